This is an optimization exercise on Yosys and OpenROAD, whose aim is small area, not a production implementation.
The RTL was checked by simulation tests, not by an equivalence proof against the original design.
Runs are listed by start time; runs that overlapped did not see each other's results, and the first one shown may already differ from the original design.
Not every run is shown, and edits may drop behaviour that the tests do not exercise.
Power and IR drop assume default switching activity.

File: flow/design.v
`timescale 1ns / 1ps
module debounce(
    input wire clk,
    input wire rst,
    input wire i_btn,
    output reg o_state,
    output wire o_ondn,
    output wire o_onup
    );
    reg sync_0, sync_1;
    always @(posedge clk) sync_0 <= rst ? 1'b0 : i_btn;
    always @(posedge clk) sync_1 <= rst ? 1'b0 : sync_0;
    reg [18:0] counter;
    wire idle = (o_state == sync_1);
    wire max = &counter;
    always @(posedge clk)
    if (rst)
    begin
        counter <= 0;
        o_state <= 1'b0;
    end
    else
    begin
        if (idle)
            counter <= 0;
        else
        begin
            counter <= counter + 1;
            if (max)
                o_state <= ~o_state;
        end
    end
    assign o_ondn = ~idle & max & ~o_state;
    assign o_onup = ~idle & max & o_state;
endmodule
`timescale 1ns / 1ps
module rocket
#(
    P_WIDTH=5,      
    P_HEIGHT=10,      
    IX=160,          
    IY=480,          
    IX_DIR=0,        
    D_WIDTH=640,     
    D_HEIGHT=480     
    )
    (
    input wire endgame,        
    input wire i_clk,          
    input wire rst,            
    input wire i_ani_stb,      
    input wire i_animate,      
    input wire [7:0] keycode,      
    output reg [11:0] o_x1,   
    output reg [11:0] o_x2,   
    output reg [11:0] o_y1,   
    output reg [11:0] o_y2,    
    output wire active,      
    output wire [7:0] com,   
    output reg [8:0] lives,
    output reg [2:0] hold 
    );
    assign com = keycode;  
    assign active = 1'b0;  
    wire [8:0] L = 5;
    reg [11:0] x;    
    reg [11:0] y;    
    reg[2:0] btnPress;
    reg[1:0] movement; 
    always @ (posedge i_clk)
    if (rst)
    begin
        x <= IX;
        y <= IY;
        btnPress <= 0;
        movement <= 0;
    end
    else
    begin
        if (endgame)   
        begin
            x <= IX;  
            y <= IY;  
        end
        if (i_animate & i_ani_stb & !endgame) begin
            if (keycode == 8'h1B & o_y2<=D_HEIGHT) begin 
                btnPress <= 1;
                movement <= 1;
            end
            else if (keycode == 8'h1D & o_y1>=10) begin 
                btnPress <= 2;
                movement <= 2;
            end
            else if (keycode == 8'h1C & o_y1>=10) begin 
                btnPress <= 3;
                movement <= 0;
            end
            else if (keycode == 8'h23 & o_y1>=10) begin 
                btnPress <= 4;
            end
           else
                btnPress <= 5;
            end 
        else
        btnPress <= 0;
    if(btnPress) begin
    if (movement == 1 && o_y2<=D_HEIGHT-5) begin
            y <= y + 10;  
    end
    else if (movement == 2 && o_y1>=10) begin
            y <= y - 10;  
    end
    end
    end
    always @(*)
    begin
        o_x1 = x - P_WIDTH;   
        o_x2 = x + P_WIDTH;   
        o_y1 = y - P_HEIGHT;   
        o_y2 = y + P_HEIGHT;   
        hold = btnPress;
        lives = L;
    end
endmodule
`timescale 1ns / 1ps
module rocket2
#(
    P_WIDTH=5,      
    P_HEIGHT=10,      
    IX=160,          
    IY=480,          
    IX_DIR=0,        
    D_WIDTH=640,     
    D_HEIGHT=480     
    )
    (
    input wire endgame,        
    input wire i_clk,          
    input wire rst,            
    input wire i_ani_stb,      
    input wire i_animate,      
    input wire [7:0] keycode,      
    output reg [11:0] o_x1,   
    output reg [11:0] o_x2,   
    output reg [11:0] o_y1,   
    output reg [11:0] o_y2,    
    output wire active,      
    output wire [7:0] com,   
    output reg [8:0] lives
    );
    assign com = keycode;  
    assign active = 1'b0;  
    wire [8:0] L = 5;
    reg [11:0] x;    
    reg [11:0] y;    
    reg[2:0] btnPress;
    reg[1:0] movement; 
     always @ (posedge i_clk)
    if (rst)
    begin
        x <= IX;
        y <= IY;
        btnPress <= 0;
        movement <= 0;
    end
    else
    begin
        if (endgame)   
        begin
            x <= IX;  
            y <= IY;  
        end
        if (i_animate & i_ani_stb & !endgame) begin
            if (keycode == 8'h72 & o_y2<=D_HEIGHT) begin 
                btnPress <= 1;
                movement <= 1;
            end
            else if (keycode == 8'h75 & o_y1>=10) begin 
                btnPress <= 2;
                movement <= 2;
            end
            else if (keycode == 8'h6B & o_y1>=10) begin 
                btnPress <= 3;
                movement <= 0;
            end
           else if (keycode == 8'h74 & o_y1>=10) begin 
                btnPress <= 4;
            end
           else
                btnPress <= 5;
            end 
        else
        btnPress <= 0;
    if(btnPress) begin
    if (movement == 1 && o_y2<=D_HEIGHT-5) begin
            y <= y + 10;  
    end
    else if (movement == 2 && o_y1>=10) begin
            y <= y - 10;  
    end
    end
    end
    always @(*)
    begin
        o_x1 = x - P_WIDTH;   
        o_x2 = x + P_WIDTH;   
        o_y1 = y - P_HEIGHT;   
        o_y2 = y + P_HEIGHT;   
        lives = L;
    end
endmodule
`timescale 1ns / 1ps
module square_4 #(
    RY=10,           
    RH=10,           
    H_SIZE=80,       
    IX=320,          
    IY=240,          
    IY_DIR=0,        
    D_WIDTH=640,     
    D_HEIGHT=480     
    )
    (
    input wire toggle,
    input wire [1:0] com,
    input wire [1:0] mode,         
    input wire start,        
    input wire [11:0] i_x1,  
    input wire [11:0] i_x2,  
    input wire [11:0] i_y1,
    input wire [11:0] i_y2,
    input wire [11:0] t_x1,
    input wire [11:0] t_x2,
    input wire [11:0] t_y1,
    input wire [11:0] t_y2,
    input wire i_clk,          
    input wire rst,            
    input wire i_ani_stb,      
    input wire i_animate,      
    output wire [11:0] o_x1,   
    output wire [11:0] o_x2,   
    output wire [11:0] o_y1,   
    output wire [11:0] o_y2,    
    output reg endgame,
    output reg [8:0] lives1,     
    output reg [8:0] lives2      
    );
    reg [8:0] s;
    reg [2:0] wall1, wall2;  
    reg [8:0] L1;    
    reg [8:0] L2;    
    reg [11:0] x;    
    reg [11:0] y;    
    reg y_dir;   
    reg x_dir;            
    reg [3:0] incx, incy;  
    assign o_x1 = x - H_SIZE;   
    assign o_x2 = x + H_SIZE;   
    assign o_y1 = y - H_SIZE;   
    assign o_y2 = y + H_SIZE;   
    reg [28:0] ctr;  
    wire y_state, y_dn, y_up;
    debounce detecty(.clk(i_clk), .rst(rst), .i_btn(y_dir), .o_state(y_state), .o_ondn(y_dn), .o_onup(y_up));  
    wire x_state, x_dn, x_up;
    debounce detectx(.clk(i_clk), .rst(rst), .i_btn(x_dir), .o_state(x_state), .o_ondn(x_dn), .o_onup(x_up));  
    always @ (posedge i_clk)
    if (rst)
    begin
        ctr = 0;
        endgame <= 0;
        L1 = 5;
        L2 = 5;
        x <= IX;
        y <= IY;
        x_dir <= 0;
        y_dir <= IY_DIR;
        incx <= 1;
        incy <= 1;
    end
    else
    begin
        ctr = ctr + 1;  
        if (ctr ==  500000000) begin  
            ctr = 0;  
        end
        if (start & endgame) begin
            endgame <= 0;
            x <= IX;  
            y <= IY;  
            x_dir <= ctr;  
            y_dir <= IY_DIR;  
            incx <= 1;  
            incy <= 1;  
        end
        if (x <= H_SIZE + 1 && toggle)   
        begin
            L2 = L2 - 1;        
                if (L2==0)
            begin
               endgame <= 1;  
            end
            x <= IX;  
            y <= IY;  
            x_dir <= ctr;  
            y_dir <= IY_DIR;  
            incx <= 1;  
            incy <= 1;  
        end
       if (x >= D_WIDTH- H_SIZE - 1 && toggle)   
        begin
            L1 = L1 - 1;     
             if (L1==0)
             begin
               endgame <= 1;  
             end
            x <= IX;  
            y <= IY;  
            x_dir <= ctr;  
            y_dir <= IY_DIR;  
            incx <= 1;  
            incy <= 1;  
        end
        if (x_up & incx !=3) begin  
            incx <= incx + 1;  
        end
        if (y_up & incy !=3) begin  
                incy <= incy + 1;  
                if ((com[0] | com[1]) & incx != 3) begin  
                    incx <= incx + 1;  
                end
        end
        if (!mode) begin  
            x <= IX;  
            y <= IY;  
            x_dir <= ctr;  
            y_dir <= IY_DIR;  
            incx <= 1;  
            incy <= 1;  
        end
        if (i_animate && i_ani_stb && !endgame && mode)
        begin;
            x <= (x_dir) ? x + incx : x - incx;   
            y <= (y_dir) ? y + incy : y - incy;   
            if (y <= H_SIZE + 1) begin  
                y_dir <= 1;   
            end
            if (y >= (D_HEIGHT - H_SIZE - 1)) begin  
                y_dir <= 0;   
            end
            if ((i_x2+1>=o_x1) && ((i_y1<=o_y1 && o_y1<=i_y2) || (i_y1<=o_y2 && o_y2<=i_y2)))
              begin
                x_dir <= 1;
          end
          if ((t_x1+1<=o_x2) && ((t_y1<=o_y1 && o_y1<=t_y2) || (t_y1<=o_y2 && o_y2<=t_y2)))
              begin
                x_dir <=0;
            end
       end
    end
    always @(*)
    begin
        lives1 = L1;
        lives2 = L2;
    end    
endmodule
`timescale 1ns / 1ps
module square1 #(
    RY=10,           
    RH=10,           
    H_SIZE=80,       
    IX=320,          
    IY=240,          
    IY_DIR=0,        
    D_WIDTH=640,     
    D_HEIGHT=480,     
    wall_l = 310
    )
    (
    input wire toggle,
    input wire [1:0] com,
    input wire [1:0] mode,         
    input wire start,        
    input wire [11:0] i_x1,  
    input wire [11:0] i_x2,  
    input wire [11:0] i_y1,
    input wire [11:0] i_y2,
    input wire [11:0] t_x1,
    input wire [11:0] t_x2,
    input wire [11:0] t_y1,
    input wire [11:0] t_y2,
    input wire i_clk,          
    input wire rst,            
    input wire i_ani_stb,      
    input wire i_animate,      
    output wire [11:0] o_x1,   
    output wire [11:0] o_x2,   
    output wire [11:0] o_y1,   
    output wire [11:0] o_y2,    
    output reg endgame,
    output reg [8:0] lives1
    );
    reg [8:0] s;
    reg [2:0] wall1, wall2;  
    reg [8:0] L1;  
    reg [11:0] x;    
    reg [11:0] y;    
    reg y_dir;   
    reg x_dir;            
    reg [3:0] incx, incy;  
    assign o_x1 = x - H_SIZE;   
    assign o_x2 = x + H_SIZE;   
    assign o_y1 = y - H_SIZE;   
    assign o_y2 = y + H_SIZE;   
    reg [28:0] ctr;  
    wire y_state, y_dn, y_up;
    debounce detecty(.clk(i_clk), .rst(rst), .i_btn(y_dir), .o_state(y_state), .o_ondn(y_dn), .o_onup(y_up));  
    wire x_state, x_dn, x_up;
    debounce detectx(.clk(i_clk), .rst(rst), .i_btn(x_dir), .o_state(x_state), .o_ondn(x_dn), .o_onup(x_up));  
    always @ (posedge i_clk)
    if (rst)
    begin
        ctr = 0;
        endgame <= 0;
        L1 = 5;
        x <= IX;
        y <= IY;
        x_dir <= 0;
        y_dir <= IY_DIR;
        incx <= 1;
        incy <= 1;
        wall2 <= 0;
    end
    else
    begin
        ctr = ctr + 1;  
        if (ctr ==  500000000) begin  
            ctr = 0;  
        end
        if (start & endgame) begin
            endgame <= 0;
            x <= IX;  
            y <= IY;  
            x_dir <= ctr;  
            y_dir <= IY_DIR;  
            incx <= 1;  
            incy <= 1;  
        end
        if (x <= H_SIZE + 1 && toggle)   
        begin
              L1 = L1 - 1; 
             if (L1==0)
                 begin
                   endgame <= 1;  
                 end
            x <= IX;  
            y <= IY;  
            x_dir <= ctr;  
            y_dir <= IY_DIR;  
            incx <= 1;  
            incy <= 1;  
        end
       if (x >= wall_l- H_SIZE - 1 && toggle)   
        begin
            x_dir <=0;
            if (wall2>=5)
              wall2 <=0;
        end
        if (x_up & incx !=3) begin  
            incx <= incx + 1;  
        end
        if (y_up & incy !=3) begin  
                incy <= incy + 1;  
                if ((com[0] | com[1]) & incx != 3) begin  
                    incx <= incx + 1;  
                end
        end
        if (!mode) begin  
            x <= IX;  
            y <= IY;  
            x_dir <= ctr;  
            y_dir <= IY_DIR;  
            incx <= 1;  
            incy <= 1;  
        end
        if (i_animate && i_ani_stb && !endgame && mode && toggle)
        begin;
            x <= (x_dir) ? x + incx : x - incx;   
            y <= (y_dir) ? y + incy : y - incy;   
            if (y <= H_SIZE + 1) begin  
                y_dir <= 1;   
            end
            if (y >= (D_HEIGHT - H_SIZE - 1)) begin  
                y_dir <= 0;   
            end
            if ((i_x2+1>=o_x1) && ((i_y1<=o_y1 && o_y1<=i_y2) || (i_y1<=o_y2 && o_y2<=i_y2)))
              begin
                x_dir <= 1;
          end
       end
    end
    always @(*)
    begin
            lives1 = L1;
    end    
endmodule
`timescale 1ns / 1ps
module square2 #(
    RY=10,           
    RH=10,           
    H_SIZE=80,       
    IX=320,          
    IY=240,          
    IY_DIR=0,        
    D_WIDTH=640,     
    D_HEIGHT=480,     
    wall_r = 330
    )
    (
    input wire toggle,
    input wire [1:0] com,
    input wire [1:0] mode,         
    input wire start,        
    input wire [11:0] i_x1,  
    input wire [11:0] i_x2,  
    input wire [11:0] i_y1,
    input wire [11:0] i_y2,
    input wire [11:0] t_x1,
    input wire [11:0] t_x2,
    input wire [11:0] t_y1,
    input wire [11:0] t_y2,
    input wire i_clk,          
    input wire rst,            
    input wire i_ani_stb,      
    input wire i_animate,      
    output wire [11:0] o_x1,   
    output wire [11:0] o_x2,   
    output wire [11:0] o_y1,   
    output wire [11:0] o_y2,    
    output reg endgame,
    output reg [8:0] lives2
    );
    reg [8:0] s;
    reg [2:0] wall1, wall2;  
    reg [8:0] L2;  
    reg [11:0] x;    
    reg [11:0] y;    
    reg y_dir;   
    reg x_dir;            
    reg [3:0] incx, incy;  
    assign o_x1 = x - H_SIZE;   
    assign o_x2 = x + H_SIZE;   
    assign o_y1 = y - H_SIZE;   
    assign o_y2 = y + H_SIZE;   
    reg [28:0] ctr;  
    wire y_state, y_dn, y_up;
    debounce detecty(.clk(i_clk), .rst(rst), .i_btn(y_dir), .o_state(y_state), .o_ondn(y_dn), .o_onup(y_up));  
    wire x_state, x_dn, x_up;
    debounce detectx(.clk(i_clk), .rst(rst), .i_btn(x_dir), .o_state(x_state), .o_ondn(x_dn), .o_onup(x_up));  
    always @ (posedge i_clk)
    if (rst)
    begin
        ctr = 0;
        endgame <= 0;
        L2 = 5;
        x <= IX;
        y <= IY;
        x_dir <= 0;
        y_dir <= IY_DIR;
        incx <= 1;
        incy <= 1;
        wall1 <= 0;
        wall2 <= 0;
    end
    else
    begin
        ctr = ctr + 1;  
        if (ctr ==  500000000) begin  
            ctr = 0;  
        end
        if (start & endgame) begin
            endgame <= 0;
            x <= IX;  
            y <= IY;  
            x_dir <= ctr;  
            y_dir <= IY_DIR;  
            incx <= 1;  
            incy <= 1;  
        end
        if (x <= wall_r + (H_SIZE + 1) && toggle)   
        begin
            wall1 <= wall1 + 1;
            if (wall1>=5)
               wall1 <=0;
               x_dir <=1;
        end
       if (x >= D_WIDTH- H_SIZE - 1 && toggle)   
        begin
            L2 = L2 - 1;
            if (L2==0)
            begin
               endgame <= 1;  
            end
            if (wall2>=5)
              wall2 <=0;
            x <= IX;  
            y <= IY;  
            x_dir <= ctr;  
            y_dir <= IY_DIR;  
            incx <= 1;  
            incy <= 1;  
        end
        if (x_up & incx !=3) begin  
            incx <= incx + 1;  
        end
        if (y_up & incy !=3) begin  
                incy <= incy + 1;  
                if ((com[0] | com[1]) & incx != 3) begin  
                    incx <= incx + 1;  
                end
        end
        if (!mode) begin  
            x <= IX;  
            y <= IY;  
            x_dir <= ctr;  
            y_dir <= IY_DIR;  
            incx <= 1;  
            incy <= 1;  
        end
        if (i_animate && i_ani_stb && !endgame && mode && toggle)
        begin;
            x <= (x_dir) ? x + incx : x - incx;   
            y <= (y_dir) ? y + incy : y - incy;   
            if (y <= H_SIZE + 1) begin  
                y_dir <= 1;   
            end
            if (y >= (D_HEIGHT - H_SIZE - 1)) begin  
                y_dir <= 0;   
            end
           if ((i_x1+1<=o_x2) && ((i_y1<=o_y1 && o_y1<=i_y2) || (i_y1<=o_y2 && o_y2<=i_y2)))
              begin
                x_dir <=0;
            end
       end
    end
    always @(*)
    begin
         lives2 = L2;
    end    
endmodule
`timescale 1ns / 1ps
module game(
    input wire [1:0] mode,
    input wire CLK,  
    input wire rst,  
    input wire [7:0] keycode,  
    input wire switch,
    input wire animate,  
    input wire [9:0] x,  
    input wire [8:0] y,  
    output reg [3:0] VGA_R,  
    output reg [3:0] VGA_G,  
    output reg [3:0] VGA_B,  
    output wire [2:0] endgame,  
    output wire [8:0] lives1,lives2
    );    
    wire lives1A,lives2A,lives10,lives20;
    localparam RW = 10;  
    localparam RH = 30;  
    localparam RY = 440 - RH;  
    localparam RX1 = 640-RW;  
    localparam RX = 0 + RW;  
    localparam RX3 = 320 - RW;  
    localparam IX = 300;  
    localparam IY = 470 -RH - RH - 30;  
    localparam IX2= 340;
    localparam B_SIZE = 10;  
    localparam wall_l = 310;
    localparam wall_r = 330;
    localparam height = 477;
    wire collide;  
    reg sq_a, sq_b, sq_c,sq_d,sq_e,sq_f;  
    wire [11:0] sq_a_x1, sq_a_x2, sq_a_y1, sq_a_y2;  
    wire [11:0] sq_b_x1, sq_b_x2, sq_b_y1, sq_b_y2;  
    wire [11:0] sq_c_x1, sq_c_x2, sq_c_y1, sq_c_y2;  
    wire [11:0] sq_d_x1, sq_d_x2, sq_d_y1, sq_d_y2;  
    wire [11:0] sq_e_x1, sq_e_x2, sq_e_y1, sq_e_y2;  
    wire [11:0] sq_f_x1, sq_f_x2, sq_f_y1, sq_f_y2;  
    wire active1;
    wire active;  
    wire active2;
    wire [1:0] com;  
    wire [1:0] com1;  
    wire [1:0] com2;  
    wire [7:0] keycode1;
    wire [7:0] keycode2;
    assign keycode1 = keycode;
    assign keycode2 = keycode;
    wire player1, player2;
    wire pix_stb = 1'b1;  
    rocket #(.P_WIDTH(RW), .P_HEIGHT(RH), .IX(RX), .IY(RY)) R1(
        .endgame(endgame|!mode),
        .i_clk(CLK), 
        .rst(rst),
        .i_ani_stb(pix_stb),
        .i_animate(animate),
        .keycode(keycode),
        .o_x1(sq_b_x1),
        .o_x2(sq_b_x2),
        .o_y1(sq_b_y1),
        .o_y2(sq_b_y2),
        .active(active),
        .com(com)
        );  
      rocket2 #(.P_WIDTH(RW), .P_HEIGHT(RH), .IX(RX1), .IY(RY)) R2(
        .endgame(endgame | !mode),
        .i_clk(CLK), 
        .rst(rst),
        .i_ani_stb(pix_stb),
        .i_animate(animate),
        .keycode(keycode1),
        .o_x1(sq_c_x1),
        .o_x2(sq_c_x2),
        .o_y1(sq_c_y1),
        .o_y2(sq_c_y2),
        .active(active1),
        .com(com1)
        );  
    square_4 #(.RY(RY), .RH(RH), .IX(IX), .IY(IY), .H_SIZE(B_SIZE)) b0 (
        .toggle(1 && switch == 1'b0),
        .com(com),
        .mode(mode),
        .start(1'b0),
        .i_x1(sq_b_x1),
        .i_x2(sq_b_x2),
        .i_y1(sq_b_y1),
        .i_y2(sq_b_y2),
        .t_x1(sq_c_x1),
        .t_x2(sq_c_x2),
        .t_y1(sq_c_y1),
        .t_y2(sq_c_y2),
        .i_clk(CLK), 
        .rst(rst),
        .i_ani_stb(pix_stb),
        .i_animate(animate),
        .o_x1(sq_a_x1),
        .o_x2(sq_a_x2),
        .o_y1(sq_a_y1),
        .o_y2(sq_a_y2),
        .endgame(endgame[0]),
        .lives1(lives1),
        .lives2(lives2)
    );  
    square1 #(.RY(RY), .RH(RH), .IX(IX), .IY(IY), .H_SIZE(B_SIZE),.wall_l(wall_l)) b1 (
        .toggle(1 && switch == 1'b1),
        .com(com),
        .mode(mode),
        .start(1'b0),
        .i_x1(sq_b_x1),
        .i_x2(sq_b_x2),
        .i_y1(sq_b_y1),
        .i_y2(sq_b_y2),
        .t_x1(sq_c_x1),
        .t_x2(sq_c_x2),
        .t_y1(sq_c_y1),
        .t_y2(sq_c_y2),
        .i_clk(CLK), 
        .rst(rst),
        .i_ani_stb(pix_stb),
        .i_animate(animate),
        .o_x1(sq_e_x1),
        .o_x2(sq_e_x2),
        .o_y1(sq_e_y1),
        .o_y2(sq_e_y2),
        .endgame(endgame[1]),
        .lives1(lives1A)
    );  
        square2 #(.RY(RY), .RH(RH), .IX(IX2), .IY(IY), .H_SIZE(B_SIZE),.wall_r(wall_r)) b2 (
        .toggle(1 && switch == 1'b1),
        .com(com),
        .mode(mode),
        .start(1'b0),
        .i_x1(sq_c_x1),
        .i_x2(sq_c_x2),
        .i_y1(sq_c_y1),
        .i_y2(sq_c_y2),
        .t_x1(sq_b_x1),
        .t_x2(sq_b_x2),
        .t_y1(sq_b_y1),
        .t_y2(sq_b_y2),
        .i_clk(CLK), 
        .rst(rst),
        .i_ani_stb(pix_stb),
        .i_animate(animate),
        .o_x1(sq_f_x1),
        .o_x2(sq_f_x2),
        .o_y1(sq_f_y1),
        .o_y2(sq_f_y2),
        .endgame(endgame[2]),
        .lives2(lives2A)
    ); 
    always @ (*)
    begin
          sq_a = ((((x > sq_a_x1) & (y > sq_a_y1) & (x < sq_a_x2) & (y < sq_a_y2)))&& switch == 1'b0) ? 1 : 0;  
            sq_b = ((x > sq_b_x1) & (y > sq_b_y1) & (x < sq_b_x2) & (y < sq_b_y2)) ? 1 : 0;  
            sq_c = ((x > sq_c_x1) & (y > sq_c_y1) & (x < sq_c_x2) & (y < sq_c_y2)) ? 1 : 0;  
            sq_d = ((x > 310) & (y > 0) & (x < 330) & (y < 480)) ? 1 : 0;  
            sq_e = (((x > sq_e_x1) & (y > sq_e_y1) & (x < sq_e_x2) & (y < sq_e_y2)) && switch == 1'b1) ? 1 : 0;  
            sq_f = (((x > sq_f_x1) & (y > sq_f_y1) & (x < sq_f_x2) & (y < sq_f_y2)) && switch == 1'b1) ? 1 : 0;  
    end
    always @(posedge CLK)
    if (rst)
        {VGA_R, VGA_G, VGA_B} <= 12'd0;
    else
    begin
          VGA_R[3] <= ((sq_a | sq_b | sq_c | (sq_d && switch == 1'b1) | sq_e | sq_f ) && (mode == 2'b00));
          VGA_G[3] <= ((sq_a| sq_b | sq_c | (sq_d && switch == 1'b1) | sq_e | sq_f) && (mode == 2'b01)) ;
          VGA_B[3] <= (( sq_a| sq_b | sq_c | (sq_d && switch == 1'b1)| sq_e | sq_f ) && (mode == 2'b10)) ;
          VGA_R[2] <= (( sq_a |sq_b | sq_c| (sq_d && switch == 1'b1) | sq_e | sq_f) && (mode == 2'b00)) ; 
          VGA_G[2] <= (( sq_a | sq_b | sq_c |( sq_d && switch == 1'b1)| sq_e | sq_f) && (mode == 2'b01));
          VGA_B[2] <= (( sq_a| sq_b | sq_c | (sq_d && switch == 1'b1)| sq_e | sq_f) && (mode == 2'b10)) ;   
          VGA_R[1] <= (( sq_a|  sq_b | sq_c | (sq_d&& switch == 1'b1)| sq_e | sq_f) && (mode == 2'b00)) ;
          VGA_G[1] <= (( sq_a| sq_b | sq_c | (sq_d && switch == 1'b1)| sq_e | sq_f) && (mode == 2'b01)) ;
          VGA_B[1] <= (( sq_a| sq_b | sq_c | (sq_d&&switch == 1'b1)| sq_e | sq_f) && (mode == 2'b10)) ;      
          VGA_R[0] <= (( sq_a| sq_b | sq_c | (sq_d&&switch == 1'b1)| sq_e | sq_f) && (mode == 2'b00));   
          VGA_G[0] <= (( sq_a| sq_b | sq_c | (sq_d&&switch == 1'b1)| sq_e | sq_f) && (mode == 2'b01)) ;    
          VGA_B[0] <= (( sq_a| sq_b | sq_c | (sq_d && switch == 1'b1)| sq_e | sq_f) && (mode == 2'b10)) ;
    end
endmodule
File: flow/run.sh
#!/bin/bash
# synth_recipe.tcl (not shown) runs the flow's synth.tcl, then flattens the netlist and writes it again
# the make line also repeats each setting of config.mk as NAME=value (left out here)
make -C /OpenROAD-flow-scripts/flow DESIGN_CONFIG=/design/flow/config.mk WORK_HOME=/design/flow/orfs CLKGATE_MAP_FILE= SYNTH_SCRIPT=/design/flow/synth_recipe.tcl finish
File: flow/config.mk
export PLATFORM = sky130hd
export DESIGN_NAME = game
export DESIGN_NICKNAME = game
export VERILOG_FILES = /design/flow/design.v
export SDC_FILE = /design/flow/constraint.sdc
export NUM_CORES = 4
export LEC_CHECK = 0
export CAP_MARGIN = 20
export CORE_MARGIN = 2
export CORE_UTILIZATION = 40
export SLEW_MARGIN = 20
File: flow/constraint.sdc
create_clock -name core_clock -period 10.0 [get_ports {CLK}]
set_input_delay 2.0000 -clock core_clock [delete_from_list [all_inputs] [get_ports {CLK}]]
set_output_delay 2.0000 -clock core_clock [all_outputs]
set_load 0.01 [all_outputs]
==> summary.txt, run 1 <==
Global routing
  – Vias in the first global route: about 26000
  – Gr ovfl total: 0
  – All-Layer GR Usage: 0.216
  – Initial antenna violation count: 0
  – Largest net degree at the start of global routing: 59
  – First-pass GRT wire length: between 100000 and 150000 um

STA
  – Worst slew pin tran: ~1100 ps
  – Total negative slack: 0 ps
  – Crit share post-route: 0.495
  – Max-slew headroom at the worst pin: 0.253
  – Hold Fails Final Rpt: 0
  – Final Hold Slack: between 400 and 500 ps
  – Slew Viols, Final: 0
  – Clock Skews: approximately 22 ps
  – Min Clock Period, post-route: 4950 ps
  – RSZ-0062 raised after global routing: false
  – Final setup violation count: 0
  – Fmax: slightly above 0.2 GHz

Power and ir drop
  – Clock Power Share: 0.374
  – P_sw: 1.68 mW
  – Combinational power share: 0.275
  – Power Internal: between 3 and 4 mW
  – Flop pwr share: 0.351
  – Worst vdd rail ir drop: 117 uV
  – P per Cell Area: about 140 nW/um^2
  – Net Sw Frac: 0.335
  – LEAKAGE: about 14 nW

Synth
  – Dominant synthesized flop cell: dfxtp_1
  – Synth async-reset ratio: 0
  – Synth unique cells: 99
  – EDFF count, synth: 0
  – Syn nets: 4497
  – Yosys reg bits: between 300 and 400
  – Seq/Total Area, Yosys: 0.248
  – Avg Cell Area, Syn: roughly 8 um^2
  – Post-Syn Area: approximately 32000 um^2
  – Post-Synthesis Cells: 4042
  – Synth warn: 13

Setup path
  – CP max stage cell: clkdlybuf4s50_1
  – CP top delay family: simple AND/OR/NAND/NOR gates
  – Worst-path fanout max: 14
  – Crit path DAT: about 5500 ps
  – Crit. End Element: flop
  – Buf+Inv Stages, Crit Path: 1
  – Max incr delay on CP: a little over 1000 ps
  – Setup crit start kind: primary input
  – Worst setup path category: primary input to flop
  – WP data required: between 10000 and 15000 ps
  – Crit-path cells: clkdlybuf4s50_1 -> ha_1 -> o21a_1 -> o21a_1 -> o211ai_1 -> a31oi_1 -> or3_1 -> nor4b_1 -> o21ai_1 -> and4_1 -> nor4b_1
  – R2r worst-path depth: 17
  – Critical path depth: 11

Die
  – Die Area: 82500 um^2
  – Cell Rows: around 100
  – Top Ports: 66
  – Core ar.: around 79000 um^2
  – Initial core utilization: 0.405
  – Die X: 287 um
  – DIE HEIGHT: about 290 um

Clocking
  – CTS root buf: clkbuf_16
  – Clock latency on the worst-skew pair: roughly 610 ps
  – CTS clock-pin slew for the worst setup and hold paths: approximately 60 ps
  – CTS Hold Bufs: 0
  – Total CTS buffers: 48
  – TritonCTS clock tree: built
  – Setup Buffers After CTS: 0
  – Htree depth: 2
  – Bufs on Longest Clock Path: 3
  – CTS sink count: ~400
  – Post-CTS Resized: 0

Placement
  – Port Buffer Count: 65
  – DP Cell Count: between 5000 and 6000
  – Hpwl dp: roughly 70000 um
  – Routability cong.: 0.946

Final layout
  – Share of post-route cells with drive strength above 1: 0.0461
  – Nets: roughly 4500
  – Post-Layout Cell Count: approximately 5100
  – Antenna diode count: 0
  – Area Growth Syn to Fin: 9.70%
  – Most frequent cells in the layout: nor2_1 (461), ha_1 (416), dfxtp_1 (397)
  – Commonest non-fill, non-tap cell in the layout: nor2_1
  – Multi-input logic area: 22600 um^2
  – Register area: between 7000 and 8000 um^2
  – Fillers: ~8000

Drt
  – DRC violations left: 0
  – Routed vias: between 20000 and 30000
  – Final ANT Viol Nets: 0
  – DR vias/cell: around 5.6
  – 1st-iter DRT viols: around 2000
  – Pre-antenna DRT Iters: 5
  – Routed wire length: roughly 91000 um
  – Routed length per instance: around 18 um

Hold path
  – WHS Path Cells: 1
  – HP Class: flop to flop

Run status
  – Status: no timing/DRC/antenna violations

Flow run
  – Max Cap Violations: 0
==> layer usage <==
layer / vias up / GRT usage / part of all wire
met5: - / 0 / 0
met2: 617 / 0.345 / 0.44
met4: 0 / 0.0658 / 0.030
met1: 13300 / 0.304 / 0.48
met3: 143 / 0.0236 / 0.048
li1: 14400 / - / -
==> cell families (layout without fill, tap and decap cells) <==
group	after synthesis	count (layout)	synth area share
muxes	37	37	0.0122
adders and majority gates	432	432	0.169
xor gates and xnor gates	402	402	0.110
DFF	397	397	0.248
buffers and inverters	366	380	0.0475
AOI/OAI and AO/OA	858	858	0.170
and+or+nand+nor	1550	1550	0.243
==> power groups by stage <==
stage,Combinational [mW],Sequential (mW),Clock (mW)
floorplan,1.04,1.71,0
global placement,1.34,1.79,0
detailed placement,1.35,1.79,0
CTS,1.36,1.76,1.93
global route,1.54,1.77,1.99
finish,1.38,1.76,1.87
==> layout make-up <==
class | instances | area share
clock buffers | 68 | 0.0403
well taps | 1050 | 0.0373
clock inverters | 21 | 0.00850
multi-input cells | 3279 | 0.643
flip-flops and latches | 397 | 0.226
repair buffers | 92 | 0.0242
inverters | 199 | 0.0212
==> stage by stage <==
step	power, mW	worst slack (ps)	utilization	cell area [um^2]
5_1_grt	5.30	4760	0.445	35200
2_1_floorplan	2.75	5850	-	32100
3_3_place_gp	3.13	4480	0.423	33500
4_1_cts	5.05	5050	0.445	35200
6_report	5.01	5050	0.445	35200
3_5_place_dp	3.14	4410	0.423	33500
==> Yosys cell counts, drive strengths merged (19+ instances only) <==
| cell | instances | area share |
|---|---|---|
| or2 | 21 | 0.0041 |
| nor2 | 463 | 0.055 |
| and3 | 94 | 0.018 |
| nand3 | 174 | 0.027 |
| a211oi | 32 | 0.0076 |
| a21oi | 246 | 0.039 |
| xor2 | 204 | 0.056 |
| a31oi | 39 | 0.0076 |
| clkbuf | 106 | 0.013 |
| nand2b | 47 | 0.0092 |
| mux2i | 21 | 0.0066 |
| buf | 61 | 0.012 |
| nor3 | 122 | 0.019 |
| a21o | 85 | 0.020 |
| o21a | 35 | 0.0082 |
| dfxtp | 397 | 0.25 |
| or3 | 46 | 0.0094 |
| nand2 | 269 | 0.032 |
| nand4 | 77 | 0.015 |
| inv | 199 | 0.023 |
| o21ai | 237 | 0.037 |
| ha | 416 | 0.16 |
| nor4 | 39 | 0.0087 |
| and2 | 30 | 0.0059 |
| nor2b | 67 | 0.013 |
| nor3b | 19 | 0.0049 |
| xnor2 | 198 | 0.055 |
==> path summary, 6_finish.rpt <==
check                                                   from                            to  slack, ps
worst min-delay path            b0.detecty.sync_0$_SDFF_PP0_  b0.detecty.sync_1$_SDFF_PP0_        440
worst min register to register  b0.detecty.sync_0$_SDFF_PP0_  b0.detecty.sync_1$_SDFF_PP0_        440
worst max-delay path                                    y[6]           VGA_G[0]$_SDFF_PP0_       5050
worst max register to register          b0.y[1]$_SDFFE_PP0P_           b0.x_dir$_SDFF_PP0_       5530
==> run 2: changes to the inputs <==
==> flow/design.v (replaced) <==
module debounce(
    input wire clk,
    input wire rst,
    input wire i_btn,
    output reg o_state,
    output wire o_ondn,
    output wire o_onup
    );
    reg sync_0, sync_1;
    always @(posedge clk) sync_0 <= rst ? 1'b0 : i_btn;
    always @(posedge clk) sync_1 <= rst ? 1'b0 : sync_0;
    reg [18:0] counter;
    wire idle = (o_state == sync_1);
    wire low0 = ~|counter[17:0];
    wire max  = counter[18] & low0;
    wire fb   = counter[18] ^ counter[4] ^ counter[1] ^ counter[0] ^ low0;
    always @(posedge clk)
    if (rst)
    begin
        counter <= 0;
        o_state <= 1'b0;
    end
    else
    begin
        if (idle)
            counter <= 0;
        else
        begin
            counter <= {counter[17:0], fb};
            if (max)
                o_state <= ~o_state;
        end
    end
    assign o_ondn = ~idle & max & ~o_state;
    assign o_onup = ~idle & max & o_state;
endmodule
module rocket
#(
    parameter [7:0] K_DOWN = 8'h1B,
    parameter [7:0] K_UP   = 8'h1D,
    parameter [7:0] K_STOP = 8'h1C,
    parameter IY = 410
    )
    (
    input wire i_clk,
    input wire rst,
    input wire hold,           
    input wire strobe,         
    input wire moved,          
    input wire [7:0] keycode,
    output reg [8:0] y
    );
    reg [1:0] movement;
    wire [11:0] Y = y;
    wire [11:0] o_y1 = Y - 30;
    wire [11:0] o_y2 = Y + 30;
    always @(posedge i_clk)
    if (rst)
    begin
        y <= IY;
        movement <= 0;
    end
    else
    begin
        if (hold)
            y <= IY;
        if (strobe) begin
            if (keycode == K_DOWN & o_y2 <= 480)
                movement <= 1;
            else if (keycode == K_UP & o_y1 >= 10)
                movement <= 2;
            else if (keycode == K_STOP & o_y1 >= 10)
                movement <= 0;
        end
        if (moved) begin
            if (movement == 1 && o_y2 <= 475)
                y <= y + 10;
            else if (movement == 2 && o_y1 >= 10)
                y <= y - 10;
        end
    end
endmodule
module ball #(
    parameter KIND = 0,
    parameter IX = 300,
    parameter IY = 380,
    parameter XW = 12          
    )
    (
    input wire i_clk,
    input wire rst,
    input wire toggle,         
    input wire mode_nz,        
    input wire animate,
    input wire com,            
    input wire par,            
    input wire [8:0] p1y,      
    input wire [8:0] p2y,      
    output reg [XW-1:0] x,
    output reg [8:0] y,
    output reg endgame,
    output wire [8:0] livesA,  
    output wire [8:0] livesB   
    );
    reg [2:0] LA, LB;
    assign livesA = {{6{LA[2] & LA[1]}}, LA};
    assign livesB = {{6{LB[2] & LB[1]}}, LB};
    reg x_dir, y_dir;
    reg [1:0] incx, incy;
    wire [11:0] X = x;
    wire [11:0] Y = y;
    wire [11:0] o_x1 = X - 10;
    wire [11:0] o_x2 = X + 10;
    wire [11:0] o_y1 = Y - 10;
    wire [11:0] o_y2 = Y + 10;
    wire [11:0] P1 = p1y;
    wire [11:0] P2 = p2y;
    wire [11:0] p1_y1 = P1 - 30, p1_y2 = P1 + 30;
    wire [11:0] p2_y1 = P2 - 30, p2_y2 = P2 + 30;
    wire hit1 = (12'd21 >= o_x1) &&
                ((p1_y1 <= o_y1 && o_y1 <= p1_y2) || (p1_y1 <= o_y2 && o_y2 <= p1_y2));
    wire hit2_0 = (12'd621 <= o_x2) &&
                ((p2_y1 <= o_y1 && o_y1 <= p2_y2) || (p2_y1 <= o_y2 && o_y2 <= p2_y2));
    wire x_up, y_up;
    wire x_st, x_dn, y_st, y_dn;
    debounce detecty(.clk(i_clk), .rst(rst), .i_btn(y_dir), .o_state(y_st), .o_ondn(y_dn), .o_onup(y_up));
    debounce detectx(.clk(i_clk), .rst(rst), .i_btn(x_dir), .o_state(x_st), .o_ondn(x_dn), .o_onup(x_up));
    wire edgeL = (KIND == 2) ? (X <= 341) : (X <= 11);
    wire edgeR = (KIND == 1) ? (X >= 299) : (X >= 629);
    always @(posedge i_clk)
    if (rst)
    begin
        endgame <= 0;
        LA <= 5;
        LB <= 5;
        x <= IX;
        y <= IY;
        x_dir <= 0;
        y_dir <= 0;
        incx <= 1;
        incy <= 1;
    end
    else
    begin
        if (edgeL && toggle)
        begin
            if (KIND == 2)
                x_dir <= 1;
            else
            begin
                if (KIND == 0) begin
                    LB <= LB - 1;
                    if (LB == 1) endgame <= 1;
                end else begin
                    LA <= LA - 1;
                    if (LA == 1) endgame <= 1;
                end
                x <= IX;
                y <= IY;
                x_dir <= ~par;
                y_dir <= 0;
                incx <= 1;
                incy <= 1;
            end
        end
        if (edgeR && toggle)
        begin
            if (KIND == 1)
                x_dir <= 0;
            else
            begin
                LA <= LA - 1;
                if (LA == 1) endgame <= 1;
                x <= IX;
                y <= IY;
                x_dir <= ~par;
                y_dir <= 0;
                incx <= 1;
                incy <= 1;
            end
        end
        if (x_up & incx != 3)
            incx <= incx + 1;
        if (y_up & incy != 3) begin
            incy <= incy + 1;
            if (com & incx != 3)
                incx <= incx + 1;
        end
        if (!mode_nz) begin
            x <= IX;
            y <= IY;
            x_dir <= ~par;
            y_dir <= 0;
            incx <= 1;
            incy <= 1;
        end
        if (animate && !endgame && mode_nz && (KIND == 0 || toggle))
        begin
            x <= x_dir ? X + incx : X - incx;
            y <= y_dir ? Y + incy : Y - incy;
            if (Y <= 11)
                y_dir <= 1;
            if (Y >= 469)
                y_dir <= 0;
            if (KIND != 2 && hit1)
                x_dir <= 1;
            if (KIND == 0 && hit2_0)
                x_dir <= 0;
            if (KIND == 2 && hit2_0)
                x_dir <= 0;
        end
    end
endmodule
`timescale 1ns / 1ps
module game(
    input wire [1:0] mode,
    input wire CLK,  
    input wire rst,  
    input wire [7:0] keycode,  
    input wire switch,
    input wire animate,  
    input wire [9:0] x,  
    input wire [8:0] y,  
    output reg [3:0] VGA_R,  
    output reg [3:0] VGA_G,  
    output reg [3:0] VGA_B,  
    output wire [2:0] endgame,  
    output wire [8:0] lives1,lives2
    );
    wire mode_nz = |mode;
    reg par;
    always @(posedge CLK) par <= rst ? 1'b0 : ~par;
    wire hold = endgame[0] | ~mode_nz;
    wire strobe = animate & ~hold;
    reg moved;
    always @(posedge CLK) moved <= rst ? 1'b0 : strobe;
    wire [8:0] p1y, p2y;
    rocket #(.K_DOWN(8'h1B), .K_UP(8'h1D), .K_STOP(8'h1C)) R1(
        .i_clk(CLK), .rst(rst), .hold(hold), .strobe(strobe), .moved(moved),
        .keycode(keycode), .y(p1y));
    rocket #(.K_DOWN(8'h72), .K_UP(8'h75), .K_STOP(8'h6B)) R2(
        .i_clk(CLK), .rst(rst), .hold(hold), .strobe(strobe), .moved(moved),
        .keycode(keycode), .y(p2y));
    wire com = keycode[1] | keycode[0];
    wire [11:0] b0x, b1x;
    wire [9:0] b2x;
    wire [8:0] b0y, b1y, b2y;
    wire [8:0] l1A, l2A, unusedB1, unusedB2;
    ball #(.KIND(0), .IX(300), .XW(12)) b0(
        .i_clk(CLK), .rst(rst), .toggle(~switch), .mode_nz(mode_nz), .animate(animate),
        .com(com), .par(par), .p1y(p1y), .p2y(p2y),
        .x(b0x), .y(b0y), .endgame(endgame[0]), .livesA(lives1), .livesB(lives2));
    ball #(.KIND(1), .IX(300), .XW(12)) b1(
        .i_clk(CLK), .rst(rst), .toggle(switch), .mode_nz(mode_nz), .animate(animate),
        .com(com), .par(par), .p1y(p1y), .p2y(p2y),
        .x(b1x), .y(b1y), .endgame(endgame[1]), .livesA(l1A), .livesB(unusedB1));
    ball #(.KIND(2), .IX(340), .XW(10)) b2(
        .i_clk(CLK), .rst(rst), .toggle(switch), .mode_nz(mode_nz), .animate(animate),
        .com(com), .par(par), .p1y(p1y), .p2y(p2y),
        .x(b2x), .y(b2y), .endgame(endgame[2]), .livesA(l2A), .livesB(unusedB2));
    wire [11:0] PX = x, PY = y;
    function automatic in_box(input [11:0] px, input [11:0] py,
                              input [11:0] x1, input [11:0] x2,
                              input [11:0] y1, input [11:0] y2);
        in_box = (px > x1) & (py > y1) & (px < x2) & (py < y2);
    endfunction
    wire [11:0] B0X = b0x, B1X = b1x, B2X = b2x;
    wire [11:0] B0Y = b0y, B1Y = b1y, B2Y = b2y;
    wire [11:0] P1 = p1y, P2 = p2y;
    wire sq_a = in_box(PX, PY, B0X - 10, B0X + 10, B0Y - 10, B0Y + 10) & ~switch;
    wire sq_b = in_box(PX, PY, 12'd0, 12'd20, P1 - 30, P1 + 30);
    wire sq_c = in_box(PX, PY, 12'd620, 12'd640, P2 - 30, P2 + 30);
    wire sq_d = (PX > 310) & (PY > 0) & (PX < 330) & (PY < 480);
    wire sq_e = in_box(PX, PY, B1X - 10, B1X + 10, B1Y - 10, B1Y + 10) & switch;
    wire sq_f = in_box(PX, PY, B2X - 10, B2X + 10, B2Y - 10, B2Y + 10) & switch;
    wire draw = sq_a | sq_b | sq_c | (sq_d & switch) | sq_e | sq_f;
    always @(posedge CLK)
    if (rst)
        {VGA_R, VGA_G, VGA_B} <= 12'd0;
    else
    begin
        VGA_R <= {4{draw & (mode == 2'b00)}};
        VGA_G <= {4{draw & (mode == 2'b01)}};
        VGA_B <= {4{draw & (mode == 2'b10)}};
    end
endmodule
==> summary.txt, run 2 <==
Setup path
  – Worst-path fanout max: 6
  – Crit-path cells: clkdlybuf4s50_1 -> ha_1 -> nor2b_1 -> o21a_1 -> o21a_1 -> o21ai_0 -> a21oi_1 -> a2111oi_0 -> o22ai_1 -> o32a_1 -> nor3b_1
  – Crit. End Element: flop
  – R2R Setup Slk: about 5300 ps
  – CP top delay family: compound AO/OA/AOI/OAI gates
  – WP data required: about 11000 ps
  – Cell mode on critical path: o21a_1
  – Setup crit start kind: primary input
  – CP max stage cell: a2111oi_0
  – Max incr delay on CP: roughly 800 ps
  – R2r worst-path depth: 13
  – Buf+Inv Stages, Crit Path: 1
  – Reg-to-reg critical path startpoint: R1.y[1]$_SDFF_PP1_
  – Reg2reg end: b0.x_dir$_SDFF_PP0_
  – Crit path DAT: about 5500 ps
  – Worst setup path category: primary input to flop

Placement
  – Hpwl dp: between 40000 and 50000 um
  – Placed cell area: roughly 23000 um^2
  – Routability cong.: between 0.9 and 1
  – Port Buffer Count: 65

Synth
  – Synth top area share: 0.234
  – Dominant synthesized flop cell: dfxtp_1
  – Synth async-reset ratio: 0
  – Synth warn: 7
  – Syn nets: 3053
  – Post-Syn Area: 21700 um^2
  – Synth unique cells: 90
  – Seq/Total Area, Yosys: 0.234
  – Most frequent cell after synthesis: ha_1
  – Post-synthesis adder-cell area fraction: 0.218
  – Xor/xnor share of the synthesized area: 0.0754
  – Multiplexer area fraction after synthesis: 0.00688
  – Synth top cells by count: ha_1 (365), dfxtp_1 (253), nor2_1 (195)
  – Post-Synthesis Cells: roughly 2600
  – EDFF count, synth: 0
  – Synth area leaders: dfxtp_1 (23%), ha_1 (21%), xnor2_1 (5.1%)
  – Avg Cell Area, Syn: 8.17 um^2
  – Yosys reg bits: ~250
  – Post-synthesis compound-gate area fraction: 0.188
  – Synth Area in Simple Gates: 0.220
  – Synth area leader: dfxtp_1
  – Largest family of logic cells by synthesized area: simple AND/OR/NAND/NOR gates

Drt
  – Pre-antenna DRT Iters: 6
  – Final ANT Viol Nets: 0
  – Routed wire length: 65400 um
  – DRC violations left: 0
  – Routed vias: about 20000
  – Routed length per instance: a little under 20 um
  – 1st-iter DRT viols: about 1400
  – DR vias/cell: slightly below 6

Global routing
  – Initial antenna violation count: 1
  – Gr ovfl total: 0
  – All-Layer GR Usage: 0.229
  – Top Usage Layer GRT: met2
  – Met1 GRT Util: 0.315
  – Vias in the first global route: ~19000
  – Largest net degree at the start of global routing: a little under 90
  – First-pass GRT wire length: slightly above 100000 um
  – Met3 Use GR: 0.0272
  – Met2 Use GR: 0.372

Clocking
  – CTS clock-pin slew for the worst setup and hold paths: 60 ps
  – Total CTS buffers: 30
  – Htree depth: 1
  – TritonCTS clock tree: built
  – Bufs on Longest Clock Path: 3
  – CTS root buf: clkbuf_16
  – Post-CTS Resized: 0
  – Clock latency on the worst-skew pair: ~590 ps
  – CTS sink count: approximately 250
  – CTS Hold Bufs: 0
  – Setup Buffers After CTS: 0

STA
  – RSZ-0062 raised after global routing: false
  – Hold Fails Final Rpt: 0
  – Worst slew pin tran: about 1100 ps
  – Min Clock Period, post-route: 4950 ps
  – Final setup violation count: 0
  – Crit share post-route: 0.495
  – Fmax: 0.202 GHz
  – Slew Viols, Final: 0
  – Clock Skews: 21.5 ps
  – Total negative slack: 0 ps
  – Max-slew headroom at the worst pin: 0.238

Power and ir drop
  – P per Cell Area: about 140 nW/um^2
  – Worst vdd rail ir drop: between 100 and 150 uV
  – LEAKAGE: 10.1 nW

Die
  – Core ar.: ~54000 um^2
  – Die X: between 200 and 250 um
  – Top Ports: 66
  – Initial core utilization: 0.403
  – Die Area: about 56000 um^2
  – Cell Rows: between 80 and 90
  – DIE HEIGHT: about 240 um

Hold path
  – Sink of the worst hold path: b1.detecty.sync_1$_SDFF_PP0_
  – Hold path startpoint: b1.detecty.sync_0$_SDFF_PP0_
  – HP Class: flop to flop
  – WHS Path Cells: 1

Final layout
  – Commonest non-fill, non-tap cell in the layout: ha_1
  – Post-route cell area: 23700 um^2
  – Nets: roughly 3000
  – Area Growth Syn to Fin: 9.23%
  – Share of post-route cells with drive strength above 1: 0.0430
  – Most frequent cells in the layout: ha_1 (365), dfxtp_1 (253), nor2_1 (195)

Flow run
  – Max Cap Violations: 0

Run status
  – Status: no timing/DRC/antenna violations
==> run 2: layout make-up <==
class,count,area (um^2)
Clock buffer,42,856
Antenna cell,1,2.50
Tap cell,696,871
Inverter,164,617
Clock inverter,14,121
Sequential cell,253,5060
Multi-Input combinational cell,2096,15400
Fill cell,5291,30100
Timing Repair Buffer,80,761
==> run 2: how the worst max path moves through the flow <==
stage,startpoint,endpoint,slack (ps),cells past startpoint
6_report,x[1],VGA_G[0]$_SDFF_PP0_,5050,11
5_1_grt,x[1],VGA_B[0]$_SDFF_PP0_,4980,11
4_1_cts,x[1],VGA_G[0]$_SDFF_PP0_,5040,11
3_5_place_dp,x[1],VGA_G[0]$_SDFF_PP0_,4440,11
3_3_place_gp,x[1],VGA_G[0]$_SDFF_PP0_,4470,11
2_1_floorplan,x[1],VGA_B[0]$_SDFF_PP0_,6000,10
==> run 2: where the power goes <==
part | leakage [nW] | internal, mW | switching [mW]
combinational | 7.60 | 0.428 | 0.586
clock | 0.478 | 0.605 | 0.471
sequential | 2.05 | 1.05 | 0.0896
total | 10.1 | 2.08 | 1.15
==> run 2: cells by family after synthesis <==
logic type | after synthesis
adder cells (fa/ha/maj) | 374
AO/OA/AOI/OAI | 628
flip-flops | 253
AND/OR/NAND/NOR | 896
multiplexers | 14
buffers and inverters | 300
XOR/XNOR | 184
==> run 2: metrics by stage <==
stage / setup slack [ps] / power [mW] / utilization / std cells / hold slack [ps]
6_report: 5050 / 3.22 / 0.440 / 3346 / 435
5_1_grt: 4980 / 3.42 / 0.440 / 3346 / 445
4_1_cts: 5040 / 3.24 / 0.440 / 3345 / 437
3_5_place_dp: 4440 / 2.15 / 0.422 / 3289 / 423
3_3_place_gp: 4470 / 2.11 / 0.422 / 3289 / 418
2_1_floorplan: 6000 / 1.86 / - / 2649 / 414
==> run 2: metal layers <==
layer,share of wire,wire (um),vias to the layer above
li1,-,-,9551
met1,0.47,30600,9379
met2,0.45,29300,577
met3,0.053,3480,120
met4,0.031,2030,0
met5,0,0,-
==> run 3: changes to the inputs <==
==> flow/design.v (replaced) <==
module debounce #(
    parameter N = 19,
    parameter [N-1:0] TAPS = 19'b000_0000_0000_0001_0011
    )
    (
    input wire clk,
    input wire rst,
    input wire i_btn,
    output reg o_state,
    output wire o_ondn,
    output wire o_onup
    );
    reg sync_0, sync_1;
    always @(posedge clk) sync_0 <= rst ? 1'b0 : i_btn;
    always @(posedge clk) sync_1 <= rst ? 1'b0 : sync_0;
    reg [N-1:0] stage;
    wire [N-1:0] INV;
    genvar g;
    generate for (g = 0; g < N; g = g + 1) begin : pol
        assign INV[g] = g % 2;
    end endgenerate
    wire [N-1:0] counter = stage ^ INV;
    wire idle = (o_state == sync_1);
    wire clr  = rst | idle;
    wire low0 = ~|counter[N-2:0];
    wire max  = counter[N-1] & low0;
    wire fb   = counter[N-1] ^ (^(counter & TAPS)) ^ low0;
    wire [N-1:0] next = {counter[N-2:0], fb} & {N{~clr}};
    always @(posedge clk)
        stage <= next ^ INV;
    always @(posedge clk)
    if (rst)
        o_state <= 1'b0;
    else if (!idle && max)
        o_state <= ~o_state;
    assign o_ondn = ~idle & max & ~o_state;
    assign o_onup = ~idle & max & o_state;
endmodule
module rocket
#(
    parameter [7:0] K_DOWN = 8'h1B,
    parameter [7:0] K_UP   = 8'h1D,
    parameter [7:0] K_STOP = 8'h1C,
    parameter [7:0] IH = 205           
    )
    (
    input wire i_clk,
    input wire rst,
    input wire hold,           
    input wire strobe,         
    input wire moved,          
    input wire [7:0] keycode,
    output reg [7:0] h
    );
    reg [1:0] movement;
    wire lo_ok  = ~lt12(h, 12'd20);
    wire hi_ok  = ~lt12(12'd222, h);
    function automatic lt12(input [11:0] a, input [11:0] b);
        integer i; reg r;
        begin
            r = 1'b0;
            for (i = 0; i < 12; i = i + 1)
                r = (~a[i] & b[i]) | (~(a[i] & ~b[i]) & r);
            lt12 = r;
        end
    endfunction
    function automatic [7:0] step5(input [7:0] a, input up);
        integer i; reg k; reg [7:0] z, c;
        begin
            z = a ^ {8{~up}};
            c = 8'd5;
            k = 1'b0;
            for (i = 0; i < 8; i = i + 1) begin
                step5[i] = a[i] ^ c[i] ^ k;
                k = (z[i] & c[i]) | (k & (z[i] | c[i]));
            end
        end
    endfunction
    always @(posedge i_clk)
    if (rst)
    begin
        h <= IH;
        movement <= 0;
    end
    else
    begin
        if (hold)
            h <= IH;
        if (strobe) begin
            if (keycode == K_DOWN)
                movement <= 1;
            else if (keycode == K_UP & lo_ok)
                movement <= 2;
            else if (keycode == K_STOP & lo_ok)
                movement <= 0;
        end
        if (moved) begin
            if (movement == 1 && hi_ok)
                h <= step5(h, 1'b1);
            else if (movement == 2 && lo_ok)
                h <= step5(h, 1'b0);
        end
    end
endmodule
module ball #(
    parameter KIND = 0,
    parameter IX = 300,
    parameter IY = 380,
    parameter XW = 12          
    )
    (
    input wire i_clk,
    input wire rst,
    input wire toggle,         
    input wire mode_nz,        
    input wire animate,
    input wire com,            
    input wire par,            
    input wire [7:0] p1lo,     
    input wire [7:0] p1hi,     
    input wire p1neg,          
    input wire [7:0] p2lo,
    input wire [7:0] p2hi,
    input wire p2neg,
    output reg [XW-1:0] x,
    output reg [8:0] y,
    output reg endgame,
    output wire [8:0] livesA,  
    output wire [8:0] livesB   
    );
    function automatic lt12(input [11:0] a, input [11:0] b);
        integer i; reg r;
        begin
            r = 1'b0;
            for (i = 0; i < 12; i = i + 1)
                r = (~a[i] & b[i]) | (~(a[i] & ~b[i]) & r);
            lt12 = r;
        end
    endfunction
    function automatic [11:0] step12(input [11:0] a, input [1:0] c, input up);
        integer i; reg k; reg [11:0] z, cc;
        begin
            z = a ^ {12{~up}};
            cc = {10'd0, c};
            k = 1'b0;
            for (i = 0; i < 12; i = i + 1) begin
                step12[i] = a[i] ^ cc[i] ^ k;
                k = (z[i] & cc[i]) | (k & (z[i] | cc[i]));
            end
        end
    endfunction
    reg [2:0] LA, LB;
    assign livesA = {{6{LA[2] & LA[1]}}, LA};
    assign livesB = {{6{LB[2] & LB[1]}}, LB};
    wire [2:0] LAm1 = {LA[2] ^ ~(LA[1] | LA[0]), LA[1] ^ ~LA[0], ~LA[0]};
    wire [2:0] LBm1 = {LB[2] ^ ~(LB[1] | LB[0]), LB[1] ^ ~LB[0], ~LB[0]};
    wire LAis1 = LA == 3'd1;
    wire LBis1 = LB == 3'd1;
    reg x_dir, y_dir;
    reg [1:0] incx, incy;
    wire [1:0] incx1 = {incx[1] ^ incx[0], ~incx[0]};
    wire [1:0] incy1 = {incy[1] ^ incy[0], ~incy[0]};
    wire [11:0] X = x;
    wire [11:0] Y = y;
    wire [11:0] YH = y[8:1];
    wire hy1 = (p1neg | ~lt12(YH, p1lo)) & ~lt12({p1hi, 1'b0}, Y);
    wire hy2 = (p2neg | ~lt12(YH, p2lo)) & ~lt12({p2hi, 1'b0}, Y);
    wire hit1 = ~lt12(X, 12'd10) & ~lt12(12'd31, X) & hy1;         
    wire hit2 = ~lt12(X, 12'd611) & ~lt12(12'd4085, X) & hy2;      
    wire x_up, y_up;
    wire x_st, x_dn, y_st, y_dn;
    debounce detecty(.clk(i_clk), .rst(rst), .i_btn(y_dir), .o_state(y_st), .o_ondn(y_dn), .o_onup(y_up));
    debounce detectx(.clk(i_clk), .rst(rst), .i_btn(x_dir), .o_state(x_st), .o_ondn(x_dn), .o_onup(x_up));
    wire edgeL = (KIND == 2) ? lt12(X, 12'd342) : lt12(X, 12'd12);
    wire edgeR = (KIND == 1) ? ~lt12(X, 12'd299) : ~lt12(X, 12'd629);
    always @(posedge i_clk)
    if (rst)
    begin
        endgame <= 0;
        LA <= 5;
        LB <= 5;
        x <= IX;
        y <= IY;
        x_dir <= 0;
        y_dir <= 0;
        incx <= 1;
        incy <= 1;
    end
    else
    begin
        if (edgeL && toggle)
        begin
            if (KIND == 2)
                x_dir <= 1;
            else
            begin
                if (KIND == 0) begin
                    LB <= LBm1;
                    if (LBis1) endgame <= 1;
                end else begin
                    LA <= LAm1;
                    if (LAis1) endgame <= 1;
                end
                x <= IX;
                y <= IY;
                x_dir <= ~par;
                y_dir <= 0;
                incx <= 1;
                incy <= 1;
            end
        end
        if (edgeR && toggle)
        begin
            if (KIND == 1)
                x_dir <= 0;
            else
            begin
                LA <= LAm1;
                if (LAis1) endgame <= 1;
                x <= IX;
                y <= IY;
                x_dir <= ~par;
                y_dir <= 0;
                incx <= 1;
                incy <= 1;
            end
        end
        if (x_up & incx != 3)
            incx <= incx1;
        if (y_up & incy != 3) begin
            incy <= incy1;
            if (com & incx != 3)
                incx <= incx1;
        end
        if (!mode_nz) begin
            x <= IX;
            y <= IY;
            x_dir <= ~par;
            y_dir <= 0;
            incx <= 1;
            incy <= 1;
        end
        if (animate && !endgame && mode_nz && (KIND == 0 || toggle))
        begin
            x <= step12(X, incx, x_dir);
            y <= step12(Y, incy, y_dir);
            if (lt12(Y, 12'd12))
                y_dir <= 1;
            if (~lt12(Y, 12'd469))
                y_dir <= 0;
            if (KIND != 2 && hit1)
                x_dir <= 1;
            if (KIND != 1 && hit2)
                x_dir <= 0;
        end
    end
endmodule
`timescale 1ns / 1ps
module game(
    input wire [1:0] mode,
    input wire CLK,  
    input wire rst,  
    input wire [7:0] keycode,  
    input wire switch,
    input wire animate,  
    input wire [9:0] x,  
    input wire [8:0] y,  
    output reg [3:0] VGA_R,  
    output reg [3:0] VGA_G,  
    output reg [3:0] VGA_B,  
    output wire [2:0] endgame,  
    output wire [8:0] lives1,lives2
    );
    function automatic lt12(input [11:0] a, input [11:0] b);
        integer i; reg r;
        begin
            r = 1'b0;
            for (i = 0; i < 12; i = i + 1)
                r = (~a[i] & b[i]) | (~(a[i] & ~b[i]) & r);
            lt12 = r;
        end
    endfunction
    function automatic [11:0] addsub12(input [11:0] a, input [11:0] c, input up);
        integer i; reg k; reg [11:0] z;
        begin
            z = a ^ {12{~up}};
            k = 1'b0;
            for (i = 0; i < 12; i = i + 1) begin
                addsub12[i] = a[i] ^ c[i] ^ k;
                k = (z[i] & c[i]) | (k & (z[i] | c[i]));
            end
        end
    endfunction
    wire mode_nz = |mode;
    reg par;
    always @(posedge CLK) par <= rst ? 1'b0 : ~par;
    wire hold = endgame[0] | ~mode_nz;
    wire strobe = animate & ~hold;
    reg moved;
    always @(posedge CLK) moved <= rst ? 1'b0 : strobe;
    wire [7:0] h1, h2;       
    rocket #(.K_DOWN(8'h1B), .K_UP(8'h1D), .K_STOP(8'h1C)) R1(
        .i_clk(CLK), .rst(rst), .hold(hold), .strobe(strobe), .moved(moved),
        .keycode(keycode), .h(h1));
    rocket #(.K_DOWN(8'h72), .K_UP(8'h75), .K_STOP(8'h6B)) R2(
        .i_clk(CLK), .rst(rst), .hold(hold), .strobe(strobe), .moved(moved),
        .keycode(keycode), .h(h2));
    wire [11:0] p1lo = addsub12(h1, 12'd20, 1'b0), p1hi = addsub12(h1, 12'd20, 1'b1);
    wire [11:0] p2lo = addsub12(h2, 12'd20, 1'b0), p2hi = addsub12(h2, 12'd20, 1'b1);
    wire p1neg = lt12(h1, 12'd20), p2neg = lt12(h2, 12'd20);
    wire com = keycode[1] | keycode[0];
    wire [11:0] b0x, b1x;
    wire [9:0] b2x;
    wire [8:0] b0y, b1y, b2y;
    wire [8:0] l1A, l2A, unusedB1, unusedB2;
    ball #(.KIND(0), .IX(300), .XW(12)) b0(
        .i_clk(CLK), .rst(rst), .toggle(~switch), .mode_nz(mode_nz), .animate(animate),
        .com(com), .par(par), .p1lo(p1lo[7:0]), .p1hi(p1hi[7:0]), .p1neg(p1neg),
        .p2lo(p2lo[7:0]), .p2hi(p2hi[7:0]), .p2neg(p2neg),
        .x(b0x), .y(b0y), .endgame(endgame[0]), .livesA(lives1), .livesB(lives2));
    ball #(.KIND(1), .IX(300), .XW(12)) b1(
        .i_clk(CLK), .rst(rst), .toggle(switch), .mode_nz(mode_nz), .animate(animate),
        .com(com), .par(par), .p1lo(p1lo[7:0]), .p1hi(p1hi[7:0]), .p1neg(p1neg),
        .p2lo(p2lo[7:0]), .p2hi(p2hi[7:0]), .p2neg(p2neg),
        .x(b1x), .y(b1y), .endgame(endgame[1]), .livesA(l1A), .livesB(unusedB1));
    ball #(.KIND(2), .IX(340), .XW(10)) b2(
        .i_clk(CLK), .rst(rst), .toggle(switch), .mode_nz(mode_nz), .animate(animate),
        .com(com), .par(par), .p1lo(p1lo[7:0]), .p1hi(p1hi[7:0]), .p1neg(p1neg),
        .p2lo(p2lo[7:0]), .p2hi(p2hi[7:0]), .p2neg(p2neg),
        .x(b2x), .y(b2y), .endgame(endgame[2]), .livesA(l2A), .livesB(unusedB2));
    wire [11:0] PX = x, PY = y;
    wire [11:0] pxp9 = addsub12(PX, 12'd9, 1'b1), pxm9 = addsub12(PX, 12'd9, 1'b0);
    wire [11:0] pyp9 = addsub12(PY, 12'd9, 1'b1), pym9 = addsub12(PY, 12'd9, 1'b0);
    wire px_lt9 = lt12(PX, 12'd9), py_lt9 = lt12(PY, 12'd9);
    function automatic ball_at(input [11:0] bx, input [11:0] by,
                               input [11:0] xp, input [11:0] xm, input xlt,
                               input [11:0] yp, input [11:0] ym, input ylt);
        ball_at = ~lt12(bx, 12'd10) & ~lt12(xp, bx) & (xlt | ~lt12(bx, xm)) &
                  ~lt12(by, 12'd10) & ~lt12(yp, by) & (ylt | ~lt12(by, ym));
    endfunction
    wire [11:0] pya = addsub12(PY, 12'd29, 1'b1) >> 1;    
    wire [11:0] pyb = addsub12(PY, 12'd28, 1'b0) >> 1;    
    wire py_lt28 = lt12(PY, 12'd28);
    wire pad1_y = ~lt12(pya, h1) & (py_lt28 | ~lt12(h1, pyb));
    wire pad2_y = ~lt12(pya, h2) & (py_lt28 | ~lt12(h2, pyb));
    wire sq_a = ball_at(b0x, b0y, pxp9, pxm9, px_lt9, pyp9, pym9, py_lt9) & ~switch;
    wire sq_b = ~lt12(PX, 12'd1) & lt12(PX, 12'd20) & pad1_y;
    wire sq_c = ~lt12(PX, 12'd621) & lt12(PX, 12'd640) & pad2_y;
    wire sq_d = ~lt12(PX, 12'd311) & lt12(PX, 12'd330) & ~lt12(PY, 12'd1) & lt12(PY, 12'd480);
    wire sq_e = ball_at(b1x, b1y, pxp9, pxm9, px_lt9, pyp9, pym9, py_lt9) & switch;
    wire sq_f = ball_at(b2x, b2y, pxp9, pxm9, px_lt9, pyp9, pym9, py_lt9) & switch;
    wire draw = sq_a | sq_b | sq_c | (sq_d & switch) | sq_e | sq_f;
    always @(posedge CLK)
    if (rst)
        {VGA_R, VGA_G, VGA_B} <= 12'd0;
    else
    begin
        VGA_R <= {4{draw & (mode == 2'b00)}};
        VGA_G <= {4{draw & (mode == 2'b01)}};
        VGA_B <= {4{draw & (mode == 2'b10)}};
    end
endmodule
--- a/flow/config.mk
+++ b/flow/config.mk
@@ -6,4 +6,5 @@
 export NUM_CORES = 4
 export LEC_CHECK = 0
+export ABC_AREA = 1
 export CAP_MARGIN = 20
 export CORE_MARGIN = 2
==> summary.txt, run 3 <==
Clocking
  – CTS Hold Bufs: 0
  – Setup Buffers After CTS: 0
  – CTS sink count: around 250
  – Clock latency on the worst-skew pair: 580 ps
  – CTS root buf: clkbuf_16
  – Total CTS buffers: 28
  – Bufs on Longest Clock Path: 3
  – Htree depth: 1
  – Post-CTS Resized: 0
  – CTS clock-pin slew for the worst setup and hold paths: about 60 ps
  – TritonCTS clock tree: built

STA
  – Fmax: 0.204 GHz
  – Final setup margin: a little over 5000 ps
  – Slew Viols, Final: 0
  – Clock Skews: approximately 34 ps
  – Final Hold Slack: 374 ps
  – Crit share post-route: 0.490
  – Total negative slack: 0 ps
  – Worst slew pin tran: 860 ps
  – Max-slew headroom at the worst pin: 0.426
  – RSZ-0062 raised after global routing: false
  – Hold Fails Final Rpt: 0
  – Min Clock Period, post-route: 4900 ps
  – Final setup violation count: 0

Die
  – Die Area: between 30000 and 40000 um^2
  – Top Ports: 66
  – DIE HEIGHT: between 150 and 200 um
  – Core ar.: between 30000 and 40000 um^2
  – Die X: between 150 and 200 um
  – Cell Rows: 71
  – Initial core utilization: 0.406

Global routing
  – All-Layer GR Usage: 0.226
  – Vias in the first global route: 13600
  – Gr ovfl total: 0
  – First-pass GRT wire length: 71800 um
  – Largest net degree at the start of global routing: between 50 and 60
  – Initial antenna violation count: 0

Synth
  – EDFF count, synth: 0
  – Most frequent cell after synthesis: nand2_1
  – Synth area leaders: dfxtp_1 (33%), nand2_1 (13%), ha_1 (8.9%)
  – Yosys reg bits: about 250
  – Post-Synthesis Cells: 2239
  – Syn nets: between 2000 and 2500
  – Synth warn: 7
  – Post-Syn Area: 15300 um^2
  – Seq/Total Area, Yosys: 0.328
  – Synth unique cells: 61
  – Dominant synthesized flop cell: dfxtp_1
  – Synth top cells by count: nand2_1 (532), inv_1 (337), dfxtp_1 (251)
  – Synth top area share: 0.328
  – Synth async-reset ratio: 0
  – Avg Cell Area, Syn: 6.83 um^2
  – Synth area leader: dfxtp_1

Setup path
  – WP data required: roughly 10000 ps
  – Worst setup path category: primary input to flop
  – Worst-path fanout max: 7
  – Crit path DAT: 5350 ps
  – Setup crit start kind: primary input
  – Crit. End Element: flop

Drt
  – DR vias/cell: approximately 5.2
  – Routed vias: roughly 15000
  – DRC violations left: 0
  – Pre-antenna DRT Iters: 6
  – Final ANT Viol Nets: 0
  – Routed wire length: 44400 um
  – Routed length per instance: about 16 um
  – 1st-iter DRT viols: approximately 1200

Final layout
  – Antenna diode count: 0
  – Nets: between 2000 and 2500
  – Commonest non-fill, non-tap cell in the layout: nand2_1
  – Area Growth Syn to Fin: 12.6%
  – Register area: between 5000 and 6000 um^2
  – Post-route cell area: 17200 um^2
  – Fillers: between 3000 and 4000
  – Most frequent cells in the layout: nand2_1 (532), inv_1 (337), dfxtp_1 (251)
  – Multi-input logic area: roughly 8500 um^2
  – Share of post-route cells with drive strength above 1: 0.0487

Run status
  – Status: no timing/DRC/antenna violations

Placement
  – Pre-CTS WS: ~4500 ps
  – Placed cell area: around 16000 um^2
  – Routability cong.: 0.883
  – Hpwl dp: 34000 um
  – Port Buffer Count: 65

Power and ir drop
  – Power Internal: between 1.5 and 2 mW
  – Worst vdd rail ir drop: roughly 150 uV
  – Net Sw Frac: 0.266
  – P per Cell Area: between 100 and 150 nW/um^2
  – Flop pwr share: 0.426
  – P_sw: about 0.65 mW
  – LEAKAGE: about 8.0 nW
  – Clock Power Share: 0.456
  – Combinational power share: 0.117

Hold path
  – HP Class: flop to flop

Flow run
  – Max Cap Violations: 0
[run 3: changes by cell type after synthesis, moves of 37 or more]
cell and delta:
ha_1 -256, o21a_1 -37, a21o_1 -43, and2_1 -63, and3_1 -75, o22ai_1 +43, clkbuf_1 -51, inv_1 +176
nand2_1 +410, xnor2_1 -95, nor3_1 -66, nor2b_1 -58
[run 3: worst paths after layout]
kind / cells past startpoint / to / start / slack [ps]
worst min register to register: 1 / b2.detectx.stage[13]$_DFF_P_ / b2.detectx.stage[12]$_DFF_P_ / 370
worst min-delay path: 1 / b2.detectx.stage[13]$_DFF_P_ / b2.detectx.stage[12]$_DFF_P_ / 370
worst max register to register: 14 / R2.h[7]$_SDFF_PP1_ / R2.h[2]$_SDFF_PP1_ / 6380
worst max-delay path: 23 / VGA_B[0]$_SDFF_PP0_ / x[0] / 5100
[run 3: cell families after synthesis]
family	synth area share
compound gates	0.166
flops	0.328
mux	0.00131
buf+inv	0.116
simple gates	0.265
fa+ha+maj	0.0918
xor+xnor	0.0315
[run 3: per-stage QoR]
step                      cells  power [mW]  utilization
after detailed placement   2741        1.35        0.430
final                      2791        2.45        0.457
after CTS                  2791        2.47        0.457
after floorplan            2239        1.26            -
after global placement     2741        1.34        0.430
after global routing       2791        2.56        0.457
[run 3: area by class of cell]
cell class              count  area share
clock buffers              40      0.0485
clock inverters            10      0.0105
inverters                 365      0.0799
multi-input cells        1546       0.494
flip-flops and latches    251       0.292
well taps                 511      0.0371
repair buffers             68      0.0388
[run 3: critical path: stages]
cell             delay, ps
clkdlybuf4s50_1        620
inv_1                  110
ha_1                   220
ha_1                   200
inv_1                   60
ha_1                   130
inv_1                   40
ha_1                   170
ha_1                   180
ha_1                   180
ha_1                   180
ha_1                   180
ha_1                   290
inv_1                  140
a22oi_1                 90
nand2_1                 80
nand2_1                 60
nand3_1                 90
nand2_1                 50
nor2_1                  90
nand3_1                110
nand2_1                 80
inv_1                   40
[run 3: power by group through the flow]
| stage | Clock (mW) | Sequential (mW) | Combinational [mW] |
|---|---|---|---|
| floorplan | 0 | 1.04 | 0.220 |
| detailed placement | 0 | 1.06 | 0.283 |
| finish | 1.12 | 1.04 | 0.287 |
| global placement | 0 | 1.06 | 0.281 |
| global route | 1.19 | 1.05 | 0.325 |
| CTS | 1.14 | 1.04 | 0.285 |
[run 3: metal layers]
metal,track usage,part of all wire
met4,0.0801,0.036
met5,0,0
met1,0.309,0.46
met3,0.0299,0.065
met2,0.365,0.44
==> run 4: changes to the inputs <==
--- a/flow/design.v
+++ b/flow/design.v
@@ -344,11 +344,12 @@
     wire pad1_y = ~lt12(pya, h1) & (py_lt28 | ~lt12(h1, pyb));
     wire pad2_y = ~lt12(pya, h2) & (py_lt28 | ~lt12(h2, pyb));
-    wire sq_a = ball_at(b0x, b0y, pxp9, pxm9, px_lt9, pyp9, pym9, py_lt9) & ~switch;
+    wire [11:0] bax = switch ? b1x : b0x;
+    wire [8:0]  bay = switch ? b1y : b0y;
+    wire sq_ae = ball_at(bax, bay, pxp9, pxm9, px_lt9, pyp9, pym9, py_lt9);
     wire sq_b = ~lt12(PX, 12'd1) & lt12(PX, 12'd20) & pad1_y;
     wire sq_c = ~lt12(PX, 12'd621) & lt12(PX, 12'd640) & pad2_y;
     wire sq_d = ~lt12(PX, 12'd311) & lt12(PX, 12'd330) & ~lt12(PY, 12'd1) & lt12(PY, 12'd480);
-    wire sq_e = ball_at(b1x, b1y, pxp9, pxm9, px_lt9, pyp9, pym9, py_lt9) & switch;
     wire sq_f = ball_at(b2x, b2y, pxp9, pxm9, px_lt9, pyp9, pym9, py_lt9) & switch;
-    wire draw = sq_a | sq_b | sq_c | (sq_d & switch) | sq_e | sq_f;
+    wire draw = sq_ae | sq_b | sq_c | (sq_d & switch) | sq_f;
     always @(posedge CLK)
     if (rst)
==> summary.txt, run 4 <==
Synth
  – Synth warn: 7
  – Synth unique cells: 70
  – Dominant synthesized flop cell: dfxtp_1
  – Avg Cell Area, Syn: ~6.9 um^2
  – EDFF count, synth: 0
  – Synth async-reset ratio: 0
  – Post-Synthesis Cells: 2227
  – Post-Syn Area: 15300 um^2
  – Syn nets: ~2400
  – Synth area leaders: dfxtp_1 (33%), nand2_1 (13%), ha_1 (8.9%)
  – Seq/Total Area, Yosys: 0.328
  – Most frequent cell after synthesis: nand2_1
  – Synth top area share: 0.328
  – Synth area leader: dfxtp_1
  – Synth top cells by count: nand2_1 (523), inv_1 (328), dfxtp_1 (251)
  – Yosys reg bits: 251

Final layout
  – Post-Layout Cell Count: 2781
  – Antenna diode count: 0
  – Fillers: about 3900
  – Register area: 5020 um^2
  – Area Growth Syn to Fin: 11.7%
  – Nets: 2393
  – Commonest non-fill, non-tap cell in the layout: nand2_1
  – Share of post-route cells with drive strength above 1: 0.0595
  – Multi-input logic area: around 8500 um^2
  – Most frequent cells in the layout: nand2_1 (523), inv_1 (328), dfxtp_1 (251)

STA
  – Max-slew headroom at the worst pin: 0.212
  – Total negative slack: 0 ps
  – Fmax: about 0.20 GHz
  – Hold Fails Final Rpt: 0
  – Worst slew pin tran: around 1200 ps
  – Crit share post-route: 0.503
  – RSZ-0062 raised after global routing: false
  – Clock Skews: around 12 ps
  – Min Clock Period, post-route: between 5000 and 6000 ps
  – Slew Viols, Final: 0
  – Final setup violation count: 0

Placement
  – Hpwl dp: 32400 um
  – Port Buffer Count: 65
  – Routability cong.: roughly 0.9
  – DP Cell Count: between 2000 and 3000

Setup path
  – WP data required: between 10000 and 15000 ps
  – Setup crit start kind: primary input
  – Crit. End Element: flop
  – Critical path depth: 21
  – Crit-path cells: clkdlybuf4s50_1 -> inv_1 -> ha_1 -> ha_1 -> inv_1 -> ha_1 -> inv_1 -> ha_1 -> ha_1 -> ha_1 -> ha_1 -> ha_1 -> ha_1 -> a2111oi_0 -> nand2_1 -> nand2_1 -> inv_1 -> nand3_1 -> nand3_2 -> nand2_1 -> inv_1
  – Cell mode on critical path: ha_1
  – R2r worst-path depth: 14
  – Crit path DAT: 5490 ps
  – Max incr delay on CP: between 500 and 600 ps
  – Buf+Inv Stages, Crit Path: 6
  – CP top delay family: adder cells
  – Worst setup path category: primary input to flop
  – Worst-path fanout max: 4
  – CP max stage cell: clkdlybuf4s50_1

Clocking
  – CTS Hold Bufs: 0
  – TritonCTS clock tree: built
  – Htree depth: 1
  – CTS clock-pin slew for the worst setup and hold paths: approximately 60 ps
  – CTS root buf: clkbuf_16
  – CTS sink count: around 250
  – Clock latency on the worst-skew pair: between 500 and 600 ps
  – Post-CTS Resized: 0
  – Total CTS buffers: 27
  – Setup Buffers After CTS: 0
  – Bufs on Longest Clock Path: 3

Power and ir drop
  – Worst vdd rail ir drop: between 100 and 150 uV
  – P per Cell Area: 136 nW/um^2
  – LEAKAGE: a little over 8 nW

Global routing
  – Gr ovfl total: 0
  – All-Layer GR Usage: 0.210
  – First-pass GRT wire length: 67600 um
  – Largest net degree at the start of global routing: 53
  – Vias in the first global route: roughly 13000
  – Initial antenna violation count: 0

Drt
  – DRC violations left: 0
  – 1st-iter DRT viols: between 1000 and 1500
  – Routed vias: 14200
  – Routed wire length: approximately 42000 um
  – Pre-antenna DRT Iters: 5
  – Routed length per instance: approximately 15 um
  – Final ANT Viol Nets: 0
  – DR vias/cell: between 5 and 6

Hold path
  – HP Class: flop to flop
  – WHS Path Cells: 1

Die
  – Die X: around 200 um
  – Die Area: ~40000 um^2
  – Cell Rows: between 70 and 80
  – Core ar.: roughly 38000 um^2
  – DIE HEIGHT: 200 um
  – Top Ports: 66
  – Initial core utilization: 0.406

Run status
  – Status: no timing/DRC/antenna violations

Flow run
  – Max Cap Violations: 0
run 4: final timing paths:
check,startpoint,end,slack (ps)
max,x[0],VGA_B[0]$_SDFF_PP0_,4970
min,b2.detectx.stage[6]$_DFF_P_,b2.detectx.stage[7]$_DFF_P_,380
max reg2reg,R1.h[2]$_SDFF_PP1_,R1.h[7]$_SDFF_PP1_,6310
min reg2reg,b2.detectx.stage[6]$_DFF_P_,b2.detectx.stage[7]$_DFF_P_,380
run 4: layout make-up:
class                   instances  area share
clock inverters                11     0.00628
repair buffers                 68      0.0390
flip-flops and latches        251       0.293
inverters                     358      0.0788
clock buffers                  37      0.0469
multi-input cells            1545       0.499
well taps                     511      0.0373
run 4: cell families (layout without fill, tap and decap cells):
group	count (synthesis)	count (layout)	share of synthesized area
adder cells (fa/ha/maj)	110	110	0.0896
buffers and inverters	431	474	0.115
AO/OA/AOI/OAI	394	394	0.150
flip-flops	251	251	0.328
AND/OR/NAND/NOR	978	978	0.281
multiplexers	2	2	0.00131
XOR/XNOR	61	61	0.0348
run 4: report_power, final:
| part | switching, mW | internal, mW | total [mW] |
|---|---|---|---|
| clock network | 0.425 | 0.590 | 1.02 |
| logic | 0.180 | 0.0998 | 0.280 |
| registers | 0.0267 | 1.01 | 1.04 |
run 4: layer usage:
layer / vias to the layer above / share of wire / track usage / wire [um]
met4: 0 / 0.018 / 0.0508 / 744
met2: 335 / 0.46 / 0.355 / 19200
met5: - / 0 / 0 / 0
li1: 7271 / - / - / -
met1: 6587 / 0.47 / 0.283 / 19800
met3: 51 / 0.056 / 0.0291 / 2360
run 4: worst register-to-register path: stages (launching register included):
cell	delay, ps
dfxtp_1	610
inv_1	280
ha_1	270
inv_1	50
ha_1	130
inv_1	40
ha_1	170
ha_1	190
ha_1	280
nor3_1	220
inv_1	120
a21oi_1	500
inv_1	300
o21ai_0	240
o2111ai_1	140
run 4: through the flow:
stage               cell area (um^2)  worst slack, ps  utilization  total power [mW]  hold slack [ps]
global route                   17100             4680        0.454              2.43              396
floorplan                      15300             5330            -              1.26              366
CTS                            17100             4980        0.454              2.36              384
finish                         17100             4970        0.454              2.33              377
detailed placement             16200             4390        0.430              1.34              372
global placement               16200             4440        0.430              1.34              370
==> run 5: changes to the inputs <==
--- a/flow/config.mk
+++ b/flow/config.mk
@@ -10,3 +10,6 @@
 export CORE_MARGIN = 2
 export CORE_UTILIZATION = 40
+export CTS_BUF_LIST = sky130_fd_sc_hd__clkbuf_8
+export CTS_CLUSTER_DIAMETER = 80
+export CTS_CLUSTER_SIZE = 16
 export SLEW_MARGIN = 20
==> summary.txt, run 5 <==
Synth
  – Yosys reg bits: about 250
  – Post-Synthesis Cells: roughly 2200
  – Post-Syn Area: 15300 um^2
  – Synth async-reset ratio: 0
  – Most frequent cell after synthesis: nand2_1
  – Synth warn: 7
  – Seq/Total Area, Yosys: 0.328
  – Dominant synthesized flop cell: dfxtp_1
  – Avg Cell Area, Syn: 6.89 um^2
  – Synth area leader: dfxtp_1
  – Synth top cells by count: nand2_1 (523), inv_1 (328), dfxtp_1 (251)
  – Synth unique cells: 70
  – Syn nets: 2369
  – EDFF count, synth: 0
  – Synth area leaders: dfxtp_1 (33%), nand2_1 (13%), ha_1 (8.9%)
  – Synth top area share: 0.328

Setup path
  – Worst-path fanout max: 4
  – R2r worst-path depth: 14
  – Crit. End Element: flop
  – Setup crit start kind: primary input
  – R2R Setup Slk: approximately 6300 ps
  – Crit path DAT: 5490 ps
  – Reg2reg end: R1.h[7]$_SDFF_PP1_
  – Reg-to-reg critical path startpoint: R1.h[2]$_SDFF_PP1_
  – Worst setup path category: primary input to flop
  – WP data required: 10460 ps

Global routing
  – Gr ovfl total: 0
  – Met1 GRT Util: 0.284
  – Top Usage Layer GRT: met2
  – Met3 Use GR: 0.0272
  – Largest net degree at the start of global routing: 53
  – All-Layer GR Usage: 0.209
  – Met2 Use GR: 0.354
  – Initial antenna violation count: 0
  – First-pass GRT wire length: a little under 70000 um
  – Vias in the first global route: roughly 13000

STA
  – Fmax: just under 0.2 GHz
  – Hold Fails Final Rpt: 0
  – RSZ-0062 raised after global routing: false
  – Min Clock Period, post-route: roughly 5000 ps
  – Final setup violation count: 0
  – Slew Viols, Final: 0
  – Total negative slack: 0 ps
  – Worst slew pin tran: 1150 ps
  – Final setup margin: just under 5000 ps
  – Max-slew headroom at the worst pin: 0.216
  – Crit share post-route: 0.503
  – Clock Skews: between 20 and 30 ps

Clocking
  – Post-CTS Resized: 0
  – Clock latency on the worst-skew pair: roughly 560 ps
  – CTS root buf: clkbuf_8
  – Total CTS buffers: 20
  – CTS clock-pin slew for the worst setup and hold paths: 100 ps
  – CTS sink count: 251
  – TritonCTS clock tree: built
  – Htree depth: 1
  – Bufs on Longest Clock Path: 3
  – CTS Hold Bufs: 0
  – Setup Buffers After CTS: 0

Placement
  – Hpwl dp: 32400 um
  – Port Buffer Count: 65
  – DP Cell Count: roughly 2700
  – Pre-CTS WS: 4390 ps
  – Routability cong.: slightly above 0.9

Drt
  – Final ANT Viol Nets: 0
  – DR vias/cell: 5.13
  – Routed vias: between 10000 and 15000
  – Routed wire length: ~42000 um
  – Routed length per instance: roughly 15 um
  – Pre-antenna DRT Iters: 5
  – DRC violations left: 0
  – 1st-iter DRT viols: 1019

Final layout
  – Antenna diode count: 0
  – Commonest non-fill, non-tap cell in the layout: nand2_1
  – Fillers: about 4000
  – Register area: 5020 um^2
  – Area Growth Syn to Fin: 7.80%
  – Share of post-route cells with drive strength above 1: 0.0494
  – Most frequent cells in the layout: nand2_1 (523), inv_1 (328), dfxtp_1 (251)
  – Nets: around 2400
  – Post-Layout Cell Count: about 2800
  – Multi-input logic area: roughly 8500 um^2

Die
  – Core ar.: ~38000 um^2
  – Die X: 200 um
  – DIE HEIGHT: about 200 um
  – Cell Rows: 71
  – Top Ports: 66
  – Die Area: 39900 um^2
  – Initial core utilization: 0.406

Hold path
  – HP Class: flop to flop
  – WHS Path Cells: 1
  – Sink of the worst hold path: b0.detecty.stage[17]$_DFF_P_
  – Hold path startpoint: b0.detecty.stage[16]$_DFF_P_

Power and ir drop
  – Power Total: about 1.8 mW
  – P per Cell Area: 112 nW/um^2
  – Worst vdd rail ir drop: 73.2 uV
  – LEAKAGE: a little under 8 nW

Flow run
  – Max Cap Violations: 0

Run status
  – Status: no timing/DRC/antenna violations
-- run 5: cell counts after synthesis --
Identical to the previous run, type by type.
-- run 5: worst max path at each step --
stage | slack, ps | start | cells past startpoint | to
4_1_cts | 4990 | x[0] | 21 | VGA_B[0]$_SDFF_PP0_
3_5_place_dp | 4390 | x[0] | 21 | VGA_G[0]$_SDFF_PP0_
5_1_grt | 4690 | x[0] | 21 | VGA_B[0]$_SDFF_PP0_
3_3_place_gp | 4440 | x[0] | 21 | VGA_B[0]$_SDFF_PP0_
6_report | 4970 | x[0] | 21 | VGA_B[0]$_SDFF_PP0_
2_1_floorplan | 5330 | x[0] | 20 | VGA_G[0]$_SDFF_PP0_
-- run 5: layer usage --
metal | share of wire | wire, um
met1 | 0.47 | 19700
met2 | 0.45 | 19000
met3 | 0.062 | 2600
met4 | 0.016 | 668
met5 | 0 | 0
-- run 5: through the flow --
stage               cell area [um^2]  utilization  hold WS, ps
floorplan                      15300            -          366
global placement               16200        0.430          370
detailed placement             16200        0.430          372
CTS                            16500        0.438          396
global route                   16500        0.438          409
finish                         16500        0.438          391
-- run 5: logic make-up after synthesis --
family,after synthesis,synth area share
AND/OR/NAND/NOR,978,0.281
multiplexers,2,0.00131
adder cells (fa/ha/maj),110,0.0896
flip-flops,251,0.328
buffers and inverters,431,0.115
XOR/XNOR,61,0.0348
AO/OA/AOI/OAI,394,0.150
-- run 5: worst max-delay path: stages --
cell,delay (ps)
clkdlybuf4s50_1,540
inv_1,100
ha_1,220
ha_1,210
inv_1,60
ha_1,130
inv_1,40
ha_1,170
ha_1,180
ha_1,180
ha_1,180
ha_1,180
ha_1,310
a2111oi_0,420
nand2_1,100
nand2_1,70
inv_1,30
nand3_1,70
nand3_2,160
nand2_1,110
inv_1,40
-- run 5: area by class of cell --
| class | count | share of cell area |
|---|---|---|
| repair buffers | 68 | 0.0404 |
| well taps | 511 | 0.0387 |
| clock inverters | 3 | 0.00204 |
| inverters | 358 | 0.0817 |
| clock buffers | 20 | 0.0166 |
| flip-flops and latches | 251 | 0.304 |
| multi-input cells | 1545 | 0.517 |
-- run 5: power by group --
group          total, mW  internal (mW)  switching (mW)
combinational      0.280         0.0998           0.180
clock              0.530          0.189           0.341
sequential          1.04           1.01          0.0266
total               1.85           1.30           0.548
==> run 6: changes to the inputs <==
==> flow/flow/run.sh (new file) <==
#!/bin/bash
# Own layout flow: the standard flow (standard.sh) with a different ABC
# script in synthesis; every later step is the standard one.
set -euo pipefail
W=$(pwd)
sed "s|SYNTH_SCRIPT=[^ ]*|SYNTH_SCRIPT=$W/flow/synth.tcl|" standard.sh > own_standard.sh
grep -q "SYNTH_SCRIPT=$W/flow/synth.tcl" own_standard.sh
export FLOW_ABC_SCRIPT=$W/flow/abc.script
export BUFFER_PORTS_ARGS="-buffer_cell sky130_fd_sc_hd__buf_1"
bash own_standard.sh > flow_make.log 2>&1
==> flow/flow/abc.script (new file) <==
strash
&get -n
&deepsyn -T 60
&dch -f
&nf -a
&put
==> flow/flow/synth.tcl (new file) <==
# The standard synthesis script (synth_recipe.tcl), with one change: every
# ABC call uses the area-oriented script named by FLOW_ABC_SCRIPT instead of
# ORFS's, which upsizes and buffers for a 10 ps delay target.  Registers are
# untouched by ABC, so their number, names and cells stay the standard ones.
proc synth {args} { yosys synth -nofsm -noshare {*}$args }
proc abc {args} {
  set i [lsearch -exact $args -script]
  if {$i >= 0} { lset args [expr {$i + 1}] $::env(FLOW_ABC_SCRIPT) }
  yosys abc {*}$args
}
source $::env(SCRIPTS_DIR)/synth.tcl
# left out here: clear keep_hierarchy, flatten, clean up, hide names made inside functions, write 1_2_yosys.v
==> flow/standard.sh (new file) <==
#!/bin/bash
# synth_recipe.tcl (not shown) runs the flow's synth.tcl, then flattens the netlist and writes it again
# the make line also repeats each setting of config.mk as NAME=value (left out here)
make -C /OpenROAD-flow-scripts/flow DESIGN_CONFIG=/design/flow/config.mk WORK_HOME=/design/flow/orfs CLKGATE_MAP_FILE= SYNTH_SCRIPT=/design/flow/synth_recipe.tcl "${@:-finish}"
removed: flow/run.sh
==> summary.txt, run 6 <==
Run status
  – Status: no timing/DRC/antenna violations

Synth
  – Synth area leaders: dfxtp_1 (37%), ha_1 (10%), nor2_1 (5.1%)
  – Synth async-reset ratio: 0
  – Synth unique cells: around 60
  – Seq/Total Area, Yosys: 0.373
  – Most frequent cell after synthesis: dfxtp_1
  – Synth warn: 7
  – Synth top area share: 0.373
  – Dominant synthesized flop cell: dfxtp_1
  – Yosys reg bits: around 250
  – Post-Synthesis Cells: around 1600
  – Post-Syn Area: between 10000 and 15000 um^2
  – Syn nets: 1744
  – Avg Cell Area, Syn: between 8 and 9 um^2
  – Synth top cells by count: dfxtp_1 (251), nor2_1 (183), nand2_1 (169)
  – Synth area leader: dfxtp_1
  – EDFF count, synth: 0

STA
  – Crit share post-route: 0.490
  – Total negative slack: 0 ps
  – Final setup margin: between 5000 and 6000 ps
  – Final setup violation count: 0
  – Final Hold Slack: around 380 ps
  – Worst slew pin tran: roughly 1100 ps
  – Slew Viols, Final: 0
  – Max-slew headroom at the worst pin: 0.263
  – Fmax: 0.204 GHz
  – Hold Fails Final Rpt: 0
  – RSZ-0062 raised after global routing: false
  – Min Clock Period, post-route: between 4000 and 5000 ps
  – Clock Skews: about 33 ps

Drt
  – 1st-iter DRT viols: between 1000 and 1500
  – DR vias/cell: roughly 5.6
  – DRC violations left: 0
  – Routed length per instance: ~17 um
  – Routed vias: between 10000 and 15000
  – Final ANT Viol Nets: 0
  – Pre-antenna DRT Iters: 8
  – Routed wire length: 37100 um

Global routing
  – Largest net degree at the start of global routing: 54
  – All-Layer GR Usage: 0.209
  – First-pass GRT wire length: just under 60000 um
  – Initial antenna violation count: 1
  – Gr ovfl total: 0
  – Vias in the first global route: 11100

Flow run
  – Max Cap Violations: 0

Setup path
  – Crit path DAT: about 5400 ps
  – Worst setup path category: primary input to flop
  – WP data required: between 10000 and 15000 ps
  – Worst-path fanout max: 6
  – Setup crit start kind: primary input
  – Crit. End Element: flop
  – R2R Setup Slk: around 6300 ps

Power and ir drop
  – LEAKAGE: ~5.4 nW
  – Worst vdd rail ir drop: roughly 81 uV
  – Power Total: about 1.8 mW
  – P per Cell Area: about 120 nW/um^2

Die
  – Initial core utilization: 0.404
  – Top Ports: 66
  – Die X: between 150 and 200 um
  – Core ar.: between 30000 and 40000 um^2
  – Die Area: around 35000 um^2
  – DIE HEIGHT: 187 um
  – Cell Rows: 67

Clocking
  – Bufs on Longest Clock Path: 3
  – CTS sink count: between 200 and 300
  – Total CTS buffers: 21
  – TritonCTS clock tree: built
  – Clock latency on the worst-skew pair: about 570 ps
  – CTS clock-pin slew for the worst setup and hold paths: 100 ps
  – Post-CTS Resized: 0
  – Htree depth: 1
  – CTS root buf: clkbuf_8
  – Setup Buffers After CTS: 0
  – CTS Hold Bufs: 0

Final layout
  – Share of post-route cells with drive strength above 1: 0.0203
  – Most frequent cells in the layout: dfxtp_1 (251), nor2_1 (183), nand2_1 (169)
  – Fillers: 3381
  – Antenna diode count: 0
  – Commonest non-fill, non-tap cell in the layout: dfxtp_1
  – Register area: roughly 5000 um^2
  – Area Growth Syn to Fin: 7.60%
  – Post-route cell area: between 10000 and 15000 um^2
  – Nets: roughly 1800
  – Multi-input logic area: roughly 8000 um^2

Hold path
  – HP Class: flop to flop

Placement
  – Hpwl dp: about 28000 um
  – Port Buffer Count: 65
  – Routability cong.: around 0.9
  – Pre-CTS WS: ~4600 ps
  – Placed cell area: 14200 um^2
[run 6: worst max-delay path: stages]
cell and delay [ps]:
buf_1 210, clkinv_1 120, ha_1 230, ha_1 210, clkinv_1 60, ha_1 140
clkinv_1 60, ha_1 180, ha_1 180, ha_1 180, ha_1 200, ha_1 190
ha_1 320, o21ai_0 120, a21oi_1 160, o211ai_1 110, a211oi_1 230, o21ai_0 170
a311oi_1 330
[run 6: area by class of cell]
cell class / count / area share
tap: 448 / 0.0387
sequential: 251 / 0.347
inverter: 127 / 0.0329
clock inverter: 5 / 0.00328
clock buffer: 21 / 0.0199
multi-input combinational: 1202 / 0.538
timing repair buffer: 71 / 0.0201
[run 6: per-stage QoR]
step,utilization,std cells
after floorplan,-,1602
after global placement,0.424,2099
after detailed placement,0.424,2099
after CTS,0.434,2125
after global routing,0.434,2125
final,0.434,2125
[run 6: worst paths after layout]
check	startpoint	endpoint	cells past startpoint
worst max-delay path	x[0]	VGA_B[0]$_SDFF_PP0_	19
worst min register to register	b1.detecty.stage[16]$_DFF_P_	b1.detecty.stage[17]$_DFF_P_	1
worst max register to register	R2.h[2]$_SDFF_PP1_	R2.h[1]$_SDFF_PP0_	14
worst min-delay path	b1.detecty.stage[16]$_DFF_P_	b1.detecty.stage[17]$_DFF_P_	1
[run 6: routing by layer]
layer,vias to the layer above,wire length (um),global-route usage
li1,5938,-,-
met1,5475,18100,0.304
met2,366,15900,0.325
met3,58,2210,0.0257
met4,4,869,0.0569
met5,-,21,0
[run 6: cell families after synthesis]
kind of cell,Yosys count,share of synthesized area
fa+ha+maj,113,0.104
mux,33,0.0254
xor+xnor,91,0.0592
simple gates,559,0.193
compound gates,406,0.197
flops,251,0.373
buf+inv,149,0.0477
[run 6: report_power, final]
part | internal [mW] | switching (mW)
logic | 0.0837 | 0.128
clock network | 0.201 | 0.348
registers | 1.01 | 0.0303
total | 1.30 | 0.506
==> run 7: changes to the inputs <==
--- a/flow/flow/run.sh
+++ b/flow/flow/run.sh
@@ -7,4 +7,3 @@
 grep -q "SYNTH_SCRIPT=$W/flow/synth.tcl" own_standard.sh
 export FLOW_ABC_SCRIPT=$W/flow/abc.script
-export BUFFER_PORTS_ARGS="-buffer_cell sky130_fd_sc_hd__buf_1"
 bash own_standard.sh > flow_make.log 2>&1
==> summary.txt, run 7 <==
Run status
  – Status: no timing/DRC/antenna violations

Die
  – Initial core utilization: 0.404
  – DIE HEIGHT: roughly 190 um
  – Core ar.: ~33000 um^2
  – Cell Rows: 67
  – Die Area: around 35000 um^2
  – Top Ports: 66
  – Die X: around 190 um

Power and ir drop
  – Power Internal: 1.30 mW
  – Clock Power Share: 0.295
  – P_sw: roughly 0.49 mW
  – Flop pwr share: 0.583
  – LEAKAGE: roughly 5.5 nW
  – Net Sw Frac: 0.274
  – Combinational power share: 0.122
  – P per Cell Area: approximately 120 nW/um^2
  – Worst vdd rail ir drop: 60.9 uV

Clocking
  – Clock latency on the worst-skew pair: roughly 570 ps
  – CTS root buf: clkbuf_8
  – TritonCTS clock tree: built
  – CTS clock-pin slew for the worst setup and hold paths: approximately 100 ps
  – Setup Buffers After CTS: 0
  – Total CTS buffers: 20
  – Bufs on Longest Clock Path: 3
  – Htree depth: 1
  – CTS sink count: about 250
  – CTS Hold Bufs: 0
  – Post-CTS Resized: 0

Synth
  – Synth top cells by count: dfxtp_1 (251), nor2_1 (183), nand2_1 (169)
  – Post-Synthesis Cells: 1602
  – Synth top area share: 0.373
  – EDFF count, synth: 0
  – Synth unique cells: 61
  – Dominant synthesized flop cell: dfxtp_1
  – Most frequent cell after synthesis: dfxtp_1
  – Avg Cell Area, Syn: approximately 8.4 um^2
  – Synth warn: 7
  – Synth async-reset ratio: 0
  – Synth area leader: dfxtp_1
  – Yosys reg bits: about 250
  – Post-Syn Area: between 10000 and 15000 um^2
  – Seq/Total Area, Yosys: 0.373
  – Synth area leaders: dfxtp_1 (37%), ha_1 (10%), nor2_1 (5.1%)
  – Syn nets: between 1500 and 2000

Setup path
  – Worst setup path category: primary input to flop
  – CP max stage cell: clkdlybuf4s50_1
  – WP data required: between 10000 and 15000 ps
  – Cell mode on critical path: ha_1
  – Crit-path cells: clkdlybuf4s50_1 -> clkinv_1 -> ha_1 -> ha_1 -> clkinv_1 -> ha_1 -> clkinv_1 -> ha_1 -> ha_1 -> ha_1 -> ha_1 -> ha_1 -> ha_1 -> o21ai_0 -> a21oi_1 -> o211ai_1 -> a211oi_1 -> o21ai_0 -> a311oi_1
  – Crit path DAT: just under 6000 ps
  – Worst-path fanout max: 6
  – Setup crit start kind: primary input
  – Crit. End Element: flop
  – Max incr delay on CP: around 580 ps
  – R2R Setup Slk: 6270 ps

Global routing
  – Largest net degree at the start of global routing: between 40 and 50
  – Initial antenna violation count: 0
  – First-pass GRT wire length: around 59000 um
  – All-Layer GR Usage: 0.205
  – Vias in the first global route: ~11000
  – Gr ovfl total: 0

STA
  – Max-slew headroom at the worst pin: 0.303
  – Min Clock Period, post-route: between 5000 and 6000 ps
  – Fmax: between 0.15 and 0.2 GHz
  – Final setup violation count: 0
  – RSZ-0062 raised after global routing: false
  – Worst slew pin tran: 1050 ps
  – Crit share post-route: 0.531
  – Hold Fails Final Rpt: 0
  – Total negative slack: 0 ps
  – Clock Skews: between 20 and 25 ps
  – Slew Viols, Final: 0

Final layout
  – Most frequent cells in the layout: dfxtp_1 (251), nor2_1 (183), nand2_1 (169)
  – Share of post-route cells with drive strength above 1: 0.0185
  – Nets: approximately 1800
  – Antenna diode count: 0
  – Commonest non-fill, non-tap cell in the layout: dfxtp_1
  – Area Growth Syn to Fin: 10.3%
  – Post-route cell area: roughly 15000 um^2

Drt
  – Routed length per instance: 17.4 um
  – Routed wire length: ~37000 um
  – Final ANT Viol Nets: 0
  – Pre-antenna DRT Iters: 6
  – Routed vias: 11900
  – 1st-iter DRT viols: between 1000 and 1500
  – DRC violations left: 0
  – DR vias/cell: 5.62

Hold path
  – HP Class: flop to flop

Flow run
  – Max Cap Violations: 0

Placement
  – Routability cong.: 0.928
  – Placed cell area: ~15000 um^2
  – Hpwl dp: between 20000 and 30000 um
  – Port Buffer Count: 65
==> run 7: final cells by class <==
type | count | area [um^2]
inverter | 127 | 477
timing repair buffer | 69 | 671
tap | 448 | 561
clock buffer | 21 | 289
multi-input combinational | 1202 | 7800
fill | 3375 | 18500
clock inverter | 4 | 27.5
sequential | 251 | 5020
==> run 7: metrics by stage <==
| step | std cells | setup slack [ps] | hold WS (ps) | total power [mW] | util |
|---|---|---|---|---|---|
| CTS | 2122 | 4760 | 371 | 1.81 | 0.445 |
| floorplan | 1602 | 5220 | 352 | 1.20 | - |
| detailed placement | 2097 | 4210 | 360 | 1.28 | 0.436 |
| global placement | 2097 | 4340 | 356 | 1.28 | 0.436 |
| finish | 2122 | 4690 | 371 | 1.79 | 0.445 |
| global route | 2122 | 4400 | 378 | 1.87 | 0.445 |
==> run 7: worst max-delay path: cells and delay by family <==
| family | cells | cell delay [ps] |
|---|---|---|
| compound gates | 6 | 1130 |
| fa+ha+maj | 9 | 1850 |
| buf+inv | 4 | 790 |
==> run 7: power by group through the flow <==
stage / clock [mW] / combinational, mW / sequential, mW
after CTS: 0.549 / 0.215 / 1.04
after global routing: 0.584 / 0.240 / 1.04
after floorplan: 0 / 0.145 / 1.05
after global placement: 0 / 0.212 / 1.07
after detailed placement: 0 / 0.213 / 1.07
final: 0.527 / 0.218 / 1.04
==> run 7: worst paths after layout <==
path / cells past startpoint / startpoint / to
min: 1 / b0.detecty.stage[16]$_DFF_P_ / b0.detecty.stage[17]$_DFF_P_
max: 19 / x[0] / VGA_B[0]$_SDFF_PP0_
min reg2reg: 1 / b0.detecty.stage[16]$_DFF_P_ / b0.detecty.stage[17]$_DFF_P_
max reg2reg: 14 / R2.h[2]$_SDFF_PP1_ / R2.h[1]$_SDFF_PP0_
==> run 7: kinds of logic after synthesis <==
logic type      after synthesis  share of synthesized area
fa+ha+maj                   113                      0.104
xor+xnor                     91                     0.0592
simple gates                559                      0.193
flops                       251                      0.373
buf+inv                     149                     0.0477
mux                          33                     0.0254
compound gates              406                      0.197
==> run 7: metal layers <==
layer	GRT usage	vias to the layer above	part of all wire
met3	0.0295	54	0.059
met1	0.292	5622	0.48
met2	0.316	338	0.43
li1	-	5906	-
met4	0.0718	0	0.032
met5	0	-	0
==> run 8: changes to the inputs <==
==> flow/flow/run.sh (replaced) <==
#!/bin/bash
# Own layout flow: the standard flow (standard.sh) with two changes:
# synthesis maps with an area-oriented ABC script (flow/abc.script), and the
# port buffers that global placement inserts on every input and output are
# sky130_fd_sc_hd__buf_1.  Every other step is the standard one.
set -euo pipefail
W=$(pwd)
sed "s|SYNTH_SCRIPT=[^ ]*|SYNTH_SCRIPT=$W/flow/synth.tcl|" standard.sh > own_standard.sh
grep -q "SYNTH_SCRIPT=$W/flow/synth.tcl" own_standard.sh
export FLOW_ABC_SCRIPT=$W/flow/abc.script
export BUFFER_PORTS_ARGS="-buffer_cell sky130_fd_sc_hd__buf_1"
bash own_standard.sh > flow_make.log 2>&1
==> summary.txt, run 8 <==
Clocking
  – CTS sink count: roughly 250
  – Post-CTS Resized: 0
  – Clock latency on the worst-skew pair: around 570 ps
  – TritonCTS clock tree: built
  – Total CTS buffers: 21
  – CTS root buf: clkbuf_8
  – Setup Buffers After CTS: 0
  – CTS clock-pin slew for the worst setup and hold paths: 100 ps
  – Htree depth: 1
  – CTS Hold Bufs: 0
  – Bufs on Longest Clock Path: 3

Global routing
  – All-Layer GR Usage: 0.209
  – Initial antenna violation count: 1
  – First-pass GRT wire length: just under 60000 um
  – Gr ovfl total: 0
  – Largest net degree at the start of global routing: 54
  – Vias in the first global route: approximately 11000

Setup path
  – Max incr delay on CP: approximately 330 ps
  – Worst setup path category: primary input to flop
  – Worst-path fanout max: 6
  – Reg-to-reg critical path startpoint: R2.h[2]$_SDFF_PP1_
  – R2R Setup Slk: ~6300 ps
  – Crit. End Element: flop
  – WP data required: roughly 10000 ps
  – Setup crit start kind: primary input
  – CP max stage cell: a311oi_1
  – Crit path DAT: about 5400 ps
  – Crit-path cells: buf_1 -> clkinv_1 -> ha_1 -> ha_1 -> clkinv_1 -> ha_1 -> clkinv_1 -> ha_1 -> ha_1 -> ha_1 -> ha_1 -> ha_1 -> ha_1 -> o21ai_0 -> a21oi_1 -> o211ai_1 -> a211oi_1 -> o21ai_0 -> a311oi_1
  – Cell mode on critical path: ha_1
  – Reg2reg end: R2.h[1]$_SDFF_PP0_
  – R2r worst-path depth: 14

Hold path
  – HP Class: flop to flop
  – Hold path startpoint: b1.detecty.stage[16]$_DFF_P_
  – Sink of the worst hold path: b1.detecty.stage[17]$_DFF_P_
  – WHS Path Cells: 1

Die
  – Top Ports: 66
  – Initial core utilization: 0.404
  – DIE HEIGHT: 187 um
  – Cell Rows: 67
  – Die X: around 190 um
  – Core ar.: between 30000 and 40000 um^2
  – Die Area: about 35000 um^2

Final layout
  – Area Growth Syn to Fin: 7.60%
  – Core Util, Final: 0.434
  – Nets: 1816
  – Share of post-route cells with drive strength above 1: 0.0203
  – Most frequent cells in the layout: dfxtp_1 (251), nor2_1 (183), nand2_1 (169)
  – Post-Layout Cell Count: approximately 2100
  – Antenna diode count: 0
  – Commonest non-fill, non-tap cell in the layout: dfxtp_1

Synth
  – Synth top area share: 0.373
  – Synth unique cells: between 60 and 70
  – Synth area leaders: dfxtp_1 (37%), ha_1 (10%), nor2_1 (5.1%)
  – Seq/Total Area, Yosys: 0.373
  – Post-Synthesis Cells: 1602
  – Synth async-reset ratio: 0
  – Avg Cell Area, Syn: ~8.4 um^2
  – Syn nets: 1744
  – Synth area leader: dfxtp_1
  – Synth warn: 7
  – Post-Syn Area: approximately 13000 um^2
  – EDFF count, synth: 0
  – Dominant synthesized flop cell: dfxtp_1
  – Yosys reg bits: 251
  – Most frequent cell after synthesis: dfxtp_1
  – Synth top cells by count: dfxtp_1 (251), nor2_1 (183), nand2_1 (169)

STA
  – Worst slew pin tran: 1110 ps
  – Fmax: approximately 0.20 GHz
  – Clock Skews: between 30 and 40 ps
  – Final setup violation count: 0
  – RSZ-0062 raised after global routing: false
  – Max-slew headroom at the worst pin: 0.263
  – Hold Fails Final Rpt: 0
  – Total negative slack: 0 ps
  – Slew Viols, Final: 0
  – Min Clock Period, post-route: a little under 5000 ps
  – Crit share post-route: 0.490

Placement
  – Hpwl dp: roughly 28000 um
  – Port Buffer Count: 65
  – Routability cong.: a little over 0.9
  – DP Cell Count: 2099

Drt
  – Pre-antenna DRT Iters: 8
  – Routed vias: approximately 12000
  – DR vias/cell: 5.57
  – Routed wire length: 37100 um
  – Final ANT Viol Nets: 0
  – Routed length per instance: ~17 um
  – 1st-iter DRT viols: between 1000 and 1500
  – DRC violations left: 0

Power and ir drop
  – LEAKAGE: between 5 and 6 nW
  – Worst vdd rail ir drop: just over 80 uV
  – P per Cell Area: ~120 nW/um^2

Flow run
  – Max Cap Violations: 0

Run status
  – Status: no timing/DRC/antenna violations
[run 8: cell counts after synthesis]
Identical to the previous run, type by type.
[run 8: power breakdown]
part	switching, mW	total, mW	internal (mW)	leakage, nW
Clock	0.348	0.549	0.201	0.172
Combinational	0.128	0.212	0.0837	3.19
Sequential	0.0303	1.04	1.01	2.03
Total	0.506	1.80	1.30	5.40
[run 8: worst max-delay path by stage]
stage | endpoint | startpoint | slack (ps)
floorplan | VGA_G[0]$_SDFF_PP0_ | x[0] | 5220
global placement | VGA_R[0]$_SDFF_PP0_ | x[0] | 4670
detailed placement | VGA_B[0]$_SDFF_PP0_ | x[0] | 4560
CTS | VGA_R[0]$_SDFF_PP0_ | x[0] | 5130
global route | VGA_B[0]$_SDFF_PP0_ | x[0] | 4690
finish | VGA_B[0]$_SDFF_PP0_ | x[0] | 5100
[run 8: kinds of logic (layout without fill, tap and decap cells)]
group,Yosys count,count (layout),share of synthesized area
buf+inv,149,224,0.0477
simple gates,559,559,0.193
compound gates,406,406,0.197
mux,33,33,0.0254
xor+xnor,91,91,0.0592
fa+ha+maj,113,113,0.104
flops,251,251,0.373
[run 8: stage by stage]
stage               setup WS [ps]  power [mW]  hold slack (ps)  area (um^2)
floorplan                    5220        1.20              352        13500
global placement             4670        1.27              359        14200
detailed placement           4560        1.27              360        14200
CTS                          5130        1.82              386        14500
global route                 4690        1.88              398        14500
finish                       5100        1.80              381        14500
[run 8: critical path, delay by kind of cell]
family          cells  cell delay (ps)
compound gates      6             1120
fa+ha+maj           9             1830
buf+inv             4              450
[run 8: layout make-up]
type | count | area (um^2)
flip-flops and latches | 251 | 5020
inverters | 127 | 477
multi-input cells | 1202 | 7800
well taps | 448 | 561
fillers | 3381 | 18900
clock inverters | 5 | 47.5
clock buffers | 21 | 289
repair buffers | 71 | 292
[run 8: layer usage]
metal  part of all wire  wire, um  vias up  track usage
li1                   -         -     5938            -
met1               0.49     18100     5475        0.304
met2               0.43     15900      366        0.325
met3              0.060      2210       58       0.0257
met4              0.023       869        4       0.0569
met5            0.00057        21        -            0
==> run 9: changes to the inputs <==
--- a/flow/design.v
+++ b/flow/design.v
@@ -42,5 +42,5 @@
     parameter [7:0] K_UP   = 8'h1D,
     parameter [7:0] K_STOP = 8'h1C,
-    parameter [7:0] IH = 205           
+    parameter [7:0] IH = 225           
     )
     (
@@ -54,6 +54,6 @@
     );
     reg [1:0] movement;
-    wire lo_ok  = ~lt12(h, 12'd20);
-    wire hi_ok  = ~lt12(12'd222, h);
+    wire lo_ok  = ~lt12(h, 12'd40);
+    wire hi_ok  = ~lt12(12'd242, h);
     function automatic lt12(input [11:0] a, input [11:0] b);
         integer i; reg r;
@@ -306,7 +306,7 @@
         .i_clk(CLK), .rst(rst), .hold(hold), .strobe(strobe), .moved(moved),
         .keycode(keycode), .h(h2));
-    wire [11:0] p1lo = addsub12(h1, 12'd20, 1'b0), p1hi = addsub12(h1, 12'd20, 1'b1);
-    wire [11:0] p2lo = addsub12(h2, 12'd20, 1'b0), p2hi = addsub12(h2, 12'd20, 1'b1);
-    wire p1neg = lt12(h1, 12'd20), p2neg = lt12(h2, 12'd20);
+    wire [11:0] p1lo = addsub12(h1, 12'd40, 1'b0), p1hi = h1;
+    wire [11:0] p2lo = addsub12(h2, 12'd40, 1'b0), p2hi = h2;
+    wire p1neg = lt12(h1, 12'd40), p2neg = lt12(h2, 12'd40);
     wire com = keycode[1] | keycode[0];
     wire [11:0] b0x, b1x;
@@ -339,9 +339,8 @@
                   ~lt12(by, 12'd10) & ~lt12(yp, by) & (ylt | ~lt12(by, ym));
     endfunction
-    wire [11:0] pya = addsub12(PY, 12'd29, 1'b1) >> 1;    
-    wire [11:0] pyb = addsub12(PY, 12'd28, 1'b0) >> 1;    
-    wire py_lt28 = lt12(PY, 12'd28);
-    wire pad1_y = ~lt12(pya, h1) & (py_lt28 | ~lt12(h1, pyb));
-    wire pad2_y = ~lt12(pya, h2) & (py_lt28 | ~lt12(h2, pyb));
+    wire [11:0] pya = addsub12(PY, 12'd69, 1'b1) >> 1;    
+    wire [11:0] pyb = addsub12(PY, 12'd12, 1'b1) >> 1;    
+    wire pad1_y = ~lt12(pya, h1) & ~lt12(h1, pyb);
+    wire pad2_y = ~lt12(pya, h2) & ~lt12(h2, pyb);
     wire [11:0] bax = switch ? b1x : b0x;
     wire [8:0]  bay = switch ? b1y : b0y;
==> flow/flow/synth.tcl (replaced) <==
# The standard synthesis script (synth_recipe.tcl), with two changes: every
# ABC call uses the area-oriented script named by FLOW_ABC_SCRIPT instead of
# ORFS's, which upsizes and buffers for a 10 ps delay target; and the
# half/full adder extraction is skipped, so ABC maps that logic too.
# Registers are untouched by both, so their number, names and cells stay the
# standard ones.
proc synth {args} { yosys synth -nofsm -noshare {*}$args }
proc abc {args} {
  set i [lsearch -exact $args -script]
  if {$i >= 0} { lset args [expr {$i + 1}] $::env(FLOW_ABC_SCRIPT) }
  yosys abc {*}$args
}
proc extract_fa {args} { puts "extract_fa skipped" }
source $::env(SCRIPTS_DIR)/synth.tcl
# left out here: clear keep_hierarchy, flatten, clean up, hide names made inside functions, write 1_2_yosys.v
==> summary.txt, run 9 <==
Run status
  – Status: no timing/DRC/antenna violations

Final layout
  – Share of post-route cells with drive strength above 1: 0.0217
  – Core Util, Final: 0.436
  – Area Growth Syn to Fin: 8.13%
  – Commonest non-fill, non-tap cell in the layout: dfxtp_1
  – Fillers: approximately 3300
  – Post-route cell area: roughly 14000 um^2
  – Most frequent cells in the layout: dfxtp_1 (251), nor2_1 (198), nand2_1 (194)
  – Antenna diode count: 0
  – Nets: 1730

Synth
  – Synth area leader: dfxtp_1
  – Post-Syn Area: roughly 13000 um^2
  – Avg Cell Area, Syn: approximately 8 um^2
  – Synth warn: 7
  – Most frequent cell after synthesis: dfxtp_1
  – EDFF count, synth: 0
  – Dominant synthesized flop cell: dfxtp_1
  – Syn nets: 1658
  – Synth top area share: 0.386
  – Seq/Total Area, Yosys: 0.386
  – Synth top cells by count: dfxtp_1 (251), nor2_1 (198), nand2_1 (194)
  – Yosys reg bits: between 200 and 300
  – Post-Synthesis Cells: roughly 1600
  – Synth unique cells: 62
  – Synth async-reset ratio: 0
  – Synth area leaders: dfxtp_1 (39%), xnor2_1 (6.1%), nor2_1 (5.7%)

Setup path
  – CP top delay family: simple AND/OR/NAND/NOR gates
  – Max incr delay on CP: about 480 ps
  – Worst setup path category: primary input to flop
  – Worst-path fanout max: 47
  – Buf+Inv Stages, Crit Path: 2
  – Crit-path cells: clkbuf_2 -> buf_4 -> o211ai_1 -> or2_0 -> nor3_1 -> o21ai_0 -> nor3_1 -> a21oi_1 -> a21oi_1 -> and3_1 -> nor3_1
  – Crit. End Element: flop
  – Setup crit start kind: primary input
  – Crit path DAT: about 5000 ps
  – Cell mode on critical path: nor3_1
  – CP max stage cell: nor3_1
  – WP data required: 10440 ps
  – R2R Setup Slk: about 6900 ps

Clocking
  – TritonCTS clock tree: built
  – Htree depth: 1
  – CTS sink count: 251
  – Clock latency on the worst-skew pair: around 580 ps
  – Bufs on Longest Clock Path: 3
  – Setup Buffers After CTS: 0
  – CTS clock-pin slew for the worst setup and hold paths: around 100 ps
  – Total CTS buffers: 22
  – CTS Hold Bufs: 0
  – CTS root buf: clkbuf_8
  – Post-CTS Resized: 0

Die
  – Top Ports: 66
  – Core ar.: 32300 um^2
  – Die X: 184 um
  – Die Area: approximately 34000 um^2
  – Initial core utilization: 0.403
  – Cell Rows: 66
  – DIE HEIGHT: 184 um

Drt
  – Pre-antenna DRT Iters: 6
  – 1st-iter DRT viols: between 1000 and 1500
  – Final ANT Viol Nets: 0
  – DR vias/cell: 5.78
  – Routed wire length: 37100 um
  – Routed length per instance: 17.3 um
  – DRC violations left: 0
  – Routed vias: roughly 12000

STA
  – Final setup violation count: 0
  – Total negative slack: 0 ps
  – Max-slew headroom at the worst pin: 0.343
  – Worst slew pin tran: 976 ps
  – Slew Viols, Final: 0
  – Final Hold Slack: between 300 and 400 ps
  – Min Clock Period, post-route: roughly 4700 ps
  – Hold Fails Final Rpt: 0
  – RSZ-0062 raised after global routing: false
  – Fmax: 0.214 GHz
  – Crit share post-route: 0.467
  – Clock Skews: roughly 30 ps

Placement
  – Hpwl dp: 27600 um
  – Placed cell area: about 14000 um^2
  – Routability cong.: between 0.9 and 1
  – Port Buffer Count: 65

Global routing
  – First-pass GRT wire length: a little over 60000 um
  – Vias in the first global route: 11600
  – All-Layer GR Usage: 0.218
  – Gr ovfl total: 0
  – Largest net degree at the start of global routing: 48
  – Initial antenna violation count: 0

Power and ir drop
  – Worst vdd rail ir drop: between 100 and 150 uV
  – LEAKAGE: around 4.8 nW
  – P per Cell Area: 132 nW/um^2

Hold path
  – HP Class: flop to flop

Flow run
  – Max Cap Violations: 0
## run 9: changes by cell type after synthesis, moves of 23 or more
cell	delta
clkinv_1	-81
ha_1	-109
nand2_1	+25
nand3_1	+28
nor3_1	+23
xnor2_1	+37
## run 9: logic make-up after synthesis
group | share of synthesized area
AOI/OAI and AO/OA | 0.211
xor gates and xnor gates | 0.0922
adders and majority gates | 0.00154
buffers and inverters | 0.0260
DFF | 0.386
muxes | 0.0226
and+or+nand+nor | 0.260
## run 9: final cells by class
class                           count  area, um^2  area share
Sequential cell                   251        5020       0.357
Clock inverter                      9        83.8     0.00596
Tap cell                          442         553      0.0393
Timing Repair Buffer               70         284      0.0202
Multi-Input combinational cell   1306        7650       0.544
Clock buffer                       22         303      0.0215
Inverter                           46         173      0.0123
## run 9: power breakdown
part           total (mW)  internal [mW]  switching (mW)
combinational       0.230         0.0889           0.141
clock               0.582          0.215           0.367
sequential           1.05           1.01          0.0369
## run 9: path summary, 6_finish.rpt
kind,from,end,cells past startpoint
worst min-delay path,b0.detectx.stage[16]$_DFF_P_,b0.detectx.stage[17]$_DFF_P_,1
worst max-delay path,switch,b2.x[9]$_SDFFE_PP0P_,11
worst min register to register,b0.detectx.stage[16]$_DFF_P_,b0.detectx.stage[17]$_DFF_P_,1
worst max register to register,b0.x[9]$_SDFFE_PP0P_,b0.x[9]$_SDFFE_PP0P_,7
## run 9: per-layer routing
layer / wire length [um] / GRT usage
met1: 17300 / 0.300
met4: 970 / 0.0608
met5: 0 / 0
met2: 16700 / 0.363
met3: 2080 / 0.0227
## run 9: worst reg2reg max path, stage by stage (launching register included)
cell and delay (ps):
dfxtp_1 400, nor3_1 400, nand2_1 160, or4_1 660, o211ai_1 210, nor2_1 170, nor2_1 760, nor3_1 160
## run 9: metrics by stage
step / cells / setup WS (ps) / total power [mW]
floorplan: 1625 / 5820 / 1.22
global placement: 2115 / 4870 / 1.30
detailed placement: 2115 / 4760 / 1.30
CTS: 2146 / 5360 / 1.88
global route: 2146 / 5020 / 1.95
finish: 2146 / 5330 / 1.86
==> run 10: changes to the inputs <==
==> flow/flow/abc.script (replaced) <==
strash
&get -n
&deepsyn -T 60
&dch -f
&nf -a
&put
mfs3 -ae
==> summary.txt, run 10 <==
STA
  – Total negative slack: 0 ps
  – Slew Viols, Final: 0
  – RSZ-0062 raised after global routing: false
  – Worst slew pin tran: between 900 and 1000 ps
  – Hold Fails Final Rpt: 0
  – Final setup margin: 5050 ps
  – Clock Skews: between 40 and 50 ps
  – Crit share post-route: 0.495
  – Max-slew headroom at the worst pin: 0.342
  – Fmax: between 0.2 and 0.25 GHz
  – Min Clock Period, post-route: ~5000 ps
  – Final setup violation count: 0

Final layout
  – Nets: 1726
  – Share of post-route cells with drive strength above 1: 0.0194
  – Antenna diode count: 0
  – Most frequent cells in the layout: dfxtp_1 (251), nor2_1 (204), nand2_1 (201)
  – Commonest non-fill, non-tap cell in the layout: dfxtp_1
  – Post-route cell area: approximately 14000 um^2
  – Area Growth Syn to Fin: 7.62%
  – Fillers: 3251
  – Post-Layout Cell Count: roughly 2100

Flow run
  – Max Cap Violations: 0

Synth
  – Synth area leaders: dfxtp_1 (39%), nor2_1 (6.0%), nand2_1 (5.9%)
  – EDFF count, synth: 0
  – Synth async-reset ratio: 0
  – Synth warn: 7
  – Synth unique cells: between 60 and 70
  – Most frequent cell after synthesis: dfxtp_1
  – Seq/Total Area, Yosys: 0.392
  – Synth top area share: 0.392
  – Syn nets: ~1700
  – Post-Syn Area: approximately 13000 um^2
  – Yosys reg bits: around 250
  – Synth top cells by count: dfxtp_1 (251), nor2_1 (204), nand2_1 (201)
  – Dominant synthesized flop cell: dfxtp_1
  – Avg Cell Area, Syn: a little under 8 um^2
  – Post-Synthesis Cells: approximately 1600
  – Synth area leader: dfxtp_1

Setup path
  – Crit-path cells: buf_1 -> a31o_1 -> nand2_1 -> xor2_1 -> a21oi_1 -> nor2_1 -> nor2b_1 -> mux2i_1 -> o31a_1 -> or4_1 -> a211oi_1 -> a221oi_1 -> nor4b_1
  – Worst setup path category: primary input to flop
  – Crit. End Element: flop
  – Worst-path fanout max: 17
  – CP max stage cell: or4_1
  – Crit path DAT: 5360 ps
  – WP data required: 10410 ps
  – Buf+Inv Stages, Crit Path: 1
  – CP top delay family: simple AND/OR/NAND/NOR gates
  – Max incr delay on CP: just over 500 ps
  – Setup crit start kind: primary input

Die
  – Cell Rows: 65
  – Die Area: about 33000 um^2
  – Core ar.: around 32000 um^2
  – DIE HEIGHT: about 180 um
  – Die X: 183 um
  – Initial core utilization: 0.406
  – Top Ports: 66

Clocking
  – CTS Hold Bufs: 0
  – CTS root buf: clkbuf_8
  – TritonCTS clock tree: built
  – Total CTS buffers: 21
  – Clock latency on the worst-skew pair: between 500 and 600 ps
  – Bufs on Longest Clock Path: 3
  – CTS clock-pin slew for the worst setup and hold paths: about 100 ps
  – Setup Buffers After CTS: 0
  – CTS sink count: 251
  – Post-CTS Resized: 0
  – Htree depth: 1

Placement
  – Routability cong.: 0.935
  – Pre-CTS WS: roughly 4600 ps
  – Port Buffer Count: 65
  – Placed cell area: 13400 um^2
  – Hpwl dp: ~26000 um
  – DP Cell Count: a little over 2000

Drt
  – Final ANT Viol Nets: 0
  – Routed wire length: 35400 um
  – 1st-iter DRT viols: ~940
  – DR vias/cell: 5.73
  – DRC violations left: 0
  – Routed vias: between 10000 and 15000
  – Routed length per instance: ~17 um
  – Pre-antenna DRT Iters: 5

Global routing
  – First-pass GRT wire length: 57200 um
  – Largest net degree at the start of global routing: 39
  – Gr ovfl total: 0
  – Initial antenna violation count: 0
  – All-Layer GR Usage: 0.207
  – Vias in the first global route: between 10000 and 15000

Power and ir drop
  – Worst vdd rail ir drop: between 60 and 70 uV
  – LEAKAGE: 4.74 nW
  – Power Total: 1.83 mW
  – P per Cell Area: 132 nW/um^2

Run status
  – Status: no timing/DRC/antenna violations

Hold path
  – HP Class: flop to flop
[run 10: cell count changes in the layout (fill, tap and decap cells not counted), moves of 5 or more]
cell / previous run / this run
xnor2_1: 90 / 80
xor2_1: 47 / 42
a21oi_1: 110 / 115
nand2_1: 194 / 201
clkinv_1: 46 / 63
nand2b_1: 23 / 30
nor2_1: 198 / 204
[run 10: cell type report]
type | count | area (um^2) | area share
sequential | 251 | 5020 | 0.364
clock inverter | 5 | 52.6 | 0.00381
multi-input combinational | 1286 | 7390 | 0.536
inverter | 63 | 236 | 0.0171
clock buffer | 22 | 303 | 0.0219
timing repair buffer | 70 | 284 | 0.0206
tap | 402 | 503 | 0.0365
[run 10: path summary, 6_finish.rpt]
kind / slack (ps) / to / from / cells after the start
setup / recovery: 5050 / VGA_B[0]$_SDFF_PP0_ / y[2] / 13
hold reg to reg: 380 / b2.detectx.stage[17]$_DFF_P_ / b2.detectx.stage[16]$_DFF_P_ / 1
setup reg to reg: 6320 / VGA_B[0]$_SDFF_PP0_ / b0.y[2]$_SDFFE_PP1P_ / 11
hold / removal: 380 / b2.detectx.stage[17]$_DFF_P_ / b2.detectx.stage[16]$_DFF_P_ / 1
[run 10: worst reg2reg max path, cell delays in order, from the launching register on]
cell and delay (ps):
dfxtp_1 510, clkinv_1 270, o21ai_0 630, clkinv_1 280
a22oi_1 240, nand3_1 100, a32oi_1 250, a211oi_1 100
o21a_1 230, a2111oi_0 410, a221oi_1 220, nor4b_1 320
[run 10: logic make-up (layout without fill, tap and decap cells)]
kind of cell	count (synthesis)	after routing	synth area share
and+or+nand+nor	709	709	0.261
AOI/OAI and AO/OA	428	428	0.211
DFF	251	251	0.392
xor gates and xnor gates	122	122	0.0833
buffers and inverters	85	160	0.0313
muxes	25	25	0.0196
adders and majority gates	2	2	0.00156
[run 10: metrics by stage]
stage / util / hold WS, ps
after floorplan: - / 352
after global placement: 0.426 / 361
after detailed placement: 0.426 / 363
after CTS: 0.437 / 383
after global routing: 0.437 / 392
final: 0.437 / 379
[run 10: power breakdown]
group / internal (mW) / switching, mW / leakage [nW]
clock network: 0.209 / 0.347 / 0.182
logic: 0.0850 / 0.138 / 2.53
registers: 1.01 / 0.0332 / 2.03
total: 1.31 / 0.519 / 4.74
[run 10: layer usage]
| layer | up-vias | GRT usage | part of all wire |
|---|---|---|---|
| met2 | 346 | 0.326 | 0.44 |
| met1 | 5645 | 0.299 | 0.48 |
| met5 | - | 0 | 0 |
| li1 | 5984 | - | - |
| met4 | 0 | 0.0570 | 0.023 |
| met3 | 62 | 0.0268 | 0.053 |
==> run 11: changes to the inputs <==
--- a/flow/design.v
+++ b/flow/design.v
@@ -341,14 +341,13 @@
     wire [11:0] pya = addsub12(PY, 12'd69, 1'b1) >> 1;    
     wire [11:0] pyb = addsub12(PY, 12'd12, 1'b1) >> 1;    
-    wire pad1_y = ~lt12(pya, h1) & ~lt12(h1, pyb);
-    wire pad2_y = ~lt12(pya, h2) & ~lt12(h2, pyb);
+    wire [7:0] hp = x[9] ? h2 : h1;
+    wire pad_y = ~lt12(pya, hp) & ~lt12(hp, pyb);
     wire [11:0] bax = switch ? b1x : b0x;
     wire [8:0]  bay = switch ? b1y : b0y;
     wire sq_ae = ball_at(bax, bay, pxp9, pxm9, px_lt9, pyp9, pym9, py_lt9);
-    wire sq_b = ~lt12(PX, 12'd1) & lt12(PX, 12'd20) & pad1_y;
-    wire sq_c = ~lt12(PX, 12'd621) & lt12(PX, 12'd640) & pad2_y;
+    wire sq_bc = ((~lt12(PX, 12'd1) & lt12(PX, 12'd20)) | (~lt12(PX, 12'd621) & lt12(PX, 12'd640))) & pad_y;
     wire sq_d = ~lt12(PX, 12'd311) & lt12(PX, 12'd330) & ~lt12(PY, 12'd1) & lt12(PY, 12'd480);
     wire sq_f = ball_at(b2x, b2y, pxp9, pxm9, px_lt9, pyp9, pym9, py_lt9) & switch;
-    wire draw = sq_ae | sq_b | sq_c | (sq_d & switch) | sq_f;
+    wire draw = sq_ae | sq_bc | (sq_d & switch) | sq_f;
     always @(posedge CLK)
     if (rst)
--- a/flow/config.mk
+++ b/flow/config.mk
@@ -10,6 +10,6 @@
 export CORE_MARGIN = 2
 export CORE_UTILIZATION = 40
-export CTS_BUF_LIST = sky130_fd_sc_hd__clkbuf_8
-export CTS_CLUSTER_DIAMETER = 80
-export CTS_CLUSTER_SIZE = 16
+export CTS_BUF_LIST = sky130_fd_sc_hd__clkbuf_16
+export CTS_CLUSTER_DIAMETER = 120
+export CTS_CLUSTER_SIZE = 28
 export SLEW_MARGIN = 20
==> summary.txt, run 11 <==
Run status
  – Status: no timing/DRC/antenna violations

STA
  – Hold Fails Final Rpt: 0
  – Min Clock Period, post-route: around 5000 ps
  – Max-slew headroom at the worst pin: 0.297
  – Total negative slack: 0 ps
  – Final setup violation count: 0
  – Crit share post-route: 0.514
  – Worst slew pin tran: about 1100 ps
  – Slew Viols, Final: 0
  – RSZ-0062 raised after global routing: false
  – Final Hold Slack: between 300 and 400 ps
  – Clock Skews: 31.5 ps
  – Fmax: just under 0.2 GHz

Drt
  – Routed wire length: approximately 33000 um
  – DR vias/cell: 5.64
  – Routed length per instance: 16.1 um
  – DRC violations left: 0
  – Routed wl met2: 14300 um
  – 1st-iter DRT viols: 1075
  – Post-Route M1 WL: around 17000 um
  – DR WL met3: 1440 um
  – Final ANT Viol Nets: 0
  – Pre-antenna DRT Iters: 5
  – DR top layer: met4
  – Routed vias: approximately 12000

Setup path
  – WP data required: 10330 ps
  – CP startpoint: x[9]
  – Crit path DAT: between 5000 and 6000 ps
  – R2R Setup Slk: roughly 6500 ps
  – Crit. End Element: flop
  – Setup crit start kind: primary input
  – Crit-path cells: buf_1 -> mux2i_1 -> o21ai_0 -> a221oi_1 -> nand2_1 -> o22ai_1 -> a21oi_1 -> nor4_1 -> a41oi_1 -> a2111oi_0
  – Worst-path fanout max: 15
  – CP max stage cell: a2111oi_0
  – Worst setup path category: primary input to flop
  – Max incr delay on CP: 800 ps
  – Reg2reg end: b0.x[11]$_SDFFE_PP0P_
  – R2r worst-path depth: 8
  – Reg-to-reg critical path startpoint: b0.x[7]$_SDFFE_PP0P_
  – Critical Path End: VGA_R[0]$_SDFF_PP0_

Final layout
  – Most frequent cells in the layout: dfxtp_1 (251), nand2_1 (223), nor2_1 (197)
  – Fillers: between 3000 and 4000
  – Antenna diode count: 0
  – Area Growth Syn to Fin: 7.60%
  – Commonest non-fill, non-tap cell in the layout: dfxtp_1
  – Share of post-route cells with drive strength above 1: 0.0127
  – Nets: about 1700

Die
  – Cell Rows: 64
  – Die Area: around 33000 um^2
  – DIE HEIGHT: about 180 um
  – Initial core utilization: 0.409
  – Die X: around 180 um
  – Core ar.: a little over 30000 um^2
  – Top Ports: 66

Clocking
  – Bufs on Longest Clock Path: 3
  – Setup Buffers After CTS: 0
  – Htree depth: 1
  – Total CTS buffers: 13
  – TritonCTS clock tree: built
  – CTS root buf: clkbuf_16
  – CTS clock-pin slew for the worst setup and hold paths: ~100 ps
  – Post-CTS Resized: 0
  – CTS sink count: about 250
  – CTS Hold Bufs: 0
  – Clock latency on the worst-skew pair: around 500 ps

Synth
  – Syn nets: between 1500 and 2000
  – Post-Synthesis Cells: roughly 1600
  – Synth top area share: 0.400
  – EDFF count, synth: 0
  – Synth area leader: dfxtp_1
  – Post-Syn Area: between 10000 and 15000 um^2
  – Synth async-reset ratio: 0
  – Synth area leaders: dfxtp_1 (40%), nand2_1 (6.7%), nor2_1 (5.9%)
  – Synth top cells by count: dfxtp_1 (251), nand2_1 (223), nor2_1 (197)
  – Yosys reg bits: 251
  – Synth warn: 7
  – Avg Cell Area, Syn: between 7 and 8 um^2
  – Dominant synthesized flop cell: dfxtp_1
  – Synth unique cells: 63
  – Seq/Total Area, Yosys: 0.400
  – Most frequent cell after synthesis: dfxtp_1

Global routing
  – Initial antenna violation count: 0
  – First-pass GRT wire length: 53700 um
  – All-Layer GR Usage: 0.197
  – Vias in the first global route: 10300
  – Gr ovfl total: 0
  – Largest net degree at the start of global routing: 61

Placement
  – Hpwl dp: 24600 um
  – Routability cong.: between 0.8 and 0.9
  – Port Buffer Count: 65

Hold path
  – HP Class: flop to flop

Power and ir drop
  – P per Cell Area: about 140 nW/um^2
  – LEAKAGE: approximately 4.7 nW
  – Worst vdd rail ir drop: around 82 uV

Flow run
  – Max Cap Violations: 0
-- run 11: cell count changes in the layout (fill, tap and decap cells not counted), sizes merged, moves of 7 or more --
cell    delta
nand2     +22
a21oi     +19
clkinv    -19
xnor2     -12
clkbuf     -9
or4        -9
xor2       -9
o21ai      +8
nor2       -7
nor3       -7
-- run 11: logic make-up after synthesis --
family	count (synthesis)	synth area share
muxes	35	0.0285
buffers and inverters	67	0.0266
adders and majority gates	2	0.00159
and+or+nand+nor	708	0.264
AOI/OAI and AO/OA	432	0.210
xor gates and xnor gates	101	0.0704
DFF	251	0.400
-- run 11: how the worst min path moves through the flow --
stage	from	endpoint	slack, ps	cells past startpoint
2_1_floorplan	b0.detecty.stage[16]$_DFF_P_	b0.detecty.stage[17]$_DFF_P_	350	1
3_3_place_gp	b0.detecty.stage[16]$_DFF_P_	b0.detecty.stage[17]$_DFF_P_	360	1
3_5_place_dp	b2.detectx.stage[6]$_DFF_P_	b2.detectx.stage[7]$_DFF_P_	360	1
4_1_cts	b1.detecty.stage[14]$_DFF_P_	b1.detecty.stage[15]$_DFF_P_	390	1
5_1_grt	b1.detecty.stage[12]$_DFF_P_	b1.detecty.stage[13]$_DFF_P_	400	1
6_report	b0.detecty.stage[16]$_DFF_P_	b0.detecty.stage[17]$_DFF_P_	390	1
-- run 11: critical path: cells and delay by family --
family                 cells  cell delay (ps)
and+or+nand+nor            2              420
muxes                      1              470
AOI/OAI and AO/OA          6             1810
buffers and inverters      1              760
-- run 11: cell type report --
| type | instances | area, um^2 | share of cell area |
|---|---|---|---|
| clock inverter | 4 | 42.5 | 0.00314 |
| timing repair buffer | 66 | 254 | 0.0188 |
| clock buffer | 13 | 325 | 0.0240 |
| sequential | 251 | 5020 | 0.371 |
| tap | 396 | 495 | 0.0366 |
| inverter | 45 | 169 | 0.0125 |
| multi-input combinational | 1278 | 7220 | 0.533 |
-- run 11: per-layer routing --
metal / track usage / vias up
met5: 0 / -
met4: 0.0452 / 0
met3: 0.0191 / 40
met2: 0.313 / 311
met1: 0.288 / 5371
li1: - / 5865
-- run 11: per-stage QoR --
stage	instance area [um^2]	power, mW	cells	worst slack (ps)	util
finish	13500	1.85	2053	4860	0.440
CTS	13500	1.87	2053	4960	0.440
floorplan	12600	1.20	1596	5790	-
global route	13500	1.93	2053	4640	0.440
detailed placement	13200	1.28	2036	4410	0.428
global placement	13200	1.28	2036	4520	0.428
-- run 11: power by group --
part | total [mW] | internal (mW) | switching, mW
logic | 0.212 | 0.0796 | 0.132
registers | 1.05 | 1.01 | 0.0340
clock network | 0.588 | 0.247 | 0.341
==> run 12: changes to the inputs <==
--- a/flow/config.mk
+++ b/flow/config.mk
@@ -10,6 +10,6 @@
 export CORE_MARGIN = 2
 export CORE_UTILIZATION = 40
-export CTS_BUF_LIST = sky130_fd_sc_hd__clkbuf_16
-export CTS_CLUSTER_DIAMETER = 120
-export CTS_CLUSTER_SIZE = 28
+export CTS_BUF_LIST = sky130_fd_sc_hd__clkbuf_4
+export CTS_CLUSTER_DIAMETER = 50
+export CTS_CLUSTER_SIZE = 8
 export SLEW_MARGIN = 20
==> summary.txt, run 12 <==
Run status
  – Status: no timing/DRC/antenna violations

STA
  – Hold Fails Final Rpt: 0
  – Final setup margin: ~5000 ps
  – Crit share post-route: 0.500
  – Clock Skews: between 70 and 80 ps
  – Slew Viols, Final: 0
  – Worst slew pin tran: approximately 1000 ps
  – Min Clock Period, post-route: 5000 ps
  – Fmax: about 0.2 GHz
  – Final Hold Slack: about 380 ps
  – Total negative slack: 0 ps
  – Max-slew headroom at the worst pin: 0.321
  – Final setup violation count: 0
  – RSZ-0062 raised after global routing: false

Flow run
  – Max Cap Violations: 0

Synth
  – EDFF count, synth: 0
  – Most frequent cell after synthesis: dfxtp_1
  – Synth top cells by count: dfxtp_1 (251), nand2_1 (223), nor2_1 (197)
  – Avg Cell Area, Syn: 7.88 um^2
  – Synth async-reset ratio: 0
  – Post-Synthesis Cells: ~1600
  – Yosys reg bits: 251
  – Synth warn: 7
  – Syn nets: between 1500 and 2000
  – Post-Syn Area: roughly 13000 um^2
  – Seq/Total Area, Yosys: 0.400
  – Synth unique cells: 63
  – Synth area leader: dfxtp_1
  – Dominant synthesized flop cell: dfxtp_1
  – Synth top area share: 0.400
  – Synth area leaders: dfxtp_1 (40%), nand2_1 (6.7%), nor2_1 (5.9%)

Setup path
  – Worst-path fanout max: 13
  – WP data required: 10470 ps
  – Crit. End Element: flop
  – Setup crit start kind: primary input
  – Worst setup path category: primary input to flop
  – Crit path DAT: ~5500 ps

Global routing
  – Gr ovfl total: 0
  – Largest net degree at the start of global routing: just over 60
  – Initial antenna violation count: 1
  – First-pass GRT wire length: roughly 55000 um
  – All-Layer GR Usage: 0.201
  – Vias in the first global route: about 11000

Placement
  – Hpwl dp: 24600 um
  – Port Buffer Count: 65
  – Routability cong.: approximately 0.9
  – Placed cell area: 13200 um^2
  – Pre-CTS WS: roughly 4400 ps
  – DP Cell Count: roughly 2000

Power and ir drop
  – LEAKAGE: between 4 and 5 nW
  – Power Total: approximately 1.9 mW
  – Combinational power share: 0.114
  – Net Sw Frac: 0.280
  – P_sw: about 0.52 mW
  – Worst vdd rail ir drop: between 70 and 80 uV
  – Clock Power Share: 0.322
  – Flop pwr share: 0.564
  – Power Internal: ~1.3 mW
  – P per Cell Area: between 100 and 150 nW/um^2

Hold path
  – HP Class: flop to flop

Die
  – Die X: approximately 180 um
  – Initial core utilization: 0.409
  – DIE HEIGHT: around 180 um
  – Core ar.: 30700 um^2
  – Cell Rows: 64
  – Die Area: about 33000 um^2
  – Top Ports: 66

Drt
  – Pre-antenna DRT Iters: 5
  – DRC violations left: 0
  – Routed vias: 11700
  – DR vias/cell: around 5.6
  – 1st-iter DRT viols: 972
  – Routed length per instance: roughly 16 um
  – Routed wire length: 33600 um
  – Final ANT Viol Nets: 0

Clocking
  – Clock latency on the worst-skew pair: 710 ps
  – Htree depth: 2
  – Setup Buffers After CTS: 0
  – Post-CTS Resized: 0
  – CTS root buf: clkbuf_4
  – Bufs on Longest Clock Path: 3
  – TritonCTS clock tree: built
  – CTS Hold Bufs: 0
  – CTS clock-pin slew for the worst setup and hold paths: 90 ps
  – Total CTS buffers: 38
  – CTS sink count: between 200 and 300

Final layout
  – Register area: about 5000 um^2
  – Fillers: about 3200
  – Most frequent cells in the layout: dfxtp_1 (251), nand2_1 (223), nor2_1 (197)
  – Core Util, Final: 0.441
  – Share of post-route cells with drive strength above 1: 0.0284
  – Area Growth Syn to Fin: 7.78%
  – Multi-input logic area: 7220 um^2
  – Nets: 1713
  – Post-Layout Cell Count: roughly 2100
  – Post-route cell area: 13600 um^2
  – Commonest non-fill, non-tap cell in the layout: dfxtp_1
==> run 12: cells by family after synthesis <==
| kind of cell | Yosys count | share of synthesized area |
|---|---|---|
| buffers and inverters | 67 | 0.0266 |
| adder cells (fa/ha/maj) | 2 | 0.00159 |
| XOR/XNOR | 101 | 0.0704 |
| AO/OA/AOI/OAI | 432 | 0.210 |
| flip-flops | 251 | 0.400 |
| AND/OR/NAND/NOR | 708 | 0.264 |
| multiplexers | 35 | 0.0285 |
==> run 12: cell type report <==
cell class / count / share of cell area
Inverter: 45 / 0.0125
Clock inverter: 7 / 0.00591
Sequential cell: 251 / 0.371
Clock buffer: 41 / 0.0227
Timing Repair Buffer: 66 / 0.0187
Multi-Input combinational cell: 1278 / 0.533
Antenna cell: 1 / 0.000185
Tap cell: 396 / 0.0366
==> run 12: critical path, stage by stage <==
cell       delay [ps]
buf_1             400
and3_1            310
or2_0             380
nand2_1           140
xor2_1            370
nand2_1            90
nor4_1            310
o31ai_1           110
nor4b_1           240
o21ai_0           270
a2111oi_0         850
==> run 12: worst paths after layout <==
check,cells past startpoint,startpoint,slack (ps),endpoint
setup / recovery,11,x[2],5000,VGA_R[0]$_SDFF_PP0_
hold / removal,1,b0.detecty.stage[16]$_DFF_P_,380,b0.detecty.stage[17]$_DFF_P_
setup reg to reg,9,b0.x[7]$_SDFFE_PP0P_,6510,b0.y[8]$_SDFFE_PP1P_
hold reg to reg,1,b0.detecty.stage[16]$_DFF_P_,380,b0.detecty.stage[17]$_DFF_P_
==> run 12: power by group through the flow <==
stage	combinational, mW	sequential, mW	clock, mW
floorplan	0.146	1.06	0
global placement	0.205	1.07	0
detailed placement	0.208	1.07	0
CTS	0.209	1.05	0.618
global route	0.236	1.05	0.659
finish	0.212	1.05	0.597
==> run 12: metal layers <==
layer  up-vias  wire length (um)  global-route usage
met2       297             14400               0.315
met4         0               741              0.0533
met1      5450             16700               0.286
met5         -                 0                   0
met3        63              1760              0.0318
li1       5918                 -                   -
==> run 13: changes to the inputs <==
--- a/flow/config.mk
+++ b/flow/config.mk
@@ -10,6 +10,6 @@
 export CORE_MARGIN = 2
 export CORE_UTILIZATION = 40
-export CTS_BUF_LIST = sky130_fd_sc_hd__clkbuf_4
-export CTS_CLUSTER_DIAMETER = 50
-export CTS_CLUSTER_SIZE = 8
+export CTS_BUF_LIST = sky130_fd_sc_hd__clkbuf_4 sky130_fd_sc_hd__clkbuf_8
+export CTS_CLUSTER_DIAMETER = 60
+export CTS_CLUSTER_SIZE = 12
 export SLEW_MARGIN = 20
==> summary.txt, run 13 <==
Synth
  – Yosys reg bits: roughly 250
  – Synth area leader: dfxtp_1
  – Synth top cells by count: dfxtp_1 (251), nand2_1 (223), nor2_1 (197)
  – Synth area leaders: dfxtp_1 (40%), nand2_1 (6.7%), nor2_1 (5.9%)
  – Synth async-reset ratio: 0
  – Synth warn: 7
  – Dominant synthesized flop cell: dfxtp_1
  – Synth unique cells: between 60 and 70
  – Synth top area share: 0.400
  – Post-Syn Area: between 10000 and 15000 um^2
  – EDFF count, synth: 0
  – Most frequent cell after synthesis: dfxtp_1
  – Avg Cell Area, Syn: between 7 and 8 um^2
  – Syn nets: around 1600
  – Post-Synthesis Cells: between 1500 and 2000
  – Seq/Total Area, Yosys: 0.400

Clocking
  – CTS Hold Bufs: 0
  – CTS clock-pin slew for the worst setup and hold paths: ~80 ps
  – Htree depth: 1
  – Post-CTS Resized: 0
  – Setup Buffers After CTS: 0
  – Total CTS buffers: 28
  – Bufs on Longest Clock Path: 3
  – CTS sink count: ~250
  – TritonCTS clock tree: built
  – CTS root buf: clkbuf_8
  – Clock latency on the worst-skew pair: roughly 600 ps

Global routing
  – All-Layer GR Usage: 0.198
  – Gr ovfl total: 0
  – Initial antenna violation count: 0
  – Largest net degree at the start of global routing: 61
  – First-pass GRT wire length: 54000 um
  – Vias in the first global route: ~10000

Drt
  – Routed wire length: about 33000 um
  – Pre-antenna DRT Iters: 5
  – 1st-iter DRT viols: 932
  – DRC violations left: 0
  – Routed length per instance: around 16 um
  – Routed vias: around 12000
  – Final ANT Viol Nets: 0
  – DR vias/cell: 5.61

STA
  – Min Clock Period, post-route: slightly above 5000 ps
  – Slew Viols, Final: 0
  – Hold Fails Final Rpt: 0
  – Fmax: 0.199 GHz
  – Clock Skews: around 18 ps
  – Total negative slack: 0 ps
  – Worst slew pin tran: about 1000 ps
  – Final Hold Slack: 379 ps
  – Max-slew headroom at the worst pin: 0.319
  – Final setup violation count: 0
  – RSZ-0062 raised after global routing: false
  – Crit share post-route: 0.503

Final layout
  – Antenna diode count: 0
  – Most frequent cells in the layout: dfxtp_1 (251), nand2_1 (223), nor2_1 (197)
  – Share of post-route cells with drive strength above 1: 0.0250
  – Core Util, Final: 0.443
  – Nets: roughly 1700
  – Area Growth Syn to Fin: 8.41%
  – Commonest non-fill, non-tap cell in the layout: dfxtp_1

Setup path
  – R2r worst-path depth: 8
  – Reg-to-reg critical path startpoint: b0.x[7]$_SDFFE_PP0P_
  – Worst setup path category: primary input to flop
  – Reg2reg end: b0.x[11]$_SDFFE_PP0P_
  – Crit. End Element: flop
  – Setup crit start kind: primary input
  – WP data required: roughly 10000 ps
  – Crit path DAT: 5450 ps
  – Worst-path fanout max: 15
  – R2R Setup Slk: around 6600 ps

Die
  – Die X: roughly 180 um
  – Cell Rows: 64
  – Initial core utilization: 0.409
  – Top Ports: 66
  – Die Area: 32900 um^2
  – DIE HEIGHT: ~180 um
  – Core ar.: a little over 30000 um^2

Hold path
  – Sink of the worst hold path: b0.detecty.stage[17]$_DFF_P_
  – HP Class: flop to flop
  – WHS Path Cells: 1
  – Hold path startpoint: b0.detecty.stage[16]$_DFF_P_

Placement
  – Routability cong.: 0.893
  – Hpwl dp: 24600 um
  – Port Buffer Count: 65

Flow run
  – Max Cap Violations: 0

Power and ir drop
  – LEAKAGE: 4.75 nW
  – P per Cell Area: between 100 and 150 nW/um^2
  – Worst vdd rail ir drop: 91.6 uV

Run status
  – Status: no timing/DRC/antenna violations
[run 13: cell counts after synthesis]
Identical to the previous run, type by type.
[run 13: worst max-delay path by stage]
| stage | from | end | slack (ps) |
|---|---|---|---|
| detailed placement | switch | VGA_R[0]$_SDFF_PP0_ | 4410 |
| floorplan | x[0] | VGA_R[0]$_SDFF_PP0_ | 5790 |
| CTS | x[2] | VGA_R[0]$_SDFF_PP0_ | 5070 |
| global route | x[2] | VGA_R[0]$_SDFF_PP0_ | 4750 |
| finish | x[9] | VGA_R[0]$_SDFF_PP0_ | 4970 |
| global placement | switch | VGA_R[0]$_SDFF_PP0_ | 4520 |
[run 13: final cells by class]
cell class / count / area [um^2]
well taps: 396 / 495
inverters: 45 / 169
multi-input cells: 1278 / 7220
fillers: 3141 / 17100
clock inverters: 10 / 83.8
clock buffers: 28 / 385
repair buffers: 66 / 254
flip-flops and latches: 251 / 5020
[run 13: metrics by stage]
stage,total power [mW],instance area (um^2),cells,setup slack (ps)
after floorplan,1.20,12600,1596,5790
after global placement,1.28,13200,2036,4520
after detailed placement,1.28,13200,2036,4410
after CTS,1.91,13600,2074,5070
after global routing,1.98,13600,2074,4750
final,1.90,13600,2074,4970
[run 13: cell families after synthesis]
group,Yosys count,share of synthesized area
compound gates,432,0.210
xor+xnor,101,0.0704
fa+ha+maj,2,0.00159
buf+inv,67,0.0266
flops,251,0.400
mux,35,0.0285
simple gates,708,0.264
[run 13: critical path, cell delays in order]
cell	delay [ps]
buf_1	740
mux2i_1	470
o21ai_0	150
a221oi_1	440
nand2_1	110
o22ai_1	140
a21oi_1	130
nor4_1	310
a41oi_1	150
a2111oi_0	800
[run 13: per-layer routing]
| layer | wire length (um) | track usage | vias to the layer above | share of wire |
|---|---|---|---|---|
| met5 | 0 | 0 | - | 0 |
| met3 | 1530 | 0.0236 | 52 | 0.046 |
| met4 | 781 | 0.0465 | 0 | 0.023 |
| li1 | - | - | 5884 | - |
| met1 | 16800 | 0.285 | 5409 | 0.50 |
| met2 | 14200 | 0.314 | 300 | 0.43 |
[run 13: power by group]
group          internal [mW]  switching [mW]
logic                 0.0796           0.132
clock network          0.265           0.372
registers               1.01          0.0339
total                   1.36           0.538

what the ideal ports hide:
How much do the figures lean on ideal ports? The routed layouts below were timed once more, with nothing changed but the port constraints.
Step 1 (the two cells are an assumption about what drives the block):
set clk [get_ports {CLK}]
set_driving_cell -lib_cell sky130_fd_sc_hd__clkbuf_16 $clk
set_driving_cell -lib_cell sky130_fd_sc_hd__buf_2 [delete_from_list [all_inputs] $clk]
Step 2 times the ports against the registers' clock, not the clock port: input delays grow and output delays shrink by t, the midpoint of the rising clock arrivals with the driver on.
Three values: ideal, step 1, step 2; two values: the first two.
run | shift t [ns] | setup WS [ns] | worst setup path after step 2 | slew at the worst register clock pin (ns) | cell pins on the clock port's net
run 1 | 0.663 | 5.046 / 5.087 / 4.424 | input to register | 0.07 / 0.07 | 1
run 2 | 0.638 | 5.051 / 5.081 / 4.443 | input to register | 0.07 / 0.07 | 1
run 3 | 0.613 | 5.097 / 5.123 / 4.510 | input to register | 0.07 / 0.07 | 1
run 4 | 0.602 | 4.970 / 4.992 / 4.390 | input to register | 0.07 / 0.07 | 1
run 5 | 0.595 | 4.970 / 4.990 / 4.395 | input to register | 0.11 / 0.11 | 1
run 6 | 0.597 | 5.101 / 5.124 / 4.527 | input to register | 0.11 / 0.11 | 1
run 7 | 0.601 | 4.691 / 4.712 / 4.111 | input to register | 0.12 / 0.12 | 1
run 8 | 0.597 | 5.101 / 5.124 / 4.527 | input to register | 0.11 / 0.11 | 1
run 9 | 0.613 | 5.329 / 5.353 / 4.740 | input to register | 0.11 / 0.11 | 1
run 10 | 0.583 | 5.048 / 5.074 / 4.490 | input to register | 0.11 / 0.11 | 1
run 11 | 0.548 | 4.860 / 4.883 / 4.335 | input to register | 0.12 / 0.12 | 1
run 12 | 0.713 | 4.997 / 4.995 / 4.282 | input to register | 0.10 / 0.10 | 1
run 13 | 0.632 | 4.973 / 4.992 / 4.360 | input to register | 0.09 / 0.09 | 1
After both steps setup and hold are still met in every run listed. For run 12, which loses most, drivers alone change the setup slack by -0.002 ns; drivers and shift together by -0.715 ns.
